This is an optimization exercise on Yosys and OpenROAD, whose aim is small area, not a production implementation. Where RTL was checked, it was by simulation tests only, not by an equivalence proof against the original. Order is by start time. A run may have started before the one above it ended, and the first run may already hold edits. Some runs may be left out. An edit can pass the tests and still lose a function that they never use. Function not checked in runs 18 to 28: the RTL went through the layout flow alone. Power figures rest on the tool's default switching activity, not on a simulated workload.

==> config.mk <==
export PLATFORM = sky130hd
export DESIGN_NAME = money
export DESIGN_NICKNAME = money
export VERILOG_FILES = /design/flow/design.v
export SDC_FILE = /design/flow/constraint.sdc
export NUM_CORES = 4
export LEC_CHECK = 0
export CAP_MARGIN = 20
export CORE_MARGIN = 2
export CORE_UTILIZATION = 40
export SLEW_MARGIN = 20
==> constraint.sdc <==
create_clock -name core_clock -period 5.0 [get_ports {CLK}]
set_input_delay 1.0000 -clock core_clock [delete_from_list [all_inputs] [get_ports {CLK}]]
set_output_delay 1.0000 -clock core_clock [all_outputs]
set_load 0.01 [all_outputs]
==> design.v <==
module money(reset,CLK, M0, M1, M2, M3, M4, M5, ti , wi, ci, B1, B2, B3, C1, C2, C3, C4, rr, out, To, Wo, Co, Bo, C, so, RRo);
input reset;
input CLK;
input M0;
input M1;
input M2;
input M3;
input M4;
input M5;
input ti;
input wi;
input ci;
input B1;
input B2;
input B3;
input C1;
input C2;
input C3;
input C4;
input rr;
output reg [7:0]out;
output reg To;
output reg Wo;
output reg Co;
output reg [2:0]Bo;
output reg [3:0]C;
output reg [9:0]so;
output reg [2:0]RRo;
parameter ONE_DOLLAR = 1, TWO_DOLLAR = 2, FIVE_DOLLAR = 5, TEN_DOLLAR = 10, TWENTY_DOLLAR = 20;
parameter TEA = 5, COOKIES = 20, COFFEE = 7;
parameter CANDIES_TYPE1 = 10, CANDIES_TYPE2 = 20, CANDIES_TYPE3 = 25;
parameter CHOCOLATES_TYPE1 = 30, CHOCOLATES_TYPE2 = 10, CHOCOLATES_TYPE3 = 25, CHOCOLATES_TYPE4= 50;
parameter MAX_TRANSACTION = 3;
reg [1:0]NumTea, NumCookies, NumCoffee;
reg [1:0]NumCandiesType1, NumCandiesType2, NumCandiesType3;
reg [1:0]NumChocolatesType1, NumChocolatesType2, NumChocolatesType3, NumChocolatesType4;
reg [1:0]NumTransaction;
always @(posedge CLK)
begin
	if (reset) 
		begin
		out = 0;
		To = 0;
		Wo = 0;
		Co = 0;
		C = 4'b0;
		so = 10'b0;
		Bo = 3'b0;
		RRo = 3'b0;
		NumTea = 2;
		NumCookies = 2;
		NumCoffee = 2;
		NumCandiesType1 = 2;
		NumCandiesType2 = 2;
		NumCandiesType3 = 2;
		NumChocolatesType1 = 2;
		NumChocolatesType2 = 2;
		NumChocolatesType3 = 2;
		NumChocolatesType4 = 2;
		NumTransaction = MAX_TRANSACTION;	
		end
	else
	begin	
		if(rr)
		begin
			if(out >= TWENTY_DOLLAR) 
			begin
				out <= out - TWENTY_DOLLAR;
				RRo <= 2;
			end
			else if((out>= TEN_DOLLAR) && (out < TWENTY_DOLLAR)) 
			begin
				out <= out - TEN_DOLLAR;
				RRo <= 1;
			end
			else if((out >= FIVE_DOLLAR) && (out < TEN_DOLLAR)) 
			begin
				out <= out - FIVE_DOLLAR;
				RRo <= 4;
			end
			else if((out >= TWO_DOLLAR) && (out < FIVE_DOLLAR)) 
			begin
				out <= out - TWO_DOLLAR;
				RRo <= 3;
			end
			else if((out >= ONE_DOLLAR) && (out < TWO_DOLLAR)) 
			begin
				out <= out - ONE_DOLLAR;
				RRo <= 5;
			end
			else if(out == 0) 
			begin
				RRo <= 0;
			end
		end
		else
		begin
			if ((~M4) && (~M5))
			begin
				if (M0)            out <= out + TEN_DOLLAR; 
				else if (M1)       out <= out + ONE_DOLLAR;
				else if (M2)       out <= out + TWO_DOLLAR;
				else if (M3)       out <= out + FIVE_DOLLAR;
				else if (ti && (out >= TEA) && NumTransaction) 
					begin 
					if (NumTea) 
					begin
					out <= out - TEA;
					To <= 1; 
					NumTea <= NumTea - 1;
					NumTransaction <= NumTransaction - 1;
					end 
					else
					so[0] <= 1;  
					end
				else if (wi && (out >= COOKIES) && NumTransaction)  
					begin
					if (NumCookies)
					begin
					out <= out - COOKIES;
					Wo <= 1;
					NumCookies <= NumCookies - 1;
					NumTransaction <= NumTransaction - 1;
					end
					else
					so[1] <= 1;
					end
				else if (ci && (out >= COFFEE) && NumTransaction)   
					begin
					if (NumCoffee)
					begin
					out <= out - COFFEE;
					Co <= 1;
					NumCoffee <= NumCoffee - 1;
					NumTransaction <= NumTransaction - 1;
					end
					else
					so[2] <= 1;
					end
				else if (B1 && (out >= CANDIES_TYPE1) && NumTransaction)  
					begin
					if (NumCandiesType1)
					begin
					out <= out - CANDIES_TYPE1;
					Bo[0] <= 1;
					NumCandiesType1 <= NumCandiesType1 - 1;
					NumTransaction <= NumTransaction - 1;
					end
					else
					so[3] <= 1;
					end
				else if (B2 && (out >= CANDIES_TYPE2) && NumTransaction)   
					begin
					if (NumCandiesType2)
					begin
					out <= out - CANDIES_TYPE2;
					Bo[1] <= 1;
					NumCandiesType2 = NumCandiesType2 - 1;
					NumTransaction <= NumTransaction - 1;
					end
					else
					so[4] <= 1;
					end
				else if (B3 && (out >= CANDIES_TYPE3) && NumTransaction)   
					begin
					if (NumCandiesType3)
					begin
					out <= out - CANDIES_TYPE3;
					Bo[2] <= 1;
					NumCandiesType3 <= NumCandiesType3 - 1;
					NumTransaction <= NumTransaction - 1;
					end
					else
					so[5] <= 1;
					end
				else if (C1 && (out >= CHOCOLATES_TYPE1) && NumTransaction)   
					begin
					if (NumChocolatesType1)
					begin
					out <= out - CHOCOLATES_TYPE1;
					C[0] <= 1;
					NumChocolatesType1 = NumChocolatesType1 - 1;
					NumTransaction <= NumTransaction - 1;
					end
					else
						so[6] <= 1;
					end
				else if (C2 && (out >= CHOCOLATES_TYPE2) && NumTransaction)   
					begin
					if (NumChocolatesType2)
					begin
					out <= out - CHOCOLATES_TYPE2;
					C[1] <= 1;
					NumChocolatesType2 <= NumChocolatesType2 - 1;
					NumTransaction <= NumTransaction - 1;
					end
					else
					so[7] <= 1;
					end
				else if (C3 && (out >= CHOCOLATES_TYPE3) && NumTransaction)   
					begin
					if (NumChocolatesType3)
					begin
					out <= out - CHOCOLATES_TYPE3;
					C[2] <= 1;
					NumChocolatesType3 <= NumChocolatesType3 - 1;
					NumTransaction <= NumTransaction - 1;
					end
					else
					so[8] <= 1;
					end
				else if (C4 && (out >= CHOCOLATES_TYPE4) && NumTransaction)   
					begin
					if (NumChocolatesType4)
					begin
					out <= out - CHOCOLATES_TYPE4;
					C[3] <= 1;
					NumChocolatesType4 = NumChocolatesType4 - 1;
					NumTransaction <= NumTransaction - 1;
					end
					else
					so[9] <= 1;
					end
			end  
			else
			begin  
				if (ti && NumTransaction)  
					begin 
					if (NumTea)  
					begin
					To <= 1; 
					NumTea <= NumTea - 1;
					NumTransaction <= NumTransaction - 1;
					end 
					else
					so[0] <= 1;  
					end
				else if (wi && NumTransaction)    
					begin
					if (NumCookies)
					begin
					Wo <= 1;
					NumCookies <= NumCookies - 1;
					NumTransaction <= NumTransaction - 1;
					end
					else
					so[1] <= 1;
					end
				else if (ci && NumTransaction)    
					begin
					if (NumCoffee)
					begin
					Co <= 1;
					NumCoffee <= NumCoffee - 1;
					NumTransaction <= NumTransaction - 1;
					end
					else
					so[2] <= 1;
					end
				else if (B1 && NumTransaction)   
					begin
					if (NumCandiesType1)
					begin
					Bo[0] <= 1;
					NumCandiesType1 <= NumCandiesType1 - 1;
					NumTransaction <= NumTransaction - 1;
					end
					else
					so[3] <= 1;
					end
				else if (B2 && NumTransaction)   
					begin
					if (NumCandiesType2)
					begin
					Bo[1] <= 1;
					NumCandiesType2 = NumCandiesType2 - 1;
					NumTransaction <= NumTransaction - 1;
					end
					else
					so[4] <= 1;
					end
				else if (B3 && NumTransaction)   
					begin
					if (NumCandiesType3)
					begin
					Bo[2] <= 1;
					NumCandiesType3 <= NumCandiesType3 - 1;
					NumTransaction <= NumTransaction - 1;
					end
					else
					so[5] <= 1;
					end
				else if (C1 && NumTransaction)  
					begin
					if (NumChocolatesType1)
					begin
					C[0] <= 1;
					NumChocolatesType1 = NumChocolatesType1 - 1;
					NumTransaction <= NumTransaction - 1;
					end
					else
					so[6] <= 1;
					end
				else if (C2 && NumTransaction)   
					begin
					if (NumChocolatesType2)
					begin
					C[1] <= 1;
					NumChocolatesType2 <= NumChocolatesType2 - 1;
					NumTransaction <= NumTransaction - 1;
					end
					else
					so[7] <= 1;
					end
				else if (C3 && NumTransaction)   
					begin
					if (NumChocolatesType3)
					begin
					C[2] <= 1;
					NumChocolatesType3 <= NumChocolatesType3 - 1;
					NumTransaction <= NumTransaction - 1;
					end
					else
					so[8] <= 1;
					end
				else if (C4 && NumTransaction)   
					begin
					if (NumChocolatesType4)
					begin
					C[3] <= 1;
					NumChocolatesType4 = NumChocolatesType4 - 1;
					NumTransaction <= NumTransaction - 1;
					end
					else
					so[9] <= 1;
					end
			end  
		end
	end
end
endmodule
==> run.sh <==
#!/bin/bash
# synth_recipe.tcl (not shown) runs the flow's synth.tcl, then flattens the netlist and writes it again
# the make line also repeats each setting of config.mk as NAME=value (left out here)
make -C /OpenROAD-flow-scripts/flow DESIGN_CONFIG=/design/flow/config.mk WORK_HOME=/design/flow/orfs CLKGATE_MAP_FILE= SYNTH_SCRIPT=/design/flow/synth_recipe.tcl finish
==> impl_metrics.yaml, run 1 <==
sta:
  setup_viol: 0
  rsz0062_at_grt: "no"
  drv_slew: 0
  period_minus_slack_ns: 3.94
  timing.fmax_mhz: 254
  hold_ws_ns: 0.450
  hold_viol_final: 0
  worst_pin_slew_ns: 0.931
  fin_crit_sh_pct: 78.8
  skew_ns: 0.0111
  fin_setup_tns_ns: 0
  max-slew-margin-rel_pct: 37.4
cells_and_area:
  layoutNonFillerInstCount: 1106
  fin_util_pct: 46.7
  layout-drive-gt1-share_pct: 7.63
  area_growth_pct: 14.6
  nets: 963
  diodes: 0
drt:
  vias_per_cell: 6.76
  drtPass1Iterations: 8
  post_drt_wl_per_cell_microns: 23.2
  drtAntennaViolNets: 0
  drc: 0
  num_vias: 7475
  drt_iter0_markers: 951
  wirelength_mm: 25.6
worst_setup_path:
  crit_chain: "clkdlybuf4s50_1, or2_2, nor3_1, nor2_1, a211oi_4, o21ai_1, nor3_1, xnor2_1, nor2_1"
  crit_fanout: 9
  cp-startpoint: "M2"
  cp.required_ns: 5.19
  crit_slowest_cell: "clkdlybuf4s50_1"
  cp-start-kind: "primary input"
  critPathMaxStageDelay_ns: 0.57
  reg2reg_from: "out[3]"
  criticalPathCategory: "in -> reg"
  arrival_ns: 4.13
  end_kind: "flip-flop"
floorplanning:
  die_area_sq_um: 16400
  core_sq_um: 15100
  rows: 45
  io_pins: 50
  start_util_pct: 40.8
  die_h_microns: 128
  fp.dieW_microns: 128
cts:
  cts_buffer_depth: 2
  cts_post_setup_buffers_inserted: 0
  cts_buffers: 5
  cts_sinks: 53
  cts_tree: "built"
  cts_hold_buf: 0
  cts_resized: 0
  h-tree-depth: 2
  clk_pin_slew_ns: 0.07
  root_buffer: "clkbuf_16"
  insertion_delay_ns: 0.32
synthesis:
  syn_area_sq_um: 6150
  ys.flop_type: "dfxtp_1"
  synth-seq-cells: 53
  synth.distinct_cells: 88
  synth_async_sr_flop_share_pct: 0
  synth_cells: 888
  synth_enable_flop_cells: 0
  synth_area_per_cell_sq_um: 6.93
  synthXorXnorAreaFrac_pct: 6.69
  ys_warn_count: 1
  yosys.area_share.simple_pct: 26.0
  synthMuxAreaShare_pct: 0.671
  synth_adder_area_share_pct: 5.49
  seq_area_frac_synth_pct: 17.2
  synth-compound-area-share_pct: 36.5
  synth_nets: 934
  synth_top_family_by_area: "compound AO/OA/AOI/OAI gates"
power_and_ir_drop:
  internal_power_w: 0.00190
  p_leak_nw: 2.54
  ir_drop_v: 0.000269
  swShare_pct: 58.2
  power_density_nw_per_um2: 643
  clkPwrFrac_pct: 9.5
  pwr-share-seq_pct: 11.2
  combPwrFrac_pct: 79.3
  p_sw_w: 0.00264
global_routing:
  antenna_found_initial: 0
  grt_pass1_vias: 6785
  grt_usage_pct: 31.3
  grt_pass1_wl_mm: 39.8
  overflow: 0
  grt_max_degree: 44
placed_design:
  dp_cells: 1098
  port-buffer-count: 49
  place_congestion: 1.02
  hpwl_mm: 18.8
job:
  drv_cap: 0
hold_path:
  hp-class: "reg -> reg"
  holdCritStartpoint: "so[0]"
status:
  outcome: "no timing/DRC/antenna violations"
-- stage by stage --
step / area, sq um / setup slack, ns / total power, W
floorplan: 6150 / 1.43 / 0.00286
global placement: 6880 / 0.871 / 0.00397
detailed placement: 6880 / 0.803 / 0.00394
CTS: 7050 / 1.13 / 0.00439
global route: 7050 / 0.922 / 0.00475
finish: 7050 / 1.06 / 0.00454
-- cells by family (layout without fill, tap and decap cells) --
logic type               Yosys count  in the layout
AND/OR/NAND/NOR                  329            329
AO/OA/AOI/OAI                    316            316
buffers and inverters            112            142
flip-flops                        53             53
XOR/XNOR                          47             47
adder cells (fa/ha/maj)           27             27
multiplexers                       4              4
-- synth_stat cells, types with 4 or more instances --
master | count | share of area, %
nand4_1 | 6 | 0.61
a31oi_1 | 34 | 3.5
a211o_1 | 9 | 1.3
nand3_1 | 24 | 2.0
buf_2 | 7 | 0.57
nor2b_1 | 14 | 1.4
nand2_1 | 73 | 4.5
xor2_1 | 6 | 0.85
nand2b_1 | 19 | 1.9
and3_1 | 8 | 0.81
buf_1 | 8 | 0.49
a21oi_1 | 66 | 5.4
nor4_1 | 9 | 0.91
o221ai_1 | 7 | 1.0
o22ai_1 | 8 | 0.81
inv_1 | 46 | 2.8
xnor2_1 | 41 | 5.8
a221oi_1 | 9 | 1.3
o211ai_1 | 27 | 3.3
a211oi_1 | 15 | 1.8
o21ai_0 | 55 | 4.5
a221o_1 | 4 | 0.65
nor2_1 | 97 | 5.9
ha_1 | 27 | 5.5
clkbuf_1 | 44 | 2.7
a2111oi_0 | 5 | 0.71
dfxtp_1 | 53 | 17
o31ai_1 | 15 | 1.8
or4_1 | 6 | 0.73
or2_2 | 4 | 0.41
a21o_1 | 5 | 0.61
nor3_1 | 39 | 3.2
or3_1 | 10 | 1.0
a21boi_0 | 4 | 0.49
-- flip-flops by register name, summed over array words and instances (netlist names), 2 cells and up --
register / cells
NumChocolatesType2: 2
out: 8
NumCandiesType2: 2
Bo: 3
RRo: 3
so: 10
NumCookies: 2
NumChocolatesType3: 2
NumTea: 2
NumChocolatesType4: 2
C: 4
NumCandiesType3: 2
NumCandiesType1: 2
NumTransaction: 2
NumChocolatesType1: 2
NumCoffee: 2
-- power by group through the flow --
stage               clock, W  sequential [W]  combinational, W
global placement           0        0.000519           0.00345
detailed placement         0        0.000519           0.00342
global route        0.000455        0.000515           0.00378
finish              0.000431        0.000509           0.00360
floorplan                  0        0.000551           0.00231
CTS                 0.000438        0.000509           0.00344
-- cells in the final DEF, fill, tap and decap left out, types with 27 or more instances in the layout --
cell,count
a21oi_1,66
a31oi_1,34
nor2_1,97
nand2_1,73
nor3_1,39
o21ai_0,55
o211ai_1,27
dfxtp_1,53
inv_1,46
xnor2_1,41
buf_4,36
ha_1,27
clkdlybuf4s50_1,48
-- path summary, 6_finish.rpt --
path | cells after the start | endpoint | slack (ns)
worst max-delay path | 9 | NumChocolatesType1[0] | 1.06
worst min-delay path | 2 | so[0] | 0.45
worst max register to register | 10 | out[7] | 1.13
worst min register to register | 2 | so[0] | 0.45
-- worst max-delay path: cells and delay by family --
kind | cells | cell delay, ns
AOI/OAI and AO/OA | 2 | 0.61
and+or+nand+nor | 5 | 1.78
buffers and inverters | 1 | 0.57
xor gates and xnor gates | 1 | 0.18
-- metal layers --
layer	vias to the layer above	wire (microns)	track usage, %
li1	3346	-	-
met1	3484	10600	41.7
met2	546	11100	49.4
met3	99	2560	5.09
met4	0	1390	15.0
met5	-	0	0
-- cell type report --
| type | instances | area (sq um) |
|---|---|---|
| multi-input combinational | 723 | 4640 |
| clock inverter | 3 | 50.0 |
| fill | 1535 | 8040 |
| sequential | 53 | 1060 |
| timing repair buffer | 85 | 756 |
| clock buffer | 5 | 125 |
| tap | 188 | 235 |
| inverter | 49 | 184 |
==> inputs of run 2 (changes only) <==
==> design.v (replaced) <==
module money(reset,CLK, M0, M1, M2, M3, M4, M5, ti , wi, ci, B1, B2, B3, C1, C2, C3, C4, rr, out, To, Wo, Co, Bo, C, so, RRo);
input reset;
input CLK;
input M0;
input M1;
input M2;
input M3;
input M4;
input M5;
input ti;
input wi;
input ci;
input B1;
input B2;
input B3;
input C1;
input C2;
input C3;
input C4;
input rr;
output reg [7:0]out;
output To;
output Wo;
output Co;
output [2:0]Bo;
output [3:0]C;
output [9:0]so;
output reg [2:0]RRo;
reg [9:0] d;
reg [9:0] z;
reg s;
reg [1:0] n;
assign {C, Bo, Co, Wo, To} = d;
assign so = z & {10{s}};
wire card = M4 | M5;
wire coin = ~card & (M0 | M1 | M2 | M3);
wire ge5  = out >= 8'd5;
wire ge7  = out >= 8'd7;
wire ge10 = out >= 8'd10;
wire ge20 = out >= 8'd20;
wire ge25 = out >= 8'd25;
wire ge30 = out >= 8'd30;
wire ge50 = out >= 8'd50;
wire [9:0] req = {C4, C3, C2, C1, B3, B2, B1, ci, wi, ti};
wire [9:0] afford = card ? 10'h3ff : {ge50, ge25, ge10, ge30, ge25, ge20, ge10, ge7, ge20, ge5};
wire [9:0] elig = req & afford & {10{~(n[1] & n[0])}};
reg [9:0] first;
reg seen;
integer i;
always @* begin
	seen = 1'b0;
	for (i = 0; i < 10; i = i + 1) begin
		first[i] = elig[i] & ~seen;
		seen = seen | elig[i];
	end
end
wire scan = ~rr & ~coin;
wire hit_zero = |(first & z);
wire sell = scan & seen & ~hit_zero;
reg [7:0] price;
always @* begin
	price = 8'd0;
	if (first[0]) price = price | 8'd5;
	if (first[1]) price = price | 8'd20;
	if (first[2]) price = price | 8'd7;
	if (first[3]) price = price | 8'd10;
	if (first[4]) price = price | 8'd20;
	if (first[5]) price = price | 8'd25;
	if (first[6]) price = price | 8'd30;
	if (first[7]) price = price | 8'd10;
	if (first[8]) price = price | 8'd25;
	if (first[9]) price = price | 8'd50;
end
reg [7:0] k;
reg [2:0] rro_n;
always @* begin
	k = 8'd0;
	rro_n = RRo;
	if (rr) begin
		if (ge20)          begin k = -8'd20; rro_n = 3'd2; end
		else if (ge10)     begin k = -8'd10; rro_n = 3'd1; end
		else if (ge5)      begin k = -8'd5;  rro_n = 3'd4; end
		else if (out >= 2) begin k = -8'd2;  rro_n = 3'd3; end
		else if (out == 1) begin k = -8'd1;  rro_n = 3'd5; end
		else               begin k = 8'd0;   rro_n = 3'd0; end
	end else if (coin) begin
		if (M0)      k = 8'd10;
		else if (M1) k = 8'd1;
		else if (M2) k = 8'd2;
		else         k = 8'd5;
	end else if (sell & ~card) begin
		k = -price;
	end
end
always @(posedge CLK) begin
	if (reset) begin
		out <= 8'd0;
		RRo <= 3'd0;
		d <= 10'd0;
		z <= 10'd0;
		s <= 1'b0;
		n <= 2'd0;
	end else begin
		out <= out + k;
		RRo <= rro_n;
		if (sell) begin
			d <= d | first;
			z <= z | (first & d);
			n <= n + 2'd1;
		end
		if (scan & hit_zero) s <= 1'b1;
	end
end
endmodule
==> run 2 against run 1 <==
Against the previous run:
- still clean on timing, DRC and antenna
- sequential power is 24% lower
- sequential share of layout area is 4.9 points higher
- design area is 52% lower
- largest power group unchanged
- highest routed layer unchanged
==> impl_metrics.yaml, run 2 <==
cells_and_area:
  nets: 413
  layout-drive-gt1-share_pct: 21.3
  layout_commonest_cell: "clkdlybuf4s50_1"
  reg.largest.list: "d: 10 flops, z: 10 flops, out: 8 flops"
  layoutNonFillerInstCount: 460
  area_growth_pct: 39.7
  mostFrequentLayoutCells: "49 x clkdlybuf4s50_1, 41 x buf_4, 40 x nor2_1"
  diodes: 0
sta:
  skew_ns: 0.00245
  hold_ws_ns: 0.465
  setup_viol: 0
  drv_slew: 0
  worst_pin_slew_ns: 0.575
  rsz0062_at_grt: "no"
  fin_crit_sh_pct: 95.7
  period_minus_slack_ns: 4.78
  max-slew-margin-rel_pct: 61.0
  timing.fmax_mhz: 209
  hold_viol_final: 0
floorplanning:
  core_sq_um: 5920
  rows: 28
  die_area_sq_um: 6750
  io_pins: 50
  die_h_microns: 82.2
  start_util_pct: 41.3
  fp.dieW_microns: 82.2
worst_setup_path:
  reg2reg_from: "out[2]"
  crit_chain: "clkdlybuf4s50_1, or2_4, buf_4, o41a_1, a21oi_2, a31oi_4, nor4_4, nand4_1, a22oi_2, ha_1, a21o_1, a21oi_2, o21bai_1, a2111o_1, and3_1, or3_1, mux2i_1"
  r2r_slack_ns: 0.65
  critPathMaxStageDelay_ns: 0.42
  ff2ff_path_depth: 17
  criticalPathCategory: "in -> reg"
  end_kind: "flip-flop"
  crit_slowest_cell: "clkdlybuf4s50_1"
  crit_fanout: 7
  arrival_ns: 5.01
  rr_endpoint: "out[7]"
  cp.required_ns: 5.23
  cp-start-kind: "primary input"
  cp_common_cell: "a21oi_2"
synthesis:
  synth_nets: 329
  ys.flop_type: "dfxtp_1"
  yosysMostFrequentCell: "nor2_1"
  ys_top_cells_by_area: "dfxtp_1 28%, nor2_1 6.1%, ha_1 4.6%, nand2_1 3.8%, inv_1 3.4%"
  netlist_top_cells_count: "40 x nor2_1, 34 x dfxtp_1, 25 x nand2_1, 22 x inv_1, 14 x a21oi_1"
  synth_area_per_cell_sq_um: 8.15
  ys_warn_count: 1
  synth_top_cell_area_share_pct: 27.9
  synth.distinct_cells: 67
  synth_top_cell_by_area: "dfxtp_1"
  seq_area_frac_synth_pct: 27.9
  synth_async_sr_flop_share_pct: 0
  synth_cells: 300
  synth-seq-cells: 34
  synth_enable_flop_cells: 0
  syn_area_sq_um: 2440
drt:
  vias_per_cell: 5.66
  num_vias: 2604
  drtPass1Iterations: 4
  post_drt_wl_per_cell_microns: 15.8
  drc: 0
  drt_iter0_markers: 140
  wirelength_mm: 7.27
  drtAntennaViolNets: 0
job:
  drv_cap: 0
cts:
  cts_buffers: 5
  clk_pin_slew_ns: 0.08
  cts_tree: "built"
  cts_buffer_depth: 2
  h-tree-depth: 2
  root_buffer: "clkbuf_8"
  insertion_delay_ns: 0.29
  cts_sinks: 34
power_and_ir_drop:
  ir_drop_v: 0.000286
  power_density_nw_per_um2: 391
  p_leak_nw: 1.33
global_routing:
  overflow: 0
  grt_pass1_vias: 2505
  grt_usage_pct: 23.0
  antenna_found_initial: 0
  grt_max_degree: 33
  grt_pass1_wl_mm: 11.9
placed_design:
  dp_cells: 451
  hpwl_mm: 5.53
  place_congestion: 0.928
  port-buffer-count: 49
hold_path:
  holdPathEnd: "RRo[0]"
  hp-class: "reg -> reg"
  holdCritStartpoint: "RRo[0]"
  holdPathStages: 2
status:
  outcome: "no timing/DRC/antenna violations"
==> run 2: cell count changes after synthesis, moves of 33 or more <==
cell / before / now
xnor2_1: 41 / 2
nand2_1: 73 / 25
nor2_1: 97 / 40
clkbuf_1: 44 / 10
o21ai_0: 55 / 7
nor3_1: 39 / 6
a21oi_1: 66 / 14
==> run 2: worst max path at each step <==
stage	start	endpoint	slack (ns)
CTS	M5	out[7]	0.03
finish	M5	out[7]	0.22
global placement	M5	out[6]	-0.15
floorplan	M5	out[7]	0.07
detailed placement	M5	out[7]	-0.20
global route	M5	out[7]	0.01
==> run 2: critical path, delay by kind of cell <==
family	cells	cell delay [ns]
AOI/OAI and AO/OA	8	1.74
muxes	1	0.13
and+or+nand+nor	5	1.32
adders and majority gates	1	0.24
buffers and inverters	2	0.58
==> run 2: where the power goes <==
part           internal (W)  total [W]  switching, W
combinational      0.000353   0.000724      0.000371
clock              0.000111   0.000225      0.000114
sequential         0.000311   0.000387     0.0000761
total              0.000775    0.00134      0.000561
==> run 2: cell families after synthesis <==
kind of cell             after synthesis  synth area share [%]
multiplexers                           2                 0.870
AND/OR/NAND/NOR                      119                  25.1
XOR/XNOR                               4                  1.43
adder cells (fa/ha/maj)               10                  5.43
buffers and inverters                 36                  6.35
flip-flops                            34                  27.9
AO/OA/AOI/OAI                         95                  32.9
==> run 2: area by class of cell <==
class                           instances  area, sq um
Fill cell                             572         2510
Multi-Input combinational cell        230         1650
Timing Repair Buffer                   91          810
Sequential cell                        34          681
Tap cell                               75         93.8
Clock buffer                            6         82.6
Inverter                               22         82.6
Clock inverter                          2         12.5
==> run 2: repair_timing <==
action                                  in CTS  in global routing
gates resized for setup                      0                 10
endpoints found under the setup margin       0                  2
buffers inserted                             0                  1
hold buffers                                 0                  0
==> run 2: stage by stage <==
| step | util (%) | total power, W | TNS, ns | area (sq um) | setup slack (ns) |
|---|---|---|---|---|---|
| finish | 57.7 | 0.00134 | 0 | 3410 | 0.217 |
| global route | 57.7 | 0.00144 | 0 | 3410 | 0.00960 |
| CTS | 56.7 | 0.00132 | 0 | 3360 | 0.0302 |
| detailed placement | 55.1 | 0.00109 | -0.361 | 3260 | -0.198 |
| global placement | 55.1 | 0.00109 | -0.314 | 3260 | -0.146 |
| floorplan | - | 0.000811 | 0 | 2440 | 0.0687 |
==> run 2: layer usage <==
metal	vias to the layer above	track usage (%)	routed length, microns
met5	-	0	0
met1	1238	31.3	3520
met4	0	7.67	102
li1	1291	-	-
met2	66	37.1	3310
met3	9	3.48	337
==> inputs of run 3 (changes only) <==
--- a/config.mk
+++ b/config.mk
@@ -5,7 +5,9 @@
 export SDC_FILE = /design/flow/constraint.sdc
 export NUM_CORES = 4
 export LEC_CHECK = 0
+export ABC_AREA = 1
 export CAP_MARGIN = 20
 export CORE_MARGIN = 2
 export CORE_UTILIZATION = 40
+export GPL_TIMING_DRIVEN = 0
 export SLEW_MARGIN = 20
==> run 3 against run 2 <==
Against the previous run:
- critical path depth rose by 16
- non-clock buffer count fell by 31
- area after synthesis rose by 0.10%
- first-iteration DRC count fell by 3.6%
- synthesized cell count rose by 18%
- sequential power fell by 5%
- power fell by 6.5%
- largest cell class unchanged
- clock skew barely moved
- clock-buffer cell count did not move
==> impl_metrics.yaml, run 3 <==
synthesis:
  synth.distinct_cells: 38
  synth_enable_flop_cells: 0
  seq_area_frac_synth_pct: 27.8
  synthMuxAreaShare_pct: 0
  yosysMostFrequentCell: "inv_1"
  ys.flop_type: "dfxtp_1"
  ys_top_cells_by_area: "dfxtp_1 28%, inv_1 9.8%, nor2_1 7.2%, nand2_1 7.1%, nand3_2 5.3%"
  synth-seq-cells: 34
  synth_top_family_by_area: "simple AND/OR/NAND/NOR gates"
  yosys.area_share.simple_pct: 37.4
  synth_adder_area_share_pct: 5.42
  syn_area_sq_um: 2450
  ys_warn_count: 1
  synth_top_cell_area_share_pct: 27.8
  synth_top_cell_by_area: "dfxtp_1"
  synth_area_per_cell_sq_um: 6.93
  synth_nets: 382
  synth_async_sr_flop_share_pct: 0
  synthXorXnorAreaFrac_pct: 1.07
  synth_cells: 353
  synth-compound-area-share_pct: 14.6
  netlist_top_cells_count: "64 x inv_1, 47 x nor2_1, 46 x nand2_1, 34 x dfxtp_1, 22 x a21oi_1"
cells_and_area:
  layout-drive-gt1-share_pct: 20.2
  layout_commonest_cell: "inv_1"
  diodes: 0
  reg.largest.list: "d: 10 flops, z: 10 flops, out: 8 flops"
  area_growth_pct: 32.3
  final_area_sq_um: 3240
  regArea_sq_um: 681
  fin_util_pct: 54.6
  mostFrequentLayoutCells: "63 x inv_1, 47 x clkdlybuf4s50_1, 46 x nand2_1"
  n_fill_cell: 574
  multi_input_area_sq_um: 1480
  nets: 444
  layoutNonFillerInstCount: 490
power_and_ir_drop:
  p_leak_nw: 1.46
  p_sw_w: 0.000527
  ir_drop_v: 0.000292
  combPwrFrac_pct: 49.3
  clkPwrFrac_pct: 21.2
  pwr-share-seq_pct: 29.5
  power_density_nw_per_um2: 386
  internal_power_w: 0.000722
  swShare_pct: 42.2
worst_setup_path:
  cp-startpoint: "M5"
  rr_endpoint: "out[7]"
  crit_slowest_cell: "ha_1"
  crit_path_end: "out[7]"
  criticalPathCategory: "in -> reg"
  cp_num_cells: 33
  arrival_ns: 4.81
  end_kind: "flip-flop"
  cp_top_family: "simple AND/OR/NAND/NOR gates"
  crit_fanout: 7
  cp_common_cell: "nor2_1"
  critPathMaxStageDelay_ns: 0.25
  r2r_slack_ns: 0.65
  cp.required_ns: 5.23
  reg2reg_from: "n[1]"
  worst-path-buf-inv: 6
  ff2ff_path_depth: 33
  cp-start-kind: "primary input"
placed_design:
  place_congestion: 0.862
  dp_cells: 477
  hpwl_mm: 5.04
  port-buffer-count: 49
  placed_cell_area_sq_um: 3030
drt:
  num_vias: 2362
  drtPass1Iterations: 4
  vias_per_cell: 4.82
  drtAntennaViolNets: 0
  post_drt_wl_per_cell_microns: 13.1
  drc: 0
  wirelength_mm: 6.42
  drt_iter0_markers: 135
sta:
  period_minus_slack_ns: 4.58
  fin_setup_tns_ns: 0
  worst_pin_slew_ns: 0.685
  skew_ns: 0.00219
  rsz0062_at_grt: "no"
  setup_viol: 0
  fin_crit_sh_pct: 91.6
  timing.fmax_mhz: 218
  drv_slew: 0
  max-slew-margin-rel_pct: 54.3
  hold_viol_final: 0
job:
  drv_cap: 0
cts:
  cts_buffers: 5
  h-tree-depth: 2
  cts_buffer_depth: 2
  insertion_delay_ns: 0.29
  root_buffer: "clkbuf_8"
  clk_pin_slew_ns: 0.07
  cts_sinks: 34
  cts_tree: "built"
status:
  outcome: "no timing/DRC/antenna violations"
global_routing:
  antenna_found_initial: 0
  grt_max_degree: 11
  grt_pass1_vias: 2242
  grt_usage_pct: 20.3
  grt_pass1_wl_mm: 10.5
  overflow: 0
floorplanning:
  rows: 28
  start_util_pct: 41.3
  die_area_sq_um: 6760
  io_pins: 50
  fp.dieW_microns: 82.2
  die_h_microns: 82.2
  core_sq_um: 5920
hold_path:
  hp-class: "reg -> reg"
==> run 3: worst reg2reg max path: cells and delay by family, from the launching register on <==
kind | cells | cell delay [ns]
simple gates | 20 | 2.05
fa+ha+maj | 3 | 0.81
compound gates | 2 | 0.21
buf+inv | 6 | 0.55
flops | 1 | 0.38
xor+xnor | 2 | 0.31
==> run 3: power by group through the flow <==
stage | Sequential [W] | Clock [W] | Combinational [W]
after floorplan | 0.000381 | 0 | 0.000385
after global placement | 0.000375 | 0 | 0.000577
after detailed placement | 0.000376 | 0 | 0.000581
after CTS | 0.000370 | 0.000268 | 0.000590
after global routing | 0.000377 | 0.000280 | 0.000701
final | 0.000369 | 0.000265 | 0.000615
==> run 3: layer usage <==
metal  vias to the layer above  GRT usage (%)  part of all wire [%]
met5                         -              0                     0
met4                         0           4.67                   1.4
met3                         7           3.91                   4.5
met2                        44           32.2                    45
met1                      1071           28.5                    49
li1                       1240              -                     -
==> run 3: worst min path at each step <==
stage                     startpoint   end  slack (ns)  cells after the start
after floorplan                    s     s        0.43                      2
after global placement             s     s        0.44                      2
after detailed placement           s     s        0.46                      2
after CTS                          s     s        0.47                      2
after global routing            z[0]  z[0]        0.48                      2
final                              s     s        0.47                      2
==> run 3: cells by family after synthesis <==
logic type | after synthesis
compound gates | 58
xor+xnor | 3
fa+ha+maj | 10
buf+inv | 81
flops | 34
simple gates | 167
==> run 3: area by class of cell <==
cell class,instances,area share (%)
Clock buffer,6,2.55
Tap cell,75,2.90
Sequential cell,34,21.0
Clock inverter,1,0.928
Buffer,5,1.08
Timing Repair Buffer,55,16.7
Inverter,76,9.20
Multi-Input combinational cell,238,45.6
==> run 3: per-stage QoR <==
stage               total power (W)  setup slack (ns)  hold slack, ns
CTS                         0.00123            0.0214           0.472
floorplan                  0.000766             0.659           0.435
global placement           0.000952            -0.438           0.444
global route                0.00136            0.0199           0.484
finish                      0.00125             0.419           0.472
detailed placement         0.000957            -0.511           0.456
==> run 3: repair_timing <==
action,in CTS,in global routing
setup endpoints to repair,1,2
cloned,0,0
buffers inserted,1,5
pin swaps,1,4
hold buffers,0,0
resized for setup,5,10
==> inputs of run 4 (changes only) <==
--- a/config.mk
+++ b/config.mk
@@ -8,6 +8,6 @@
 export ABC_AREA = 1
 export CAP_MARGIN = 20
 export CORE_MARGIN = 2
-export CORE_UTILIZATION = 40
+export CORE_UTILIZATION = 70
 export GPL_TIMING_DRIVEN = 0
 export SLEW_MARGIN = 20
==> run 4 against run 3 <==
Against the previous run:
- the run now fails in global routing (5_1_grt)
- synthesized cell count did not move
- area after synthesis did not move
==> impl_metrics.yaml, run 4 <==
synthesis:
  yosysMostFrequentCell: "inv_1"
  synth_area_per_cell_sq_um: 6.93
  synth_top_cell_by_area: "dfxtp_1"
  synth-seq-cells: 34
  synth.distinct_cells: 38
  ys_top_cells_by_area: "dfxtp_1 28%, inv_1 9.8%, nor2_1 7.2%, nand2_1 7.1%, nand3_2 5.3%"
  synth_nets: 382
  ys_warn_count: 1
  ys.flop_type: "dfxtp_1"
  synth_enable_flop_cells: 0
  netlist_top_cells_count: "64 x inv_1, 47 x nor2_1, 46 x nand2_1, 34 x dfxtp_1, 22 x a21oi_1"
  seq_area_frac_synth_pct: 27.8
  synth_cells: 353
  synth_async_sr_flop_share_pct: 0
  synth_top_cell_area_share_pct: 27.8
  syn_area_sq_um: 2450
cts:
  cts_hold_buf: 0
  h-tree-depth: 2
  cts_sinks: 34
  cts_buffer_depth: 2
  cts_buffers: 5
  root_buffer: "clkbuf_4"
global_routing:
  antenna_found_initial: 0
  grt_max_degree: 11
floorplanning:
  rows: 21
  die_h_microns: 63.1
  io_pins: 50
  fp.dieW_microns: 63.1
  start_util_pct: 73.3
status:
  error: "[ERROR DPL-0033] detailed placement checks failed during check placement."
  outcome: "did not finish"
  haltStage: "global routing (5_1_grt)"
placed_design:
  port-buffer-count: 49
  place_congestion: 1.03
  hpwl_mm: 5.39
sta:
  endpoint_type: "sequential cell input"
  grt-worst-endpoint: "out[7]$_SDFF_PP0_/D"
==> run 4: cell counts after synthesis <==
Identical to the previous run, type by type.
==> run 4: worst max path at each step <==
stage               slack [ns]  start      to
floorplan                 0.66     M5  out[7]
global placement         -0.34     M5  out[7]
CTS                       0.08     M4  out[7]
detailed placement       -0.50     M5  out[7]
==> run 4: timing repair <==
| action | CTS |
|---|---|
| pin swaps | 1 |
| gates resized for setup | 5 |
| endpoints found under the setup margin | 1 |
| setup buffers | 1 |
==> run 4: power by group through the flow <==
| stage | combinational, W | sequential [W] | clock (W) |
|---|---|---|---|
| 2_1_floorplan | 0.000385 | 0.000381 | 0 |
| 3_3_place_gp | 0.000557 | 0.000371 | 0 |
| 3_5_place_dp | 0.000597 | 0.000374 | 0 |
| 4_1_cts | 0.000623 | 0.000369 | 0.000213 |
==> run 4: stage by stage <==
stage | std cells | setup TNS, ns | setup WS (ns) | area (sq um)
detailed placement | 448 | -0.615 | -0.498 | 2990
CTS | 456 | 0 | 0.0779 | 3090
global placement | 448 | -0.340 | -0.340 | 2990
floorplan | 353 | 0 | 0.659 | 2450
==> run 4: cells by family after synthesis <==
| kind of cell | count (synthesis) | synth area share [%] |
|---|---|---|
| simple gates | 167 | 37.4 |
| flops | 34 | 27.8 |
| fa+ha+maj | 10 | 5.42 |
| buf+inv | 81 | 13.6 |
| xor+xnor | 3 | 1.07 |
| compound gates | 58 | 14.6 |
==> inputs of run 5 (changes only) <==
==> flow/run.sh (new file) <==
#!/bin/bash
# Own layout flow: the standard ORFS flow (standard.sh) with
#  - an area-oriented ABC mapping script for the combinational logic
#    (flip-flops are mapped by Yosys as in the standard synthesis, so their
#    names and cell types are unchanged),
#  - port buffers of the smallest buffer cell.
set -euo pipefail
W=$PWD
rm -rf "$W/myscripts"
cp -r "$FLOW_HOME/scripts" "$W/myscripts"
python3 - "$W/myscripts/synth_preamble.tcl" <<'PY'
import sys
p = sys.argv[1]
s = open(p).read()
key = "# Create argument list for stat"
assert key in s
s = s.replace(key, "if { [info exists ::env(MY_ABC_SCRIPT)] } {\n  set abc_script $::env(MY_ABC_SCRIPT)\n}\n" + key, 1)
open(p, "w").write(s)
PY
export SCRIPTS_DIR="$W/myscripts"
export MY_ABC_SCRIPT="$W/flow/abc.script"
if [[ -f "$W/flow/buffer_ports_args" ]]; then
  export BUFFER_PORTS_ARGS="$(cat "$W/flow/buffer_ports_args")"
fi
bash "$W/standard.sh" finish > "$W/flow_make.log" 2>&1
==> flow/abc.script (new file) <==
strash
dch
map -a
==> standard.sh (new file) <==
#!/bin/bash
# synth_recipe.tcl (not shown) runs the flow's synth.tcl, then flattens the netlist and writes it again
# the make line also repeats each setting of config.mk as NAME=value (left out here)
make -C /OpenROAD-flow-scripts/flow DESIGN_CONFIG=/design/flow/config.mk WORK_HOME=/design/flow/orfs CLKGATE_MAP_FILE= SYNTH_SCRIPT=/design/flow/synth_recipe.tcl "${@:-finish}"
--- a/config.mk
+++ b/config.mk
@@ -5,9 +5,8 @@
 export SDC_FILE = /design/flow/constraint.sdc
 export NUM_CORES = 4
 export LEC_CHECK = 0
-export ABC_AREA = 1
 export CAP_MARGIN = 20
 export CORE_MARGIN = 2
-export CORE_UTILIZATION = 70
+export CORE_UTILIZATION = 40
 export GPL_TIMING_DRIVEN = 0
 export SLEW_MARGIN = 20
removed: run.sh
==> run 5 against run 4 <==
Against the previous run:
- now fails the layout checks on setup timing
- synthesized cell count fell by 18%
- area after synthesis is 21% lower
==> impl_metrics.yaml, run 5 <==
power_and_ir_drop:
  clkPwrFrac_pct: 15.7
  pwr-share-seq_pct: 27.8
  internal_power_w: 0.000793
  power_density_nw_per_um2: 434
  ir_drop_v: 0.000372
  p_sw_w: 0.000583
  swShare_pct: 42.4
  combPwrFrac_pct: 56.5
  p_leak_nw: 1.27
job:
  drv_cap: 0
placed_design:
  port-buffer-count: 49
  place_congestion: 0.834
  hpwl_mm: 4.05
drt:
  drc: 0
  post_drt_wl_per_cell_microns: 13.9
  drtPass1Iterations: 4
  num_vias: 2309
  wirelength_mm: 6.14
  vias_per_cell: 5.21
  drt_iter0_markers: 153
  drtAntennaViolNets: 0
status:
  violations: "setup timing"
  outcome: "finished with violations"
sta:
  fin_ws_ns: -0.107
  period_minus_slack_ns: 5.11
  setup_viol: 2
  drv_slew: 0
  hold_ws_ns: 0.464
  worst_pin_slew_ns: 0.578
  fin_crit_sh_pct: 102
  max-slew-margin-rel_pct: 61.3
  skew_ns: 0.00176
  timing.fmax_mhz: 196
  hold_viol_final: 0
  rsz0062_at_grt: "yes"
synthesis:
  syn_area_sq_um: 1930
  yosysMostFrequentCell: "nor2_1"
  synth_area_per_cell_sq_um: 6.64
  synth_top_cell_by_area: "dfxtp_1"
  synth.distinct_cells: 22
  synth-seq-cells: 34
  synth_async_sr_flop_share_pct: 0
  synth_enable_flop_cells: 0
  synth_top_cell_area_share_pct: 35.3
  seq_area_frac_synth_pct: 35.3
  synth_cells: 290
  ys_warn_count: 1
  netlist_top_cells_count: "56 x nor2_1, 50 x clkinv_1, 40 x a21oi_1, 34 x dfxtp_1, 34 x nand2_1"
  synth_nets: 319
  ys.flop_type: "dfxtp_1"
  ys_top_cells_by_area: "dfxtp_1 35%, nor2_1 11%, a21oi_1 10%, clkinv_1 9.7%, nand2_1 6.6%"
cells_and_area:
  n_fill_cell: 424
  diodes: 0
  layout-drive-gt1-share_pct: 28.0
  fin_util_pct: 67.5
  area_growth_pct: 64.5
  nets: 417
  mostFrequentLayoutCells: "47 x nor2_1, 44 x clkdlybuf4s50_1, 42 x buf_4"
  reg.largest.list: "d: 10 flops, z: 10 flops, out: 8 flops"
  layout_commonest_cell: "nor2_1"
cts:
  cts_hold_buf: 0
  cts_tree: "built"
  cts_sinks: 34
  root_buffer: "clkbuf_8"
  h-tree-depth: 2
  cts_buffers: 5
  cts_buffer_depth: 2
  insertion_delay_ns: 0.29
  clk_pin_slew_ns: 0.07
worst_setup_path:
  end_kind: "flip-flop"
  cp.required_ns: 5.23
  crit_fanout: 5
  criticalPathCategory: "in -> reg"
  r2r_slack_ns: 0.02
  rr_endpoint: "out[7]"
  crit_path_end: "out[7]"
  arrival_ns: 5.33
  critPathMaxStageDelay_ns: 0.34
  reg2reg_from: "out[6]"
  cp_common_cell: "nand2_1"
  ff2ff_path_depth: 39
  cp-start-kind: "primary input"
  cp-startpoint: "M5"
  crit_slowest_cell: "ha_1"
floorplanning:
  core_sq_um: 4690
  start_util_pct: 41.0
  die_h_microns: 73.4
  die_area_sq_um: 5380
  fp.dieW_microns: 73.4
  io_pins: 50
  rows: 25
hold_path:
  hp-class: "reg -> reg"
  holdPathStages: 2
global_routing:
  overflow: 0
  grt_max_degree: 30
  grt_pass1_wl_mm: 9.75
  grt_usage_pct: 23.7
  grt_pass1_vias: 2115
  antenna_found_initial: 0
run 5: changes by cell type after synthesis, sizes merged, moves of 2 or more:
cell and delta:
inv -75, clkinv +49, nand2 -23, nand3 -15
a21oi +9, o21a -6, nand4 -5, a22oi +4
clkbuf -4, a31oi +3, nor2 -3, nor3 +2
nor4 +2
run 5: critical path: cells and delay by family:
kind	cells	cell delay (ns)
buffers and inverters	10	0.98
xor gates and xnor gates	1	0.14
AOI/OAI and AO/OA	9	1.13
and+or+nand+nor	15	1.77
adders and majority gates	1	0.34
run 5: cell families (layout without fill, tap and decap cells):
group	count (synthesis)	in the layout	share of synthesized area, %
buffers and inverters	50	149	9.75
DFF	34	34	35.3
and+or+nand+nor	123	123	26.4
AOI/OAI and AO/OA	69	69	19.8
xor gates and xnor gates	4	4	1.82
adders and majority gates	10	10	6.89
run 5: per-layer routing:
layer	global-route usage [%]	wire (microns)
met3	5.35	336
met4	9.49	195
met2	36.4	2730
met1	32.2	2870
met5	0	0
run 5: worst min-delay path by stage:
stage / from / endpoint / slack [ns]
after floorplan: z[0] / z[0] / 0.43
after CTS: z[9] / z[9] / 0.46
after global routing: RRo[2] / RRo[2] / 0.48
final: z[0] / z[0] / 0.46
after global placement: z[7] / z[7] / 0.45
after detailed placement: z[9] / z[9] / 0.45
run 5: power groups by stage:
stage | Combinational [W] | Sequential (W) | Clock [W]
4_1_cts | 0.000682 | 0.000374 | 0.000219
2_1_floorplan | 0.000345 | 0.000384 | 0
5_1_grt | 0.000856 | 0.000388 | 0.000232
3_3_place_gp | 0.000531 | 0.000376 | 0
6_report | 0.000778 | 0.000383 | 0.000216
3_5_place_dp | 0.000538 | 0.000376 | 0
run 5: area by class of cell:
| cell class | instances | area (sq um) | share of cell area [%] |
|---|---|---|---|
| multi-input combinational | 206 | 1310 | 41.3 |
| tap | 54 | 67.6 | 2.13 |
| inverter | 50 | 213 | 6.71 |
| sequential | 34 | 683 | 21.6 |
| clock inverter | 1 | 5.00 | 0.158 |
| clock buffer | 7 | 86.3 | 2.73 |
| timing repair buffer | 91 | 805 | 25.4 |
run 5: metrics by stage:
stage | setup slack, ns | power (W) | instance area, sq um | setup TNS [ns] | std cells
2_1_floorplan | 0.0234 | 0.000729 | 1960 | 0 | 290
3_3_place_gp | -1.18 | 0.000907 | 2520 | -9.31 | 393
3_5_place_dp | -1.27 | 0.000914 | 2520 | -10.51 | 393
4_1_cts | -0.00222 | 0.00128 | 3030 | -0.00222 | 433
5_1_grt | -0.379 | 0.00148 | 3170 | -0.757 | 443
6_report | -0.107 | 0.00138 | 3170 | -0.180 | 443
run 5: repair_timing:
action                     CTS  global route
setup endpoints to repair    7             4
gates cloned                 0             0
resized for setup           57            27
pin swaps                   30            36
setup buffers               32            11
==> inputs of run 6 (changes only) <==
==> flow/buffer_ports_args (new file) <==
-buffer_cell sky130_fd_sc_hd__buf_1
==> run 6 against run 5 <==
Against the previous run:
- the layout still fails its checks (setup timing)
- sequential share of layout area is 2.9 points higher
- non-clock buffer count fell by 10
- die area unchanged
- critical path depth grew 3
- register-to-register slack got worse by 0.04 ns
- critical path type unchanged
- critical endpoint unchanged
- largest cell class unchanged
- highest routed layer unchanged
==> impl_metrics.yaml, run 6 <==
drt:
  drt_iter0_markers: 142
  num_vias: 2219
  drc: 0
  drtPass1Iterations: 4
  vias_per_cell: 5.12
  wirelength_mm: 5.81
  post_drt_wl_per_cell_microns: 13.4
  drtAntennaViolNets: 0
cts:
  insertion_delay_ns: 0.30
  h-tree-depth: 2
  clk_pin_slew_ns: 0.07
  cts_hold_buf: 0
  cts_buffer_depth: 2
  cts_sinks: 34
  cts_tree: "built"
  cts_buffers: 5
  root_buffer: "clkbuf_8"
cells_and_area:
  mostFrequentLayoutCells: "49 x nor2_1, 46 x buf_1, 39 x clkinv_1"
  reg.largest.list: "d: 10 flops, z: 10 flops, out: 8 flops"
  fin_util_pct: 59.5
  layout_commonest_cell: "nor2_1"
  area_growth_pct: 45.0
  nets: 407
  diodes: 0
  layout-drive-gt1-share_pct: 23.0
global_routing:
  grt_max_degree: 30
  grt_pass1_vias: 1924
  grt_usage_pct: 21.5
  overflow: 0
  antenna_found_initial: 0
  grt_pass1_wl_mm: 8.86
placed_design:
  hpwl_mm: 3.86
  place_congestion: 0.887
  dpl_worst_slack_ns: -0.826
  port-buffer-count: 49
synthesis:
  synth-seq-cells: 34
  synth_nets: 319
  ys_top_cells_by_area: "dfxtp_1 35%, nor2_1 11%, a21oi_1 10%, clkinv_1 9.7%, nand2_1 6.6%"
  synth.distinct_cells: 22
  netlist_top_cells_count: "56 x nor2_1, 50 x clkinv_1, 40 x a21oi_1, 34 x dfxtp_1, 34 x nand2_1"
  synth_adder_area_share_pct: 6.89
  synthMuxAreaShare_pct: 0
  synth_top_cell_area_share_pct: 35.3
  yosysMostFrequentCell: "nor2_1"
  synth_async_sr_flop_share_pct: 0
  ys.flop_type: "dfxtp_1"
  ys_warn_count: 1
  synth_enable_flop_cells: 0
  synth_cells: 290
  synth_top_cell_by_area: "dfxtp_1"
  syn_area_sq_um: 1930
  synth_area_per_cell_sq_um: 6.64
  synth-compound-area-share_pct: 19.8
  seq_area_frac_synth_pct: 35.3
  yosys.area_share.simple_pct: 26.4
  synth_top_family_by_area: "simple AND/OR/NAND/NOR gates"
  synthXorXnorAreaFrac_pct: 1.82
floorplanning:
  die_area_sq_um: 5380
  core_sq_um: 4690
  fp.dieW_microns: 73.4
  io_pins: 50
  start_util_pct: 41.0
  die_h_microns: 73.4
  rows: 25
power_and_ir_drop:
  p_sw_w: 0.000544
  internal_power_w: 0.000791
  p_leak_nw: 1.10
  power_density_nw_per_um2: 478
  pwr-share-seq_pct: 28.0
  ir_drop_v: 0.000290
  clkPwrFrac_pct: 24.0
  swShare_pct: 40.8
  combPwrFrac_pct: 48.1
sta:
  fin_crit_sh_pct: 103
  rsz0062_at_grt: "yes"
  fin_ws_ns: -0.131
  hold_viol_final: 0
  drv_slew: 0
  setup_viol: 1
  max-slew-margin-rel_pct: 61.4
  timing.fmax_mhz: 195
  period_minus_slack_ns: 5.13
  worst_pin_slew_ns: 0.576
  skew_ns: 0.00610
hold_path:
  hp-class: "reg -> reg"
status:
  violations: "setup timing"
  outcome: "finished with violations"
worst_setup_path:
  crit_slowest_cell: "ha_1"
  crit_fanout: 5
  arrival_ns: 5.36
  criticalPathCategory: "in -> reg"
  end_kind: "flip-flop"
  critPathMaxStageDelay_ns: 0.30
  cp_common_cell: "nand2_1"
  cp-start-kind: "primary input"
  cp.required_ns: 5.23
job:
  drv_cap: 0
-- run 6: worst paths after layout --
path	start	endpoint	slack, ns	cells past startpoint
max	M5	out[7]	-0.13	39
min	z[3]	z[3]	0.46	2
max reg2reg	out[3]	out[7]	-0.02	40
min reg2reg	z[3]	z[3]	0.46	2
-- run 6: per-layer routing --
metal  up-vias  global-route usage [%]  wire length, microns
met1       993                    30.0                  2810
met4         0                    6.26                    95
met5         -                       0                     0
met2        70                    33.1                  2610
met3        10                    4.94                   291
li1       1146                       -                     -
-- run 6: logic make-up after synthesis --
logic type	count (synthesis)
AND/OR/NAND/NOR	123
buffers and inverters	50
adder cells (fa/ha/maj)	10
AO/OA/AOI/OAI	69
XOR/XNOR	4
flip-flops	34
-- run 6: through the flow --
step                instances  area, sq um  power (W)  hold slack [ns]  setup TNS, ns
floorplan                 290         1960   0.000729            0.429              0
global placement          393         2210   0.000844            0.449          -3.18
detailed placement        393         2210   0.000854            0.453          -3.11
CTS                       416         2590    0.00125            0.465       -0.00131
global route              433         2790    0.00144            0.490         -0.984
finish                    433         2790    0.00134            0.461         -0.131
-- run 6: critical path, delay by kind of cell --
family,cells,cell delay (ns)
compound gates,8,1.01
xor+xnor,1,0.16
fa+ha+maj,1,0.30
buf+inv,9,0.81
simple gates,20,2.09
-- run 6: timing repair --
action / 4_1_cts / 5_1_grt
setup endpoints to repair: 4 / 7
pin swaps: 14 / 27
gates resized for setup: 29 / 29
setup buffers: 15 / 17
-- run 6: cell type report --
class	instances	area [sq um]
Timing Repair Buffer	81	434
Sequential cell	34	682
Clock inverter	2	60.1
Multi-Input combinational cell	206	1260
Clock buffer	6	82.6
Fill cell	443	1900
Tap cell	54	67.6
Inverter	50	206
-- run 6: power by group through the flow --
stage | clock network [W] | logic (W) | registers (W)
after floorplan | 0 | 0.000345 | 0.000384
after global placement | 0 | 0.000469 | 0.000375
after detailed placement | 0 | 0.000478 | 0.000376
after CTS | 0.000326 | 0.000555 | 0.000371
after global routing | 0.000339 | 0.000715 | 0.000382
final | 0.000320 | 0.000642 | 0.000373
==> inputs of run 7 (changes only) <==
--- a/config.mk
+++ b/config.mk
@@ -8,5 +8,4 @@
 export CAP_MARGIN = 20
 export CORE_MARGIN = 2
 export CORE_UTILIZATION = 40
-export GPL_TIMING_DRIVEN = 0
 export SLEW_MARGIN = 20
==> run 7 against run 6 <==
Against the previous run:
- now clean on timing, DRC and antenna
- largest cell class unchanged
- highest routed layer unchanged
- non-clock buffer count up 30
- via count up 4.9%
- area after synthesis unchanged
- fmax up 4.6%
- critical path type unchanged
- hold slack better by 0.0018 ns
- sequential share of layout area down 1.8 points
- setup slack better by 0.23 ns
- first-iteration DRC count up 26%
- core utilization up 4.5 points
- register-to-register slack better by 0.15 ns
==> impl_metrics.yaml, run 7 <==
status:
  outcome: "no timing/DRC/antenna violations"
worst_setup_path:
  critPathMaxStageDelay_ns: 0.27
  crit_slowest_cell: "ha_1"
  end_kind: "flip-flop"
  cp-start-kind: "primary input"
  arrival_ns: 5.13
  criticalPathCategory: "in -> reg"
  cp.required_ns: 5.23
  crit_fanout: 4
floorplanning:
  io_pins: 50
  die_area_sq_um: 5380
  rows: 25
  core_sq_um: 4690
  start_util_pct: 41.0
  fp.dieW_microns: 73.4
  die_h_microns: 73.4
synthesis:
  synth_nets: 319
  yosysMostFrequentCell: "nor2_1"
  ys.flop_type: "dfxtp_1"
  synth.distinct_cells: 22
  netlist_top_cells_count: "56 x nor2_1, 50 x clkinv_1, 40 x a21oi_1, 34 x dfxtp_1, 34 x nand2_1"
  ys_top_cells_by_area: "dfxtp_1 35%, nor2_1 11%, a21oi_1 10%, clkinv_1 9.7%, nand2_1 6.6%"
  synth_enable_flop_cells: 0
  synth_top_cell_area_share_pct: 35.3
  synth-seq-cells: 34
  synth_area_per_cell_sq_um: 6.64
  ys_warn_count: 1
  synth_cells: 290
  synth_async_sr_flop_share_pct: 0
  synth_top_cell_by_area: "dfxtp_1"
  syn_area_sq_um: 1930
  seq_area_frac_synth_pct: 35.3
drt:
  post_drt_wl_per_cell_microns: 13.2
  wirelength_mm: 6.11
  drc: 0
  drtAntennaViolNets: 0
  drt_iter0_markers: 179
  drtPass1Iterations: 4
  num_vias: 2328
  vias_per_cell: 5.03
power_and_ir_drop:
  power_density_nw_per_um2: 490
  pwr-share-seq_pct: 23.8
  p_sw_w: 0.000581
  ir_drop_v: 0.000283
  clkPwrFrac_pct: 21.7
  power.total_w: 0.00147
  internal_power_w: 0.000891
  combPwrFrac_pct: 54.5
  swShare_pct: 39.5
  p_leak_nw: 1.25
cts:
  clk_pin_slew_ns: 0.07
  root_buffer: "clkbuf_8"
  cts_hold_buf: 0
  insertion_delay_ns: 0.29
  h-tree-depth: 2
  cts_tree: "built"
  cts_buffers: 5
  cts_buffer_depth: 2
  cts_sinks: 34
hold_path:
  hp-class: "reg -> reg"
sta:
  worst_pin_slew_ns: 0.656
  fin_crit_sh_pct: 98.1
  setup_viol: 0
  period_minus_slack_ns: 4.90
  hold_ws_ns: 0.463
  timing.fmax_mhz: 204
  rsz0062_at_grt: "yes"
  max-slew-margin-rel_pct: 56.2
  hold_viol_final: 0
  fin_ws_ns: 0.0952
  skew_ns: 0.00622
  drv_slew: 0
global_routing:
  grt_pass1_wl_mm: 9.24
  grt_usage_pct: 22.2
  grt_pass1_vias: 2021
  grt_max_degree: 22
  overflow: 0
  antenna_found_initial: 0
cells_and_area:
  area_growth_pct: 56.0
  layout_commonest_cell: "buf_4"
  fin_util_pct: 64.0
  layout-drive-gt1-share_pct: 28.6
  reg.largest.list: "d: 10 flops, z: 10 flops, out: 8 flops"
  diodes: 0
  mostFrequentLayoutCells: "62 x buf_4, 49 x nor2_1, 48 x buf_1"
  n_fill_cell: 419
  nets: 437
placed_design:
  place_congestion: 0.937
  port-buffer-count: 49
  hpwl_mm: 4.41
  dpl_worst_slack_ns: -0.510
job:
  drv_cap: 0
-- run 7: kinds of logic (layout without fill, tap and decap cells) --
| family | count (synthesis) | count (layout) | share of synthesized area (%) |
|---|---|---|---|
| AO/OA/AOI/OAI | 69 | 69 | 19.8 |
| AND/OR/NAND/NOR | 123 | 123 | 26.4 |
| buffers and inverters | 50 | 169 | 9.75 |
| flip-flops | 34 | 34 | 35.3 |
| XOR/XNOR | 4 | 4 | 1.82 |
| adder cells (fa/ha/maj) | 10 | 10 | 6.89 |
-- run 7: cell type report --
| type | count | area [sq um] | area share [%] |
|---|---|---|---|
| Multi-Input combinational cell | 206 | 1270 | 42.2 |
| Tap cell | 54 | 67.6 | 2.25 |
| Timing Repair Buffer | 111 | 651 | 21.7 |
| Clock inverter | 2 | 60.1 | 2.00 |
| Inverter | 50 | 194 | 6.46 |
| Sequential cell | 34 | 681 | 22.7 |
| Clock buffer | 6 | 82.6 | 2.75 |
-- run 7: routing by layer --
| layer | vias to the layer above | wire length, microns | track usage [%] |
|---|---|---|---|
| li1 | 1206 | - | - |
| met4 | 0 | 128 | 9.49 |
| met5 | - | 0 | 0 |
| met2 | 69 | 2780 | 33.3 |
| met1 | 1040 | 2890 | 31.0 |
| met3 | 13 | 314 | 4.39 |
-- run 7: stage by stage --
stage	setup TNS [ns]	instance area [sq um]	cells
global placement	-0.801	2570	441
floorplan	0	1960	290
CTS	0	2800	451
global route	-0.555	3000	463
detailed placement	-1.53	2570	441
finish	0	3000	463
-- run 7: power groups by stage --
stage / Combinational (W) / Sequential [W] / Clock, W
2_1_floorplan: 0.000345 / 0.000384 / 0
3_3_place_gp: 0.000638 / 0.000352 / 0
3_5_place_dp: 0.000641 / 0.000353 / 0
4_1_cts: 0.000680 / 0.000348 / 0.000324
5_1_grt: 0.000883 / 0.000356 / 0.000337
6_report: 0.000803 / 0.000351 / 0.000319
-- run 7: final timing paths --
path | cells past startpoint | slack [ns] | endpoint | startpoint
setup / recovery | 37 | 0.1 | out[7] | M5
hold / removal | 2 | 0.46 | z[1] | z[1]
setup reg to reg | 39 | 0.13 | out[7] | out[6]
hold reg to reg | 2 | 0.46 | z[1] | z[1]
-- run 7: what timing repair did --
action / 4_1_cts / 5_1_grt
setup buffers: 2 / 12
endpoints found under the setup margin: 2 / 6
resized for setup: 12 / 40
pin swaps: 8 / 30
hold endpoints to repair: 0 / 0
cloned: 0 / 0
-- run 7: worst max-delay path: cells and delay by family --
family	cells	cell delay, ns
fa+ha+maj	2	0.49
simple gates	17	1.67
compound gates	7	0.99
buf+inv	9	0.63
xor+xnor	2	0.32
==> inputs of run 8 (changes only) <==
--- a/design.v
+++ b/design.v
@@ -60,36 +60,38 @@
 reg [7:0] price;
 always @* begin
 	price = 8'd0;
-	if (first[0]) price = price | 8'd5;
-	if (first[1]) price = price | 8'd20;
-	if (first[2]) price = price | 8'd7;
-	if (first[3]) price = price | 8'd10;
-	if (first[4]) price = price | 8'd20;
-	if (first[5]) price = price | 8'd25;
-	if (first[6]) price = price | 8'd30;
-	if (first[7]) price = price | 8'd10;
-	if (first[8]) price = price | 8'd25;
-	if (first[9]) price = price | 8'd50;
+	if (first[0] & ~z[0]) price = price | 8'd5;
+	if (first[1] & ~z[1]) price = price | 8'd20;
+	if (first[2] & ~z[2]) price = price | 8'd7;
+	if (first[3] & ~z[3]) price = price | 8'd10;
+	if (first[4] & ~z[4]) price = price | 8'd20;
+	if (first[5] & ~z[5]) price = price | 8'd25;
+	if (first[6] & ~z[6]) price = price | 8'd30;
+	if (first[7] & ~z[7]) price = price | 8'd10;
+	if (first[8] & ~z[8]) price = price | 8'd25;
+	if (first[9] & ~z[9]) price = price | 8'd50;
 end
 reg [7:0] k;
+reg sub;
 reg [2:0] rro_n;
 always @* begin
 	k = 8'd0;
+	sub = 1'b0;
 	rro_n = RRo;
 	if (rr) begin
-		if (ge20)          begin k = -8'd20; rro_n = 3'd2; end
-		else if (ge10)     begin k = -8'd10; rro_n = 3'd1; end
-		else if (ge5)      begin k = -8'd5;  rro_n = 3'd4; end
-		else if (out >= 2) begin k = -8'd2;  rro_n = 3'd3; end
-		else if (out == 1) begin k = -8'd1;  rro_n = 3'd5; end
+		if (ge20)          begin k = ~8'd20; sub = 1'b1; rro_n = 3'd2; end
+		else if (ge10)     begin k = ~8'd10; sub = 1'b1; rro_n = 3'd1; end
+		else if (ge5)      begin k = ~8'd5; sub = 1'b1;  rro_n = 3'd4; end
+		else if (out >= 2) begin k = ~8'd2; sub = 1'b1;  rro_n = 3'd3; end
+		else if (out == 1) begin k = ~8'd1; sub = 1'b1;  rro_n = 3'd5; end
 		else               begin k = 8'd0;   rro_n = 3'd0; end
 	end else if (coin) begin
 		if (M0)      k = 8'd10;
 		else if (M1) k = 8'd1;
 		else if (M2) k = 8'd2;
 		else         k = 8'd5;
-	end else if (sell & ~card) begin
-		k = -price;
+	end else if (~card) begin
+		k = ~price; sub = 1'b1;
 	end
 end
 always @(posedge CLK) begin
@@ -101,7 +103,7 @@
 		s <= 1'b0;
 		n <= 2'd0;
 	end else begin
-		out <= out + k;
+		out <= out + k + sub;
 		RRo <= rro_n;
 		if (sell) begin
 			d <= d | first;
==> flow/abc.script (replaced) <==
strash
balance
rewrite
refactor
balance
rewrite
rewrite -z
balance
refactor -z
rewrite -z
balance
dch
map -a
--- a/config.mk
+++ b/config.mk
@@ -8,4 +8,5 @@
 export CAP_MARGIN = 20
 export CORE_MARGIN = 2
 export CORE_UTILIZATION = 40
+export GPL_TIMING_DRIVEN = 0
 export SLEW_MARGIN = 20
==> run 8 against run 7 <==
Against the previous run:
- clock power is 22% lower
- power is 29% lower
- largest power group unchanged
- critical path type is now reg -> reg
- fmax is 8.9% higher
- critical path depth is 5 lower
- non-clock buffer count is 60 lower
- design area is 22% lower
==> impl_metrics.yaml, run 8 <==
worst_setup_path:
  rr_endpoint: "out[7]"
  worst-path-buf-inv: 5
  arrival_ns: 4.68
  r2r_slack_ns: 0.50
  ff2ff_path_depth: 32
  criticalPathCategory: "reg -> reg"
  cp_top_family: "compound AO/OA/AOI/OAI gates"
  reg2reg_from: "out[7]"
  cp_num_cells: 32
  crit_slowest_cell: "dfxtp_1"
  crit_path_end: "out[7]"
  cp_common_cell: "nand2_1"
  cp.required_ns: 5.17
  crit_fanout: 5
  end_kind: "flip-flop"
  cp-startpoint: "out[7]"
  critPathMaxStageDelay_ns: 0.34
  cp-start-kind: "flip-flop"
floorplanning:
  core_sq_um: 4660
  rows: 25
  die_area_sq_um: 5360
  die_h_microns: 73.2
  start_util_pct: 41.1
  fp.dieW_microns: 73.2
  io_pins: 50
synthesis:
  synth-seq-cells: 34
  yosysMostFrequentCell: "nor2_1"
  ys_top_cells_by_area: "dfxtp_1 36%, nor2_1 11%, a21oi_1 10%, clkinv_1 8.8%, nand3_1 7.1%"
  synth_top_cell_by_area: "dfxtp_1"
  seq_area_frac_synth_pct: 35.5
  synth_top_cell_area_share_pct: 35.5
  ys.flop_type: "dfxtp_1"
  synth_nets: 313
  synth.distinct_cells: 21
  netlist_top_cells_count: "56 x nor2_1, 45 x clkinv_1, 40 x a21oi_1, 34 x dfxtp_1, 27 x nand3_1"
  syn_area_sq_um: 1920
  synth_enable_flop_cells: 0
  synth_cells: 285
  synth_area_per_cell_sq_um: 6.72
  ys_warn_count: 1
  synth_async_sr_flop_share_pct: 0
status:
  outcome: "no timing/DRC/antenna violations"
cts:
  cts_tree: "built"
  cts_sinks: 34
  h-tree-depth: 2
  cts_buffers: 5
  insertion_delay_ns: 0.29
  root_buffer: "clkbuf_8"
  cts_buffer_depth: 2
  clk_pin_slew_ns: 0.07
power_and_ir_drop:
  power_density_nw_per_um2: 450
  ir_drop_v: 0.000284
  p_leak_nw: 0.843
sta:
  hold_ws_ns: 0.465
  timing.fmax_mhz: 222
  rsz0062_at_grt: "no"
  setup_viol: 0
  max-slew-margin-rel_pct: 61.0
  drv_slew: 0
  fin_setup_tns_ns: 0
  period_minus_slack_ns: 4.50
  skew_ns: 0.00576
  worst_pin_slew_ns: 0.585
  fin_ws_ns: 0.495
  fin_crit_sh_pct: 90.1
  hold_viol_final: 0
placed_design:
  dpl_worst_slack_ns: -0.563
  hpwl_mm: 3.82
  port-buffer-count: 49
  placed_cell_area_sq_um: 2170
  place_congestion: 0.851
global_routing:
  grt_pass1_vias: 1815
  met3_usage_pct: 4.42
  busiest_layer: "met1"
  grt_usage_pct: 20.0
  overflow: 0
  grt_use_met1_pct: 29.5
  antenna_found_initial: 0
  grt_use_met2_pct: 29.1
  grt_pass1_wl_mm: 8.37
  grt_max_degree: 26
drt:
  wirelength_mm: 4.94
  num_vias: 2012
  drt_iter0_markers: 122
  drtPass1Iterations: 4
  vias_per_cell: 5.06
  drc: 0
  post_drt_wl_per_cell_microns: 12.4
  drtAntennaViolNets: 0
cells_and_area:
  layout-drive-gt1-share_pct: 6.69
  final_area_sq_um: 2340
  mostFrequentLayoutCells: "51 x nor2_1, 48 x buf_1, 43 x clkinv_1"
  fin_util_pct: 50.2
  diodes: 0
  layout_commonest_cell: "nor2_1"
  n_fill_cell: 500
  nets: 371
  reg.largest.list: "d: 10 flops, z: 10 flops, out: 8 flops"
  area_growth_pct: 22.1
job:
  drv_cap: 0
hold_path:
  hp-class: "reg -> reg"
run 8: power by group:
part	internal [W]	leakage [nW]	switching, W	total [W]
Combinational	0.000154	0.508	0.000289	0.000444
Sequential	0.000312	0.278	0.0000465	0.000359
Clock	0.000147	0.0579	0.000104	0.000250
run 8: kinds of logic (layout without fill, tap and decap cells):
| kind of cell | count (synthesis) | count (layout) | share of synthesized area [%] |
|---|---|---|---|
| xor gates and xnor gates | 1 | 1 | 0.457 |
| AOI/OAI and AO/OA | 83 | 83 | 24.3 |
| buffers and inverters | 45 | 104 | 8.82 |
| and+or+nand+nor | 113 | 113 | 24.2 |
| adders and majority gates | 9 | 9 | 6.66 |
| DFF | 34 | 34 | 35.5 |
run 8: layout make-up:
cell class	count	area (sq um)	area share (%)
clock buffers	5	68.8	2.94
clock inverters	3	40.0	1.71
inverters	45	169	7.22
multi-input cells	206	1110	47.6
flip-flops and latches	34	681	29.1
well taps	54	67.6	2.89
repair buffers	51	200	8.56
run 8: worst min path at each step:
stage / start / to / cells past startpoint / slack (ns)
floorplan: n[0] / n[0] / 1 / 0.43
global placement: n[0] / n[0] / 1 / 0.45
detailed placement: n[0] / n[0] / 1 / 0.46
CTS: n[0] / n[0] / 1 / 0.47
global route: n[0] / n[0] / 1 / 0.49
finish: n[0] / n[0] / 1 / 0.46
run 8: per-layer routing:
layer / part of all wire [%] / up-vias
met1: 51 / 866
met3: 4.5 / 5
met5: 0 / -
li1: - / 1095
met2: 43 / 46
met4: 1.2 / 0
run 8: through the flow:
stage,total power [W],std cells
after floorplan,0.000669,285
after global placement,0.000774,388
after detailed placement,0.000779,388
after CTS,0.00103,396
after global routing,0.00115,398
final,0.00105,398
run 8: repair_timing:
| action | in CTS | in global routing |
|---|---|---|
| hold buffers | 0 | 0 |
| resized for setup | 2 | 15 |
| setup endpoints to repair | 2 | 4 |
| hold endpoints to repair | 0 | 0 |
| buffers inserted | 0 | 2 |
| pin swaps | 0 | 3 |
==> inputs of run 9 (changes only) <==
--- a/config.mk
+++ b/config.mk
@@ -8,5 +8,4 @@
 export CAP_MARGIN = 20
 export CORE_MARGIN = 2
 export CORE_UTILIZATION = 40
-export GPL_TIMING_DRIVEN = 0
 export SLEW_MARGIN = 20
==> run 9 against run 8 <==
Against the previous run:
- routed wire length increased by 5.6%
- sequential share of layout area decreased by 0.093 points
- critical path type unchanged
- largest cell class unchanged
- flip-flop and latch count unchanged
- design area increased by 0.32%
- still clean
- register-to-register slack improved by 0.04 ns
- global-route usage increased by 0.80 points
- cell count increased by 0.75%
- via count increased by 3.0%
- die area unchanged
- setup slack improved by 0.043 ns
- area after synthesis unchanged
==> impl_metrics.yaml, run 9 <==
cells_and_area:
  layout_commonest_cell: "nor2_1"
  mostFrequentLayoutCells: "52 x nor2_1, 49 x buf_1, 44 x clkinv_1"
  area_growth_pct: 22.5
  nets: 375
  reg.largest.list: "d: 10 flops, z: 10 flops, out: 8 flops"
  diodes: 0
  layout-drive-gt1-share_pct: 6.05
worst_setup_path:
  crit_fanout: 4
  crit_slowest_cell: "dfxtp_1"
  criticalPathCategory: "reg -> reg"
  end_kind: "flip-flop"
  critPathMaxStageDelay_ns: 0.34
  cp.required_ns: 5.17
  arrival_ns: 4.64
  cp-start-kind: "flip-flop"
placed_design:
  port-buffer-count: 49
  dpl_worst_slack_ns: 0.105
  place_congestion: 0.907
  hpwl_mm: 3.96
cts:
  insertion_delay_ns: 0.29
  cts_sinks: 34
  clk_pin_slew_ns: 0.07
  root_buffer: "clkbuf_8"
  cts_tree: "built"
  cts_buffer_depth: 2
  h-tree-depth: 2
  cts_buffers: 5
synthesis:
  ys_warn_count: 1
  synth_enable_flop_cells: 0
  synth.distinct_cells: 21
  seq_area_frac_synth_pct: 35.5
  ys.flop_type: "dfxtp_1"
  synth-seq-cells: 34
  ys_top_cells_by_area: "dfxtp_1 36%, nor2_1 11%, a21oi_1 10%, clkinv_1 8.8%, nand3_1 7.1%"
  synth_async_sr_flop_share_pct: 0
  synth_area_per_cell_sq_um: 6.72
  synth_nets: 313
  yosysMostFrequentCell: "nor2_1"
  synth_cells: 285
  synth_top_cell_by_area: "dfxtp_1"
  synth_top_cell_area_share_pct: 35.5
  netlist_top_cells_count: "56 x nor2_1, 45 x clkinv_1, 40 x a21oi_1, 34 x dfxtp_1, 27 x nand3_1"
  syn_area_sq_um: 1920
global_routing:
  antenna_found_initial: 0
  grt_pass1_vias: 1829
  grt_usage_pct: 20.8
  grt_pass1_wl_mm: 8.66
  grt_max_degree: 26
  overflow: 0
sta:
  rsz0062_at_grt: "no"
  drv_slew: 0
  fin_crit_sh_pct: 89.2
  worst_pin_slew_ns: 0.605
  setup_viol: 0
  period_minus_slack_ns: 4.46
  skew_ns: 0.00168
  max-slew-margin-rel_pct: 59.7
  fin_ws_ns: 0.538
  timing.fmax_mhz: 224
  fin_setup_tns_ns: 0
  hold_viol_final: 0
  hold_ws_ns: 0.466
floorplanning:
  start_util_pct: 41.1
  fp.dieW_microns: 73.2
  die_area_sq_um: 5360
  core_sq_um: 4660
  rows: 25
  die_h_microns: 73.2
  io_pins: 50
hold_path:
  hp-class: "reg -> reg"
drt:
  drtPass1Iterations: 4
  num_vias: 2073
  drtAntennaViolNets: 0
  vias_per_cell: 5.17
  post_drt_wl_per_cell_microns: 13.0
  wirelength_mm: 5.22
  drt_iter0_markers: 110
  drc: 0
power_and_ir_drop:
  p_leak_nw: 0.854
  ir_drop_v: 0.000230
  power_density_nw_per_um2: 459
status:
  outcome: "no timing/DRC/antenna violations"
job:
  drv_cap: 0
-- run 9: layout make-up --
class                   instances  area [sq um]
fillers                       526          2310
clock inverters                 1          30.0
inverters                      45           169
flip-flops and latches         34           681
multi-input cells             206          1090
well taps                      54          67.6
clock buffers                   6          82.6
repair buffers                 55           229
-- run 9: layer usage --
| layer | routed length [microns] | GRT usage (%) |
|---|---|---|
| met4 | 95 | 7.00 |
| met2 | 2190 | 29.6 |
| met3 | 224 | 4.42 |
| met1 | 2710 | 30.9 |
| met5 | 0 | 0 |
-- run 9: per-stage QoR --
step	power, W	utilization, %	instance area, sq um	instances
final	0.00108	50.4	2350	401
after global routing	0.00117	50.4	2350	401
after CTS	0.00105	49.7	2320	400
after detailed placement	0.000788	47.3	2200	393
after global placement	0.000786	47.3	2200	393
after floorplan	0.000669	-	1920	285
-- run 9: worst paths after layout --
check / start / to / slack, ns / cells after the start
worst max-delay path: out[7] / out[7] / 0.54 / 30
worst min register to register: n[0] / n[0] / 0.47 / 1
worst max register to register: out[7] / out[7] / 0.54 / 30
worst min-delay path: n[0] / n[0] / 0.47 / 1
-- run 9: repair_timing --
action,CTS,global route
gates resized for setup,0,11
setup buffers,0,1
setup endpoints to repair,0,4
hold buffers,0,0
hold endpoints to repair,0,0
-- run 9: critical path, delay by kind of cell, from the launching register on --
family | cells | cell delay (ns)
AO/OA/AOI/OAI | 13 | 1.86
AND/OR/NAND/NOR | 11 | 1.34
adder cells (fa/ha/maj) | 1 | 0.31
flip-flops | 1 | 0.34
buffers and inverters | 5 | 0.51
-- run 9: kinds of logic after synthesis --
| logic type | count (synthesis) | share of synthesized area, % |
|---|---|---|
| adders and majority gates | 9 | 6.66 |
| and+or+nand+nor | 113 | 24.2 |
| xor gates and xnor gates | 1 | 0.457 |
| AOI/OAI and AO/OA | 83 | 24.3 |
| buffers and inverters | 45 | 8.82 |
| DFF | 34 | 35.5 |
-- run 9: power breakdown --
part           internal [W]  leakage, nW  switching [W]  total (W)
clock              0.000160       0.0573       0.000102   0.000262
combinational      0.000161        0.519       0.000294   0.000455
sequential         0.000312        0.278      0.0000482   0.000360
total              0.000633        0.854       0.000444    0.00108
==> inputs of run 10 (changes only) <==
--- a/flow/run.sh
+++ b/flow/run.sh
@@ -22,4 +22,7 @@
 if [[ -f "$W/flow/buffer_ports_args" ]]; then
   export BUFFER_PORTS_ARGS="$(cat "$W/flow/buffer_ports_args")"
 fi
+if [[ -f "$W/flow/cts_args" ]]; then
+  export CTS_ARGS="$(cat "$W/flow/cts_args")"
+fi
 bash "$W/standard.sh" finish > "$W/flow_make.log" 2>&1
==> flow/cts_args (new file) <==
-sink_clustering_enable -repair_clock_nets -dont_use_dummy_load -buf_list sky130_fd_sc_hd__clkbuf_2 -root_buf sky130_fd_sc_hd__clkbuf_4 -sink_clustering_size 12 -sink_clustering_max_diameter 60
--- a/config.mk
+++ b/config.mk
@@ -8,4 +8,5 @@
 export CAP_MARGIN = 20
 export CORE_MARGIN = 2
 export CORE_UTILIZATION = 40
+export GPL_TIMING_DRIVEN = 0
 export SLEW_MARGIN = 20
==> run 10 against run 9 <==
Against the previous run:
- clock power decreased by about 50%
- fmax down 0.61%
- first-iteration DRC count up 31%
- core utilization fell by 1.7 points
- global-route usage down 1.0 points
- sequential share of layout area increased by 1.0 points
- routed wire length down 6.2%
- setup slack worse by 0.027 ns
- highest routed layer unchanged
- clock-buffer cell count fell by 1
- area after synthesis unchanged
- combinational power is 3% lower
- via count is 3.2% lower
==> impl_metrics.yaml, run 10 <==
status:
  outcome: "no timing/DRC/antenna violations"
worst_setup_path:
  end_kind: "flip-flop"
  arrival_ns: 4.70
  rr_endpoint: "out[7]"
  cp_common_cell: "nand2_1"
  cp-start-kind: "flip-flop"
  reg2reg_from: "out[7]"
  crit_fanout: 5
  critPathMaxStageDelay_ns: 0.35
  cp.required_ns: 5.21
  ff2ff_path_depth: 32
  r2r_slack_ns: 0.51
  criticalPathCategory: "reg -> reg"
  crit_slowest_cell: "dfxtp_1"
power_and_ir_drop:
  ir_drop_v: 0.000252
  power_density_nw_per_um2: 411
  power.total_w: 0.000931
  p_leak_nw: 0.808
cells_and_area:
  layout-drive-gt1-share_pct: 5.87
  area_growth_pct: 18.4
  layoutNonFillerInstCount: 395
  mostFrequentLayoutCells: "51 x nor2_1, 48 x buf_1, 43 x clkinv_1"
  n_fill_cell: 513
  reg.largest.list: "d: 10 flops, z: 10 flops, out: 8 flops"
  diodes: 0
  layout_commonest_cell: "nor2_1"
  nets: 371
synthesis:
  synth-seq-cells: 34
  ys.flop_type: "dfxtp_1"
  netlist_top_cells_count: "56 x nor2_1, 45 x clkinv_1, 40 x a21oi_1, 34 x dfxtp_1, 27 x nand3_1"
  ys_top_cells_by_area: "dfxtp_1 36%, nor2_1 11%, a21oi_1 10%, clkinv_1 8.8%, nand3_1 7.1%"
  seq_area_frac_synth_pct: 35.5
  synth.distinct_cells: 21
  syn_area_sq_um: 1920
  synth_nets: 313
  synth_top_cell_by_area: "dfxtp_1"
  ys_warn_count: 1
  synth_enable_flop_cells: 0
  synth_async_sr_flop_share_pct: 0
  synth_top_cell_area_share_pct: 35.5
  synth_area_per_cell_sq_um: 6.72
  yosysMostFrequentCell: "nor2_1"
  synth_cells: 285
floorplanning:
  rows: 25
  core_sq_um: 4660
  fp.dieW_microns: 73.2
  io_pins: 50
  die_area_sq_um: 5360
  start_util_pct: 41.1
  die_h_microns: 73.2
cts:
  clk_pin_slew_ns: 0.09
  insertion_delay_ns: 0.34
  cts_buffer_depth: 2
  cts_tree: "built"
  h-tree-depth: 2
  cts_sinks: 34
  cts_buffers: 5
  root_buffer: "clkbuf_4"
drt:
  drt_iter0_markers: 144
  drtAntennaViolNets: 0
  num_vias: 2006
  drc: 0
  vias_per_cell: 5.08
  wirelength_mm: 4.90
  drtPass1Iterations: 4
  post_drt_wl_per_cell_microns: 12.4
sta:
  hold_ws_ns: 0.466
  rsz0062_at_grt: "no"
  fin_crit_sh_pct: 89.8
  fin_setup_tns_ns: 0
  setup_viol: 0
  hold_viol_final: 0
  drv_slew: 0
  fin_ws_ns: 0.510
  period_minus_slack_ns: 4.49
  skew_ns: 0.0255
  worst_pin_slew_ns: 0.592
  max-slew-margin-rel_pct: 60.6
  timing.fmax_mhz: 223
placed_design:
  place_congestion: 0.851
  dpl_worst_slack_ns: -0.563
  dp_cells: 388
  port-buffer-count: 49
  hpwl_mm: 3.82
hold_path:
  hp-class: "reg -> reg"
  holdPathStages: 1
  holdPathEnd: "n[0]"
  holdCritStartpoint: "n[0]"
global_routing:
  antenna_found_initial: 0
  grt_pass1_vias: 1807
  grt_pass1_wl_mm: 8.35
  grt_max_degree: 26
  overflow: 0
  grt_usage_pct: 19.8
job:
  drv_cap: 0
run 10: cell counts after synthesis:
No cell type changed its count.
run 10: critical path, delay by kind of cell, from the launching register on:
family	cells	cell delay [ns]
fa+ha+maj	1	0.31
compound gates	12	1.72
buf+inv	5	0.43
flops	1	0.35
simple gates	14	1.54
run 10: cells by family (layout without fill, tap and decap cells):
| logic type | Yosys count | in the layout | share of synthesized area (%) |
|---|---|---|---|
| xor+xnor | 1 | 1 | 0.457 |
| simple gates | 113 | 113 | 24.2 |
| buf+inv | 45 | 101 | 8.82 |
| compound gates | 83 | 83 | 24.3 |
| flops | 34 | 34 | 35.5 |
| fa+ha+maj | 9 | 9 | 6.66 |
run 10: repair_timing:
item | 4_1_cts | 5_1_grt
endpoints found under the setup margin | 2 | 4
hold buffers | 0 | 0
gates cloned | 0 | 0
buffers inserted | 0 | 2
pin swaps | 0 | 3
resized for setup | 2 | 15
run 10: power by group:
group	switching [W]	total (W)	internal [W]
clock	0.0000847	0.000132	0.0000470
combinational	0.000287	0.000441	0.000154
sequential	0.0000464	0.000358	0.000312
total	0.000418	0.000931	0.000513
run 10: area by class of cell:
cell class              count  area [sq um]  share of cell area [%]
clock buffers               5          37.5                    1.65
inverters                  45           169                    7.45
multi-input cells         206          1110                    49.1
flip-flops and latches     34           681                    30.0
well taps                  54          67.6                    2.98
repair buffers             51           200                    8.83
run 10: how the worst max path moves through the flow:
stage | startpoint | endpoint | slack [ns] | cells past startpoint
final | out[7] | out[7] | 0.51 | 32
after CTS | M5 | out[7] | 0.09 | 29
after global routing | out[7] | out[7] | 0.0005 | 32
after global placement | M5 | out[6] | -0.52 | 25
after floorplan | M5 | out[6] | 0.29 | 24
after detailed placement | M5 | out[6] | -0.56 | 25
run 10: routing by layer:
metal	up-vias	GRT usage (%)	part of all wire [%]
li1	1091	-	-
met1	868	29.5	52
met2	45	29.0	43
met3	2	4.01	3.9
met4	0	4.94	0.59
met5	-	0	0
run 10: stage by stage:
stage / instance area (sq um) / utilization [%]
4_1_cts: 2210 / 47.5
3_5_place_dp: 2170 / 46.5
3_3_place_gp: 2170 / 46.5
5_1_grt: 2270 / 48.7
2_1_floorplan: 1920 / -
6_report: 2270 / 48.7
==> inputs of run 11 (changes only) <==
==> flow/cts_args (replaced) <==
-sink_clustering_enable -repair_clock_nets -dont_use_dummy_load -buf_list sky130_fd_sc_hd__clkbuf_4 -root_buf sky130_fd_sc_hd__clkbuf_4 -sink_clustering_size 20 -sink_clustering_max_diameter 100
==> run 11 against run 10 <==
Against the previous run:
- still clean
- via count is the same
- setup slack did not move
- clock skew is the same
- first-iteration DRC count is the same
- fmax stayed put
- global-route usage stayed put
- power did not move
- clock-buffer cell count unchanged
- area after synthesis unchanged
==> impl_metrics.yaml, run 11 <==
status:
  outcome: "no timing/DRC/antenna violations"
worst_setup_path:
  r2r_slack_ns: 0.51
  end_kind: "flip-flop"
  ff2ff_path_depth: 32
  cp.required_ns: 5.21
  rr_endpoint: "out[7]"
  cp-startpoint: "out[7]"
  reg2reg_from: "out[7]"
  cp-start-kind: "flip-flop"
  arrival_ns: 4.70
  criticalPathCategory: "reg -> reg"
  crit_slowest_cell: "dfxtp_1"
  critPathMaxStageDelay_ns: 0.35
  crit_path_end: "out[7]"
  cp_common_cell: "nand2_1"
  crit_fanout: 5
sta:
  setup_viol: 0
  max-slew-margin-rel_pct: 60.6
  drv_slew: 0
  period_minus_slack_ns: 4.49
  timing.fmax_mhz: 223
  skew_ns: 0.0255
  fin_crit_sh_pct: 89.8
  hold_viol_final: 0
  hold_ws_ns: 0.466
  rsz0062_at_grt: "no"
  fin_ws_ns: 0.510
  worst_pin_slew_ns: 0.592
drt:
  drc: 0
  drtPass1Iterations: 4
  vias_per_cell: 5.08
  routed.top_layer: "met4"
  drtAntennaViolNets: 0
  wl_met1_mm: 2.56
  met3WireLength_microns: 190
  dr_wl_met2_mm: 2.12
  wirelength_mm: 4.90
  num_vias: 2006
  post_drt_wl_per_cell_microns: 12.4
  drt_iter0_markers: 144
cells_and_area:
  layout-drive-gt1-share_pct: 5.87
  area_growth_pct: 18.4
  layoutNonFillerInstCount: 395
  mostFrequentLayoutCells: "51 x nor2_1, 48 x buf_1, 43 x clkinv_1"
  n_fill_cell: 513
  nets: 371
  layout_commonest_cell: "nor2_1"
  reg.largest.list: "d: 10 flops, z: 10 flops, out: 8 flops"
  diodes: 0
  fin_util_pct: 48.7
cts:
  clk_pin_slew_ns: 0.09
  cts_sinks: 34
  cts_buffer_depth: 2
  insertion_delay_ns: 0.34
  cts_buffers: 5
  h-tree-depth: 2
  cts_tree: "built"
  root_buffer: "clkbuf_4"
  cts_hold_buf: 0
floorplanning:
  die_area_sq_um: 5360
  fp.dieW_microns: 73.2
  start_util_pct: 41.1
  die_h_microns: 73.2
  core_sq_um: 4660
  io_pins: 50
  rows: 25
synthesis:
  synth_nets: 313
  synth_top_cell_by_area: "dfxtp_1"
  ys_top_cells_by_area: "dfxtp_1 36%, nor2_1 11%, a21oi_1 10%, clkinv_1 8.8%, nand3_1 7.1%"
  synth_enable_flop_cells: 0
  yosysMostFrequentCell: "nor2_1"
  synth.distinct_cells: 21
  seq_area_frac_synth_pct: 35.5
  synth_async_sr_flop_share_pct: 0
  syn_area_sq_um: 1920
  synth_cells: 285
  synth_area_per_cell_sq_um: 6.72
  synth_top_cell_area_share_pct: 35.5
  netlist_top_cells_count: "56 x nor2_1, 45 x clkinv_1, 40 x a21oi_1, 34 x dfxtp_1, 27 x nand3_1"
  synth-seq-cells: 34
  ys.flop_type: "dfxtp_1"
  ys_warn_count: 1
power_and_ir_drop:
  internal_power_w: 0.000513
  p_sw_w: 0.000418
  combPwrFrac_pct: 47.4
  clkPwrFrac_pct: 14.1
  power_density_nw_per_um2: 411
  p_leak_nw: 0.808
  swShare_pct: 44.9
  ir_drop_v: 0.000252
  pwr-share-seq_pct: 38.5
global_routing:
  antenna_found_initial: 0
  grt_pass1_vias: 1807
  grt_pass1_wl_mm: 8.35
  grt_usage_pct: 19.8
  grt_max_degree: 26
  overflow: 0
placed_design:
  port-buffer-count: 49
  hpwl_mm: 3.82
  place_congestion: 0.851
  dp_cells: 388
  dpl_worst_slack_ns: -0.563
hold_path:
  hp-class: "reg -> reg"
job:
  drv_cap: 0
==> run 11: cell counts after synthesis <==
Identical to the previous run, type by type.
==> run 11: cells by family (layout without fill, tap and decap cells) <==
group                    count (synthesis)  count (layout)  synth area share, %
AO/OA/AOI/OAI                           83              83                 24.3
AND/OR/NAND/NOR                        113             113                 24.2
buffers and inverters                   45             101                 8.82
flip-flops                              34              34                 35.5
XOR/XNOR                                 1               1                0.457
adder cells (fa/ha/maj)                  9               9                 6.66
==> run 11: layout make-up <==
cell class / count / area, sq um / area share (%)
well taps: 54 / 67.6 / 2.98
multi-input cells: 206 / 1110 / 49.1
repair buffers: 51 / 200 / 8.83
inverters: 45 / 169 / 7.45
clock buffers: 5 / 37.5 / 1.65
flip-flops and latches: 34 / 681 / 30.0
==> run 11: routing by layer <==
| metal | vias up | GRT usage (%) |
|---|---|---|
| met2 | 45 | 29.0 |
| met1 | 868 | 29.5 |
| met4 | 0 | 4.94 |
| met3 | 2 | 4.01 |
| li1 | 1091 | - |
| met5 | - | 0 |
==> run 11: worst min path at each step <==
stage                     from   end  slack, ns  cells after the start
after detailed placement  n[0]  n[0]       0.46                      1
after floorplan           n[0]  n[0]       0.43                      1
after global placement    n[0]  n[0]       0.45                      1
after CTS                 n[0]  n[0]       0.47                      1
final                     n[0]  n[0]       0.47                      1
after global routing      n[0]  n[0]       0.50                      1
==> run 11: power by group through the flow <==
stage / registers (W) / logic, W / clock network, W
after floorplan: 0.000372 / 0.000296 / 0
after global placement: 0.000363 / 0.000411 / 0
after detailed placement: 0.000363 / 0.000416 / 0
after CTS: 0.000356 / 0.000420 / 0.000139
after global routing: 0.000366 / 0.000519 / 0.000146
final: 0.000358 / 0.000441 / 0.000132
==> run 11: what timing repair did <==
action | in CTS | in global routing
setup endpoints to repair | 2 | 4
gates resized for setup | 2 | 15
pin swaps | 0 | 3
setup buffers | 0 | 2
==> run 11: critical path, delay by kind of cell, from the launching register on <==
kind	cells	cell delay, ns
DFF	1	0.35
buffers and inverters	5	0.43
AOI/OAI and AO/OA	12	1.72
and+or+nand+nor	14	1.54
adders and majority gates	1	0.31
==> run 11: per-stage QoR <==
step / total power (W) / instance area [sq um] / TNS [ns]
CTS: 0.000915 / 2210 / 0
floorplan: 0.000669 / 1920 / 0
detailed placement: 0.000779 / 2170 / -1.50
global route: 0.00103 / 2270 / 0
finish: 0.000931 / 2270 / 0
global placement: 0.000774 / 2170 / -1.31
==> inputs of run 12 (changes only) <==
removed: flow/cts_args
==> run 12 against run 11 <==
Against the previous run:
- still clean on timing, DRC and antenna
- die area unchanged
- combinational power about the same
- design area rose by 3.1%
- synthesized cell count did not move
- fmax shrank 0.34%
- cell count is 0.76% higher
- register-to-register slack lost 0.02 ns
- sequential power is essentially flat
- core utilization up 1.5 points
- routed wire length rose by 0.96%
- largest cell class unchanged
- highest routed layer unchanged
==> impl_metrics.yaml, run 12 <==
placed_design:
  place_congestion: 0.851
  hpwl_mm: 3.82
  dp_cells: 388
  port-buffer-count: 49
  dpl_worst_slack_ns: -0.563
floorplanning:
  start_util_pct: 41.1
  rows: 25
  fp.dieW_microns: 73.2
  die_h_microns: 73.2
  core_sq_um: 4660
  io_pins: 50
  die_area_sq_um: 5360
worst_setup_path:
  critPathMaxStageDelay_ns: 0.34
  cp.required_ns: 5.17
  crit_slowest_cell: "dfxtp_1"
  cp_common_cell: "nand2_1"
  end_kind: "flip-flop"
  criticalPathCategory: "reg -> reg"
  arrival_ns: 4.68
  cp-start-kind: "flip-flop"
  crit_fanout: 5
global_routing:
  grt_pass1_wl_mm: 8.37
  antenna_found_initial: 0
  grt_usage_pct: 20.0
  overflow: 0
  grt_max_degree: 26
  grt_pass1_vias: 1815
synthesis:
  yosysMostFrequentCell: "nor2_1"
  synth_async_sr_flop_share_pct: 0
  syn_area_sq_um: 1920
  seq_area_frac_synth_pct: 35.5
  ys_top_cells_by_area: "dfxtp_1 36%, nor2_1 11%, a21oi_1 10%, clkinv_1 8.8%, nand3_1 7.1%"
  ys_warn_count: 1
  synth.distinct_cells: 21
  synth_top_cell_area_share_pct: 35.5
  netlist_top_cells_count: "56 x nor2_1, 45 x clkinv_1, 40 x a21oi_1, 34 x dfxtp_1, 27 x nand3_1"
  synth_top_cell_by_area: "dfxtp_1"
  synth-seq-cells: 34
  synth_cells: 285
  ys.flop_type: "dfxtp_1"
  synth_enable_flop_cells: 0
  synth_nets: 313
  synth_area_per_cell_sq_um: 6.72
drt:
  num_vias: 2012
  drc: 0
  drt_iter0_markers: 122
  drtPass1Iterations: 4
  wirelength_mm: 4.94
  drtAntennaViolNets: 0
  post_drt_wl_per_cell_microns: 12.4
  vias_per_cell: 5.06
cts:
  cts_hold_buf: 0
  cts_buffer_depth: 2
  insertion_delay_ns: 0.29
  cts_buffers: 5
  clk_pin_slew_ns: 0.07
  h-tree-depth: 2
  cts_sinks: 34
  cts_tree: "built"
  root_buffer: "clkbuf_8"
power_and_ir_drop:
  ir_drop_v: 0.000284
  p_leak_nw: 0.843
  internal_power_w: 0.000613
  clkPwrFrac_pct: 23.8
  pwr-share-seq_pct: 34.1
  power_density_nw_per_um2: 450
  combPwrFrac_pct: 42.2
  p_sw_w: 0.000440
  swShare_pct: 41.7
cells_and_area:
  area_growth_pct: 22.1
  diodes: 0
  n_fill_cell: 500
  fin_util_pct: 50.2
  nets: 371
  layoutNonFillerInstCount: 398
  layout_commonest_cell: "nor2_1"
  mostFrequentLayoutCells: "51 x nor2_1, 48 x buf_1, 43 x clkinv_1"
  reg.largest.list: "d: 10 flops, z: 10 flops, out: 8 flops"
  layout-drive-gt1-share_pct: 6.69
sta:
  setup_viol: 0
  period_minus_slack_ns: 4.50
  fin_crit_sh_pct: 90.1
  fin_ws_ns: 0.495
  rsz0062_at_grt: "no"
  drv_slew: 0
  skew_ns: 0.00576
  worst_pin_slew_ns: 0.585
  timing.fmax_mhz: 222
  hold_viol_final: 0
  max-slew-margin-rel_pct: 61.0
hold_path:
  hp-class: "reg -> reg"
job:
  drv_cap: 0
status:
  outcome: "no timing/DRC/antenna violations"
## run 12: power groups by stage
| stage | Sequential [W] | Combinational, W | Clock, W |
|---|---|---|---|
| after floorplan | 0.000372 | 0.000296 | 0 |
| after global placement | 0.000363 | 0.000411 | 0 |
| after detailed placement | 0.000363 | 0.000416 | 0 |
| after CTS | 0.000356 | 0.000420 | 0.000257 |
| after global routing | 0.000366 | 0.000518 | 0.000266 |
| final | 0.000359 | 0.000444 | 0.000250 |
## run 12: cell type report
cell class	count	area [sq um]	share of cell area, %
multi-input cells	206	1110	47.6
well taps	54	67.6	2.89
inverters	45	169	7.22
repair buffers	51	200	8.56
flip-flops and latches	34	681	29.1
clock buffers	5	68.8	2.94
clock inverters	3	40.0	1.71
## run 12: path summary, 6_finish.rpt
kind | slack (ns) | cells past startpoint | to | start
max | 0.50 | 32 | out[7] | out[7]
min | 0.46 | 1 | n[0] | n[0]
max reg2reg | 0.50 | 32 | out[7] | out[7]
min reg2reg | 0.46 | 1 | n[0] | n[0]
## run 12: stage by stage
| stage | power (W) | area, sq um | hold slack (ns) | TNS (ns) |
|---|---|---|---|---|
| CTS | 0.00103 | 2280 | 0.468 | 0 |
| detailed placement | 0.000779 | 2170 | 0.459 | -1.50 |
| global placement | 0.000774 | 2170 | 0.450 | -1.31 |
| global route | 0.00115 | 2340 | 0.494 | 0 |
| floorplan | 0.000669 | 1920 | 0.429 | 0 |
| finish | 0.00105 | 2340 | 0.465 | 0 |
## run 12: repair_timing
action,CTS,global route
resized for setup,2,15
setup endpoints to repair,2,4
setup buffers,0,2
pin swaps,0,3
## run 12: critical path: cells and delay by family, from the launching register on
family,cells,cell delay [ns]
AO/OA/AOI/OAI,12,1.74
adder cells (fa/ha/maj),1,0.31
buffers and inverters,5,0.44
AND/OR/NAND/NOR,14,1.54
flip-flops,1,0.34
## run 12: kinds of logic (layout without fill, tap and decap cells)
family                     after synthesis  after routing  synth area share (%)
xor gates and xnor gates                 1              1                 0.457
DFF                                     34             34                  35.5
adders and majority gates                9              9                  6.66
and+or+nand+nor                        113            113                  24.2
buffers and inverters                   45            104                  8.82
AOI/OAI and AO/OA                       83             83                  24.3
## run 12: metal layers
metal	GRT usage [%]	share of wire [%]	vias to the layer above
met2	29.1	43	46
met3	4.42	4.5	5
met4	5.56	1.2	0
li1	-	-	1095
met5	0	0	-
met1	29.5	51	866
==> inputs of run 13 (changes only) <==
==> flow/run.sh (replaced) <==
#!/bin/bash
# Own layout flow: the standard ORFS flow (standard.sh) with
#  - an area-oriented ABC mapping script (flow/abc.script) for the
#    combinational logic; flip-flops are mapped by Yosys exactly as in the
#    standard synthesis, so their names and cell types are unchanged,
#  - extra settings from flow/env.sh (port buffer cell, clock tree options,
#    area recovery).
# Each tool's output is logged by ORFS under orfs/logs/; make's own output
# goes to flow_make.log.
set -euo pipefail
W=$PWD
rm -rf "$W/myscripts"
cp -r "$FLOW_HOME/scripts" "$W/myscripts"
python3 - "$W/myscripts/synth_preamble.tcl" <<'PY'
import sys
p = sys.argv[1]
s = open(p).read()
key = "# Create argument list for stat"
assert key in s
s = s.replace(key, "if { [info exists ::env(MY_ABC_SCRIPT)] } {\n  set abc_script $::env(MY_ABC_SCRIPT)\n}\n" + key, 1)
open(p, "w").write(s)
PY
export SCRIPTS_DIR="$W/myscripts"
export MY_ABC_SCRIPT="$W/flow/abc.script"
if [[ -f "$W/flow/env.sh" ]]; then
  source "$W/flow/env.sh"
fi
bash "$W/standard.sh" finish > "$W/flow_make.log" 2>&1
==> flow/env.sh (new file) <==
export BUFFER_PORTS_ARGS="-buffer_cell sky130_fd_sc_hd__buf_1"
export CTS_ARGS="-sink_clustering_enable -repair_clock_nets -dont_use_dummy_load -buf_list sky130_fd_sc_hd__clkbuf_4 -root_buf sky130_fd_sc_hd__clkbuf_4 -sink_clustering_size 20 -sink_clustering_max_diameter 100"
export RECOVER_POWER=100
removed: flow/buffer_ports_args
==> run 13 against run 12 <==
Against the previous run:
- core utilization fell by 1.6 points
- critical path depth did not move
- still clean on timing, DRC and antenna
- routed wire length fell by 1.3%
- cell count fell by 0.75%
- hold slack improved by 0.0059 ns
- sequential share of layout area rose by 0.96 points
- first-iteration DRC count rose by 11%
- clock power fell by 48%
- critical path type unchanged
- area after synthesis did not move
==> impl_metrics.yaml, run 13 <==
status:
  outcome: "no timing/DRC/antenna violations"
synthesis:
  seq_area_frac_synth_pct: 35.5
  synth_area_per_cell_sq_um: 6.72
  synthXorXnorAreaFrac_pct: 0.457
  synth-compound-area-share_pct: 24.3
  synth_top_family_by_area: "compound AO/OA/AOI/OAI gates"
  synth_nets: 313
  synth_adder_area_share_pct: 6.66
  ys.flop_type: "dfxtp_1"
  ys_top_cells_by_area: "dfxtp_1 36%, nor2_1 11%, a21oi_1 10%, clkinv_1 8.8%, nand3_1 7.1%"
  yosysMostFrequentCell: "nor2_1"
  synth_top_cell_area_share_pct: 35.5
  synth.distinct_cells: 21
  synth_top_cell_by_area: "dfxtp_1"
  netlist_top_cells_count: "56 x nor2_1, 45 x clkinv_1, 40 x a21oi_1, 34 x dfxtp_1, 27 x nand3_1"
  ys_warn_count: 1
  yosys.area_share.simple_pct: 24.2
  synth-seq-cells: 34
  synth_cells: 285
  syn_area_sq_um: 1920
  synth_async_sr_flop_share_pct: 0
  synth_enable_flop_cells: 0
  synthMuxAreaShare_pct: 0
sta:
  hold_viol_final: 0
  fin_setup_tns_ns: 0
  fin_crit_sh_pct: 90.0
  skew_ns: 0.0266
  setup_viol: 0
  period_minus_slack_ns: 4.50
  max-slew-margin-rel_pct: 27.2
  drv_slew: 0
  timing.fmax_mhz: 222
  worst_pin_slew_ns: 1.09
floorplanning:
  io_pins: 50
  core_sq_um: 4660
  die_h_microns: 73.2
  die_area_sq_um: 5360
  rows: 25
  start_util_pct: 41.1
  fp.dieW_microns: 73.2
placed_design:
  hpwl_mm: 3.82
  placed_cell_area_sq_um: 2170
  place_congestion: 0.851
  port-buffer-count: 49
drt:
  vias_per_cell: 5.07
  num_vias: 2003
  drtAntennaViolNets: 0
  drtPass1Iterations: 4
  post_drt_wl_per_cell_microns: 12.3
  drc: 0
  drt_iter0_markers: 136
  wirelength_mm: 4.88
worst_setup_path:
  arrival_ns: 4.71
  ff2ff_path_depth: 32
  crit_fanout: 5
  cp.required_ns: 5.21
  worst-path-buf-inv: 5
  cp-start-kind: "flip-flop"
  end_kind: "flip-flop"
  cp_top_family: "compound AO/OA/AOI/OAI gates"
  cp_common_cell: "nand2_1"
  crit_slowest_cell: "dfxtp_1"
  cp_num_cells: 32
  criticalPathCategory: "reg -> reg"
  critPathMaxStageDelay_ns: 0.35
cts:
  clk_pin_slew_ns: 0.09
  root_buffer: "clkbuf_4"
  cts_sinks: 34
  cts_buffer_depth: 2
  cts_hold_buf: 0
  insertion_delay_ns: 0.34
  cts_buffers: 5
  cts_tree: "built"
  h-tree-depth: 2
cells_and_area:
  final_area_sq_um: 2260
  layout_commonest_cell: "nor2_1"
  area_growth_pct: 18.2
  layout-drive-gt1-share_pct: 5.28
  diodes: 0
  reg.largest.list: "d: 10 flops, z: 10 flops, out: 8 flops"
  n_fill_cell: 515
  nets: 371
  mostFrequentLayoutCells: "51 x nor2_1, 47 x buf_1, 43 x clkinv_1"
global_routing:
  grt_usage_pct: 19.8
  grt_pass1_wl_mm: 8.35
  overflow: 0
  antenna_found_initial: 0
  grt_pass1_vias: 1807
  grt_max_degree: 26
job:
  drv_cap: 0
power_and_ir_drop:
  ir_drop_v: 0.000251
  p_leak_nw: 0.806
  power_density_nw_per_um2: 410
hold_path:
  holdPathStages: 1
  hp-class: "reg -> reg"
-- run 13: cell counts after synthesis --
No cell type changed its count.
-- run 13: cells by family after synthesis --
logic type,after synthesis
simple gates,113
flops,34
fa+ha+maj,9
compound gates,83
xor+xnor,1
buf+inv,45
-- run 13: repair_timing --
action / CTS / global route
gates cloned: 0 / 0
pin swaps: 0 / 3
setup endpoints to repair: 2 / 4
setup buffers: 0 / 2
resized for setup: 2 / 15
-- run 13: cell type report --
type | count | area (sq um) | share of cell area, %
clock buffers | 5 | 37.5 | 1.66
repair buffers | 51 | 199 | 8.78
flip-flops and latches | 34 | 681 | 30.1
inverters | 45 | 169 | 7.46
well taps | 54 | 67.6 | 2.98
multi-input cells | 206 | 1110 | 49.1
-- run 13: final timing paths --
| kind | start | to | slack (ns) |
|---|---|---|---|
| setup / recovery | out[7] | out[7] | 0.50 |
| hold / removal | n[0] | n[0] | 0.47 |
| setup reg to reg | out[7] | out[7] | 0.50 |
| hold reg to reg | n[0] | n[0] | 0.47 |
-- run 13: stage by stage --
stage / utilization [%] / setup WS [ns] / cells / hold slack (ns) / total power (W)
after floorplan: - / 0.285 / 285 / 0.429 / 0.000669
after global placement: 46.5 / -0.517 / 388 / 0.450 / 0.000774
after detailed placement: 46.5 / -0.563 / 388 / 0.459 / 0.000779
after CTS: 47.5 / 0.0941 / 393 / 0.471 / 0.000915
after global routing: 48.6 / -0.000994 / 395 / 0.500 / 0.00103
final: 48.6 / 0.501 / 395 / 0.471 / 0.000929
-- run 13: metal layers --
| layer | vias to the layer above | share of wire (%) | track usage (%) |
|---|---|---|---|
| li1 | 1085 | - | - |
| met1 | 875 | 52 | 29.5 |
| met2 | 41 | 44 | 29.0 |
| met3 | 2 | 3.6 | 4.01 |
| met4 | 0 | 0.59 | 4.94 |
| met5 | - | 0 | 0 |
-- run 13: report_power, final --
part,internal (W),leakage [nW],switching (W)
registers,0.000312,0.278,0.0000462
logic,0.000154,0.505,0.000286
clock network,0.0000470,0.0230,0.0000841
==> inputs of run 14 (changes only) <==
==> flow/env.sh (replaced) <==
export BUFFER_PORTS_ARGS="-buffer_cell sky130_fd_sc_hd__buf_1"
export CTS_ARGS="-sink_clustering_enable -repair_clock_nets -dont_use_dummy_load -buf_list sky130_fd_sc_hd__clkbuf_8 -root_buf sky130_fd_sc_hd__clkbuf_4 -sink_clustering_size 20 -sink_clustering_max_diameter 100"
export RECOVER_POWER=100
==> run 14 against run 13 <==
Against the previous run:
- register-to-register slack barely moved
- first-iteration DRC count did not move
- synthesized cell count did not move
- cell count did not move
- area after synthesis did not move
- setup slack did not move
- clock skew did not move
- non-clock buffer count did not move
==> impl_metrics.yaml, run 14 <==
synthesis:
  synth.distinct_cells: 21
  yosysMostFrequentCell: "nor2_1"
  synth_top_cell_by_area: "dfxtp_1"
  synth_async_sr_flop_share_pct: 0
  seq_area_frac_synth_pct: 35.5
  synth_cells: 285
  synth_top_cell_area_share_pct: 35.5
  netlist_top_cells_count: "56 x nor2_1, 45 x clkinv_1, 40 x a21oi_1, 34 x dfxtp_1, 27 x nand3_1"
  synth_nets: 313
  ys_warn_count: 1
  synth-seq-cells: 34
  synth_enable_flop_cells: 0
  ys.flop_type: "dfxtp_1"
  synth_area_per_cell_sq_um: 6.72
  syn_area_sq_um: 1920
  ys_top_cells_by_area: "dfxtp_1 36%, nor2_1 11%, a21oi_1 10%, clkinv_1 8.8%, nand3_1 7.1%"
drt:
  vias_per_cell: 5.07
  post_drt_wl_per_cell_microns: 12.3
  num_vias: 2003
  drtAntennaViolNets: 0
  drt_iter0_markers: 136
  wirelength_mm: 4.88
  drc: 0
  drtPass1Iterations: 4
global_routing:
  overflow: 0
  grt_use_met1_pct: 29.5
  antenna_found_initial: 0
  grt_use_met2_pct: 29.0
  grt_max_degree: 26
  grt_pass1_vias: 1807
  grt_usage_pct: 19.8
  met3_usage_pct: 4.01
  busiest_layer: "met1"
  grt_pass1_wl_mm: 8.35
worst_setup_path:
  rr_endpoint: "out[7]"
  arrival_ns: 4.71
  cp-start-kind: "flip-flop"
  end_kind: "flip-flop"
  ff2ff_path_depth: 32
  cp_common_cell: "nand2_1"
  critPathMaxStageDelay_ns: 0.35
  crit_slowest_cell: "dfxtp_1"
  reg2reg_from: "out[7]"
  r2r_slack_ns: 0.50
  cp.required_ns: 5.21
  crit_fanout: 5
  criticalPathCategory: "reg -> reg"
cells_and_area:
  mostFrequentLayoutCells: "51 x nor2_1, 47 x buf_1, 43 x clkinv_1"
  diodes: 0
  area_growth_pct: 18.2
  nets: 371
  layoutNonFillerInstCount: 395
  layout_commonest_cell: "nor2_1"
  final_area_sq_um: 2260
  layout-drive-gt1-share_pct: 5.28
  reg.largest.list: "d: 10 flops, z: 10 flops, out: 8 flops"
placed_design:
  hpwl_mm: 3.82
  place_congestion: 0.851
  port-buffer-count: 49
  placed_cell_area_sq_um: 2170
  dp_cells: 388
  dpl_worst_slack_ns: -0.563
cts:
  root_buffer: "clkbuf_4"
  cts_buffers: 5
  cts_buffer_depth: 2
  cts_hold_buf: 0
  cts_sinks: 34
  cts_tree: "built"
  insertion_delay_ns: 0.34
  clk_pin_slew_ns: 0.09
  h-tree-depth: 2
job:
  drv_cap: 0
sta:
  hold_viol_final: 0
  worst_pin_slew_ns: 1.09
  hold_ws_ns: 0.471
  setup_viol: 0
  fin_ws_ns: 0.501
  max-slew-margin-rel_pct: 27.2
  timing.fmax_mhz: 222
  drv_slew: 0
  skew_ns: 0.0266
  period_minus_slack_ns: 4.50
  fin_crit_sh_pct: 90.0
power_and_ir_drop:
  power.total_w: 0.000929
  p_leak_nw: 0.806
  power_density_nw_per_um2: 410
  ir_drop_v: 0.000251
hold_path:
  hp-class: "reg -> reg"
  holdPathEnd: "n[0]"
  holdCritStartpoint: "n[0]"
  holdPathStages: 1
status:
  outcome: "no timing/DRC/antenna violations"
floorplanning:
  start_util_pct: 41.1
  fp.dieW_microns: 73.2
  rows: 25
  die_h_microns: 73.2
  core_sq_um: 4660
  io_pins: 50
  die_area_sq_um: 5360
[run 14: cell counts in the layout (fill, tap and decap cells not counted)]
Identical to the previous run, type by type.
[run 14: worst max-delay path by stage]
stage,startpoint,end,slack [ns]
after floorplan,M5,out[6],0.29
after global placement,M5,out[6],-0.52
after detailed placement,M5,out[6],-0.56
after CTS,M5,out[7],0.09
after global routing,out[7],out[7],-0.001
final,out[7],out[7],0.50
[run 14: kinds of logic after synthesis]
logic type	Yosys count	synth area share, %
xor+xnor	1	0.457
buf+inv	45	8.82
compound gates	83	24.3
flops	34	35.5
fa+ha+maj	9	6.66
simple gates	113	24.2
[run 14: repair_timing]
action / CTS / global route
setup buffers: 0 / 2
gates resized for setup: 2 / 15
pin swaps: 0 / 3
setup endpoints to repair: 2 / 4
[run 14: routing by layer]
metal | part of all wire (%) | vias to the layer above
li1 | - | 1085
met1 | 52 | 875
met2 | 44 | 41
met3 | 3.6 | 2
met4 | 0.59 | 0
met5 | 0 | -
[run 14: where the power goes]
| part | total, W | switching [W] | internal [W] |
|---|---|---|---|
| sequential | 0.000358 | 0.0000462 | 0.000312 |
| combinational | 0.000440 | 0.000286 | 0.000154 |
| clock | 0.000131 | 0.0000841 | 0.0000470 |
| total | 0.000929 | 0.000417 | 0.000513 |
[run 14: area by class of cell]
class	instances	area (sq um)
multi-input cells	206	1110
fillers	515	2400
well taps	54	67.6
clock buffers	5	37.5
inverters	45	169
flip-flops and latches	34	681
repair buffers	51	199
[run 14: metrics by stage]
step	setup TNS, ns	util, %
finish	0	48.6
global route	-0.000994	48.6
CTS	0	47.5
detailed placement	-1.50	46.5
global placement	-1.31	46.5
floorplan	0	-
[run 14: worst max-delay path: cells and delay by family, from the launching register on]
family                   cells  cell delay, ns
AO/OA/AOI/OAI               12            1.73
adder cells (fa/ha/maj)      1            0.31
buffers and inverters        5            0.43
flip-flops                   1            0.35
AND/OR/NAND/NOR             14            1.54
==> inputs of run 15 (changes only) <==
==> flow/env.sh (replaced) <==
export BUFFER_PORTS_ARGS="-buffer_cell sky130_fd_sc_hd__buf_1"
export CTS_ARGS="-sink_clustering_enable -repair_clock_nets -dont_use_dummy_load -sink_clustering_size 12"
export RECOVER_POWER=100
==> run 15 against run 14 <==
Against the previous run:
- core utilization increased by 0.67 points
- global-route usage is 0.057 points higher
- hold slack lost 0.0071 ns
- setup slack got worse by 0.011 ns
- sequential share of layout area decreased by 0.41 points
- clock skew shrank 0.012 ns
- fmax decreased by 0.25%
- flip-flop and latch count unchanged
- combinational power barely moved
- first-iteration DRC count is 6.6% lower
- design area grew 1.4%
- area after synthesis is the same
- critical path type unchanged
- critical endpoint unchanged
- highest routed layer unchanged
==> impl_metrics.yaml, run 15 <==
global_routing:
  overflow: 0
  grt_max_degree: 26
  grt_pass1_vias: 1805
  antenna_found_initial: 0
  grt_usage_pct: 19.9
  grt_pass1_wl_mm: 8.34
synthesis:
  synth_adder_area_share_pct: 6.66
  synth.distinct_cells: 21
  synth_top_family_by_area: "compound AO/OA/AOI/OAI gates"
  ys_top_cells_by_area: "dfxtp_1 36%, nor2_1 11%, a21oi_1 10%, clkinv_1 8.8%, nand3_1 7.1%"
  synth_cells: 285
  synth_nets: 313
  ys_warn_count: 1
  synth_enable_flop_cells: 0
  synth-compound-area-share_pct: 24.3
  netlist_top_cells_count: "56 x nor2_1, 45 x clkinv_1, 40 x a21oi_1, 34 x dfxtp_1, 27 x nand3_1"
  synthXorXnorAreaFrac_pct: 0.457
  syn_area_sq_um: 1920
  yosysMostFrequentCell: "nor2_1"
  synth_top_cell_area_share_pct: 35.5
  synthMuxAreaShare_pct: 0
  ys.flop_type: "dfxtp_1"
  synth_async_sr_flop_share_pct: 0
  yosys.area_share.simple_pct: 24.2
  seq_area_frac_synth_pct: 35.5
  synth_top_cell_by_area: "dfxtp_1"
  synth-seq-cells: 34
  synth_area_per_cell_sq_um: 6.72
sta:
  setup_viol: 0
  fin_setup_tns_ns: 0
  rsz0062_at_grt: "no"
  skew_ns: 0.0149
  hold_viol_final: 0
  timing.fmax_mhz: 222
  drv_slew: 0
  worst_pin_slew_ns: 1.09
  period_minus_slack_ns: 4.51
  fin_ws_ns: 0.489
  fin_crit_sh_pct: 90.2
  max-slew-margin-rel_pct: 27.6
drt:
  post_drt_wl_per_cell_microns: 12.4
  wirelength_mm: 4.90
  drt_iter0_markers: 127
  drtAntennaViolNets: 0
  drtPass1Iterations: 4
  num_vias: 1996
  drc: 0
  vias_per_cell: 5.05
cts:
  cts_sinks: 34
  clk_pin_slew_ns: 0.06
  root_buffer: "clkbuf_8"
  h-tree-depth: 2
  insertion_delay_ns: 0.28
  cts_buffers: 5
  cts_tree: "built"
  cts_buffer_depth: 2
worst_setup_path:
  cp-start-kind: "flip-flop"
  r2r_slack_ns: 0.49
  end_kind: "flip-flop"
  critPathMaxStageDelay_ns: 0.34
  criticalPathCategory: "reg -> reg"
  crit_slowest_cell: "dfxtp_1"
  arrival_ns: 4.67
  cp_common_cell: "nand2_1"
  cp.required_ns: 5.16
  crit_fanout: 5
status:
  outcome: "no timing/DRC/antenna violations"
placed_design:
  dp_cells: 388
  place_congestion: 0.851
  hpwl_mm: 3.82
  port-buffer-count: 49
  dpl_worst_slack_ns: -0.563
floorplanning:
  fp.dieW_microns: 73.2
  start_util_pct: 41.1
  core_sq_um: 4660
  die_area_sq_um: 5360
  rows: 25
  die_h_microns: 73.2
  io_pins: 50
cells_and_area:
  area_growth_pct: 19.9
  layoutNonFillerInstCount: 395
  diodes: 0
  nets: 371
  n_fill_cell: 504
  layout-drive-gt1-share_pct: 5.28
  mostFrequentLayoutCells: "51 x nor2_1, 47 x buf_1, 43 x clkinv_1"
  layout_commonest_cell: "nor2_1"
  reg.largest.list: "d: 10 flops, z: 10 flops, out: 8 flops"
hold_path:
  hp-class: "reg -> reg"
power_and_ir_drop:
  ir_drop_v: 0.000246
  power_density_nw_per_um2: 426
  p_leak_nw: 0.819
job:
  drv_cap: 0
-- run 15: logic make-up after synthesis --
| family | count (synthesis) |
|---|---|
| fa+ha+maj | 9 |
| buf+inv | 45 |
| xor+xnor | 1 |
| compound gates | 83 |
| flops | 34 |
| simple gates | 113 |
-- run 15: worst max-delay path, delay by kind of cell, from the launching register on --
kind,cells,cell delay (ns)
AND/OR/NAND/NOR,14,1.53
adder cells (fa/ha/maj),1,0.31
buffers and inverters,5,0.43
flip-flops,1,0.34
AO/OA/AOI/OAI,12,1.76
-- run 15: repair_timing --
item,CTS,global route
setup buffers,0,2
endpoints found under the hold margin,0,0
setup endpoints to repair,2,4
resized for setup,2,15
hold buffers,0,0
pin swaps,0,3
-- run 15: final cells by class --
cell class | count | area, sq um | area share (%)
clock buffer | 5 | 68.8 | 3.00
inverter | 45 | 169 | 7.36
timing repair buffer | 51 | 199 | 8.66
sequential | 34 | 681 | 29.6
multi-input combinational | 206 | 1110 | 48.4
tap | 54 | 67.6 | 2.94
-- run 15: path summary, 6_finish.rpt --
check,startpoint,to,cells past startpoint
worst max-delay path,out[7],out[7],32
worst min-delay path,n[0],n[0],1
worst max register to register,out[7],out[7],32
worst min register to register,n[0],n[0],1
-- run 15: stage by stage --
stage	instance area [sq um]	total power (W)	util (%)	hold slack (ns)
5_1_grt	2300	0.00108	49.3	0.492
6_report	2300	0.000979	49.3	0.464
3_3_place_gp	2170	0.000774	46.5	0.450
4_1_cts	2240	0.000963	48.1	0.467
2_1_floorplan	1920	0.000669	-	0.429
3_5_place_dp	2170	0.000779	46.5	0.459
-- run 15: power breakdown --
part	leakage, nW	internal (W)	switching, W	total, W
Sequential	0.278	0.000312	0.0000461	0.000358
Combinational	0.505	0.000154	0.000287	0.000441
Clock	0.0359	0.0000896	0.0000895	0.000179
-- run 15: metal layers --
metal	track usage, %	vias up	routed length [microns]
met5	0	-	0
met4	4.94	0	45
met3	4.42	4	196
met2	29.0	41	2130
met1	29.5	866	2520
li1	-	1085	-
==> inputs of run 16 (changes only) <==
==> flow/env.sh (replaced) <==
export BUFFER_PORTS_ARGS="-buffer_cell sky130_fd_sc_hd__buf_1"
export CTS_ARGS="-sink_clustering_enable -dont_use_dummy_load -buf_list sky130_fd_sc_hd__clkbuf_8 -root_buf sky130_fd_sc_hd__clkbuf_8 -sink_clustering_size 40 -sink_clustering_max_diameter 500"
export RECOVER_POWER=100
==> run 16 against run 15 <==
Against the previous run:
- sequential share of layout area unchanged
- non-clock buffer count unchanged
- die area unchanged
- largest power group unchanged
- area after synthesis unchanged
- sequential power about the same
- global-route usage unchanged
- routed wire length unchanged
==> impl_metrics.yaml, run 16 <==
drt:
  drtPass1Iterations: 4
  num_vias: 1996
  drtAntennaViolNets: 0
  vias_per_cell: 5.05
  drc: 0
  post_drt_wl_per_cell_microns: 12.4
  wirelength_mm: 4.90
  drt_iter0_markers: 127
global_routing:
  grt_usage_pct: 19.9
  overflow: 0
  grt_pass1_wl_mm: 8.34
  grt_max_degree: 26
  antenna_found_initial: 0
  grt_pass1_vias: 1805
synthesis:
  synth_top_cell_area_share_pct: 35.5
  ys_warn_count: 1
  synth_area_per_cell_sq_um: 6.72
  synth.distinct_cells: 21
  synth-seq-cells: 34
  yosysMostFrequentCell: "nor2_1"
  synth_nets: 313
  ys_top_cells_by_area: "dfxtp_1 36%, nor2_1 11%, a21oi_1 10%, clkinv_1 8.8%, nand3_1 7.1%"
  netlist_top_cells_count: "56 x nor2_1, 45 x clkinv_1, 40 x a21oi_1, 34 x dfxtp_1, 27 x nand3_1"
  seq_area_frac_synth_pct: 35.5
  synth_top_cell_by_area: "dfxtp_1"
  syn_area_sq_um: 1920
  synth_cells: 285
  synth_async_sr_flop_share_pct: 0
  synth_enable_flop_cells: 0
  ys.flop_type: "dfxtp_1"
worst_setup_path:
  end_kind: "flip-flop"
  crit_fanout: 5
  critPathMaxStageDelay_ns: 0.34
  cp-start-kind: "flip-flop"
  crit_slowest_cell: "dfxtp_1"
  criticalPathCategory: "reg -> reg"
  cp.required_ns: 5.16
  arrival_ns: 4.67
  cp_common_cell: "nand2_1"
cts:
  insertion_delay_ns: 0.28
  clk_pin_slew_ns: 0.06
  cts_hold_buf: 0
  root_buffer: "clkbuf_8"
  h-tree-depth: 2
  cts_sinks: 34
  cts_tree: "built"
  cts_buffers: 5
  cts_buffer_depth: 2
power_and_ir_drop:
  power_density_nw_per_um2: 426
  p_leak_nw: 0.819
  ir_drop_v: 0.000246
sta:
  fin_crit_sh_pct: 90.2
  max-slew-margin-rel_pct: 27.6
  skew_ns: 0.0149
  setup_viol: 0
  worst_pin_slew_ns: 1.09
  rsz0062_at_grt: "no"
  timing.fmax_mhz: 222
  drv_slew: 0
  hold_viol_final: 0
  period_minus_slack_ns: 4.51
  hold_ws_ns: 0.464
floorplanning:
  io_pins: 50
  rows: 25
  fp.dieW_microns: 73.2
  die_h_microns: 73.2
  core_sq_um: 4660
  start_util_pct: 41.1
  die_area_sq_um: 5360
job:
  drv_cap: 0
cells_and_area:
  reg.largest.list: "d: 10 flops, z: 10 flops, out: 8 flops"
  fin_util_pct: 49.3
  layout_commonest_cell: "nor2_1"
  nets: 371
  area_growth_pct: 19.9
  diodes: 0
  multi_input_area_sq_um: 1110
  mostFrequentLayoutCells: "51 x nor2_1, 47 x buf_1, 43 x clkinv_1"
  layout-drive-gt1-share_pct: 5.28
  regArea_sq_um: 681
  n_fill_cell: 504
placed_design:
  place_congestion: 0.851
  port-buffer-count: 49
  hpwl_mm: 3.82
hold_path:
  hp-class: "reg -> reg"
status:
  outcome: "no timing/DRC/antenna violations"
==> run 16: final cells by class <==
type                       instances  area share (%)
clock buffer                       5            3.00
inverter                          45            7.36
multi-input combinational        206            48.4
sequential                        34            29.6
tap                               54            2.94
timing repair buffer              51            8.66
==> run 16: kinds of logic (layout without fill, tap and decap cells) <==
family                   count (synthesis)  count (layout)  share of synthesized area (%)
AO/OA/AOI/OAI                           83              83                           24.3
XOR/XNOR                                 1               1                          0.457
adder cells (fa/ha/maj)                  9               9                           6.66
buffers and inverters                   45             101                           8.82
flip-flops                              34              34                           35.5
AND/OR/NAND/NOR                        113             113                           24.2
==> run 16: worst max-delay path, delay by kind of cell (launching register included) <==
family | cells | cell delay, ns
AND/OR/NAND/NOR | 14 | 1.53
AO/OA/AOI/OAI | 12 | 1.76
adder cells (fa/ha/maj) | 1 | 0.31
flip-flops | 1 | 0.34
buffers and inverters | 5 | 0.43
==> run 16: routing by layer <==
| layer | GRT usage, % | part of all wire, % | vias up |
|---|---|---|---|
| li1 | - | - | 1085 |
| met1 | 29.5 | 52 | 866 |
| met2 | 29.0 | 44 | 41 |
| met3 | 4.42 | 4.0 | 4 |
| met4 | 4.94 | 0.92 | 0 |
| met5 | 0 | 0 | - |
==> run 16: path summary, 6_finish.rpt <==
kind	to	from	slack, ns	cells past startpoint
worst max-delay path	out[7]	out[7]	0.49	32
worst min-delay path	n[0]	n[0]	0.46	1
worst max register to register	out[7]	out[7]	0.49	32
worst min register to register	n[0]	n[0]	0.46	1
==> run 16: through the flow <==
stage | instance area (sq um) | std cells | TNS (ns) | power (W) | setup slack (ns)
after floorplan | 1920 | 285 | 0 | 0.000669 | 0.285
after global placement | 2170 | 388 | -1.31 | 0.000774 | -0.517
after detailed placement | 2170 | 388 | -1.50 | 0.000779 | -0.563
after CTS | 2240 | 393 | 0 | 0.000963 | 0.0373
after global routing | 2300 | 395 | 0 | 0.00108 | 0.0149
final | 2300 | 395 | 0 | 0.000979 | 0.489
==> run 16: what timing repair did <==
action | in CTS | in global routing
pin swaps | 0 | 3
setup endpoints to repair | 2 | 4
setup buffers | 0 | 2
resized for setup | 2 | 15
endpoints found under the hold margin | 0 | 0
==> run 16: power by group <==
group          total [W]  internal [W]  switching (W)
clock network   0.000179     0.0000896      0.0000895
logic           0.000441      0.000154       0.000287
registers       0.000358      0.000312      0.0000461
==> inputs of run 17 (changes only) <==
--- a/design.v
+++ b/design.v
@@ -72,26 +72,24 @@
 	if (first[9] & ~z[9]) price = price | 8'd50;
 end
 reg [7:0] k;
-reg sub;
 reg [2:0] rro_n;
 always @* begin
-	k = 8'd0;
-	sub = 1'b0;
+	k = 8'hff;
 	rro_n = RRo;
 	if (rr) begin
-		if (ge20)          begin k = ~8'd20; sub = 1'b1; rro_n = 3'd2; end
-		else if (ge10)     begin k = ~8'd10; sub = 1'b1; rro_n = 3'd1; end
-		else if (ge5)      begin k = ~8'd5; sub = 1'b1;  rro_n = 3'd4; end
-		else if (out >= 2) begin k = ~8'd2; sub = 1'b1;  rro_n = 3'd3; end
-		else if (out == 1) begin k = ~8'd1; sub = 1'b1;  rro_n = 3'd5; end
-		else               begin k = 8'd0;   rro_n = 3'd0; end
+		if (ge20)          begin k = ~8'd20; rro_n = 3'd2; end
+		else if (ge10)     begin k = ~8'd10; rro_n = 3'd1; end
+		else if (ge5)      begin k = ~8'd5;  rro_n = 3'd4; end
+		else if (out >= 2) begin k = ~8'd2;  rro_n = 3'd3; end
+		else if (out == 1) begin k = ~8'd1;  rro_n = 3'd5; end
+		else               rro_n = 3'd0;
 	end else if (coin) begin
-		if (M0)      k = 8'd10;
-		else if (M1) k = 8'd1;
-		else if (M2) k = 8'd2;
-		else         k = 8'd5;
+		if (M0)      k = 8'd9;
+		else if (M1) k = 8'd0;
+		else if (M2) k = 8'd1;
+		else         k = 8'd4;
 	end else if (~card) begin
-		k = ~price; sub = 1'b1;
+		k = ~price;
 	end
 end
 always @(posedge CLK) begin
@@ -103,7 +101,7 @@
 		s <= 1'b0;
 		n <= 2'd0;
 	end else begin
-		out <= out + k + sub;
+		out <= out + k + 8'd1;
 		RRo <= rro_n;
 		if (sell) begin
 			d <= d | first;
==> flow/run.sh (replaced) <==
#!/bin/bash
# Own layout flow: the standard ORFS flow (standard.sh) with
#  - the combinational logic mapped by whichever ABC script in flow/abc/
#    gives the smallest cell area while its netlist still meets the clock
#    before layout (flip-flops are mapped by Yosys exactly as in the standard
#    synthesis, so their names and cell types are unchanged),
#  - extra settings from flow/env.sh (port buffer cell, clock tree options,
#    area recovery).
# ORFS logs each tool under orfs/logs/; make's output of each synthesis try
# goes to try_<script>.log and of the final run to flow_make.log; the
# choice is logged in choose.log.
set -euo pipefail
W=$PWD
rm -rf "$W/myscripts"
cp -r "$FLOW_HOME/scripts" "$W/myscripts"
python3 - "$W/myscripts/synth_preamble.tcl" <<'PY'
import sys
p = sys.argv[1]
s = open(p).read()
key = "# Create argument list for stat"
assert key in s
s = s.replace(key, "if { [info exists ::env(MY_ABC_SCRIPT)] } {\n  set abc_script $::env(MY_ABC_SCRIPT)\n}\n" + key, 1)
open(p, "w").write(s)
PY
export SCRIPTS_DIR="$W/myscripts"
if [[ -f "$W/flow/env.sh" ]]; then
  source "$W/flow/env.sh"
fi
RES="$W/orfs/results/$FLOW_PLATFORM/money/base"
REP="$W/orfs/reports/$FLOW_PLATFORM/money/base"
PLAT="$FLOW_HOME/platforms/$FLOW_PLATFORM"
LIB="$PLAT/lib/sky130_fd_sc_hd__tt_025C_1v80.lib"
: > "$W/choose.log"
for s in "$W"/flow/abc/*.script; do
  name=$(basename "$s" .script)
  rm -rf "$W/orfs"
  if ! MY_ABC_SCRIPT="$s" bash "$W/standard.sh" synth > "$W/try_$name.log" 2>&1; then
    echo "$name failed" >> "$W/choose.log"
    continue
  fi
  area=$(grep "Chip area" "$REP/synth_stat.txt" | awk '{print $NF}')
  cat > "$W/sta_$name.tcl" <<EOT
read_lef $PLAT/lef/sky130_fd_sc_hd.tlef
read_lef $PLAT/lef/sky130_fd_sc_hd_merged.lef
read_liberty $LIB
read_verilog $RES/1_2_yosys.v
link_design $FLOW_TOP
read_sdc $FLOW_SDC
set_driving_cell -lib_cell sky130_fd_sc_hd__buf_1 [delete_from_list [all_inputs] [get_ports CLK]]
report_worst_slack -max -digits 3
EOT
  slack=$(openroad -no_init -exit "$W/sta_$name.tcl" 2>&1 | tee "$W/sta_$name.log" | awk '/^worst slack max/ {print $4}')
  echo "$name $area $slack" >> "$W/choose.log"
done
best=$(python3 - "$W/choose.log" <<'PY'
import sys
rows = []
for line in open(sys.argv[1]):
    f = line.split()
    if len(f) == 3 and f[1] != "failed":
        try:
            rows.append((f[0], float(f[1]), float(f[2])))
        except ValueError:
            pass
ok = [r for r in rows if r[2] >= 0.0]
if ok:
    print(min(ok, key=lambda r: (r[1], r[0]))[0])
else:
    print(max(rows, key=lambda r: r[2])[0])
PY
)
echo "chosen $best" >> "$W/choose.log"
rm -rf "$W/orfs"
export MY_ABC_SCRIPT="$W/flow/abc/$best.script"
bash "$W/standard.sh" finish > "$W/flow_make.log" 2>&1
==> flow/abc/abc2.script (new file) <==
strash
dch
map -a
==> flow/abc/abc6.script (new file) <==
strash
dch
amap
==> flow/abc/s3.script (new file) <==
strash
balance
rewrite
refactor
balance
rewrite
rewrite -z
balance
refactor -z
rewrite -z
balance
dch
map -a
==> flow/abc/s7.script (new file) <==
strash
balance
rewrite
refactor
balance
rewrite
rewrite -z
balance
refactor -z
rewrite -z
balance
dch -f
map -a
strash
dch -f
map -a
==> flow/abc/s9.script (new file) <==
strash
ifraig
balance
rewrite
refactor
balance
rewrite
rewrite -z
balance
refactor -z
rewrite -z
balance
dch -f
amap
==> flow/abc/t2.script (new file) <==
strash
balance
rewrite
refactor
balance
rewrite
rewrite -z
balance
refactor -z
rewrite -z
balance
&get -n
&deepsyn -T 60
&put
dch -f
map -a
==> flow/abc/u1.script (new file) <==
strash
balance
rewrite
refactor
balance
rewrite
rewrite -z
balance
refactor -z
rewrite -z
balance
dch -f
amap
==> flow/abc/u2.script (new file) <==
strash
dch -f
amap
==> flow/abc/u3.script (new file) <==
strash
&get -n
&deepsyn -T 30
&put
dch
amap
==> flow/abc/u5.script (new file) <==
strash
ifraig
balance
rewrite
refactor
balance
rewrite
rewrite -z
balance
refactor -z
rewrite -z
balance
dch
amap
==> flow/env.sh (replaced) <==
export BUFFER_PORTS_ARGS="-buffer_cell sky130_fd_sc_hd__buf_1"
export CTS_ARGS="-sink_clustering_enable -repair_clock_nets -dont_use_dummy_load -buf_list sky130_fd_sc_hd__clkbuf_4 -root_buf sky130_fd_sc_hd__clkbuf_4 -sink_clustering_size 20 -sink_clustering_max_diameter 100"
export RECOVER_POWER=100
removed: flow/abc.script
==> run 17 against run 16 <==
Against the previous run:
- still clean
- clock power fell by 26%
- clock skew grew 0.0025 ns
- design area shrank 3.6%
- combinational power down 2%
- core utilization up 0.54 points
- synthesized cell count fell by 5.3%
- first-iteration DRC count is 13% lower
- register-to-register slack hardly changed
- critical path type is now in -> reg
==> impl_metrics.yaml, run 17 <==
worst_setup_path:
  worst-path-buf-inv: 3
  crit_fanout: 9
  cp_common_cell: "nor2_1"
  cp.required_ns: 5.20
  cp_top_family: "simple AND/OR/NAND/NOR gates"
  cp-start-kind: "primary input"
  arrival_ns: 4.81
  end_kind: "flip-flop"
  critPathMaxStageDelay_ns: 0.43
  criticalPathCategory: "in -> reg"
  crit_slowest_cell: "or3_1"
synthesis:
  synth_cells: 270
  syn_area_sq_um: 1870
  synth.distinct_cells: 28
  synth-seq-cells: 34
  synth_top_cell_area_share_pct: 36.3
  seq_area_frac_synth_pct: 36.3
  yosysMostFrequentCell: "nor2_1"
  ys.flop_type: "dfxtp_1"
  synth_nets: 298
  ys_top_cells_by_area: "dfxtp_1 36%, nor2_1 18%, clkinv_1 5.6%, a21oi_1 5.3%, ha_1 5.3%"
  synth_async_sr_flop_share_pct: 0
  ys_warn_count: 1
  netlist_top_cells_count: "88 x nor2_1, 34 x dfxtp_1, 28 x clkinv_1, 20 x a21oi_1, 16 x o21ai_0"
  synth_top_cell_by_area: "dfxtp_1"
  synth_area_per_cell_sq_um: 6.94
  synth_enable_flop_cells: 0
global_routing:
  overflow: 0
  grt_max_degree: 33
  grt_pass1_wl_mm: 7.75
  grt_usage_pct: 19.0
  antenna_found_initial: 0
  grt_pass1_vias: 1676
floorplanning:
  die_h_microns: 72.4
  core_sq_um: 4440
  start_util_pct: 42.1
  die_area_sq_um: 5250
  fp.dieW_microns: 72.4
  rows: 24
  io_pins: 50
cells_and_area:
  n_fill_cell: 496
  diodes: 0
  final_area_sq_um: 2210
  mostFrequentLayoutCells: "83 x nor2_1, 47 x buf_1, 34 x dfxtp_1"
  area_growth_pct: 18.2
  reg.largest.list: "d: 10 flops, z: 10 flops, out: 8 flops"
  layout-drive-gt1-share_pct: 4.92
  layout_commonest_cell: "nor2_1"
  nets: 355
drt:
  num_vias: 1931
  post_drt_wl_per_cell_microns: 12.8
  drtPass1Iterations: 4
  drtAntennaViolNets: 0
  wirelength_mm: 4.83
  vias_per_cell: 5.12
  drc: 0
  drt_iter0_markers: 110
power_and_ir_drop:
  power.total_w: 0.000935
  power_density_nw_per_um2: 423
  ir_drop_v: 0.000172
  p_leak_nw: 0.787
cts:
  cts_sinks: 34
  clk_pin_slew_ns: 0.10
  insertion_delay_ns: 0.33
  cts_buffer_depth: 2
  root_buffer: "clkbuf_4"
  cts_tree: "built"
  cts_buffers: 5
  h-tree-depth: 2
status:
  outcome: "no timing/DRC/antenna violations"
job:
  drv_cap: 0
sta:
  setup_viol: 0
  drv_slew: 0
  max-slew-margin-rel_pct: 59.8
  fin_crit_sh_pct: 92.3
  hold_viol_final: 0
  timing.fmax_mhz: 217
  skew_ns: 0.0174
  period_minus_slack_ns: 4.61
  worst_pin_slew_ns: 0.603
placed_design:
  port-buffer-count: 49
  place_congestion: 0.880
  hpwl_mm: 3.75
  placed_cell_area_sq_um: 2120
hold_path:
  hp-class: "reg -> reg"
==> run 17: cell count changes after synthesis, moves of 3 or more <==
| cell | delta |
|---|---|
| or2_0 | +5 |
| a21oi_1 | -20 |
| o21ai_0 | -6 |
| nand2_1 | -14 |
| nand2b_1 | +4 |
| nor2b_1 | +10 |
| nor3_1 | +10 |
| o21a_1 | +5 |
| a22oi_1 | -3 |
| nand3_1 | -25 |
| clkinv_1 | -17 |
| nor2_1 | +32 |
| o211ai_1 | -3 |
==> run 17: cell type report <==
| cell class | instances | area (sq um) | area share, % |
|---|---|---|---|
| inverter | 28 | 108 | 4.86 |
| sequential | 34 | 681 | 30.8 |
| tap | 52 | 65.1 | 2.94 |
| clock buffer | 5 | 37.5 | 1.70 |
| multi-input combinational | 208 | 1130 | 51.0 |
| timing repair buffer | 50 | 193 | 8.71 |
==> run 17: power breakdown <==
group	leakage, nW	total [W]	internal (W)	switching, W
combinational	0.486	0.000432	0.000170	0.000262
sequential	0.278	0.000371	0.000312	0.0000590
clock	0.0230	0.000133	0.0000470	0.0000858
==> run 17: logic make-up (layout without fill, tap and decap cells) <==
group                    count (synthesis)  count (layout)  share of synthesized area [%]
buffers and inverters                   28              83                           5.61
AO/OA/AOI/OAI                           60              60                           19.4
AND/OR/NAND/NOR                        139             139                           32.2
adder cells (fa/ha/maj)                  9               9                           6.41
flip-flops                              34              34                           36.3
==> run 17: worst paths after layout <==
| kind | startpoint | endpoint | slack [ns] | depth (start not counted) |
|---|---|---|---|---|
| hold reg to reg | d[4] | d[4] | 0.47 | 2 |
| setup reg to reg | out[1] | out[7] | 0.49 | 25 |
| hold / removal | d[4] | d[4] | 0.47 | 2 |
| setup / recovery | M5 | out[7] | 0.39 | 26 |
==> run 17: stage by stage <==
step	setup slack [ns]	hold slack [ns]	util (%)	setup TNS, ns	cells
2_1_floorplan	0.193	0.428	-	0	270
3_3_place_gp	-0.746	0.449	47.7	-4.98	371
3_5_place_dp	-0.706	0.451	47.8	-4.52	371
4_1_cts	0.00586	0.469	49.0	0	377
5_1_grt	-0.00453	0.482	49.8	-0.00453	377
6_report	0.386	0.468	49.8	0	377
==> run 17: layer usage <==
metal  global-route usage (%)  up-vias  wire, microns  part of all wire, %
met5                        0        -              0                    0
met2                     28.6       46           2080                   43
met1                     27.2      860           2430                   50
met4                     5.56        0             55                  1.1
li1                         -     1019              -                    -
met3                     4.44        6            264                  5.5
==> run 17: timing repair <==
item	in CTS	in global routing
gates resized for setup	4	13
setup endpoints to repair	3	16
hold buffers	0	0
pin swaps	1	1
setup buffers	1	0
hold endpoints to repair	0	0
==> run 17: worst register-to-register path, stage by stage (launching register included) <==
cell      delay (ns)
dfxtp_1         0.42
nor2_2          0.21
clkinv_1        0.13
a21oi_2         0.21
clkinv_1        0.13
o21ai_1         0.24
nor2b_1         0.12
clkinv_1        0.08
nand4_1         0.12
nor2_2          0.18
nand2b_1        0.10
or3_1           0.43
o31ai_2         0.22
or2_0           0.17
o21ai_1         0.13
ha_1            0.29
a21oi_1         0.14
nor2_1          0.05
nor2_1          0.14
nor2_1          0.08
o21a_1          0.16
nor2_1          0.13
nor2_1          0.07
o21a_1          0.18
nor3_1          0.17
nor3_1          0.07
==> inputs of run 18 (changes only) <==
--- a/design.v
+++ b/design.v
@@ -43,7 +43,8 @@
 wire ge50 = out >= 8'd50;
 wire [9:0] req = {C4, C3, C2, C1, B3, B2, B1, ci, wi, ti};
 wire [9:0] afford = card ? 10'h3ff : {ge50, ge25, ge10, ge30, ge25, ge20, ge10, ge7, ge20, ge5};
-wire [9:0] elig = req & afford & {10{~(n[1] & n[0])}};
+wire open = ~(n[1] & ~n[0]);
+wire [9:0] elig = req & afford;
 reg [9:0] first;
 reg seen;
 integer i;
@@ -54,7 +55,7 @@
 		seen = seen | elig[i];
 	end
 end
-wire scan = ~rr & ~coin;
+wire scan = ~rr & ~coin & open;
 wire hit_zero = |(first & z);
 wire sell = scan & seen & ~hit_zero;
 reg [7:0] price;
@@ -88,7 +89,7 @@
 		else if (M1) k = 8'd0;
 		else if (M2) k = 8'd1;
 		else         k = 8'd4;
-	end else if (~card) begin
+	end else if (~card & open) begin
 		k = ~price;
 	end
 end
@@ -106,7 +107,7 @@
 		if (sell) begin
 			d <= d | first;
 			z <= z | (first & d);
-			n <= n + 2'd1;
+			n <= {n[0], ~n[1]};
 		end
 		if (scan & hit_zero) s <= 1'b1;
 	end
removed: flow/abc/abc2.script
removed: flow/abc/abc6.script
removed: flow/abc/s3.script
removed: flow/abc/s7.script
removed: flow/abc/s9.script
removed: flow/abc/t2.script
removed: flow/abc/u2.script
removed: flow/abc/u3.script
removed: flow/abc/u5.script
==> run 18 against run 17 <==
Against the previous run:
- area after synthesis down 0.47%
- global-route usage increased by 0.73 points
- clock power increased by 3%
- clock skew is 0.0089 ns higher
- via count increased by 1.9%
- register-to-register slack got worse by 0.15 ns
- power rose by 2.8%
- sequential share of layout area shrank 1.1 points
- largest power group unchanged
==> impl_metrics.yaml, run 18 <==
floorplanning:
  start_util_pct: 42.2
  die_area_sq_um: 5220
  die_h_microns: 72.3
  rows: 24
  fp.dieW_microns: 72.3
  io_pins: 50
  core_sq_um: 4410
synthesis:
  synth_top_cell_by_area: "dfxtp_1"
  synthXorXnorAreaFrac_pct: 0.470
  synth_cells: 262
  synth_top_cell_area_share_pct: 36.5
  synth-seq-cells: 34
  synth.distinct_cells: 31
  yosysMostFrequentCell: "nor2_1"
  netlist_top_cells_count: "57 x nor2_1, 35 x clkinv_1, 34 x dfxtp_1, 30 x a21oi_1, 21 x o21ai_0"
  synth_adder_area_share_pct: 5.77
  ys_warn_count: 1
  synth-compound-area-share_pct: 23.9
  ys_top_cells_by_area: "dfxtp_1 37%, nor2_1 11%, a21oi_1 8.1%, clkinv_1 7.0%, o21ai_0 5.6%"
  yosys.area_share.simple_pct: 26.3
  ys.flop_type: "dfxtp_1"
  synth_area_per_cell_sq_um: 7.12
  synthMuxAreaShare_pct: 0
  synth_top_family_by_area: "simple AND/OR/NAND/NOR gates"
  syn_area_sq_um: 1860
  synth_nets: 289
  synth_async_sr_flop_share_pct: 0
  seq_area_frac_synth_pct: 36.5
  synth_enable_flop_cells: 0
cts:
  cts_buffers: 5
  h-tree-depth: 2
  cts_tree: "built"
  root_buffer: "clkbuf_4"
  clk_pin_slew_ns: 0.08
  cts_sinks: 34
  cts_hold_buf: 0
  cts_buffer_depth: 2
  insertion_delay_ns: 0.34
worst_setup_path:
  end_kind: "flip-flop"
  cp.required_ns: 5.25
  criticalPathCategory: "in -> reg"
  arrival_ns: 4.99
  cp_common_cell: "nor2_1"
  cp-startpoint: "M5"
  crit_slowest_cell: "or3_1"
  cp-start-kind: "primary input"
  rr_endpoint: "out[7]"
  r2r_slack_ns: 0.34
  reg2reg_from: "out[7]"
  crit_path_end: "out[7]"
  crit_fanout: 6
  critPathMaxStageDelay_ns: 0.40
  ff2ff_path_depth: 28
cells_and_area:
  final_area_sq_um: 2290
  area_growth_pct: 23.0
  layout-drive-gt1-share_pct: 9.32
  mostFrequentLayoutCells: "52 x nor2_1, 47 x buf_1, 34 x dfxtp_1"
  nets: 351
  layout_commonest_cell: "nor2_1"
  diodes: 0
  reg.largest.list: "d: 10 flops, z: 10 flops, out: 8 flops"
drt:
  num_vias: 1968
  drt_iter0_markers: 114
  post_drt_wl_per_cell_microns: 13.2
  drc: 0
  drtAntennaViolNets: 0
  wirelength_mm: 4.94
  vias_per_cell: 5.26
  drtPass1Iterations: 4
global_routing:
  grt_max_degree: 33
  grt_pass1_wl_mm: 7.97
  overflow: 0
  antenna_found_initial: 0
  grt_pass1_vias: 1741
  grt_usage_pct: 19.8
power_and_ir_drop:
  p_leak_nw: 0.758
  p_sw_w: 0.000427
  clkPwrFrac_pct: 14.2
  ir_drop_v: 0.000303
  swShare_pct: 44.4
  combPwrFrac_pct: 49.1
  power_density_nw_per_um2: 419
  pwr-share-seq_pct: 36.7
  internal_power_w: 0.000535
status:
  outcome: "no timing/DRC/antenna violations"
placed_design:
  place_congestion: 0.903
  hpwl_mm: 3.75
  port-buffer-count: 49
  placed_cell_area_sq_um: 2140
sta:
  timing.fmax_mhz: 211
  hold_ws_ns: 0.466
  fin_crit_sh_pct: 94.8
  skew_ns: 0.0263
  hold_viol_final: 0
  max-slew-margin-rel_pct: 25.6
  worst_pin_slew_ns: 1.11
  drv_slew: 0
  period_minus_slack_ns: 4.74
  setup_viol: 0
hold_path:
  hp-class: "reg -> reg"
  holdPathStages: 1
job:
  drv_cap: 0
==> run 18: cell type report <==
cell class	instances	area, sq um
Multi-Input combinational cell	193	1140
Clock buffer	5	37.5
Timing Repair Buffer	55	238
Sequential cell	34	681
Tap cell	52	65.1
Inverter	35	133
Fill cell	466	2120
==> run 18: layer usage <==
layer,vias to the layer above,global-route usage (%),wire length [microns]
li1,1041,-,-
met1,878,27.2,2500
met2,42,29.9,2160
met3,7,5.56,220
met4,0,6.50,65
met5,-,0,0
==> run 18: power groups by stage <==
stage,Clock [W],Combinational (W),Sequential (W)
2_1_floorplan,0,0.000307,0.000366
3_3_place_gp,0,0.000427,0.000355
3_5_place_dp,0,0.000436,0.000357
4_1_cts,0.000140,0.000452,0.000352
5_1_grt,0.000152,0.000534,0.000361
6_report,0.000137,0.000472,0.000353
==> run 18: through the flow <==
stage               std cells  utilization (%)  setup TNS, ns  power (W)  worst slack, ns
floorplan                 262                -              0   0.000673            0.237
global placement          363             47.9         -18.56   0.000782           -0.825
detailed placement        364             48.5          -1.35   0.000793           -0.746
CTS                       372             50.9              0   0.000944          0.00140
global route              374             52.0        -0.0168    0.00105          -0.0168
finish                    374             52.0              0   0.000962            0.258
==> run 18: how the worst min path moves through the flow <==
stage	startpoint	end	slack [ns]
after floorplan	n[1]	n[0]	0.43
after global placement	n[1]	n[0]	0.45
after detailed placement	n[1]	n[0]	0.45
after CTS	n[1]	n[0]	0.46
after global routing	n[0]	n[1]	0.51
final	n[1]	n[0]	0.47
==> run 18: what timing repair did <==
| item | in CTS | in global routing |
|---|---|---|
| setup endpoints to repair | 2 | 2 |
| gates resized for setup | 11 | 17 |
| buffers inserted | 3 | 2 |
| endpoints found under the hold margin | 0 | 0 |
| pin swaps | 1 | 2 |
==> run 18: kinds of logic after synthesis <==
group                    Yosys count
AO/OA/AOI/OAI                     76
XOR/XNOR                           1
adder cells (fa/ha/maj)            8
buffers and inverters             35
flip-flops                        34
AND/OR/NAND/NOR                  108
==> run 18: critical path, delay by kind of cell <==
family                   cells  cell delay, ns
AO/OA/AOI/OAI                9            1.51
XOR/XNOR                     1            0.20
adder cells (fa/ha/maj)      1            0.29
buffers and inverters        2            0.23
AND/OR/NAND/NOR             13            1.76
==> inputs of run 19 (changes only) <==
==> flow/abc/s3.script (new file) <==
strash
balance
rewrite
refactor
balance
rewrite
rewrite -z
balance
refactor -z
rewrite -z
balance
dch
map -a
removed: flow/abc/u1.script
==> run 19 against run 18 <==
Against the previous run:
- core utilization fell by 3.2 points
- synthesized cell count rose by 8.8%
- power fell by 1.7%
- combinational power fell by 7.4%
- cell count rose by 5.9%
==> impl_metrics.yaml, run 19 <==
worst_setup_path:
  cp_top_family: "simple AND/OR/NAND/NOR gates"
  end_kind: "flip-flop"
  crit_slowest_cell: "ha_1"
  cp.required_ns: 5.27
  criticalPathCategory: "in -> reg"
  arrival_ns: 4.75
  crit_fanout: 6
  cp_common_cell: "nand2_1"
  worst-path-buf-inv: 3
  cp-start-kind: "primary input"
  critPathMaxStageDelay_ns: 0.29
job:
  drv_cap: 0
drt:
  vias_per_cell: 5.09
  drt_iter0_markers: 51
  post_drt_wl_per_cell_microns: 12.3
  drtAntennaViolNets: 0
  wirelength_mm: 4.88
  num_vias: 2017
  drtPass1Iterations: 6
  drc: 0
global_routing:
  grt_pass1_vias: 1801
  antenna_found_initial: 0
  met3_usage_pct: 4.83
  grt_pass1_wl_mm: 8.09
  busiest_layer: "met2"
  overflow: 0
  grt_use_met1_pct: 26.6
  grt_usage_pct: 19.8
  grt_use_met2_pct: 30.8
  grt_max_degree: 26
sta:
  fin_setup_tns_ns: 0
  fin_ws_ns: 0.523
  fin_crit_sh_pct: 89.5
  rsz0062_at_grt: "no"
  period_minus_slack_ns: 4.48
  max-slew-margin-rel_pct: 26.7
  hold_ws_ns: 0.464
  worst_pin_slew_ns: 1.10
  drv_slew: 0
  hold_viol_final: 0
  timing.fmax_mhz: 223
  skew_ns: 0.0215
  setup_viol: 0
floorplanning:
  die_area_sq_um: 5290
  core_sq_um: 4630
  start_util_pct: 40.8
  rows: 25
  die_h_microns: 72.7
  io_pins: 50
  fp.dieW_microns: 72.7
cts:
  h-tree-depth: 2
  cts_buffer_depth: 2
  cts_tree: "built"
  root_buffer: "clkbuf_4"
  cts_buffers: 5
  cts_sinks: 34
  clk_pin_slew_ns: 0.11
  insertion_delay_ns: 0.34
synthesis:
  yosysMostFrequentCell: "nor2_1"
  syn_area_sq_um: 1890
  ys.flop_type: "dfxtp_1"
  ys_warn_count: 1
  synth-seq-cells: 34
  ys_top_cells_by_area: "dfxtp_1 36%, a21oi_1 11%, nor2_1 10%, clkinv_1 8.9%, nand2_1 7.7%"
  netlist_top_cells_count: "51 x nor2_1, 45 x clkinv_1, 43 x a21oi_1, 39 x nand2_1, 34 x dfxtp_1"
  synth_top_cell_by_area: "dfxtp_1"
  synth_area_per_cell_sq_um: 6.63
  synth_cells: 285
  seq_area_frac_synth_pct: 36.0
  synth_top_cell_area_share_pct: 36.0
  synth.distinct_cells: 23
  synth_async_sr_flop_share_pct: 0
  synth_nets: 312
  synth_enable_flop_cells: 0
cells_and_area:
  layout-drive-gt1-share_pct: 7.60
  layoutNonFillerInstCount: 396
  diodes: 0
  area_growth_pct: 19.5
  nets: 371
  fin_util_pct: 48.8
  reg.largest.list: "d: 10 flops, z: 10 flops, out: 8 flops"
  n_fill_cell: 534
  mostFrequentLayoutCells: "47 x nor2_1, 47 x buf_1, 43 x clkinv_1"
placed_design:
  dpl_worst_slack_ns: -0.380
  port-buffer-count: 49
  place_congestion: 0.886
  dp_cells: 388
  hpwl_mm: 3.75
status:
  outcome: "no timing/DRC/antenna violations"
power_and_ir_drop:
  power_density_nw_per_um2: 419
  p_leak_nw: 0.820
  ir_drop_v: 0.000244
hold_path:
  hp-class: "reg -> reg"
[run 19: per-layer routing]
layer | wire length (microns) | part of all wire (%)
met1 | 2380 | 49
met2 | 2210 | 45
met3 | 212 | 4.3
met4 | 80 | 1.6
met5 | 0 | 0
[run 19: what timing repair did]
item,in CTS,in global routing
setup buffers,0,3
hold buffers,0,0
resized for setup,3,16
setup endpoints to repair,2,4
gates cloned,0,0
pin swaps,0,4
[run 19: stage by stage]
step	cell area, sq um	total power [W]
2_1_floorplan	1890	0.000660
3_3_place_gp	2140	0.000761
3_5_place_dp	2140	0.000768
4_1_cts	2180	0.000913
5_1_grt	2260	0.00104
6_report	2260	0.000946
[run 19: path summary, 6_finish.rpt]
kind	startpoint	end	slack, ns	depth (start not counted)
worst max register to register	out[6]	out[7]	0.53	31
worst max-delay path	M5	out[7]	0.52	30
worst min register to register	z[0]	z[0]	0.46	2
worst min-delay path	z[0]	z[0]	0.46	2
[run 19: report_power, final]
| group | switching (W) | internal, W |
|---|---|---|
| sequential | 0.0000604 | 0.000311 |
| clock | 0.0000907 | 0.0000470 |
| combinational | 0.000270 | 0.000166 |
[run 19: cell type report]
class / instances / area [sq um] / area share, %
multi-input cells: 206 / 1100 / 48.5
repair buffers: 52 / 206 / 9.14
well taps: 54 / 67.6 / 2.99
inverters: 45 / 169 / 7.48
clock buffers: 5 / 37.5 / 1.66
flip-flops and latches: 34 / 682 / 30.2
[run 19: worst min-delay path, delay by kind of cell (launching register included)]
family                 cells  cell delay (ns)
DFF                        1             0.32
buffers and inverters      1             0.06
AOI/OAI and AO/OA          1             0.06
[run 19: cell families after synthesis]
family | count (synthesis) | share of synthesized area (%)
XOR/XNOR | 1 | 0.464
adder cells (fa/ha/maj) | 8 | 5.70
buffers and inverters | 45 | 8.94
AND/OR/NAND/NOR | 116 | 25.4
flip-flops | 34 | 36.0
AO/OA/AOI/OAI | 81 | 23.5
==> inputs of run 20 (changes only) <==
==> flow/abc/u1.script (new file) <==
strash
balance
rewrite
refactor
balance
rewrite
rewrite -z
balance
refactor -z
rewrite -z
balance
dch -f
amap
==> flow/env.sh (replaced) <==
export BUFFER_PORTS_ARGS="-buffer_cell sky130_fd_sc_hd__buf_1"
export CTS_ARGS="-sink_clustering_enable -repair_clock_nets -dont_use_dummy_load -buf_list sky130_fd_sc_hd__clkbuf_4 -root_buf sky130_fd_sc_hd__clkbuf_4 -sink_clustering_size 20 -sink_clustering_max_diameter 100"
export RECOVER_POWER=100
export SKIP_CTS_REPAIR_TIMING=1
removed: flow/abc/s3.script
==> run 20 against run 19 <==
Against the previous run:
- via count is 4.3% lower
- fmax is 5.6% lower
- routed wire length is 2.6% higher
- clock power hardly changed
- register-to-register slack worse by 0.12 ns
- design area is 2.1% higher
- cell count is 6.6% lower
- synthesized cell count is 8.1% lower
- largest cell class unchanged
- highest routed layer unchanged
==> impl_metrics.yaml, run 20 <==
hold_path:
  holdPathStages: 1
  holdCritStartpoint: "n[1]"
  holdPathEnd: "n[0]"
  hp-class: "reg -> reg"
sta:
  drv_slew: 0
  period_minus_slack_ns: 4.74
  fin_crit_sh_pct: 94.9
  skew_ns: 0.0258
  setup_viol: 0
  hold_viol_final: 0
  fin_setup_tns_ns: 0
  max-slew-margin-rel_pct: 23.5
  timing.fmax_mhz: 211
  worst_pin_slew_ns: 1.13
drt:
  num_vias: 1931
  post_drt_wl_per_cell_microns: 13.5
  drc: 0
  drt_iter0_markers: 122
  drtPass1Iterations: 4
  drtAntennaViolNets: 0
  wirelength_mm: 5.00
  vias_per_cell: 5.22
synthesis:
  synth_top_family_by_area: "simple AND/OR/NAND/NOR gates"
  synth_top_cell_area_share_pct: 36.5
  netlist_top_cells_count: "57 x nor2_1, 35 x clkinv_1, 34 x dfxtp_1, 30 x a21oi_1, 21 x o21ai_0"
  synth_async_sr_flop_share_pct: 0
  synth_cells: 262
  synthMuxAreaShare_pct: 0
  synth_enable_flop_cells: 0
  yosys.area_share.simple_pct: 26.3
  ys.flop_type: "dfxtp_1"
  synth-seq-cells: 34
  seq_area_frac_synth_pct: 36.5
  yosysMostFrequentCell: "nor2_1"
  synth-compound-area-share_pct: 23.9
  synth_nets: 289
  ys_warn_count: 1
  synth.distinct_cells: 31
  synth_adder_area_share_pct: 5.77
  synthXorXnorAreaFrac_pct: 0.470
  synth_area_per_cell_sq_um: 7.12
  synth_top_cell_by_area: "dfxtp_1"
  syn_area_sq_um: 1860
  ys_top_cells_by_area: "dfxtp_1 37%, nor2_1 11%, a21oi_1 8.1%, clkinv_1 7.0%, o21ai_0 5.6%"
cells_and_area:
  reg.largest.list: "d: 10 flops, z: 10 flops, out: 8 flops"
  nets: 347
  final_area_sq_um: 2310
  diodes: 0
  layoutNonFillerInstCount: 370
  mostFrequentLayoutCells: "53 x nor2_1, 47 x buf_1, 34 x dfxtp_1"
  layout-drive-gt1-share_pct: 9.12
  layout_commonest_cell: "nor2_1"
  area_growth_pct: 23.7
worst_setup_path:
  rr_endpoint: "out[7]"
  ff2ff_path_depth: 28
  end_kind: "flip-flop"
  reg2reg_from: "out[7]"
  cp.required_ns: 5.25
  cp-start-kind: "primary input"
  crit_fanout: 10
  arrival_ns: 5.00
  cp-startpoint: "M5"
  r2r_slack_ns: 0.41
  criticalPathCategory: "in -> reg"
floorplanning:
  core_sq_um: 4410
  start_util_pct: 42.2
  die_area_sq_um: 5220
  fp.dieW_microns: 72.3
  die_h_microns: 72.3
  io_pins: 50
  rows: 24
global_routing:
  grt_usage_pct: 19.6
  grt_use_met1_pct: 27.5
  grt_use_met2_pct: 28.8
  met3_usage_pct: 5.14
  grt_pass1_vias: 1715
  busiest_layer: "met2"
  overflow: 0
  grt_max_degree: 33
  grt_pass1_wl_mm: 7.89
  antenna_found_initial: 0
cts:
  clk_pin_slew_ns: 0.08
  cts_buffer_depth: 2
  h-tree-depth: 2
  cts_sinks: 34
  cts_tree: "built"
  cts_buffers: 5
  root_buffer: "clkbuf_4"
  insertion_delay_ns: 0.35
placed_design:
  placed_cell_area_sq_um: 2140
  port-buffer-count: 49
  dp_cells: 364
  hpwl_mm: 3.75
  place_congestion: 0.903
power_and_ir_drop:
  ir_drop_v: 0.000316
  p_leak_nw: 0.745
  power_density_nw_per_um2: 427
job:
  drv_cap: 0
status:
  outcome: "no timing/DRC/antenna violations"
-- run 20: changes by cell type in the layout (fill, tap and decap cells not counted), moves of 3 or more --
cell,delta
a31oi_1,+4
nand3_1,-7
clkinv_1,-11
or2_0,+3
nor2b_1,+9
nand2_1,-35
nor3_1,+10
o21ai_0,-6
nor2_1,+6
o21a_1,+3
and2_2,-3
a21oi_1,-10
-- run 20: how the worst max path moves through the flow --
stage          endpoint  slack (ns)  cells after the start
6_report         out[7]        0.26                     24
3_3_place_gp       z[4]       -0.82                     12
5_1_grt          out[7]       -0.01                     24
4_1_cts          out[7]       -0.49                     28
2_1_floorplan    out[7]        0.24                     25
3_5_place_dp     out[7]       -0.75                     26
-- run 20: worst max-delay path, stage by stage --
cell	delay (ns)
buf_1	0.08
nor2_2	0.15
inv_2	0.14
or3_1	0.41
o21ai_1	0.42
nand3_1	0.22
nor3_4	0.18
inv_2	0.07
nor4_4	0.18
nor2_1	0.12
o311a_1	0.19
ha_1	0.29
a21oi_1	0.15
nor2_1	0.05
nor2_1	0.15
nor2_1	0.08
o21a_1	0.17
nor2_1	0.13
nor2_1	0.07
o21a_1	0.16
nor2_1	0.13
xor2_1	0.20
o21ai_0	0.10
a21oi_1	0.14
-- run 20: logic make-up after synthesis --
group,count (synthesis)
buffers and inverters,35
AO/OA/AOI/OAI,76
AND/OR/NAND/NOR,108
XOR/XNOR,1
flip-flops,34
adder cells (fa/ha/maj),8
-- run 20: layout make-up --
type / count / area (sq um)
Fill cell: 462 / 2110
Timing Repair Buffer: 51 / 208
Tap cell: 52 / 65.1
Clock buffer: 5 / 37.5
Multi-Input combinational cell: 193 / 1180
Sequential cell: 34 / 681
Inverter: 35 / 131
-- run 20: per-stage QoR --
stage	hold WS [ns]	total power, W	setup WS (ns)	util [%]
finish	0.466	0.000986	0.257	52.2
global placement	0.447	0.000782	-0.825	47.9
detailed placement	0.452	0.000793	-0.746	48.5
global route	0.505	0.00107	-0.0117	52.2
CTS	0.464	0.000931	-0.489	49.4
floorplan	0.430	0.000673	0.237	-
-- run 20: layer usage --
layer | part of all wire [%] | up-vias
met4 | 1.4 | 0
met2 | 44 | 36
met5 | 0 | -
li1 | - | 1030
met1 | 51 | 857
met3 | 4.2 | 8
-- run 20: where the power goes --
| group | internal, W | switching (W) |
|---|---|---|
| combinational | 0.000182 | 0.000307 |
| sequential | 0.000310 | 0.0000484 |
| clock | 0.0000470 | 0.0000910 |
| total | 0.000540 | 0.000446 |
==> inputs of run 21 (changes only) <==
==> flow/abc/s3.script (new file) <==
strash
balance
rewrite
refactor
balance
rewrite
rewrite -z
balance
refactor -z
rewrite -z
balance
dch
map -a
removed: flow/abc/u1.script
==> run 21 against run 20 <==
Against the previous run:
- non-clock buffer count rose by 1
- critical path type unchanged
- highest routed layer unchanged
- sequential power rose by 3%
- still clean on timing, DRC and antenna
- cell count rose by 7.0%
==> impl_metrics.yaml, run 21 <==
cells_and_area:
  fin_util_pct: 48.8
  area_growth_pct: 19.5
  nets: 371
  layout-drive-gt1-share_pct: 7.60
  mostFrequentLayoutCells: "47 x nor2_1, 47 x buf_1, 43 x clkinv_1"
  reg.largest.list: "d: 10 flops, z: 10 flops, out: 8 flops"
  diodes: 0
sta:
  skew_ns: 0.0215
  fin_ws_ns: 0.523
  hold_viol_final: 0
  setup_viol: 0
  timing.fmax_mhz: 223
  max-slew-margin-rel_pct: 26.7
  period_minus_slack_ns: 4.48
  fin_crit_sh_pct: 89.5
  worst_pin_slew_ns: 1.10
  rsz0062_at_grt: "no"
  drv_slew: 0
global_routing:
  grt_pass1_vias: 1799
  antenna_found_initial: 0
  grt_usage_pct: 19.8
  grt_pass1_wl_mm: 8.07
  overflow: 0
  grt_max_degree: 26
drt:
  wirelength_mm: 4.88
  post_drt_wl_per_cell_microns: 12.3
  drtPass1Iterations: 6
  num_vias: 2017
  drt_iter0_markers: 51
  drtAntennaViolNets: 0
  drc: 0
  vias_per_cell: 5.09
floorplanning:
  io_pins: 50
  start_util_pct: 40.8
  fp.dieW_microns: 72.7
  die_h_microns: 72.7
  rows: 25
  die_area_sq_um: 5290
  core_sq_um: 4630
synthesis:
  synth-seq-cells: 34
  synth_enable_flop_cells: 0
  seq_area_frac_synth_pct: 36.0
  synth.distinct_cells: 23
  synth_async_sr_flop_share_pct: 0
  synth_adder_area_share_pct: 5.70
  synth_top_cell_by_area: "dfxtp_1"
  ys.flop_type: "dfxtp_1"
  syn_area_sq_um: 1890
  synth_top_cell_area_share_pct: 36.0
  ys_warn_count: 1
  synth_cells: 285
  synth_area_per_cell_sq_um: 6.63
  synthXorXnorAreaFrac_pct: 0.464
  synthMuxAreaShare_pct: 0
  yosysMostFrequentCell: "nor2_1"
  yosys.area_share.simple_pct: 25.4
  ys_top_cells_by_area: "dfxtp_1 36%, a21oi_1 11%, nor2_1 10%, clkinv_1 8.9%, nand2_1 7.7%"
  synth_nets: 312
  netlist_top_cells_count: "51 x nor2_1, 45 x clkinv_1, 43 x a21oi_1, 39 x nand2_1, 34 x dfxtp_1"
  synth_top_family_by_area: "simple AND/OR/NAND/NOR gates"
  synth-compound-area-share_pct: 23.5
placed_design:
  place_congestion: 0.886
  port-buffer-count: 49
  hpwl_mm: 3.75
  dpl_worst_slack_ns: -0.380
hold_path:
  hp-class: "reg -> reg"
status:
  outcome: "no timing/DRC/antenna violations"
worst_setup_path:
  cp.required_ns: 5.27
  r2r_slack_ns: 0.53
  cp_common_cell: "nand2_1"
  crit_fanout: 6
  criticalPathCategory: "in -> reg"
  arrival_ns: 4.75
  cp-start-kind: "primary input"
  end_kind: "flip-flop"
  critPathMaxStageDelay_ns: 0.29
  crit_slowest_cell: "ha_1"
cts:
  insertion_delay_ns: 0.34
  root_buffer: "clkbuf_4"
  cts_buffer_depth: 2
  cts_sinks: 34
  cts_buffers: 5
  cts_tree: "built"
  h-tree-depth: 2
  clk_pin_slew_ns: 0.11
power_and_ir_drop:
  ir_drop_v: 0.000244
  power_density_nw_per_um2: 419
  p_leak_nw: 0.820
job:
  drv_cap: 0
[run 21: cell types whose count changed after synthesis, sizes merged, moves of 4 or more]
cell    before  now
clkinv      35   45
o21ai       21   25
a21oi       30   43
nand3        9   17
nor2b        9    0
a31oi        6    1
nor3        16    3
nor2        57   51
nand2        5   39
[run 21: power by group]
group	internal, W	switching [W]	total [W]
clock	0.0000470	0.0000907	0.000138
combinational	0.000166	0.000270	0.000437
sequential	0.000311	0.0000604	0.000371
[run 21: worst paths after layout]
path / startpoint / end / cells past startpoint
worst min-delay path: z[0] / z[0] / 2
worst min register to register: z[0] / z[0] / 2
worst max-delay path: M5 / out[7] / 30
worst max register to register: out[6] / out[7] / 31
[run 21: metal layers]
metal / global-route usage (%) / wire, microns / part of all wire (%) / up-vias
li1: - / - / - / 1075
met1: 26.4 / 2380 / 49 / 890
met2: 30.8 / 2210 / 45 / 44
met3: 4.83 / 212 / 4.3 / 8
met4: 7.61 / 80 / 1.6 / 0
met5: 0 / 0 / 0 / -
[run 21: worst max-delay path, delay by kind of cell]
kind | cells | cell delay (ns)
fa+ha+maj | 1 | 0.29
compound gates | 9 | 1.25
simple gates | 16 | 1.71
buf+inv | 3 | 0.30
xor+xnor | 1 | 0.19
[run 21: metrics by stage]
stage	hold slack, ns	instances	instance area [sq um]	setup TNS (ns)	power [W]
final	0.464	396	2260	0	0.000946
after floorplan	0.433	285	1890	0	0.000660
after detailed placement	0.453	388	2140	-0.901	0.000768
after CTS	0.469	393	2180	-0.320	0.000908
after global placement	0.449	388	2140	-0.895	0.000761
after global routing	0.506	396	2260	0	0.00104
[run 21: layout make-up]
type / instances / area (sq um)
Clock buffer: 5 / 37.5
Fill cell: 534 / 2370
Inverter: 45 / 169
Multi-Input combinational cell: 206 / 1100
Sequential cell: 34 / 682
Tap cell: 54 / 67.6
Timing Repair Buffer: 52 / 206
[run 21: kinds of logic after synthesis]
| kind of cell | after synthesis |
|---|---|
| AO/OA/AOI/OAI | 81 |
| flip-flops | 34 |
| adder cells (fa/ha/maj) | 8 |
| XOR/XNOR | 1 |
| buffers and inverters | 45 |
| AND/OR/NAND/NOR | 116 |
==> inputs of run 22 (changes only) <==
==> flow/abc/u1.script (new file) <==
strash
balance
rewrite
refactor
balance
rewrite
rewrite -z
balance
refactor -z
rewrite -z
balance
dch -f
amap
--- a/flow/env.sh
+++ b/flow/env.sh
@@ -2,3 +2,4 @@
 export CTS_ARGS="-sink_clustering_enable -repair_clock_nets -dont_use_dummy_load -buf_list sky130_fd_sc_hd__clkbuf_4 -root_buf sky130_fd_sc_hd__clkbuf_4 -sink_clustering_size 20 -sink_clustering_max_diameter 100"
 export RECOVER_POWER=100
 export SKIP_CTS_REPAIR_TIMING=1
+export SKIP_INCREMENTAL_REPAIR=1
removed: flow/abc/s3.script
==> run 22 against run 21 <==
Against the previous run:
- the layout now fails its checks (setup timing)
- combinational power is essentially flat
- die area down 1.2%
- first-iteration DRC count increased to 2.6 times the previous value
- register-to-register slack worse by 1.2 ns
- area after synthesis down 1.3%
- synthesized cell count fell by 8.1%
- global-route usage decreased by 0.18 points
- clock-buffer cell count did not move
- sequential power is 5.7% lower
- routed wire length decreased by 0.12%
- critical endpoint unchanged
- largest power group unchanged
==> impl_metrics.yaml, run 22 <==
global_routing:
  antenna_found_initial: 0
  grt_pass1_wl_mm: 7.89
  grt_max_degree: 33
  overflow: 0
  grt_usage_pct: 19.6
  grt_pass1_vias: 1715
worst_setup_path:
  criticalPathCategory: "reg -> reg"
  reg2reg_from: "out[7]"
  arrival_ns: 5.88
  cp-start-kind: "flip-flop"
  cp.required_ns: 5.25
  r2r_slack_ns: -0.64
  cp_common_cell: "nor2_1"
  end_kind: "flip-flop"
  crit_fanout: 5
  ff2ff_path_depth: 28
  crit_slowest_cell: "o21ai_0"
  critPathMaxStageDelay_ns: 0.46
  rr_endpoint: "out[7]"
drt:
  drc: 0
  num_vias: 1950
  drtAntennaViolNets: 0
  wirelength_mm: 4.87
  drt_iter0_markers: 133
  post_drt_wl_per_cell_microns: 13.2
  drtPass1Iterations: 5
  vias_per_cell: 5.28
cells_and_area:
  nets: 346
  layout_commonest_cell: "nor2_1"
  n_fill_cell: 488
  layoutNonFillerInstCount: 369
  reg.largest.list: "d: 10 flops, z: 10 flops, out: 8 flops"
  layout-drive-gt1-share_pct: 2.21
  mostFrequentLayoutCells: "57 x nor2_1, 47 x buf_1, 35 x clkinv_1"
  diodes: 0
  area_growth_pct: 16.3
placed_design:
  dp_cells: 364
  place_congestion: 0.903
  port-buffer-count: 49
  hpwl_mm: 3.75
floorplanning:
  fp.dieW_microns: 72.3
  rows: 24
  die_area_sq_um: 5220
  start_util_pct: 42.2
  core_sq_um: 4410
  io_pins: 50
  die_h_microns: 72.3
sta:
  max-slew-margin-rel_pct: 43.0
  fin_crit_sh_pct: 113
  worst_pin_slew_ns: 0.844
  skew_ns: 0.0278
  fin_setup_tns_ns: -0.899
  drv_slew: 0
  fin_ws_ns: -0.638
  period_minus_slack_ns: 5.64
  setup_viol: 3
  timing.fmax_mhz: 177
  hold_viol_final: 0
synthesis:
  synth_top_cell_area_share_pct: 36.5
  synth_async_sr_flop_share_pct: 0
  synth_cells: 262
  netlist_top_cells_count: "57 x nor2_1, 35 x clkinv_1, 34 x dfxtp_1, 30 x a21oi_1, 21 x o21ai_0"
  seq_area_frac_synth_pct: 36.5
  synth_area_per_cell_sq_um: 7.12
  synth_enable_flop_cells: 0
  ys_top_cells_by_area: "dfxtp_1 37%, nor2_1 11%, a21oi_1 8.1%, clkinv_1 7.0%, o21ai_0 5.6%"
  synth_top_cell_by_area: "dfxtp_1"
  yosysMostFrequentCell: "nor2_1"
  ys_warn_count: 1
  synth_nets: 289
  synth-seq-cells: 34
  syn_area_sq_um: 1860
  ys.flop_type: "dfxtp_1"
  synth.distinct_cells: 31
power_and_ir_drop:
  p_leak_nw: 0.711
  ir_drop_v: 0.000292
  swShare_pct: 43.9
  power_density_nw_per_um2: 426
  power.total_w: 0.000923
  internal_power_w: 0.000518
  combPwrFrac_pct: 47.5
  clkPwrFrac_pct: 14.6
  pwr-share-seq_pct: 37.9
  p_sw_w: 0.000405
cts:
  cts_buffer_depth: 2
  insertion_delay_ns: 0.34
  h-tree-depth: 2
  cts_sinks: 34
  root_buffer: "clkbuf_4"
  cts_tree: "built"
  clk_pin_slew_ns: 0.08
  cts_buffers: 5
job:
  drv_cap: 0
hold_path:
  hp-class: "reg -> reg"
  holdPathEnd: "n[0]"
  holdPathStages: 1
  holdCritStartpoint: "n[1]"
status:
  outcome: "finished with violations"
  violations: "setup timing"
==> run 22: cell types whose count changed after synthesis, moves of 3 or more <==
cell,before,now
nand3_1,17,9
nand2_1,39,5
o21a_1,2,5
clkinv_1,45,35
nor3_1,3,16
or2_0,0,4
nor2_1,51,57
o21ai_0,25,21
a31oi_1,1,6
a21oi_1,43,30
nor2b_1,0,9
and2_2,3,0
==> run 22: final cells by class <==
type                            count  area (sq um)  area share (%)
Clock buffer                        5          37.5            1.73
Inverter                           35           131            6.06
Multi-Input combinational cell    193          1060            49.1
Sequential cell                    34           681            31.4
Tap cell                           52          65.1            3.00
Timing Repair Buffer               50           189            8.71
==> run 22: stage by stage <==
step | utilization (%) | cell area, sq um | worst slack, ns | hold slack, ns
3_3_place_gp | 47.9 | 2110 | -0.825 | 0.447
5_1_grt | 49.1 | 2170 | -1.20 | 0.505
2_1_floorplan | - | 1860 | 0.237 | 0.430
3_5_place_dp | 48.5 | 2140 | -0.746 | 0.452
4_1_cts | 49.4 | 2180 | -0.489 | 0.464
6_report | 49.1 | 2170 | -0.638 | 0.465
==> run 22: cell families after synthesis <==
family	synth area share, %
AND/OR/NAND/NOR	26.3
AO/OA/AOI/OAI	23.9
XOR/XNOR	0.470
flip-flops	36.5
adder cells (fa/ha/maj)	5.77
buffers and inverters	7.05
==> run 22: power groups by stage <==
stage	Clock, W	Sequential (W)	Combinational (W)
final	0.000135	0.000350	0.000438
after global placement	0	0.000355	0.000427
after detailed placement	0	0.000357	0.000436
after global routing	0.000152	0.000358	0.000499
after floorplan	0	0.000366	0.000307
after CTS	0.000140	0.000351	0.000441
==> run 22: worst max-delay path, delay by kind of cell, from the launching register on <==
kind                     cells  cell delay, ns
adder cells (fa/ha/maj)      1            0.29
AND/OR/NAND/NOR             17            3.04
buffers and inverters        2            0.31
AO/OA/AOI/OAI                7            1.38
XOR/XNOR                     1            0.20
flip-flops                   1            0.34
==> run 22: worst max path at each step <==
| stage | slack (ns) | cells after the start | endpoint | from |
|---|---|---|---|---|
| after global placement | -0.82 | 12 | z[4] | M5 |
| after CTS | -0.49 | 28 | out[7] | out[7] |
| after floorplan | 0.24 | 25 | out[7] | M5 |
| after global routing | -1.20 | 28 | out[7] | out[7] |
| after detailed placement | -0.75 | 26 | out[7] | M5 |
| final | -0.64 | 28 | out[7] | out[7] |
==> run 22: routing by layer <==
metal	GRT usage (%)	vias up	part of all wire (%)
li1	-	1028	-
met1	27.5	856	50
met2	28.8	56	42
met3	5.14	10	5.2
met4	7.13	0	2.1
met5	0	-	0
==> inputs of run 23 (changes only) <==
==> flow/abc/s3.script (new file) <==
strash
balance
rewrite
refactor
balance
rewrite
rewrite -z
balance
refactor -z
rewrite -z
balance
dch
map -a
removed: flow/abc/u1.script
==> run 23 against run 22 <==
Against the previous run:
- the layout still fails its checks (setup timing)
- critical endpoint is now out[6]
- largest power group unchanged
- clock-buffer cell count is the same
- via count grew 2.3%
- die area grew 1.3%
- sequential share of layout area shrank 0.14 points
- flip-flop and latch count is the same
- clock skew shrank 0.0073 ns
- critical path depth grew 2
- global-route usage grew 0.18 points
- power shrank 2.4%
==> impl_metrics.yaml, run 23 <==
drt:
  wirelength_mm: 4.84
  drc: 0
  drtPass1Iterations: 6
  num_vias: 1994
  post_drt_wl_per_cell_microns: 12.3
  vias_per_cell: 5.07
  drt_iter0_markers: 61
  drtAntennaViolNets: 0
sta:
  setup_viol: 2
  hold_viol_final: 0
  hold_ws_ns: 0.464
  period_minus_slack_ns: 5.12
  timing.fmax_mhz: 195
  fin_ws_ns: -0.123
  worst_pin_slew_ns: 1.11
  max-slew-margin-rel_pct: 26.0
  fin_crit_sh_pct: 102
  fin_setup_tns_ns: -0.246
  drv_slew: 0
  skew_ns: 0.0205
synthesis:
  synth.distinct_cells: 23
  seq_area_frac_synth_pct: 36.0
  synth_enable_flop_cells: 0
  ys.flop_type: "dfxtp_1"
  synth_cells: 285
  synth_area_per_cell_sq_um: 6.63
  synth_async_sr_flop_share_pct: 0
  synth-seq-cells: 34
  synth_nets: 312
  ys_warn_count: 1
  syn_area_sq_um: 1890
  yosysMostFrequentCell: "nor2_1"
  ys_top_cells_by_area: "dfxtp_1 36%, a21oi_1 11%, nor2_1 10%, clkinv_1 8.9%, nand2_1 7.7%"
  synth_top_cell_by_area: "dfxtp_1"
  synth_top_cell_area_share_pct: 36.0
  netlist_top_cells_count: "51 x nor2_1, 45 x clkinv_1, 43 x a21oi_1, 39 x nand2_1, 34 x dfxtp_1"
hold_path:
  holdCritStartpoint: "z[0]"
  holdPathStages: 2
  hp-class: "reg -> reg"
placed_design:
  hpwl_mm: 3.75
  port-buffer-count: 49
  place_congestion: 0.886
cells_and_area:
  layout-drive-gt1-share_pct: 2.65
  area_growth_pct: 15.3
  mostFrequentLayoutCells: "51 x nor2_1, 48 x buf_1, 45 x clkinv_1"
  diodes: 0
  n_fill_cell: 533
  reg.largest.list: "d: 10 flops, z: 10 flops, out: 8 flops"
  nets: 368
  layout_commonest_cell: "nor2_1"
cts:
  insertion_delay_ns: 0.35
  cts_buffer_depth: 2
  cts_buffers: 5
  h-tree-depth: 2
  cts_sinks: 34
  root_buffer: "clkbuf_4"
  cts_tree: "built"
  clk_pin_slew_ns: 0.11
worst_setup_path:
  criticalPathCategory: "reg -> reg"
  critPathMaxStageDelay_ns: 0.41
  end_kind: "flip-flop"
  arrival_ns: 5.39
  reg2reg_from: "out[7]"
  cp-start-kind: "flip-flop"
  ff2ff_path_depth: 30
  cp.required_ns: 5.27
  crit_slowest_cell: "nor4_1"
  crit_fanout: 5
  cp_common_cell: "nor2_1"
  cp-startpoint: "out[7]"
status:
  violations: "setup timing"
  outcome: "finished with violations"
global_routing:
  grt_max_degree: 26
  antenna_found_initial: 0
  grt_pass1_vias: 1799
  overflow: 0
  grt_usage_pct: 19.8
  grt_pass1_wl_mm: 8.07
power_and_ir_drop:
  ir_drop_v: 0.000236
  power_density_nw_per_um2: 414
  p_leak_nw: 0.794
floorplanning:
  start_util_pct: 40.8
  core_sq_um: 4630
  rows: 25
  io_pins: 50
  fp.dieW_microns: 72.7
  die_area_sq_um: 5290
  die_h_microns: 72.7
job:
  drv_cap: 0
-- run 23: logic make-up after synthesis --
kind of cell,Yosys count,share of synthesized area [%]
buffers and inverters,45,8.94
flip-flops,34,36.0
AND/OR/NAND/NOR,116,25.4
adder cells (fa/ha/maj),8,5.70
AO/OA/AOI/OAI,81,23.5
XOR/XNOR,1,0.464
-- run 23: path summary, 6_finish.rpt --
check            to  slack [ns]
max          out[6]       -0.12
min            z[0]        0.46
max reg2reg  out[6]       -0.12
min reg2reg    z[0]        0.46
-- run 23: area by class of cell --
type | count | area [sq um] | share of cell area [%]
inverters | 45 | 169 | 7.75
repair buffers | 49 | 184 | 8.44
clock buffers | 5 | 37.5 | 1.72
well taps | 54 | 67.6 | 3.10
multi-input cells | 206 | 1040 | 47.7
flip-flops and latches | 34 | 681 | 31.2
-- run 23: per-layer routing --
metal  wire, microns  share of wire [%]  track usage (%)  up-vias
met5               0                  0                0        -
met4              76                1.6             7.61        0
met3             232                4.8             4.83        7
met2            2150                 44             30.8       44
met1            2380                 49             26.4      870
li1                -                  -                -     1073
-- run 23: critical path, delay by kind of cell (launching register included) --
family	cells	cell delay, ns
AO/OA/AOI/OAI	9	1.83
adder cells (fa/ha/maj)	2	0.55
buffers and inverters	5	0.51
flip-flops	1	0.36
AND/OR/NAND/NOR	14	1.83
-- run 23: report_power, final --
part	total (W)	leakage, nW	internal, W	switching, W
clock network	0.000138	0.0230	0.0000470	0.0000906
logic	0.000402	0.493	0.000146	0.000256
registers	0.000361	0.278	0.000310	0.0000514
-- run 23: stage by stage --
stage               setup WS (ns)  area [sq um]  total power (W)  cells  utilization, %
detailed placement         -0.380          2140         0.000768    388            46.2
floorplan                   0.474          1890         0.000660    285               -
global placement           -0.376          2140         0.000761    388            46.2
CTS                        -0.171          2180         0.000908    393            47.1
finish                     -0.123          2180         0.000901    393            47.1
global route                -1.08          2180         0.000996    393            47.1
==> inputs of run 24 (changes only) <==
==> flow/env.sh (replaced) <==
export BUFFER_PORTS_ARGS="-buffer_cell sky130_fd_sc_hd__buf_1"
export CTS_ARGS="-dont_use_dummy_load -buf_list sky130_fd_sc_hd__clkbuf_8 -root_buf sky130_fd_sc_hd__clkbuf_8"
export RECOVER_POWER=100
==> run 24 against run 23 <==
Against the previous run:
- the run now finishes clean
- power rose by 10%
- area after synthesis is the same
- hold slack worse by 0.0055 ns
- largest power group unchanged
- register-to-register slack better by 0.64 ns
- clock power is 34% higher
- combinational power up 8.7%
- sequential share of layout area down 1.5 points
- via count is 1.4% higher
==> impl_metrics.yaml, run 24 <==
sta:
  fin_crit_sh_pct: 91.0
  worst_pin_slew_ns: 1.11
  fin_setup_tns_ns: 0
  hold_ws_ns: 0.459
  timing.fmax_mhz: 220
  fin_ws_ns: 0.451
  drv_slew: 0
  setup_viol: 0
  skew_ns: 0.0131
  max-slew-margin-rel_pct: 26.2
  period_minus_slack_ns: 4.55
  rsz0062_at_grt: "no"
  hold_viol_final: 0
hold_path:
  hp-class: "reg -> reg"
  holdPathStages: 2
  holdCritStartpoint: "z[0]"
  holdPathEnd: "z[0]"
synthesis:
  synth_top_cell_area_share_pct: 36.0
  synth_area_per_cell_sq_um: 6.63
  ys.flop_type: "dfxtp_1"
  synth_top_cell_by_area: "dfxtp_1"
  ys_top_cells_by_area: "dfxtp_1 36%, a21oi_1 11%, nor2_1 10%, clkinv_1 8.9%, nand2_1 7.7%"
  synth_enable_flop_cells: 0
  ys_warn_count: 1
  netlist_top_cells_count: "51 x nor2_1, 45 x clkinv_1, 43 x a21oi_1, 39 x nand2_1, 34 x dfxtp_1"
  synth_cells: 285
  synth_async_sr_flop_share_pct: 0
  synth-seq-cells: 34
  yosysMostFrequentCell: "nor2_1"
  seq_area_frac_synth_pct: 36.0
  synth_nets: 312
  synth.distinct_cells: 23
  syn_area_sq_um: 1890
cts:
  root_buffer: "clkbuf_8"
  cts_sinks: 34
  cts_buffer_depth: 2
  insertion_delay_ns: 0.29
  clk_pin_slew_ns: 0.07
  cts_hold_buf: 0
  cts_tree: "built"
  cts_buffers: 5
  h-tree-depth: 2
power_and_ir_drop:
  power_density_nw_per_um2: 434
  power.total_w: 0.000993
  ir_drop_v: 0.000242
  p_leak_nw: 0.833
drt:
  drtAntennaViolNets: 0
  num_vias: 2021
  drc: 0
  wirelength_mm: 4.88
  drt_iter0_markers: 74
  post_drt_wl_per_cell_microns: 12.3
  vias_per_cell: 5.10
  drtPass1Iterations: 6
floorplanning:
  fp.dieW_microns: 72.7
  start_util_pct: 40.8
  core_sq_um: 4630
  die_h_microns: 72.7
  io_pins: 50
  die_area_sq_um: 5290
  rows: 25
worst_setup_path:
  reg2reg_from: "out[6]"
  cp.required_ns: 5.22
  cp_common_cell: "nand2_1"
  ff2ff_path_depth: 31
  end_kind: "flip-flop"
  rr_endpoint: "out[7]"
  criticalPathCategory: "in -> reg"
  cp-start-kind: "primary input"
  crit_fanout: 6
  crit_slowest_cell: "ha_1"
  critPathMaxStageDelay_ns: 0.29
  arrival_ns: 4.76
  r2r_slack_ns: 0.52
placed_design:
  port-buffer-count: 49
  place_congestion: 0.886
  hpwl_mm: 3.75
  dpl_worst_slack_ns: -0.380
job:
  drv_cap: 0
cells_and_area:
  diodes: 0
  mostFrequentLayoutCells: "47 x nor2_1, 47 x buf_1, 43 x clkinv_1"
  area_growth_pct: 21.2
  reg.largest.list: "d: 10 flops, z: 10 flops, out: 8 flops"
  layout-drive-gt1-share_pct: 7.60
  nets: 371
global_routing:
  grt_pass1_wl_mm: 8.14
  grt_pass1_vias: 1815
  grt_max_degree: 26
  antenna_found_initial: 0
  grt_usage_pct: 19.9
  overflow: 0
status:
  outcome: "no timing/DRC/antenna violations"
run 24: cell counts after synthesis:
Identical to the previous run, type by type.
run 24: worst max-delay path by stage:
stage	startpoint	slack, ns	endpoint	cells past startpoint
final	M5	0.45	out[7]	30
after global routing	M5	0.03	out[6]	29
after CTS	out[7]	0.04	out[7]	31
after detailed placement	M5	-0.38	out[6]	27
after global placement	M5	-0.38	out[6]	27
after floorplan	M5	0.47	out[6]	26
run 24: final cells by class:
class | instances | area, sq um
tap | 54 | 67.6
sequential | 34 | 682
timing repair buffer | 52 | 206
fill | 531 | 2340
inverter | 45 | 169
clock buffer | 5 | 68.8
multi-input combinational | 206 | 1100
run 24: worst max-delay path: cells and delay by family:
family / cells / cell delay [ns]
fa+ha+maj: 1 / 0.29
buf+inv: 3 / 0.30
xor+xnor: 1 / 0.19
compound gates: 9 / 1.26
simple gates: 16 / 1.72
run 24: metrics by stage:
step	utilization, %	instance area (sq um)	std cells
4_1_cts	47.9	2220	393
5_1_grt	49.5	2290	396
3_3_place_gp	46.2	2140	388
2_1_floorplan	-	1890	285
6_report	49.5	2290	396
3_5_place_dp	46.2	2140	388
run 24: cell families (layout without fill, tap and decap cells):
| kind of cell | after synthesis | after routing | share of synthesized area, % |
|---|---|---|---|
| adder cells (fa/ha/maj) | 8 | 8 | 5.70 |
| AO/OA/AOI/OAI | 81 | 81 | 23.5 |
| AND/OR/NAND/NOR | 116 | 116 | 25.4 |
| flip-flops | 34 | 34 | 36.0 |
| buffers and inverters | 45 | 102 | 8.94 |
| XOR/XNOR | 1 | 1 | 0.464 |
run 24: routing by layer:
metal  up-vias  global-route usage [%]  part of all wire [%]  wire length [microns]
li1       1076                       -                     -                      -
met1       891                    26.8                    49                   2370
met2        46                    30.9                    45                   2170
met3         8                    4.42                   5.2                    255
met4         0                    8.23                   1.6                     79
met5         -                       0                     0                      0
run 24: what timing repair did:
action / 4_1_cts / 5_1_grt
cloned: 0 / 0
resized for setup: 4 / 14
hold endpoints to repair: 0 / 0
buffers inserted: 0 / 3
endpoints found under the setup margin: 2 / 4
pin swaps: 0 / 4
run 24: power by group:
| group | internal, W | switching (W) |
|---|---|---|
| combinational | 0.000166 | 0.000270 |
| sequential | 0.000311 | 0.0000599 |
| clock | 0.0000898 | 0.0000956 |
| total | 0.000567 | 0.000426 |
==> inputs of run 25 (changes only) <==
==> flow/env.sh (replaced) <==
export BUFFER_PORTS_ARGS="-buffer_cell sky130_fd_sc_hd__buf_1"
export CTS_ARGS="-dont_use_dummy_load -buf_list sky130_fd_sc_hd__clkbuf_16 -root_buf sky130_fd_sc_hd__clkbuf_16 -distance_between_buffers 500"
export RECOVER_POWER=100
==> run 25 against run 24 <==
Against the previous run:
- non-clock buffer count shrank 1
- via count shrank 0.20%
- hold slack lost 0.0022 ns
- routed wire length grew 0.12%
- critical endpoint unchanged
- largest power group unchanged
- highest routed layer unchanged
==> impl_metrics.yaml, run 25 <==
status:
  outcome: "no timing/DRC/antenna violations"
worst_setup_path:
  criticalPathCategory: "in -> reg"
  critPathMaxStageDelay_ns: 0.29
  cp.required_ns: 5.20
  end_kind: "flip-flop"
  cp-start-kind: "primary input"
  cp_common_cell: "nand2_1"
  arrival_ns: 4.75
  crit_slowest_cell: "ha_1"
  crit_fanout: 6
cts:
  clk_pin_slew_ns: 0.05
  cts_buffer_depth: 2
  cts_buffers: 5
  root_buffer: "clkbuf_16"
  cts_tree: "built"
  cts_sinks: 34
  insertion_delay_ns: 0.28
  h-tree-depth: 2
  cts_hold_buf: 0
drt:
  wirelength_mm: 4.89
  drtPass1Iterations: 4
  drt_iter0_markers: 71
  drtAntennaViolNets: 0
  post_drt_wl_per_cell_microns: 12.4
  drc: 0
  num_vias: 2017
  vias_per_cell: 5.11
synthesis:
  synth_adder_area_share_pct: 5.70
  synth_nets: 312
  ys.flop_type: "dfxtp_1"
  synth.distinct_cells: 23
  netlist_top_cells_count: "51 x nor2_1, 45 x clkinv_1, 43 x a21oi_1, 39 x nand2_1, 34 x dfxtp_1"
  synth_enable_flop_cells: 0
  synthMuxAreaShare_pct: 0
  ys_warn_count: 1
  yosys.area_share.simple_pct: 25.4
  synth_cells: 285
  seq_area_frac_synth_pct: 36.0
  syn_area_sq_um: 1890
  synth_top_cell_by_area: "dfxtp_1"
  synth_area_per_cell_sq_um: 6.63
  synth_async_sr_flop_share_pct: 0
  synthXorXnorAreaFrac_pct: 0.464
  ys_top_cells_by_area: "dfxtp_1 36%, a21oi_1 11%, nor2_1 10%, clkinv_1 8.9%, nand2_1 7.7%"
  synth_top_cell_area_share_pct: 36.0
  synth-seq-cells: 34
  synth_top_family_by_area: "simple AND/OR/NAND/NOR gates"
  synth-compound-area-share_pct: 23.5
  yosysMostFrequentCell: "nor2_1"
floorplanning:
  fp.dieW_microns: 72.7
  die_area_sq_um: 5290
  io_pins: 50
  core_sq_um: 4630
  rows: 25
  die_h_microns: 72.7
  start_util_pct: 40.8
sta:
  setup_viol: 0
  drv_slew: 0
  hold_viol_final: 0
  skew_ns: 0.00930
  worst_pin_slew_ns: 1.09
  hold_ws_ns: 0.457
  fin_crit_sh_pct: 90.9
  period_minus_slack_ns: 4.54
  rsz0062_at_grt: "no"
  max-slew-margin-rel_pct: 27.0
  timing.fmax_mhz: 220
cells_and_area:
  layoutNonFillerInstCount: 395
  nets: 370
  mostFrequentLayoutCells: "47 x nor2_1, 47 x buf_1, 43 x clkinv_1"
  reg.largest.list: "d: 10 flops, z: 10 flops, out: 8 flops"
  area_growth_pct: 23.7
  diodes: 0
  layout-drive-gt1-share_pct: 7.04
global_routing:
  grt_max_degree: 26
  grt_usage_pct: 19.9
  grt_pass1_wl_mm: 8.16
  grt_pass1_vias: 1834
  antenna_found_initial: 0
  overflow: 0
job:
  drv_cap: 0
placed_design:
  dp_cells: 388
  place_congestion: 0.886
  hpwl_mm: 3.75
  port-buffer-count: 49
hold_path:
  hp-class: "reg -> reg"
power_and_ir_drop:
  power_density_nw_per_um2: 463
  p_leak_nw: 0.853
  ir_drop_v: 0.000297
-- run 25: cell counts after synthesis --
Identical to the previous run, type by type.
-- run 25: per-layer routing --
layer | wire length (microns) | track usage (%) | vias up
li1 | - | - | 1074
met1 | 2360 | 26.3 | 894
met2 | 2230 | 31.6 | 45
met3 | 245 | 4.42 | 4
met4 | 43 | 7.61 | 0
met5 | 0 | 0 | -
-- run 25: area by class of cell --
class | instances | area, sq um
tap | 54 | 67.6
fill | 522 | 2290
inverter | 45 | 169
multi-input combinational | 206 | 1100
clock buffer | 5 | 125
sequential | 34 | 681
timing repair buffer | 51 | 199
-- run 25: cells by family after synthesis --
group / after synthesis
adder cells (fa/ha/maj): 8
AND/OR/NAND/NOR: 116
XOR/XNOR: 1
buffers and inverters: 45
flip-flops: 34
AO/OA/AOI/OAI: 81
-- run 25: repair_timing --
item                       in CTS  in global routing
buffers inserted                0                  2
pin swaps                       0                  4
cloned                          0                  0
resized for setup               4                 13
setup endpoints to repair       2                  4
-- run 25: worst max-delay path: cells and delay by family --
family	cells	cell delay [ns]
AO/OA/AOI/OAI	9	1.25
XOR/XNOR	1	0.19
adder cells (fa/ha/maj)	1	0.29
buffers and inverters	3	0.30
AND/OR/NAND/NOR	16	1.69
-- run 25: path summary, 6_finish.rpt --
check              start      to  slack, ns  cells past startpoint
setup / recovery      M5  out[7]       0.46                     30
hold / removal      z[0]    z[0]       0.46                      2
setup reg to reg  out[4]  out[7]       0.52                     31
hold reg to reg     z[0]    z[0]       0.46                      2
-- run 25: metrics by stage --
| stage | worst slack (ns) | setup TNS, ns | area [sq um] | total power [W] | utilization [%] |
|---|---|---|---|---|---|
| after floorplan | 0.474 | 0 | 1890 | 0.000660 | - |
| after global placement | -0.376 | -0.895 | 2140 | 0.000761 | 46.2 |
| after detailed placement | -0.380 | -0.901 | 2140 | 0.000768 | 46.2 |
| after CTS | 0.0420 | 0 | 2270 | 0.00106 | 49.1 |
| after global routing | 0.00477 | 0 | 2340 | 0.00118 | 50.5 |
| final | 0.457 | 0 | 2340 | 0.00108 | 50.5 |
-- run 25: report_power, final --
part	switching [W]	leakage, nW	internal (W)
clock network	0.000106	0.0616	0.000176
logic	0.000268	0.514	0.000161
registers	0.0000614	0.278	0.000311
==> inputs of run 26 (changes only) <==
==> flow/env.sh (replaced) <==
export BUFFER_PORTS_ARGS="-buffer_cell sky130_fd_sc_hd__buf_1"
export CTS_ARGS="-sink_clustering_enable -repair_clock_nets -dont_use_dummy_load -buf_list sky130_fd_sc_hd__clkbuf_4 -root_buf sky130_fd_sc_hd__clkbuf_4 -sink_clustering_size 20 -sink_clustering_max_diameter 100"
export RECOVER_POWER=100
--- a/config.mk
+++ b/config.mk
@@ -7,6 +7,6 @@
 export LEC_CHECK = 0
 export CAP_MARGIN = 20
 export CORE_MARGIN = 2
-export CORE_UTILIZATION = 40
+export CORE_UTILIZATION = 60
 export GPL_TIMING_DRIVEN = 0
 export SLEW_MARGIN = 20
==> run 26 against run 25 <==
Against the previous run:
- still clean on timing, DRC and antenna
- core utilization is 24 points higher
- flip-flop and latch count unchanged
- critical path depth stayed put
- clock skew hardly changed
- largest cell class unchanged
==> impl_metrics.yaml, run 26 <==
status:
  outcome: "no timing/DRC/antenna violations"
global_routing:
  grt_use_met2_pct: 43.9
  met3_usage_pct: 7.58
  grt_pass1_vias: 1785
  antenna_found_initial: 0
  busiest_layer: "met2"
  grt_pass1_wl_mm: 7.77
  grt_use_met1_pct: 39.5
  overflow: 0
  grt_usage_pct: 28.5
  grt_max_degree: 26
sta:
  drv_slew: 0
  hold_viol_final: 0
  fin_setup_tns_ns: 0
  hold_ws_ns: 0.469
  timing.fmax_mhz: 227
  worst_pin_slew_ns: 1.11
  fin_crit_sh_pct: 88.0
  max-slew-margin-rel_pct: 26.0
  skew_ns: 0.00943
  period_minus_slack_ns: 4.40
  setup_viol: 0
power_and_ir_drop:
  power.total_w: 0.000938
  ir_drop_v: 0.000362
  power_density_nw_per_um2: 418
  p_leak_nw: 0.812
drt:
  drt_iter0_markers: 173
  num_vias: 2036
  vias_per_cell: 5.29
  post_drt_wl_per_cell_microns: 12.2
  drc: 0
  wirelength_mm: 4.69
  drtPass1Iterations: 4
  drtAntennaViolNets: 0
synthesis:
  synth_area_per_cell_sq_um: 6.63
  synth_top_cell_area_share_pct: 36.0
  ys_warn_count: 1
  seq_area_frac_synth_pct: 36.0
  ys_top_cells_by_area: "dfxtp_1 36%, a21oi_1 11%, nor2_1 10%, clkinv_1 8.9%, nand2_1 7.7%"
  yosysMostFrequentCell: "nor2_1"
  syn_area_sq_um: 1890
  synth-seq-cells: 34
  ys.flop_type: "dfxtp_1"
  synth_async_sr_flop_share_pct: 0
  synth.distinct_cells: 23
  netlist_top_cells_count: "51 x nor2_1, 45 x clkinv_1, 43 x a21oi_1, 39 x nand2_1, 34 x dfxtp_1"
  synth_top_cell_by_area: "dfxtp_1"
  synth_enable_flop_cells: 0
  synth_nets: 312
  synth_cells: 285
hold_path:
  holdPathStages: 2
  holdCritStartpoint: "n[0]"
  hp-class: "reg -> reg"
  holdPathEnd: "n[1]"
cells_and_area:
  diodes: 0
  reg.largest.list: "d: 10 flops, z: 10 flops, out: 8 flops"
  layoutNonFillerInstCount: 385
  mostFrequentLayoutCells: "47 x nor2_1, 47 x buf_1, 44 x clkinv_1"
  final_area_sq_um: 2240
  layout-drive-gt1-share_pct: 7.33
  area_growth_pct: 18.7
  nets: 370
cts:
  clk_pin_slew_ns: 0.10
  root_buffer: "clkbuf_4"
  insertion_delay_ns: 0.34
  cts_tree: "built"
  h-tree-depth: 2
  cts_buffers: 5
  cts_buffer_depth: 2
  cts_sinks: 34
  cts_hold_buf: 0
worst_setup_path:
  cp_top_family: "simple AND/OR/NAND/NOR gates"
  ff2ff_path_depth: 30
  criticalPathCategory: "reg -> reg"
  reg2reg_from: "out[7]"
  cp-start-kind: "flip-flop"
  critPathMaxStageDelay_ns: 0.38
  cp.required_ns: 5.27
  worst-path-buf-inv: 5
  end_kind: "flip-flop"
  crit_slowest_cell: "fa_1"
  cp_common_cell: "clkinv_1"
  rr_endpoint: "out[6]"
  crit_fanout: 5
  cp-startpoint: "out[7]"
  arrival_ns: 4.67
  cp_num_cells: 30
  r2r_slack_ns: 0.60
placed_design:
  hpwl_mm: 3.51
  placed_cell_area_sq_um: 2130
  port-buffer-count: 49
  dp_cells: 378
  place_congestion: 0.878
floorplanning:
  io_pins: 50
  start_util_pct: 62.4
  fp.dieW_microns: 60.1
  core_sq_um: 3030
  die_area_sq_um: 3610
  die_h_microns: 60.1
  rows: 20
job:
  drv_cap: 0
-- run 26: cell counts after synthesis --
Identical to the previous run, type by type.
-- run 26: power by group --
group          total (W)  leakage, nW  internal (W)  switching [W]
logic           0.000433        0.511      0.000164       0.000269
clock network   0.000133       0.0230     0.0000469      0.0000859
registers       0.000371        0.278      0.000312      0.0000597
-- run 26: per-stage QoR --
step | util (%) | setup WS, ns
CTS | 71.5 | 0.00979
global route | 74.1 | -0.0518
detailed placement | 70.3 | -0.396
global placement | 70.3 | -0.287
finish | 74.1 | 0.601
floorplan | - | 0.474
-- run 26: cell families (layout without fill, tap and decap cells) --
family / Yosys count / count (layout) / share of synthesized area [%]
and+or+nand+nor: 116 / 116 / 25.4
AOI/OAI and AO/OA: 81 / 81 / 23.5
buffers and inverters: 45 / 101 / 8.94
DFF: 34 / 34 / 36.0
adders and majority gates: 8 / 8 / 5.70
xor gates and xnor gates: 1 / 1 / 0.464
-- run 26: worst max path at each step --
| stage | slack [ns] | endpoint |
|---|---|---|
| floorplan | 0.47 | out[6] |
| global placement | -0.29 | out[7] |
| detailed placement | -0.40 | out[7] |
| CTS | 0.01 | out[7] |
| global route | -0.05 | out[7] |
| finish | 0.60 | out[6] |
-- run 26: cell type report --
class	count	area, sq um
clock buffers	5	37.5
fillers	271	785
inverters	45	169
multi-input cells	206	1100
flip-flops and latches	34	683
well taps	44	55.1
repair buffers	51	199
-- run 26: routing by layer --
metal	vias to the layer above	share of wire (%)
met5	-	0
li1	1072	-
met4	0	0.79
met3	4	6.3
met2	65	45
met1	895	48
-- run 26: tightest hold or removal path, cell delays in order (launching register included) --
cell	delay, ns
dfxtp_1	0.32
clkinv_1	0.06
a21oi_1	0.06
-- run 26: repair_timing --
action	CTS	global route
setup endpoints to repair	2	4
pin swaps	0	3
endpoints found under the hold margin	0	0
buffers inserted	0	2
gates resized for setup	1	19
==> inputs of run 27 (changes only) <==
--- a/config.mk
+++ b/config.mk
@@ -7,6 +7,7 @@
 export LEC_CHECK = 0
 export CAP_MARGIN = 20
 export CORE_MARGIN = 2
-export CORE_UTILIZATION = 60
+export CORE_UTILIZATION = 40
 export GPL_TIMING_DRIVEN = 0
+export SETUP_SLACK_MARGIN = -0.3
 export SLEW_MARGIN = 20
==> run 27 against run 26 <==
Against the previous run:
- routed wire length increased by 3.7%
- hold slack got worse by 0.0060 ns
- clock skew increased by 0.0094 ns
- design area decreased by 0.95%
- core utilization decreased by 26 points
- sequential share of layout area increased by 0.18 points
==> impl_metrics.yaml, run 27 <==
status:
  outcome: "no timing/DRC/antenna violations"
cells_and_area:
  layout_commonest_cell: "nor2_1"
  layout-drive-gt1-share_pct: 5.29
  n_fill_cell: 532
  nets: 369
  area_growth_pct: 17.6
  diodes: 0
  mostFrequentLayoutCells: "49 x nor2_1, 47 x buf_1, 45 x clkinv_1"
  layoutNonFillerInstCount: 394
  reg.largest.list: "d: 10 flops, z: 10 flops, out: 8 flops"
drt:
  drtAntennaViolNets: 0
  vias_per_cell: 5.04
  post_drt_wl_per_cell_microns: 12.4
  wirelength_mm: 4.87
  drc: 0
  drt_iter0_markers: 74
  drtPass1Iterations: 6
  num_vias: 1986
floorplanning:
  start_util_pct: 40.8
  rows: 25
  fp.dieW_microns: 72.7
  die_h_microns: 72.7
  io_pins: 50
  die_area_sq_um: 5290
  core_sq_um: 4630
synthesis:
  synth_nets: 312
  synth_cells: 285
  ys_top_cells_by_area: "dfxtp_1 36%, a21oi_1 11%, nor2_1 10%, clkinv_1 8.9%, nand2_1 7.7%"
  synth_adder_area_share_pct: 5.70
  netlist_top_cells_count: "51 x nor2_1, 45 x clkinv_1, 43 x a21oi_1, 39 x nand2_1, 34 x dfxtp_1"
  seq_area_frac_synth_pct: 36.0
  synthXorXnorAreaFrac_pct: 0.464
  ys.flop_type: "dfxtp_1"
  syn_area_sq_um: 1890
  synth-compound-area-share_pct: 23.5
  synth.distinct_cells: 23
  synth_area_per_cell_sq_um: 6.63
  yosys.area_share.simple_pct: 25.4
  synth-seq-cells: 34
  synth_async_sr_flop_share_pct: 0
  synth_enable_flop_cells: 0
  synth_top_cell_area_share_pct: 36.0
  yosysMostFrequentCell: "nor2_1"
  ys_warn_count: 1
  synth_top_family_by_area: "simple AND/OR/NAND/NOR gates"
  synthMuxAreaShare_pct: 0
  synth_top_cell_by_area: "dfxtp_1"
power_and_ir_drop:
  ir_drop_v: 0.000239
  power_density_nw_per_um2: 414
  p_leak_nw: 0.808
sta:
  setup_viol: 0
  period_minus_slack_ns: 4.70
  hold_viol_final: 0
  skew_ns: 0.0189
  fin_setup_tns_ns: 0
  worst_pin_slew_ns: 0.632
  drv_slew: 0
  fin_crit_sh_pct: 94.0
  max-slew-margin-rel_pct: 57.6
  timing.fmax_mhz: 213
placed_design:
  dp_cells: 388
  hpwl_mm: 3.75
  port-buffer-count: 49
  place_congestion: 0.886
worst_setup_path:
  crit_slowest_cell: "ha_1"
  ff2ff_path_depth: 31
  criticalPathCategory: "in -> reg"
  critPathMaxStageDelay_ns: 0.29
  cp_common_cell: "nand2_1"
  cp.required_ns: 5.27
  reg2reg_from: "out[7]"
  arrival_ns: 4.97
  cp-start-kind: "primary input"
  end_kind: "flip-flop"
  r2r_slack_ns: 0.38
  rr_endpoint: "out[7]"
  crit_fanout: 6
global_routing:
  grt_pass1_wl_mm: 8.07
  grt_pass1_vias: 1799
  antenna_found_initial: 0
  grt_usage_pct: 19.8
  grt_max_degree: 26
  overflow: 0
hold_path:
  hp-class: "reg -> reg"
  holdPathEnd: "z[0]"
  holdPathStages: 2
  holdCritStartpoint: "z[0]"
cts:
  cts_sinks: 34
  cts_buffer_depth: 2
  cts_hold_buf: 0
  cts_buffers: 5
  root_buffer: "clkbuf_4"
  h-tree-depth: 2
  clk_pin_slew_ns: 0.11
  insertion_delay_ns: 0.34
  cts_tree: "built"
job:
  drv_cap: 0
run 27: cell types whose count changed in the layout (fill, tap and decap cells not counted), sizes merged:
cell	before	now
buf	49	48
clkinv	44	45
inv	1	0
run 27: layout make-up:
cell class,count,area [sq um],share of cell area (%)
Inverter,45,169,7.60
Multi-Input combinational cell,206,1070,48.4
Tap cell,54,67.6,3.04
Sequential cell,34,681,30.6
Timing Repair Buffer,50,193,8.67
Clock buffer,5,37.5,1.69
run 27: per-layer routing:
metal	GRT usage (%)	share of wire, %	vias to the layer above
met2	30.8	44	39
met4	7.61	1.6	0
met1	26.4	50	871
li1	-	-	1068
met5	0	0	-
met3	4.83	4.4	8
run 27: power by group:
| group | leakage (nW) | internal [W] | total, W | switching [W] |
|---|---|---|---|---|
| combinational | 0.507 | 0.000154 | 0.000413 | 0.000259 |
| sequential | 0.278 | 0.000310 | 0.000369 | 0.0000593 |
| clock | 0.0230 | 0.0000470 | 0.000138 | 0.0000906 |
| total | 0.808 | 0.000511 | 0.000920 | 0.000409 |
run 27: critical path: cells and delay by family:
kind | cells | cell delay [ns]
XOR/XNOR | 1 | 0.19
AND/OR/NAND/NOR | 16 | 1.79
buffers and inverters | 3 | 0.43
adder cells (fa/ha/maj) | 1 | 0.29
AO/OA/AOI/OAI | 9 | 1.26
run 27: metrics by stage:
step	utilization (%)	instance area, sq um	total power, W	hold WS [ns]	setup slack [ns]
final	48.0	2220	0.000920	0.463	0.300
after global routing	48.0	2220	0.00102	0.506	-0.289
after CTS	47.1	2180	0.000908	0.469	-0.171
after detailed placement	46.2	2140	0.000768	0.453	-0.380
after global placement	46.2	2140	0.000761	0.449	-0.376
after floorplan	-	1890	0.000660	0.433	0.474
run 27: worst max-delay path by stage:
stage,start,endpoint,cells after the start
after global routing,out[7],out[6],30
final,M5,out[7],30
after detailed placement,M5,out[6],27
after CTS,out[7],out[6],30
after floorplan,M5,out[6],26
after global placement,M5,out[6],27
run 27: timing repair:
item                                    in CTS  in global routing
endpoints found under the setup margin       0                  4
hold endpoints to repair                     0                  0
buffers inserted                             0                  1
gates resized for setup                      0                 10
run 27: cell families after synthesis:
logic type	Yosys count
simple gates	116
compound gates	81
buf+inv	45
flops	34
fa+ha+maj	8
xor+xnor	1
==> inputs of run 28 (changes only) <==
--- a/flow/run.sh
+++ b/flow/run.sh
@@ -1,14 +1,15 @@
 #!/bin/bash
 # Own layout flow: the standard ORFS flow (standard.sh) with
 #  - the combinational logic mapped by whichever ABC script in flow/abc/
-#    gives the smallest cell area while its netlist still meets the clock
-#    before layout (flip-flops are mapped by Yosys exactly as in the standard
+#    gives the smallest cell area while its netlist meets the clock before
+#    layout (flip-flops are mapped by Yosys exactly as in the standard
 #    synthesis, so their names and cell types are unchanged),
 #  - extra settings from flow/env.sh (port buffer cell, clock tree options,
-#    area recovery).
+#    area recovery),
+#  - timing repair aiming at a negative setup margin first (see below).
 # ORFS logs each tool under orfs/logs/; make's output of each synthesis try
-# goes to try_<script>.log and of the final run to flow_make.log; the
-# choice is logged in choose.log.
+# goes to try_<script>.log and of the layout to flow_make*.log; the choices
+# are logged in choose.log.
 set -euo pipefail
 W=$PWD
 rm -rf "$W/myscripts"
@@ -34,7 +35,7 @@
 for s in "$W"/flow/abc/*.script; do
   name=$(basename "$s" .script)
   rm -rf "$W/orfs"
-  if ! MY_ABC_SCRIPT="$s" bash "$W/standard.sh" synth > "$W/try_$name.log" 2>&1; then
+  if ! MY_ABC_SCRIPT="$s" timeout 600 bash "$W/standard.sh" synth > "$W/try_$name.log" 2>&1; then
     echo "$name failed" >> "$W/choose.log"
     continue
   fi
@@ -49,7 +50,7 @@
 set_driving_cell -lib_cell sky130_fd_sc_hd__buf_1 [delete_from_list [all_inputs] [get_ports CLK]]
 report_worst_slack -max -digits 3
 EOT
-  slack=$(openroad -no_init -exit "$W/sta_$name.tcl" 2>&1 | tee "$W/sta_$name.log" | awk '/^worst slack max/ {print $4}')
+  slack=$(openroad -no_init -exit "$W/sta_$name.tcl" 2>&1 | tee "$W/sta_$name.log" | awk '/^worst slack max/ {print $4}' || true)
   echo "$name $area $slack" >> "$W/choose.log"
 done
 best=$(python3 - "$W/choose.log" <<'PY'
@@ -57,19 +58,29 @@
 rows = []
 for line in open(sys.argv[1]):
     f = line.split()
-    if len(f) == 3 and f[1] != "failed":
+    if len(f) == 3:
         try:
             rows.append((f[0], float(f[1]), float(f[2])))
         except ValueError:
             pass
-ok = [r for r in rows if r[2] >= 0.0]
+ok = [r for r in rows if r[2] >= 0.1]
 if ok:
     print(min(ok, key=lambda r: (r[1], r[0]))[0])
 else:
-    print(max(rows, key=lambda r: r[2])[0])
+    print(max(rows, key=lambda r: (r[2], -r[1]))[0])
 PY
 )
 echo "chosen $best" >> "$W/choose.log"
-rm -rf "$W/orfs"
 export MY_ABC_SCRIPT="$W/flow/abc/$best.script"
-bash "$W/standard.sh" finish > "$W/flow_make.log" 2>&1
+# Timing repair during the layout works from estimated parasitics that are
+# pessimistic here, so it first aims below zero slack and only aims higher if
+# ORFS's final report (extracted parasitics) shows too little slack left.
+for m in -0.4 -0.2 0; do
+  rm -rf "$W/orfs" "$W/out/final.def"
+  bash "$W/standard.sh" SETUP_SLACK_MARGIN=$m finish > "$W/flow_make_$m.log" 2>&1
+  fslack=$(awk '/^worst slack max/ {print $4}' "$REP/6_finish.rpt" | head -1 || true)
+  echo "setup margin $m: final worst slack by ORFS: $fslack" >> "$W/choose.log"
+  if python3 -c "import sys; sys.exit(0 if float('${fslack:-x}') >= 0.2 else 1)" 2>/dev/null; then
+    break
+  fi
+done
==> flow/abc/abc2.script (new file) <==
strash
dch
map -a
==> flow/abc/abc6.script (new file) <==
strash
dch
amap
==> flow/abc/s7.script (new file) <==
strash
balance
rewrite
refactor
balance
rewrite
rewrite -z
balance
refactor -z
rewrite -z
balance
dch -f
map -a
strash
dch -f
map -a
==> flow/abc/s9.script (new file) <==
strash
ifraig
balance
rewrite
refactor
balance
rewrite
rewrite -z
balance
refactor -z
rewrite -z
balance
dch -f
amap
==> flow/abc/t2.script (new file) <==
strash
balance
rewrite
refactor
balance
rewrite
rewrite -z
balance
refactor -z
rewrite -z
balance
&get -n
&deepsyn -T 60
&put
dch -f
map -a
==> flow/abc/u1.script (new file) <==
strash
balance
rewrite
refactor
balance
rewrite
rewrite -z
balance
refactor -z
rewrite -z
balance
dch -f
amap
==> flow/abc/u2.script (new file) <==
strash
dch -f
amap
==> flow/abc/u5.script (new file) <==
strash
ifraig
balance
rewrite
refactor
balance
rewrite
rewrite -z
balance
refactor -z
rewrite -z
balance
dch
amap
==> flow/abc/v1.script (new file) <==
strash
balance
rewrite
refactor
balance
rewrite
rewrite -z
balance
refactor -z
rewrite -z
balance
dch -f
amap
==> flow/abc/v2.script (new file) <==
strash
dc2
dch -f
amap
==> flow/abc/v7.script (new file) <==
strash
balance
rewrite
refactor
balance
rewrite
rewrite -z
balance
refactor -z
rewrite -z
balance
dch -f
map -a
amap
--- a/config.mk
+++ b/config.mk
@@ -9,5 +9,4 @@
 export CORE_MARGIN = 2
 export CORE_UTILIZATION = 40
 export GPL_TIMING_DRIVEN = 0
-export SETUP_SLACK_MARGIN = -0.3
 export SLEW_MARGIN = 20
==> run 28 against run 27 <==
Against the previous run:
- via count decreased by 0.91%
- clock-buffer cell count unchanged
- global-route usage about the same
- synthesized cell count decreased by 8.1%
- power increased by 4.6%
- largest cell class unchanged
- die area decreased by 1.2%
- design area increased by 3.2%
- sequential share of layout area decreased by 0.95 points
- clock power about the same
- critical path depth decreased by 4
- sequential power decreased by 4%
==> impl_metrics.yaml, run 28 <==
drt:
  drtPass1Iterations: 4
  drt_iter0_markers: 114
  vias_per_cell: 5.26
  num_vias: 1968
  wirelength_mm: 4.94
  drc: 0
  post_drt_wl_per_cell_microns: 13.2
  drtAntennaViolNets: 0
synthesis:
  seq_area_frac_synth_pct: 36.5
  ys_top_cells_by_area: "dfxtp_1 37%, nor2_1 11%, a21oi_1 8.1%, clkinv_1 7.0%, o21ai_0 5.6%"
  synth_nets: 289
  synth_top_cell_by_area: "dfxtp_1"
  yosysMostFrequentCell: "nor2_1"
  synth.distinct_cells: 31
  netlist_top_cells_count: "57 x nor2_1, 35 x clkinv_1, 34 x dfxtp_1, 30 x a21oi_1, 21 x o21ai_0"
  synth_enable_flop_cells: 0
  synth_cells: 262
  ys.flop_type: "dfxtp_1"
  syn_area_sq_um: 1860
  synth_area_per_cell_sq_um: 7.12
  ys_warn_count: 1
  synth_top_cell_area_share_pct: 36.5
  synth-seq-cells: 34
  synth_async_sr_flop_share_pct: 0
floorplanning:
  die_area_sq_um: 5220
  io_pins: 50
  start_util_pct: 42.2
  rows: 24
  die_h_microns: 72.3
  core_sq_um: 4410
  fp.dieW_microns: 72.3
cts:
  cts_buffers: 5
  cts_buffer_depth: 2
  cts_sinks: 34
  h-tree-depth: 2
  cts_tree: "built"
  clk_pin_slew_ns: 0.08
  insertion_delay_ns: 0.34
  root_buffer: "clkbuf_4"
  cts_hold_buf: 0
power_and_ir_drop:
  ir_drop_v: 0.000303
  p_sw_w: 0.000427
  internal_power_w: 0.000535
  power.total_w: 0.000962
  power_density_nw_per_um2: 419
  pwr-share-seq_pct: 36.7
  swShare_pct: 44.4
  clkPwrFrac_pct: 14.2
  combPwrFrac_pct: 49.1
  p_leak_nw: 0.758
sta:
  setup_viol: 0
  skew_ns: 0.0263
  period_minus_slack_ns: 4.74
  worst_pin_slew_ns: 1.11
  max-slew-margin-rel_pct: 25.6
  drv_slew: 0
  timing.fmax_mhz: 211
  fin_crit_sh_pct: 94.8
  hold_viol_final: 0
worst_setup_path:
  cp.required_ns: 5.25
  crit_fanout: 6
  cp-start-kind: "primary input"
  end_kind: "flip-flop"
  criticalPathCategory: "in -> reg"
  ff2ff_path_depth: 28
  r2r_slack_ns: 0.34
  arrival_ns: 4.99
cells_and_area:
  diodes: 0
  n_fill_cell: 466
  reg.largest.list: "d: 10 flops, z: 10 flops, out: 8 flops"
  final_area_sq_um: 2290
  layout_commonest_cell: "nor2_1"
  layout-drive-gt1-share_pct: 9.32
  area_growth_pct: 23.0
  nets: 351
  mostFrequentLayoutCells: "52 x nor2_1, 47 x buf_1, 34 x dfxtp_1"
job:
  drv_cap: 0
placed_design:
  port-buffer-count: 49
  hpwl_mm: 3.75
  place_congestion: 0.903
  placed_cell_area_sq_um: 2140
status:
  outcome: "no timing/DRC/antenna violations"
hold_path:
  holdPathStages: 1
  hp-class: "reg -> reg"
global_routing:
  grt_pass1_wl_mm: 7.97
  overflow: 0
  grt_pass1_vias: 1741
  antenna_found_initial: 0
  grt_usage_pct: 19.8
  grt_max_degree: 33
[run 28: power by group through the flow]
stage          Sequential, W  Clock (W)  Combinational [W]
2_1_floorplan       0.000366          0           0.000307
3_3_place_gp        0.000355          0           0.000427
3_5_place_dp        0.000357          0           0.000436
4_1_cts             0.000352   0.000140           0.000452
5_1_grt             0.000361   0.000152           0.000534
6_report            0.000353   0.000137           0.000472
[run 28: worst max-delay path: stages]
cell,delay [ns]
buf_1,0.08
nor2_2,0.15
clkinv_2,0.15
or3_1,0.40
a31oi_2,0.23
nor2b_1,0.13
nor2_2,0.16
nand2_1,0.10
nor2_2,0.17
a21oi_1,0.09
o21ai_0,0.13
nor2_1,0.07
o311a_1,0.35
ha_1,0.29
a21oi_1,0.15
nor2_1,0.06
nor2_2,0.12
nor2_1,0.07
o21a_1,0.16
nor2_1,0.13
nor2_1,0.07
o21a_1,0.16
nor2_1,0.13
xor2_1,0.20
o21ai_0,0.10
a21oi_1,0.14
[run 28: worst paths after layout]
check / start / end
setup reg to reg: out[7] / out[7]
hold reg to reg: n[1] / n[0]
hold / removal: n[1] / n[0]
setup / recovery: M5 / out[7]
[run 28: area by class of cell]
type | instances | area (sq um) | area share, %
multi-input cells | 193 | 1140 | 49.7
repair buffers | 55 | 238 | 10.4
flip-flops and latches | 34 | 681 | 29.7
inverters | 35 | 133 | 5.78
clock buffers | 5 | 37.5 | 1.64
well taps | 52 | 65.1 | 2.84
[run 28: cells by family after synthesis]
kind of cell	count (synthesis)	share of synthesized area (%)
AO/OA/AOI/OAI	76	23.9
XOR/XNOR	1	0.470
adder cells (fa/ha/maj)	8	5.77
buffers and inverters	35	7.05
flip-flops	34	36.5
AND/OR/NAND/NOR	108	26.3
[run 28: what timing repair did]
item / 4_1_cts / 5_1_grt
resized for setup: 11 / 17
pin swaps: 1 / 2
setup buffers: 3 / 2
gates cloned: 0 / 0
endpoints found under the hold margin: 0 / 0
setup endpoints to repair: 2 / 2
[run 28: metal layers]
metal / wire (microns) / GRT usage (%)
met4: 65 / 6.50
met1: 2500 / 27.2
met3: 220 / 5.56
met5: 0 / 0
met2: 2160 / 29.9
[run 28: stage by stage]
step	instances	setup WS, ns	hold slack (ns)	setup TNS (ns)	util (%)
after global placement	363	-0.825	0.447	-18.56	47.9
after CTS	372	0.00140	0.464	0	50.9
after floorplan	262	0.237	0.430	0	-
after detailed placement	364	-0.746	0.452	-1.35	48.5
after global routing	374	-0.0168	0.505	-0.0168	52.0
final	374	0.258	0.466	0	52.0
==> inputs of run 29 (changes only) <==
--- a/design.v
+++ b/design.v
@@ -58,41 +58,23 @@
 wire scan = ~rr & ~coin & open;
 wire hit_zero = |(first & z);
 wire sell = scan & seen & ~hit_zero;
-reg [7:0] price;
-always @* begin
-	price = 8'd0;
-	if (first[0] & ~z[0]) price = price | 8'd5;
-	if (first[1] & ~z[1]) price = price | 8'd20;
-	if (first[2] & ~z[2]) price = price | 8'd7;
-	if (first[3] & ~z[3]) price = price | 8'd10;
-	if (first[4] & ~z[4]) price = price | 8'd20;
-	if (first[5] & ~z[5]) price = price | 8'd25;
-	if (first[6] & ~z[6]) price = price | 8'd30;
-	if (first[7] & ~z[7]) price = price | 8'd10;
-	if (first[8] & ~z[8]) price = price | 8'd25;
-	if (first[9] & ~z[9]) price = price | 8'd50;
-end
-reg [7:0] k;
-reg [2:0] rro_n;
-always @* begin
-	k = 8'hff;
-	rro_n = RRo;
-	if (rr) begin
-		if (ge20)          begin k = ~8'd20; rro_n = 3'd2; end
-		else if (ge10)     begin k = ~8'd10; rro_n = 3'd1; end
-		else if (ge5)      begin k = ~8'd5;  rro_n = 3'd4; end
-		else if (out >= 2) begin k = ~8'd2;  rro_n = 3'd3; end
-		else if (out == 1) begin k = ~8'd1;  rro_n = 3'd5; end
-		else               rro_n = 3'd0;
-	end else if (coin) begin
-		if (M0)      k = 8'd9;
-		else if (M1) k = 8'd0;
-		else if (M2) k = 8'd1;
-		else         k = 8'd4;
-	end else if (~card & open) begin
-		k = ~price;
-	end
-end
+wire [9:0] g = first & ~z & {10{~rr & ~coin & ~card & open}};
+wire r20 = rr & ge20;
+wire r10 = rr & ~ge20 & ge10;
+wire r5  = rr & ~ge10 & ge5;
+wire r2  = rr & ~ge5 & (out >= 8'd2);
+wire r1  = rr & (out == 8'd1);
+wire c10 = ~rr & coin & M0;
+wire c1  = ~rr & coin & ~M0 & M1;
+wire c2  = ~rr & coin & ~M0 & ~M1 & M2;
+wire c5  = ~rr & coin & ~M0 & ~M1 & ~M2;
+wire [7:0] sub_v = ({8{g[0] | r5}} & 8'd5) | ({8{g[1] | g[4] | r20}} & 8'd20) |
+                   ({8{g[2]}} & 8'd7) | ({8{g[3] | g[7] | r10}} & 8'd10) |
+                   ({8{g[5] | g[8]}} & 8'd25) | ({8{g[6]}} & 8'd30) |
+                   ({8{g[9]}} & 8'd50) | ({8{r2}} & 8'd2) | ({8{r1}} & 8'd1);
+wire [7:0] add_clr = ({8{c10}} & ~8'd9) | ({8{c1}} & ~8'd0) | ({8{c2}} & ~8'd1) | ({8{c5}} & ~8'd4);
+wire [7:0] k = ~(sub_v | add_clr);
+wire [2:0] rro_n = rr ? {r5 | r1, r20 | r2, r10 | r2 | r1} : RRo;
 always @(posedge CLK) begin
 	if (reset) begin
 		out <= 8'd0;
==> run 29 against run 28 <==
Against the previous run:
- die area down 2.4%
- register-to-register slack got worse by 0.07 ns
- clock skew shrank 0.0019 ns
- hold slack gained 0.011 ns
- non-clock buffer count shrank 6
- critical path depth down 2
- global-route usage is 0.40 points lower
- core utilization decreased by 3.3 points
- combinational power down 8.7%
- clock-buffer cell count is the same
==> impl_metrics.yaml, run 29 <==
status:
  outcome: "no timing/DRC/antenna violations"
sta:
  setup_viol: 0
  rsz0062_at_grt: "yes"
  timing.fmax_mhz: 211
  hold_viol_final: 0
  drv_slew: 0
  worst_pin_slew_ns: 0.599
  fin_ws_ns: 0.261
  skew_ns: 0.0245
  period_minus_slack_ns: 4.74
  max-slew-margin-rel_pct: 60.1
  fin_crit_sh_pct: 94.8
cts:
  cts_tree: "built"
  cts_post_setup_buffers_inserted: 0
  h-tree-depth: 2
  cts_sinks: 34
  cts_hold_buf: 0
  cts_resized: 0
  cts_buffers: 5
  root_buffer: "clkbuf_4"
  clk_pin_slew_ns: 0.09
  insertion_delay_ns: 0.34
  cts_buffer_depth: 2
power_and_ir_drop:
  clkPwrFrac_pct: 14.6
  swShare_pct: 42.6
  pwr-share-seq_pct: 38.0
  power_density_nw_per_um2: 429
  ir_drop_v: 0.000316
  internal_power_w: 0.000522
  combPwrFrac_pct: 47.4
  p_leak_nw: 0.721
  p_sw_w: 0.000388
cells_and_area:
  mostFrequentLayoutCells: "55 x nor2_1, 47 x buf_1, 34 x dfxtp_1"
  fin_util_pct: 48.6
  final_area_sq_um: 2120
  layout_commonest_cell: "nor2_1"
  layoutNonFillerInstCount: 357
  nets: 334
  n_fill_cell: 455
  layout-drive-gt1-share_pct: 2.62
  diodes: 0
  reg.largest.list: "d: 10 flops, z: 10 flops, out: 8 flops"
  area_growth_pct: 16.6
placed_design:
  hpwl_mm: 3.69
  dpl_worst_slack_ns: -0.454
  placed_cell_area_sq_um: 2070
  dp_cells: 352
  place_congestion: 0.880
  port-buffer-count: 49
synthesis:
  synth_top_cell_area_share_pct: 37.5
  ys_warn_count: 1
  seq_area_frac_synth_pct: 37.5
  yosysMostFrequentCell: "nor2_1"
  netlist_top_cells_count: "55 x nor2_1, 34 x clkinv_1, 34 x dfxtp_1, 24 x a21oi_1, 19 x nor3_1"
  ys_top_cells_by_area: "dfxtp_1 37%, nor2_1 11%, clkinv_1 7.0%, a21oi_1 6.6%, nor3_1 5.2%"
  synth_nets: 278
  synth_top_cell_by_area: "dfxtp_1"
  ys.flop_type: "dfxtp_1"
  synth.distinct_cells: 32
  synth_cells: 251
  synth_async_sr_flop_share_pct: 0
  synth-seq-cells: 34
  synth_area_per_cell_sq_um: 7.24
  synth_enable_flop_cells: 0
  syn_area_sq_um: 1820
job:
  drv_cap: 0
worst_setup_path:
  cp_top_family: "simple AND/OR/NAND/NOR gates"
  crit_fanout: 7
  critPathMaxStageDelay_ns: 0.39
  cp.required_ns: 5.25
  arrival_ns: 4.99
  worst-path-buf-inv: 3
  cp-start-kind: "primary input"
  crit_chain: "buf_1, nor2_1, inv_2, o31ai_4, nand4_1, nand2b_1, nand2b_1, nand2b_1, nand2b_1, nor2_1, a22oi_1, nor2_1, or4_1, ha_1, clkinv_1, fa_1, nor2b_1, o21a_1, nor2_1, nor2_1, o21a_1, nor2_1, nor2_1, a211oi_1"
  crit_slowest_cell: "fa_1"
  criticalPathCategory: "in -> reg"
  end_kind: "flip-flop"
  cp_common_cell: "nor2_1"
floorplanning:
  die_area_sq_um: 5100
  core_sq_um: 4350
  start_util_pct: 41.7
  rows: 24
  die_h_microns: 71.4
  io_pins: 50
  fp.dieW_microns: 71.4
global_routing:
  antenna_found_initial: 0
  overflow: 0
  grt_max_degree: 33
  grt_pass1_wl_mm: 7.76
  grt_pass1_vias: 1660
  grt_usage_pct: 19.4
drt:
  drt_iter0_markers: 128
  wirelength_mm: 4.69
  vias_per_cell: 5.11
  drtPass1Iterations: 4
  post_drt_wl_per_cell_microns: 13.1
  num_vias: 1823
  drtAntennaViolNets: 0
  drc: 0
hold_path:
  hp-class: "reg -> reg"
## run 29: cell count changes after synthesis, moves of 2 or more
cell       before  now
a31oi_1         6    3
nand2b_1        1    6
or2_0           4    2
nor2_1         57   55
and3_1          0    2
a21oi_1        30   24
o21ai_0        21   12
nor2b_1         9    4
a2111oi_0       2    0
nand2_1         5    8
a22oi_1         1    4
nor3_1         16   19
## run 29: logic make-up after synthesis
family / count (synthesis) / share of synthesized area (%)
flops: 34 / 37.5
fa+ha+maj: 8 / 5.92
simple gates: 113 / 28.4
compound gates: 61 / 20.7
xor+xnor: 1 / 0.482
buf+inv: 34 / 7.02
## run 29: cell type report
type	count	area (sq um)	area share, %
Tap cell	52	65.1	3.07
Inverter	34	128	6.02
Clock buffer	5	37.5	1.77
Timing Repair Buffer	49	185	8.74
Sequential cell	34	681	32.1
Multi-Input combinational cell	183	1020	48.3
## run 29: power by group through the flow
stage / combinational, W / sequential [W] / clock, W
final: 0.000431 / 0.000346 / 0.000133
after global routing: 0.000495 / 0.000352 / 0.000147
after CTS: 0.000425 / 0.000347 / 0.000138
after detailed placement: 0.000422 / 0.000353 / 0
after global placement: 0.000416 / 0.000351 / 0
after floorplan: 0.000307 / 0.000362 / 0
## run 29: metrics by stage
step                      hold slack [ns]  total power (W)  setup TNS (ns)
after floorplan                     0.435         0.000669               0
after global placement              0.461         0.000768          -0.981
after detailed placement            0.469         0.000775          -0.964
after CTS                           0.483         0.000910          -0.237
after global routing                0.498         0.000994          -0.401
final                               0.476         0.000910               0
## run 29: final timing paths
| check | start | to | slack, ns | depth (start not counted) |
|---|---|---|---|---|
| setup reg to reg | out[1] | out[7] | 0.27 | 26 |
| setup / recovery | M5 | out[6] | 0.26 | 24 |
| hold reg to reg | RRo[2] | RRo[2] | 0.48 | 2 |
| hold / removal | RRo[2] | RRo[2] | 0.48 | 2 |
## run 29: tightest hold or removal path: stages (launching register included)
cell and delay (ns):
dfxtp_1 0.31, nor2_1 0.08, nor3_1 0.04
## run 29: metal layers
layer	share of wire (%)	global-route usage, %	vias to the layer above
li1	-	-	985
met1	49	26.9	781
met2	44	30.3	50
met3	4.9	4.22	7
met4	1.5	5.66	0
met5	0	0	-
==> inputs of run 30 (changes only) <==
--- a/design.v
+++ b/design.v
@@ -34,13 +34,17 @@
 assign so = z & {10{s}};
 wire card = M4 | M5;
 wire coin = ~card & (M0 | M1 | M2 | M3);
-wire ge5  = out >= 8'd5;
-wire ge7  = out >= 8'd7;
-wire ge10 = out >= 8'd10;
-wire ge20 = out >= 8'd20;
-wire ge25 = out >= 8'd25;
-wire ge30 = out >= 8'd30;
-wire ge50 = out >= 8'd50;
+wire hi   = out[7] | out[6];
+wire ge50 = hi | (out[5] & out[4] & (out[3] | out[2] | out[1]));
+wire m32  = hi | out[5];
+wire ge30 = m32 | (out[4] & out[3] & out[2] & out[1]);
+wire ge25 = m32 | (out[4] & out[3] & (out[2] | out[1] | out[0]));
+wire ge20 = m32 | (out[4] & (out[3] | out[2]));
+wire m16  = m32 | out[4];
+wire ge10 = m16 | (out[3] & (out[2] | out[1]));
+wire m8   = m16 | out[3];
+wire ge7  = m8 | (out[2] & out[1] & out[0]);
+wire ge5  = m8 | (out[2] & (out[1] | out[0]));
 wire [9:0] req = {C4, C3, C2, C1, B3, B2, B1, ci, wi, ti};
 wire [9:0] afford = card ? 10'h3ff : {ge50, ge25, ge10, ge30, ge25, ge20, ge10, ge7, ge20, ge5};
 wire open = ~(n[1] & ~n[0]);
@@ -62,8 +66,9 @@
 wire r20 = rr & ge20;
 wire r10 = rr & ~ge20 & ge10;
 wire r5  = rr & ~ge10 & ge5;
-wire r2  = rr & ~ge5 & (out >= 8'd2);
-wire r1  = rr & (out == 8'd1);
+wire ge2  = m8 | out[2] | out[1];
+wire r2  = rr & ~ge5 & ge2;
+wire r1  = rr & ~ge2 & out[0];
 wire c10 = ~rr & coin & M0;
 wire c1  = ~rr & coin & ~M0 & M1;
 wire c2  = ~rr & coin & ~M0 & ~M1 & M2;
--- a/flow/run.sh
+++ b/flow/run.sh
@@ -63,7 +63,7 @@
             rows.append((f[0], float(f[1]), float(f[2])))
         except ValueError:
             pass
-ok = [r for r in rows if r[2] >= 0.1]
+ok = [r for r in rows if r[2] >= 0.3]
 if ok:
     print(min(ok, key=lambda r: (r[1], r[0]))[0])
 else:
@@ -75,7 +75,7 @@
 # Timing repair during the layout works from estimated parasitics that are
 # pessimistic here, so it first aims below zero slack and only aims higher if
 # ORFS's final report (extracted parasitics) shows too little slack left.
-for m in -0.4 -0.2 0; do
+for m in -0.4 -0.3 -0.2 -0.1 0; do
   rm -rf "$W/orfs" "$W/out/final.def"
   bash "$W/standard.sh" SETUP_SLACK_MARGIN=$m finish > "$W/flow_make_$m.log" 2>&1
   fslack=$(awk '/^worst slack max/ {print $4}' "$REP/6_finish.rpt" | head -1 || true)
==> run 30 against run 29 <==
Against the previous run:
- register-to-register slack worse by 0.02 ns
- clock skew is 0.0065 ns lower
- first-iteration DRC count is 29% lower
- fmax is 0.20% lower
- critical path depth is 2 higher
- still clean on timing, DRC and antenna
- design area is 1.3% lower
- hold slack better by 0.0083 ns
- global-route usage is 0.11 points lower
==> impl_metrics.yaml, run 30 <==
status:
  outcome: "no timing/DRC/antenna violations"
power_and_ir_drop:
  combPwrFrac_pct: 47.1
  clkPwrFrac_pct: 14.6
  pwr-share-seq_pct: 38.4
  p_leak_nw: 0.704
  ir_drop_v: 0.000249
  p_sw_w: 0.000405
  internal_power_w: 0.000532
  power_density_nw_per_um2: 448
  swShare_pct: 43.2
  power.total_w: 0.000937
drt:
  met3WireLength_microns: 174
  vias_per_cell: 5.19
  wl_met1_mm: 2.34
  drt_iter0_markers: 91
  drc: 0
  wirelength_mm: 4.65
  post_drt_wl_per_cell_microns: 13.2
  drtAntennaViolNets: 0
  dr_wl_met2_mm: 2.09
  drtPass1Iterations: 4
  num_vias: 1833
  routed.top_layer: "met4"
sta:
  max-slew-margin-rel_pct: 57.0
  fin_setup_tns_ns: 0
  setup_viol: 0
  period_minus_slack_ns: 4.75
  hold_viol_final: 0
  skew_ns: 0.0180
  timing.fmax_mhz: 211
  drv_slew: 0
  fin_ws_ns: 0.252
  worst_pin_slew_ns: 0.636
  hold_ws_ns: 0.485
  fin_crit_sh_pct: 95.0
floorplanning:
  rows: 24
  io_pins: 50
  core_sq_um: 4350
  die_h_microns: 71.1
  die_area_sq_um: 5060
  start_util_pct: 41.4
  fp.dieW_microns: 71.1
worst_setup_path:
  cp-start-kind: "flip-flop"
  crit_fanout: 5
  ff2ff_path_depth: 26
  r2r_slack_ns: 0.25
  end_kind: "flip-flop"
  cp-startpoint: "out[7]"
  crit_path_end: "out[7]"
  reg2reg_from: "out[7]"
  arrival_ns: 5.00
  criticalPathCategory: "reg -> reg"
  rr_endpoint: "out[7]"
  cp.required_ns: 5.25
synthesis:
  yosysMostFrequentCell: "nor2_1"
  netlist_top_cells_count: "60 x nor2_1, 34 x dfxtp_1, 32 x clkinv_1, 21 x a21oi_1"
  synth_top_family_by_area: "simple AND/OR/NAND/NOR gates"
  seq_area_frac_synth_pct: 37.8
  synth_area_per_cell_sq_um: 7.30
  synthMuxAreaShare_pct: 0
  yosys.area_share.simple_pct: 27.5
  synth.distinct_cells: 29
  synth_top_cell_by_area: "dfxtp_1"
  synth_top_cell_area_share_pct: 37.8
  syn_area_sq_um: 1800
  synth_enable_flop_cells: 0
  synth_cells: 247
  synth_nets: 274
  synthXorXnorAreaFrac_pct: 0
  synth_adder_area_share_pct: 5.97
  ys.flop_type: "dfxtp_1"
  synth-seq-cells: 34
  synth_async_sr_flop_share_pct: 0
  ys_warn_count: 1
  ys_top_cells_by_area: "dfxtp_1 38%, nor2_1 12%, clkinv_1 6.7%, a21oi_1 5.8%, ha_1 4.9%"
  synth-compound-area-share_pct: 22.1
global_routing:
  overflow: 0
  antenna_found_initial: 0
  grt_usage_pct: 19.3
  grt_max_degree: 35
  grt_pass1_wl_mm: 7.62
  grt_pass1_vias: 1575
cts:
  cts_buffer_depth: 2
  insertion_delay_ns: 0.35
  cts_buffers: 5
  cts_sinks: 34
  h-tree-depth: 2
  cts_tree: "built"
  cts_hold_buf: 0
  clk_pin_slew_ns: 0.10
  cts_post_setup_buffers_inserted: 0
  root_buffer: "clkbuf_4"
placed_design:
  port-buffer-count: 49
  dpl_worst_slack_ns: -0.0631
  place_congestion: 0.896
  hpwl_mm: 3.58
cells_and_area:
  layout_commonest_cell: "nor2_1"
  mostFrequentLayoutCells: "60 x nor2_1, 48 x buf_1, 34 x dfxtp_1"
  reg.largest.list: "d: 10 flops, z: 10 flops, out: 8 flops"
  layout-drive-gt1-share_pct: 1.99
  n_fill_cell: 480
  area_growth_pct: 16.0
  nets: 330
  diodes: 0
job:
  drv_cap: 0
hold_path:
  hp-class: "reg -> reg"
-- run 30: worst min path at each step --
stage | from | end | depth (start not counted)
2_1_floorplan | z[3] | z[3] | 2
3_3_place_gp | s | s | 2
3_5_place_dp | s | s | 2
4_1_cts | z[6] | z[6] | 2
5_1_grt | d[8] | z[8] | 2
6_report | z[6] | z[6] | 2
-- run 30: stage by stage --
| stage | instances | instance area (sq um) | utilization, % |
|---|---|---|---|
| after floorplan | 247 | 1800 | - |
| after global placement | 348 | 2050 | 47.1 |
| after detailed placement | 348 | 2050 | 47.2 |
| after CTS | 353 | 2090 | 48.0 |
| after global routing | 353 | 2090 | 48.0 |
| final | 353 | 2090 | 48.0 |
-- run 30: cell type report --
type                       instances  area [sq um]  area share [%]
clock buffer                       5          37.5            1.80
inverter                          32           120            5.75
multi-input combinational        181          1000            47.9
sequential                        34           681            32.6
tap                               52          65.1            3.11
timing repair buffer              49           185            8.86
-- run 30: cell families after synthesis --
group / after synthesis
flops: 34
fa+ha+maj: 8
simple gates: 110
buf+inv: 32
compound gates: 63
-- run 30: metal layers --
| layer | global-route usage [%] | up-vias |
|---|---|---|
| li1 | - | 977 |
| met1 | 27.3 | 819 |
| met5 | 0 | - |
| met4 | 5.03 | 0 |
| met2 | 29.6 | 31 |
| met3 | 4.56 | 6 |
-- run 30: timing repair --
action,in CTS,in global routing
endpoints found under the setup margin,0,1
resized for setup,0,1
hold endpoints to repair,0,0
-- run 30: power groups by stage --
stage               logic (W)  clock network (W)  registers, W
global route         0.000511           0.000152      0.000369
floorplan            0.000318                  0      0.000374
CTS                  0.000443           0.000140      0.000361
finish               0.000441           0.000136      0.000360
detailed placement   0.000440                  0      0.000367
global placement     0.000435                  0      0.000366
-- run 30: critical path: stages (launching register included) --
cell and delay (ns):
dfxtp_1 0.35, or3_1 0.43, nor2_1 0.22, nand2_1 0.10, nor2_1 0.14, clkinv_1 0.09
o21ai_1 0.25, nand4_1 0.15, nand2b_1 0.21, nor2_1 0.17, nand2_1 0.07, nor2_1 0.27
a22oi_1 0.13, o21ai_0 0.34, nor4_1 0.15, ha_1 0.30, a21oi_1 0.15, nor2_1 0.06
nor2_1 0.15, nor2_1 0.07, o21a_1 0.17, nor2_1 0.12, nor2_1 0.07, o21a_1 0.16
nor2_1 0.12, nor2_1 0.06, a211oi_1 0.16
==> inputs of run 31 (changes only) <==
--- a/flow/run.sh
+++ b/flow/run.sh
@@ -1,9 +1,10 @@
 #!/bin/bash
 # Own layout flow: the standard ORFS flow (standard.sh) with
-#  - the combinational logic mapped by whichever ABC script in flow/abc/
-#    gives the smallest cell area while its netlist meets the clock before
-#    layout (flip-flops are mapped by Yosys exactly as in the standard
-#    synthesis, so their names and cell types are unchanged),
+#  - the combinational logic mapped by whichever ABC script in flow/abc/,
+#    with or without Yosys's adder extraction, gives the smallest cell area
+#    while its netlist has at least 0.3 ns of setup slack before layout
+#    (flip-flops are mapped by Yosys exactly as in the standard synthesis,
+#    so their names and cell types are unchanged),
 #  - extra settings from flow/env.sh (port buffer cell, clock tree options,
 #    area recovery),
 #  - timing repair aiming at a negative setup margin first (see below).
@@ -32,10 +33,14 @@
 PLAT="$FLOW_HOME/platforms/$FLOW_PLATFORM"
 LIB="$PLAT/lib/sky130_fd_sc_hd__tt_025C_1v80.lib"
 : > "$W/choose.log"
+# Each ABC script is tried with Yosys's full-adder extraction (std) and
+# without it (noadd, ADDER_MAP_FILE empty).
 for s in "$W"/flow/abc/*.script; do
-  name=$(basename "$s" .script)
+ for mode in std noadd; do
+  name=$(basename "$s" .script)_$mode
+  if [[ $mode == noadd ]]; then extra=(ADDER_MAP_FILE=); else extra=(); fi
   rm -rf "$W/orfs"
-  if ! MY_ABC_SCRIPT="$s" timeout 600 bash "$W/standard.sh" synth > "$W/try_$name.log" 2>&1; then
+  if ! MY_ABC_SCRIPT="$s" timeout 600 bash "$W/standard.sh" "${extra[@]}" synth > "$W/try_$name.log" 2>&1; then
     echo "$name failed" >> "$W/choose.log"
     continue
   fi
@@ -52,6 +57,7 @@
 EOT
   slack=$(openroad -no_init -exit "$W/sta_$name.tcl" 2>&1 | tee "$W/sta_$name.log" | awk '/^worst slack max/ {print $4}' || true)
   echo "$name $area $slack" >> "$W/choose.log"
+ done
 done
 best=$(python3 - "$W/choose.log" <<'PY'
 import sys
@@ -71,13 +77,14 @@
 PY
 )
 echo "chosen $best" >> "$W/choose.log"
-export MY_ABC_SCRIPT="$W/flow/abc/$best.script"
+export MY_ABC_SCRIPT="$W/flow/abc/${best%_*}.script"
+if [[ ${best##*_} == noadd ]]; then extra=(ADDER_MAP_FILE=); else extra=(); fi
 # Timing repair during the layout works from estimated parasitics that are
 # pessimistic here, so it first aims below zero slack and only aims higher if
 # ORFS's final report (extracted parasitics) shows too little slack left.
 for m in -0.4 -0.3 -0.2 -0.1 0; do
   rm -rf "$W/orfs" "$W/out/final.def"
-  bash "$W/standard.sh" SETUP_SLACK_MARGIN=$m finish > "$W/flow_make_$m.log" 2>&1
+  bash "$W/standard.sh" "${extra[@]}" SETUP_SLACK_MARGIN=$m finish > "$W/flow_make_$m.log" 2>&1
   fslack=$(awk '/^worst slack max/ {print $4}' "$REP/6_finish.rpt" | head -1 || true)
   echo "setup margin $m: final worst slack by ORFS: $fslack" >> "$W/choose.log"
   if python3 -c "import sys; sys.exit(0 if float('${fslack:-x}') >= 0.2 else 1)" 2>/dev/null; then
==> run 31 against run 30 <==
Against the previous run:
- sequential power shrank 1%
- clock-buffer cell count is the same
- cell count grew 4.0%
- fmax shrank 0.73%
- critical path type unchanged
- critical endpoint is now out[6]
- highest routed layer unchanged
==> impl_metrics.yaml, run 31 <==
floorplanning:
  fp.dieW_microns: 70.7
  start_util_pct: 41.1
  rows: 24
  die_area_sq_um: 4990
  die_h_microns: 70.7
  io_pins: 50
  core_sq_um: 4320
synthesis:
  ys.flop_type: "dfxtp_1"
  seq_area_frac_synth_pct: 38.3
  ys_top_cells_by_area: "dfxtp_1 38%, nor2_1 16%, o21ai_0 6.8%, a21oi_1 6.5%, clkinv_1 6.1%"
  netlist_top_cells_count: "74 x nor2_1, 34 x dfxtp_1, 29 x clkinv_1, 24 x o21ai_0, 23 x a21oi_1"
  synth_top_cell_by_area: "dfxtp_1"
  synth_nets: 279
  synth_cells: 260
  syn_area_sq_um: 1780
  synth_enable_flop_cells: 0
  synth_async_sr_flop_share_pct: 0
  synth_area_per_cell_sq_um: 6.84
  ys_warn_count: 1
  yosysMostFrequentCell: "nor2_1"
  synth.distinct_cells: 31
  synth_top_cell_area_share_pct: 38.3
  synth-seq-cells: 34
job:
  drv_cap: 0
worst_setup_path:
  cp-start-kind: "flip-flop"
  cp.required_ns: 5.25
  rr_endpoint: "out[6]"
  r2r_slack_ns: 0.22
  crit_path_end: "out[6]"
  ff2ff_path_depth: 21
  reg2reg_from: "out[7]"
  crit_fanout: 5
  end_kind: "flip-flop"
  criticalPathCategory: "reg -> reg"
  arrival_ns: 5.03
  cp-startpoint: "out[7]"
sta:
  hold_viol_final: 0
  setup_viol: 0
  fin_crit_sh_pct: 95.7
  max-slew-margin-rel_pct: 47.5
  drv_slew: 0
  fin_setup_tns_ns: 0
  skew_ns: 0.0272
  period_minus_slack_ns: 4.78
  hold_ws_ns: 0.475
  worst_pin_slew_ns: 0.768
  timing.fmax_mhz: 209
cells_and_area:
  n_fill_cell: 481
  layoutNonFillerInstCount: 367
  mostFrequentLayoutCells: "74 x nor2_1, 48 x buf_1, 34 x dfxtp_1"
  reg.largest.list: "d: 10 flops, z: 10 flops, out: 8 flops"
  area_growth_pct: 17.3
  regArea_sq_um: 681
  multi_input_area_sq_um: 1000
  diodes: 0
  layout-drive-gt1-share_pct: 3.17
  nets: 336
  layout_commonest_cell: "nor2_1"
power_and_ir_drop:
  power_density_nw_per_um2: 432
  p_leak_nw: 0.688
  ir_drop_v: 0.000207
cts:
  cts_buffers: 5
  cts_sinks: 34
  cts_tree: "built"
  cts_buffer_depth: 2
  clk_pin_slew_ns: 0.09
  h-tree-depth: 2
  insertion_delay_ns: 0.34
  root_buffer: "clkbuf_4"
placed_design:
  hpwl_mm: 3.78
  place_congestion: 0.954
  port-buffer-count: 49
  dp_cells: 361
drt:
  vias_per_cell: 5.29
  drtAntennaViolNets: 0
  drt_iter0_markers: 118
  post_drt_wl_per_cell_microns: 13.1
  num_vias: 1943
  drtPass1Iterations: 5
  wirelength_mm: 4.82
  drc: 0
global_routing:
  grt_pass1_vias: 1726
  grt_pass1_wl_mm: 8.05
  overflow: 0
  grt_max_degree: 32
  grt_usage_pct: 20.3
  antenna_found_initial: 0
status:
  outcome: "no timing/DRC/antenna violations"
hold_path:
  hp-class: "reg -> reg"
## run 31: changes by cell type after synthesis, sizes merged, moves of 5 or more
cell / change
nor2b: -6
o21a: -5
nand3: -8
or2: +9
nor3: -6
nor2: +14
o22ai: +5
o21ai: +12
nand2: +5
ha: -7
a22oi: -5
## run 31: per-layer routing
layer | vias to the layer above | share of wire [%] | track usage [%]
met3 | 9 | 6.1 | 5.41
met2 | 61 | 44 | 30.9
met4 | 0 | 1.6 | 6.08
met5 | - | 0 | 0
met1 | 863 | 49 | 28.5
li1 | 1010 | - | -
## run 31: kinds of logic (layout without fill, tap and decap cells)
kind of cell,after synthesis,count (layout),synth area share (%)
AND/OR/NAND/NOR,124,124,30.9
AO/OA/AOI/OAI,73,73,24.7
buffers and inverters,29,84,6.12
flip-flops,34,34,38.3
## run 31: repair_timing
| item | in CTS | in global routing |
|---|---|---|
| hold buffers | 0 | 0 |
| endpoints found under the setup margin | 0 | 4 |
| gates resized for setup | 0 | 5 |
| buffers inserted | 0 | 1 |
## run 31: where the power goes
part           total, W  leakage [nW]  internal [W]  switching, W
registers      0.000356         0.277      0.000312     0.0000438
logic          0.000412         0.388      0.000140      0.000272
clock network  0.000134        0.0230     0.0000470     0.0000865
total          0.000901         0.688      0.000499      0.000402
## run 31: through the flow
step           worst slack, ns  utilization, %  total power [W]  cell area (sq um)
2_1_floorplan            0.467               -         0.000652               1780
3_3_place_gp            -0.390            46.9         0.000758               2030
3_5_place_dp            -0.396            46.9         0.000762               2030
4_1_cts                 -0.262            47.8         0.000897               2070
5_1_grt                 -0.256            48.2         0.000983               2090
6_report                 0.217            48.2         0.000901               2090
## run 31: layout make-up
| cell class | instances | share of cell area, % |
|---|---|---|
| inverter | 29 | 5.22 |
| clock buffer | 5 | 1.80 |
| timing repair buffer | 50 | 9.24 |
| tap | 52 | 3.12 |
| multi-input combinational | 197 | 48.0 |
| sequential | 34 | 32.6 |
## run 31: worst min-delay path by stage
stage	startpoint	endpoint	slack, ns	cells after the start
floorplan	n[1]	n[0]	0.44	1
global placement	n[1]	n[0]	0.45	1
detailed placement	RRo[1]	RRo[1]	0.46	2
CTS	RRo[1]	RRo[1]	0.48	2
global route	RRo[1]	RRo[1]	0.50	2
finish	RRo[1]	RRo[1]	0.48	2
## run 31: critical path, stage by stage, from the launching register on
cell and delay, ns:
dfxtp_1 0.35, or3_1 0.43, o31ai_1 0.40, clkinv_1 0.22, o21ai_2 0.21, nand4_1 0.14
nand2b_1 0.17, nand2b_1 0.15, nand2b_1 0.15, nand2b_1 0.16, nor2b_1 0.17, nand2b_1 0.15
o31ai_2 0.37, nor3_1 0.16, nand2_1 0.11, o21ai_0 0.11, nor2_1 0.18, a21oi_1 0.09
o311a_1 0.34, o311ai_0 0.36, o21ai_0 0.15, a21oi_1 0.13
==> inputs of run 32 (changes only) <==
==> flow/abc/w4.script (new file) <==
strash
fraig
dch -f
amap
strash
dch -f
amap
strash
dch -f
amap
==> flow/abc/w6.script (new file) <==
strash
fraig
strash
dch -f
amap
mfs
strash
dch -f
amap
mfs
strash
dch -f
amap
==> flow/abc/x1.script (new file) <==
strash
fraig
strash
dch -f
amap
mfs
strash
dch -f
amap
mfs
strash
dch -f
amap
mfs
strash
dch -f
amap
==> run 32 against run 31 <==
Against the previous run:
- design area shrank 0.60%
- critical path depth rose by 6
- synthesized cell count increased by 1.5%
- die area about the same
- core utilization decreased by 0.29 points
- area after synthesis about the same
- sequential share of layout area up 0.20 points
- first-iteration DRC count decreased by 2.5%
- sequential power grew 2%
==> impl_metrics.yaml, run 32 <==
status:
  outcome: "no timing/DRC/antenna violations"
sta:
  max-slew-margin-rel_pct: 43.3
  fin_setup_tns_ns: 0
  timing.fmax_mhz: 210
  drv_slew: 0
  hold_viol_final: 0
  period_minus_slack_ns: 4.75
  skew_ns: 0.00994
  worst_pin_slew_ns: 0.828
  fin_crit_sh_pct: 95.1
  setup_viol: 0
placed_design:
  port-buffer-count: 49
  place_congestion: 0.908
  hpwl_mm: 3.70
  placed_cell_area_sq_um: 2030
cells_and_area:
  layout-drive-gt1-share_pct: 2.52
  final_area_sq_um: 2070
  reg.largest.list: "d: 10 flops, z: 10 flops, out: 8 flops"
  nets: 339
  area_growth_pct: 16.7
  mostFrequentLayoutCells: "75 x nor2_1, 48 x buf_1, 34 x dfxtp_1"
  diodes: 0
  n_fill_cell: 472
  layout_commonest_cell: "nor2_1"
floorplanning:
  fp.dieW_microns: 70.6
  start_util_pct: 41.1
  die_area_sq_um: 4990
  die_h_microns: 70.6
  core_sq_um: 4320
  io_pins: 50
  rows: 24
synthesis:
  ys_warn_count: 1
  synth_enable_flop_cells: 0
  synth_nets: 283
  synth.distinct_cells: 30
  synth_async_sr_flop_share_pct: 0
  synth_top_cell_by_area: "dfxtp_1"
  ys_top_cells_by_area: "dfxtp_1 38%, nor2_1 16%, a21oi_1 6.8%, clkinv_1 6.5%, o21ai_0 5.9%"
  netlist_top_cells_count: "75 x nor2_1, 34 x dfxtp_1, 31 x clkinv_1, 24 x a21oi_1, 21 x o21ai_0"
  synth_cells: 264
  yosysMostFrequentCell: "nor2_1"
  synth_top_cell_area_share_pct: 38.3
  synth_area_per_cell_sq_um: 6.73
  ys.flop_type: "dfxtp_1"
  synth-seq-cells: 34
  syn_area_sq_um: 1780
  seq_area_frac_synth_pct: 38.3
worst_setup_path:
  rr_endpoint: "out[7]"
  crit_path_end: "out[7]"
  cp-startpoint: "out[6]"
  reg2reg_from: "out[6]"
  end_kind: "flip-flop"
  crit_fanout: 7
  cp-start-kind: "flip-flop"
  arrival_ns: 5.00
  criticalPathCategory: "reg -> reg"
  cp.required_ns: 5.25
  r2r_slack_ns: 0.25
  ff2ff_path_depth: 27
global_routing:
  grt_usage_pct: 19.6
  antenna_found_initial: 0
  overflow: 0
  grt_pass1_wl_mm: 7.80
  grt_pass1_vias: 1715
  grt_max_degree: 33
drt:
  num_vias: 1887
  drtPass1Iterations: 4
  met3WireLength_microns: 257
  routed.top_layer: "met4"
  wl_met1_mm: 2.25
  drt_iter0_markers: 115
  drc: 0
  wirelength_mm: 4.64
  drtAntennaViolNets: 0
  post_drt_wl_per_cell_microns: 12.5
  vias_per_cell: 5.10
  dr_wl_met2_mm: 2.10
cts:
  h-tree-depth: 2
  root_buffer: "clkbuf_4"
  cts_buffer_depth: 2
  cts_sinks: 34
  insertion_delay_ns: 0.33
  cts_buffers: 5
  clk_pin_slew_ns: 0.09
  cts_post_setup_buffers_inserted: 0
  cts_tree: "built"
power_and_ir_drop:
  power_density_nw_per_um2: 435
  ir_drop_v: 0.000280
  p_leak_nw: 0.676
  power.total_w: 0.000902
hold_path:
  hp-class: "reg -> reg"
job:
  drv_cap: 0
[run 32: worst min path at each step]
stage / from / end / slack [ns] / cells after the start
after floorplan: n[1] / n[0] / 0.44 / 1
after global placement: d[9] / d[9] / 0.44 / 2
after detailed placement: d[9] / d[9] / 0.45 / 2
after CTS: d[9] / d[9] / 0.47 / 2
after global routing: d[9] / d[9] / 0.50 / 2
final: d[9] / d[9] / 0.47 / 2
[run 32: logic make-up after synthesis]
kind of cell,synth area share (%)
AO/OA/AOI/OAI,24.3
buffers and inverters,6.55
flip-flops,38.3
AND/OR/NAND/NOR,30.8
[run 32: metrics by stage]
stage / std cells / hold WS [ns] / util, % / setup WS, ns
5_1_grt: 370 / 0.501 / 47.9 / -0.359
3_3_place_gp: 365 / 0.443 / 46.8 / -0.257
3_5_place_dp: 365 / 0.451 / 46.9 / -0.275
4_1_cts: 370 / 0.468 / 47.7 / -0.177
2_1_floorplan: 264 / 0.436 / - / 0.572
6_report: 370 / 0.466 / 47.9 / 0.246
[run 32: critical path: stages, from the launching register on]
cell and delay, ns:
dfxtp_1 0.37, or3_1 0.41, nor2_1 0.14, clkinv_1 0.11, nor2_1 0.12, o21ai_0 0.21, o21ai_2 0.35, nand4_1 0.15
nand2b_1 0.18, nor2_1 0.21, nand3_1 0.14, nor3_2 0.35, a31oi_1 0.18, clkinv_1 0.09, nor3_1 0.08, nand2_1 0.08
o21ai_0 0.10, a21oi_1 0.20, a21oi_1 0.09, clkinv_1 0.09, nand2_1 0.05, a31oi_1 0.24, nand2_1 0.10, nand2_1 0.08
nand2_1 0.07, o221ai_1 0.21, nor2_1 0.08, a211oi_1 0.19
[run 32: power by group]
part	total (W)	switching [W]	internal [W]	leakage, nW
sequential	0.000364	0.0000500	0.000314	0.277
combinational	0.000407	0.000269	0.000138	0.376
clock	0.000131	0.0000840	0.0000469	0.0230
[run 32: final cells by class]
class / instances / area, sq um / share of cell area (%)
Multi-Input combinational cell: 199 / 988 / 47.7
Sequential cell: 34 / 681 / 32.8
Timing Repair Buffer: 49 / 185 / 8.93
Inverter: 31 / 116 / 5.61
Tap cell: 52 / 65.1 / 3.14
Clock buffer: 5 / 37.5 / 1.81
[run 32: metal layers]
| layer | GRT usage (%) | up-vias |
|---|---|---|
| met5 | 0 | - |
| met4 | 6.08 | 0 |
| met3 | 4.42 | 2 |
| met2 | 31.4 | 47 |
| met1 | 26.3 | 822 |
| li1 | - | 1016 |
[run 32: what timing repair did]
item	CTS	global route
resized for setup	0	3
setup endpoints to repair	0	4
hold buffers	0	0
==> inputs of run 33 (changes only) <==
--- a/flow/run.sh
+++ b/flow/run.sh
@@ -2,7 +2,7 @@
 # Own layout flow: the standard ORFS flow (standard.sh) with
 #  - the combinational logic mapped by whichever ABC script in flow/abc/,
 #    with or without Yosys's adder extraction, gives the smallest cell area
-#    while its netlist has at least 0.3 ns of setup slack before layout
+#    while its netlist has at least 0.1 ns of setup slack before layout
 #    (flip-flops are mapped by Yosys exactly as in the standard synthesis,
 #    so their names and cell types are unchanged),
 #  - extra settings from flow/env.sh (port buffer cell, clock tree options,
@@ -69,7 +69,7 @@
             rows.append((f[0], float(f[1]), float(f[2])))
         except ValueError:
             pass
-ok = [r for r in rows if r[2] >= 0.3]
+ok = [r for r in rows if r[2] >= 0.1]
 if ok:
     print(min(ok, key=lambda r: (r[1], r[0]))[0])
 else:
==> run 33 against run 32 <==
Against the previous run:
- die area shrank 1.3%
- fmax grew 0.94%
- non-clock buffer count grew 3
- clock-buffer cell count is the same
- clock skew grew 0.016 ns
- largest power group unchanged
- design area grew 1.2%
- critical path depth shrank 1
- setup slack gained 0.044 ns
- sequential power is essentially flat
- highest routed layer unchanged
- first-iteration DRC count grew 32%
- sequential share of layout area shrank 0.39 points
==> impl_metrics.yaml, run 33 <==
cells_and_area:
  regArea_sq_um: 681
  layout_commonest_cell: "nor2_1"
  fin_util_pct: 48.9
  final_area_sq_um: 2100
  nets: 333
  reg.largest.list: "d: 10 flops, z: 10 flops, out: 8 flops"
  diodes: 0
  n_fill_cell: 463
  multi_input_area_sq_um: 1000
  layout-drive-gt1-share_pct: 5.13
  mostFrequentLayoutCells: "75 x nor2_1, 47 x buf_1, 34 x dfxtp_1"
  layoutNonFillerInstCount: 364
  area_growth_pct: 19.7
synthesis:
  ys_top_cells_by_area: "dfxtp_1 39%, nor2_1 16%, a21oi_1 6.0%, clkinv_1 6.0%, o21ai_0 6.0%"
  synth_enable_flop_cells: 0
  synth_cells: 255
  seq_area_frac_synth_pct: 38.8
  netlist_top_cells_count: "76 x nor2_1, 34 x dfxtp_1, 28 x clkinv_1, 21 x a21oi_1, 21 x o21ai_0"
  synth_top_cell_by_area: "dfxtp_1"
  synth_area_per_cell_sq_um: 6.87
  ys_warn_count: 1
  synth_nets: 274
  syn_area_sq_um: 1750
  synth_top_cell_area_share_pct: 38.8
  synth-seq-cells: 34
  synth_async_sr_flop_share_pct: 0
  synth.distinct_cells: 31
  yosysMostFrequentCell: "nor2_1"
  ys.flop_type: "dfxtp_1"
worst_setup_path:
  reg2reg_from: "out[6]"
  worst-path-buf-inv: 2
  criticalPathCategory: "reg -> reg"
  crit_slowest_cell: "dfxtp_1"
  cp_top_family: "simple AND/OR/NAND/NOR gates"
  cp.required_ns: 5.24
  r2r_slack_ns: 0.29
  ff2ff_path_depth: 26
  end_kind: "flip-flop"
  cp_common_cell: "nand2b_1"
  rr_endpoint: "out[6]"
  cp-start-kind: "flip-flop"
  crit_fanout: 5
  critPathMaxStageDelay_ns: 0.35
  crit_path_end: "out[6]"
  cp_num_cells: 26
  cp-startpoint: "out[6]"
  arrival_ns: 4.95
drt:
  drtAntennaViolNets: 0
  drt_iter0_markers: 152
  wirelength_mm: 4.83
  drc: 0
  drtPass1Iterations: 4
  num_vias: 1871
  post_drt_wl_per_cell_microns: 13.3
  vias_per_cell: 5.14
placed_design:
  dpl_worst_slack_ns: -0.822
  placed_cell_area_sq_um: 2000
  hpwl_mm: 3.69
  port-buffer-count: 49
  dp_cells: 356
  place_congestion: 0.843
power_and_ir_drop:
  power_density_nw_per_um2: 444
  ir_drop_v: 0.000268
  p_leak_nw: 0.667
sta:
  timing.fmax_mhz: 212
  max-slew-margin-rel_pct: 49.0
  skew_ns: 0.0260
  fin_ws_ns: 0.290
  hold_viol_final: 0
  worst_pin_slew_ns: 0.746
  hold_ws_ns: 0.481
  fin_crit_sh_pct: 94.2
  drv_slew: 0
  setup_viol: 0
  period_minus_slack_ns: 4.71
global_routing:
  grt_pass1_vias: 1689
  grt_max_degree: 35
  grt_pass1_wl_mm: 7.91
  overflow: 0
  grt_usage_pct: 20.4
  antenna_found_initial: 0
hold_path:
  hp-class: "reg -> reg"
cts:
  cts_sinks: 34
  insertion_delay_ns: 0.34
  cts_buffer_depth: 2
  root_buffer: "clkbuf_4"
  h-tree-depth: 2
  cts_hold_buf: 0
  cts_tree: "built"
  clk_pin_slew_ns: 0.11
  cts_buffers: 5
status:
  outcome: "no timing/DRC/antenna violations"
floorplanning:
  die_area_sq_um: 4930
  start_util_pct: 40.8
  core_sq_um: 4290
  rows: 24
  io_pins: 50
  die_h_microns: 70.2
  fp.dieW_microns: 70.2
job:
  drv_cap: 0
run 33: changes by cell type in the layout (fill, tap and decap cells not counted), moves of 3 or more:
cell,delta
clkinv_1,-4
nand2_1,-8
buf_4,+3
a31oi_1,-4
o21ai_1,+7
a21oi_1,-3
o21ai_0,-8
run 33: layout make-up:
| type | instances | share of cell area, % |
|---|---|---|
| Multi-Input combinational cell | 193 | 47.8 |
| Sequential cell | 34 | 32.4 |
| Timing Repair Buffer | 52 | 9.90 |
| Inverter | 28 | 5.01 |
| Tap cell | 52 | 3.10 |
| Clock buffer | 5 | 1.79 |
run 33: per-layer routing:
| layer | GRT usage [%] | wire length [microns] | share of wire (%) |
|---|---|---|---|
| met5 | 0 | 0 | 0 |
| met1 | 28.1 | 2400 | 50 |
| met3 | 3.61 | 203 | 4.2 |
| met4 | 7.69 | 77 | 1.6 |
| met2 | 31.7 | 2150 | 45 |
run 33: worst min path at each step:
stage / startpoint / end / slack (ns) / cells after the start
after detailed placement: RRo[1] / RRo[1] / 0.47 / 2
after floorplan: n[1] / n[1] / 0.44 / 2
final: RRo[1] / RRo[1] / 0.48 / 2
after global placement: s / s / 0.46 / 2
after global routing: RRo[1] / RRo[1] / 0.50 / 2
after CTS: RRo[1] / RRo[1] / 0.49 / 2
run 33: repair_timing:
action | 4_1_cts | 5_1_grt
pin swaps | 0 | 2
gates resized for setup | 4 | 13
setup buffers | 0 | 3
endpoints found under the setup margin | 3 | 4
run 33: kinds of logic after synthesis:
family                 share of synthesized area (%)
and+or+nand+nor                                 30.8
AOI/OAI and AO/OA                               24.3
DFF                                             38.8
buffers and inverters                           6.00
run 33: through the flow:
stage / setup TNS, ns / power (W)
2_1_floorplan: 0 / 0.000654
3_3_place_gp: -2.50 / 0.000757
3_5_place_dp: -2.53 / 0.000762
4_1_cts: -0.120 / 0.000900
5_1_grt: -0.212 / 0.00101
6_report: 0 / 0.000932
run 33: worst reg2reg max path, cell delays in order (launching register included):
cell and delay, ns:
dfxtp_1 0.35, clkinv_1 0.07, nand3_1 0.15, nor2_2 0.19, clkinv_1 0.12, nor2_1 0.18
o21ai_1 0.15, o21ai_2 0.21, nand4_1 0.12, nand2b_1 0.18, nand2b_1 0.15, nand2b_1 0.14
nand2b_1 0.16, nor2b_1 0.17, nand2b_1 0.16, o31ai_4 0.28, nor3_1 0.14, o21ai_0 0.22
a21oi_1 0.08, a21oi_1 0.22, o21ai_1 0.12, nor2b_1 0.15, a21oi_1 0.24, nor2_1 0.11
a221oi_2 0.28, nor2_1 0.08, a211oi_1 0.20
run 33: report_power, final:
part / total, W / internal (W) / switching (W)
logic: 0.000429 / 0.000153 / 0.000276
registers: 0.000365 / 0.000314 / 0.0000512
clock network: 0.000138 / 0.0000470 / 0.0000909
total: 0.000932 / 0.000514 / 0.000418

[re-timing with driven ports]
In the flow no input, the clock included, has a driving cell. The finished layouts below were timed again as built, in two steps.
Step 1 assumes that a clkbuf_16 drives the clock port and a buf_2 every other input.
Step 2 adds t to the input delays and takes it off the output delays; t is the mean of the earliest and latest rising clock arrival at the registers after step 1. Input paths then give back, and output paths get back, about the clock's delay inside the block.
Three values: ideal ports, drivers, drivers and shift; two values: the first two.
run	shift t [ns]	setup slack, ns	hold WS [ns]
run 1	0.352	1.058 / 1.076 / 0.724	0.450 / 0.450 / 0.450
run 2	0.321	0.217 / 0.222 / -0.099	0.465 / 0.465 / 0.465
run 3	0.319	0.419 / 0.427 / 0.108	0.472 / 0.472 / 0.472
run 5	0.318	-0.107 / -0.116 / -0.434	0.464 / 0.464 / 0.464
run 6	0.321	-0.131 / -0.135 / -0.456	0.461 / 0.461 / 0.461
run 7	0.318	0.095 / 0.105 / -0.212	0.463 / 0.463 / 0.463
run 8	0.312	0.495 / 0.495 / 0.212	0.465 / 0.465 / 0.465
run 9	0.312	0.538 / 0.538 / 0.234	0.466 / 0.466 / 0.466
run 10	0.351	0.510 / 0.510 / 0.214	0.466 / 0.466 / 0.466
run 11	0.351	0.510 / 0.510 / 0.214	0.466 / 0.466 / 0.466
run 12	0.312	0.495 / 0.495 / 0.212	0.465 / 0.465 / 0.465
run 13	0.350	0.501 / 0.501 / 0.206	0.471 / 0.471 / 0.471
run 14	0.350	0.501 / 0.501 / 0.206	0.471 / 0.471 / 0.471
run 15	0.304	0.489 / 0.489 / 0.201	0.464 / 0.464 / 0.464
run 16	0.304	0.489 / 0.489 / 0.201	0.464 / 0.464 / 0.464
run 17	0.350	0.386 / 0.390 / 0.040	0.468 / 0.468 / 0.468
run 18	0.356	0.258 / 0.264 / -0.092	0.466 / 0.466 / 0.466
run 19	0.355	0.523 / 0.525 / 0.169	0.464 / 0.464 / 0.464
run 20	0.359	0.257 / 0.263 / -0.096	0.466 / 0.466 / 0.466
run 21	0.355	0.523 / 0.525 / 0.169	0.464 / 0.464 / 0.464
run 22	0.353	-0.638 / -0.638 / -0.954	0.465 / 0.465 / 0.465
run 23	0.359	-0.123 / -0.123 / -0.401	0.464 / 0.464 / 0.464
run 24	0.308	0.451 / 0.455 / 0.147	0.459 / 0.459 / 0.459
run 25	0.304	0.457 / 0.466 / 0.162	0.457 / 0.457 / 0.457
run 26	0.357	0.601 / 0.601 / 0.305	0.469 / 0.469 / 0.469
run 27	0.358	0.300 / 0.301 / -0.058	0.463 / 0.463 / 0.463
run 28	0.356	0.258 / 0.264 / -0.092	0.466 / 0.466 / 0.466
run 29	0.354	0.261 / 0.262 / -0.091	0.476 / 0.476 / 0.476
run 30	0.358	0.252 / 0.252 / -0.075	0.485 / 0.485 / 0.485
run 31	0.353	0.217 / 0.217 / -0.058	0.475 / 0.475 / 0.475
run 32	0.353	0.246 / 0.246 / 0.057	0.466 / 0.466 / 0.466
run 33	0.355	0.290 / 0.290 / 0.043	0.481 / 0.481 / 0.481
Met with ideal ports but missed after step 2: setup timing in 9 of these runs. For run 27, which loses most, drivers alone change the setup slack by +0.001 ns; drivers and shift together by -0.358 ns.
